This design comes from an exercise in tuning for small area on the open sky130 flow, not from production work. Where RTL was checked, it was by simulation tests only, not by an equivalence proof against the original. Runs are listed by start time; runs that overlapped did not see each other's results, and the first one shown may already differ from the original design. The series may have gaps, and a smaller design here may also do less where the tests do not look. Only the layout flow was run in runs 13 and 14; the RTL was not checked for function there. Power figures rest on the tool's default switching activity, not on a simulated workload.

## flow/run.sh

```bash
#!/bin/bash
# synth_recipe.tcl (not shown) runs the flow's synth.tcl, then flattens the netlist and writes it again
# the make line also repeats each setting of config.mk as NAME=value (left out here)
make -C /OpenROAD-flow-scripts/flow DESIGN_CONFIG=/design/flow/config.mk WORK_HOME=/design/flow/orfs CLKGATE_MAP_FILE= SYNTH_SCRIPT=/design/flow/synth_recipe.tcl finish
```

## flow/config.mk

```make
export PLATFORM = sky130hd
export DESIGN_NAME = audio_controller
export DESIGN_NICKNAME = audio_controller
export VERILOG_FILES = /design/flow/design.v
export SDC_FILE = /design/flow/constraint.sdc
export NUM_CORES = 4
export LEC_CHECK = 0
export CAP_MARGIN = 20
export CORE_MARGIN = 2
export CORE_UTILIZATION = 40
export PLACE_DENSITY = 0.6
export SLEW_MARGIN = 20
```

## flow/constraint.sdc

```tcl
create_clock -name core_clock -period 20.0 [get_ports {clk}]
set_input_delay 4.0000 -clock core_clock [delete_from_list [all_inputs] [get_ports {clk}]]
set_output_delay 4.0000 -clock core_clock [all_outputs]
set_load 0.01 [all_outputs]
```

## flow/design.v

```verilog
module dsync #(
parameter STAGE = 2
) (
output  Q,
input   D,
input   clk,
input   rst
);
reg [STAGE-1:0] sync;
integer i;
always @(posedge clk) begin
    if (rst) sync <= 'b0;
    else begin
        sync[0] <= D;
        for(i = 1; i < STAGE; i = i + 10)
            sync[i] <= sync[i-1];
    end
end
assign Q = sync[STAGE-1];
endmodule
module fifo #(
parameter DWIDTH = 32,           
parameter DEPTH = 4
) (
input               rst,
input               clk,
input               write,
input               read,
input [DWIDTH-1:0]  din,
output [DWIDTH-1:0] dout,
output              full,
output              empty
);
localparam AWIDTH = $clog2(DEPTH);
reg [DWIDTH-1:0]  mem[2**AWIDTH-1:0];    
reg [AWIDTH:0]    rdptr;                 
reg [AWIDTH:0]    wtptr;                 
reg [DWIDTH-1:0]  data_out;
wire [AWIDTH:0]   count;
wire              ren;
wire              wen;
always @(posedge clk)
begin
    if (rst)
    begin
        rdptr <= 'b0;
        wtptr <= 'b0;
    end
    else
    begin
        if (!empty && read)
        begin
            rdptr <= rdptr + 1'b1;
        end
        if (!full && write)
        begin
            wtptr <= wtptr + 1'b1;
        end
    end
end
assign wen = !full & write;
assign ren = !empty & read;
assign count = wtptr - rdptr;
assign full  = (count == DEPTH) ? 1'b1 : 1'b0;
assign empty = (count == 0)     ? 1'b1 : 1'b0;
always @(posedge clk)
begin
    if (rst)
    begin
        data_out <= 'b0;
    end
    else if (ren)
    begin
        data_out <= mem[rdptr[AWIDTH-1:0]];
    end
    if (wen)
    begin
        mem[wtptr[AWIDTH-1:0]] <= din;
    end
end
assign dout = data_out;
endmodule
module fwft_fifo #(
parameter DWIDTH = 32,           
parameter DEPTH  = 4
) (
input               rst,
input               clk,
input               write,
input               read,
input [DWIDTH-1:0]  din,
output [DWIDTH-1:0] dout,
output              full,
output              empty
);
localparam AWIDTH = $clog2(DEPTH);
reg [DWIDTH-1:0]  mem[2**AWIDTH-1:0];    
reg [AWIDTH:0]    rdptr;                 
reg [AWIDTH:0]    wtptr;                 
wire [DWIDTH-1:0] data_out;
reg [DWIDTH-1:0]  data_buffer;
wire              last;                
wire [AWIDTH:0]   count;
wire              ren;
wire              wen;
wire [AWIDTH-1:0] mem_rdptr;           
always @(posedge clk)
begin
    if (rst)
    begin
        rdptr <= 'b0;
        wtptr <= 'b0;
    end
    else
    begin
        if (!empty && read)
        begin
            rdptr <= rdptr + 1'b1;
        end
        if (!full && write)
        begin
            wtptr <= wtptr + 1'b1;
        end
    end
end
assign count = wtptr - rdptr;
assign full  = (count == DEPTH) ? 1'b1 : 1'b0;
assign empty = (count == 0)     ? 1'b1 : 1'b0;
assign last  = (count == 1)     ? 1'b1 : 1'b0;
always @(posedge clk) begin
    if (wen && (empty || (ren && last))) data_buffer <= din;
    else if (ren)     data_buffer <= data_out;
end
assign dout = data_buffer;
assign wen = !full & write;
assign ren = !empty & read;
assign mem_rdptr = rdptr[AWIDTH-1:0] + 1'b1;
always @(posedge clk)
begin
    if (wen) mem[wtptr[AWIDTH-1:0]] <= din;
end
assign data_out = mem[mem_rdptr];
endmodule
module i2c_master #(
parameter       CLK_FREQ = 50,           
parameter       I2C_CLK_FREQ = 100,      
parameter       NUM_BYTE = 4,            
parameter       BYTE_SIZE = 8,           
parameter       DATA_WIDTH = NUM_BYTE * BYTE_SIZE
) (
input                           clk,    
input                           rst,
input                           req,         
input                           wen,         
input  [BYTE_SIZE-2:0]          slave_addr,  
input  [DATA_WIDTH-1:0]         writedata,   
output                          ready,
input                           i2c_SDA_i,
output                          i2c_SDA_w,
output                          i2c_SDA_o,
output                          i2c_SCL_w,
output                          i2c_SCL_o,
output                          i2c_slave_addr_err,     
output                          i2c_slave_noack_err     
);
localparam ADDR_DATA_WIDTH = NUM_BYTE * BYTE_SIZE + BYTE_SIZE;
localparam SYSCLK_COUNT    = (CLK_FREQ * 1000) / I2C_CLK_FREQ;
localparam  I2C_IDLE  = 0,
            I2C_START = 1,
            I2C_ADDR  = 2,
            I2C_DATA  = 3,
            I2C_STOP  = 4;
localparam  I2C_STATE_SIZE = I2C_STOP + 1;
localparam I2C_DATA_STATE_SIZE = BYTE_SIZE + 1;
localparam ACK_PHASE = BYTE_SIZE;
wire i2c_SDA_i_sysclk;
reg  i2c_SDA_w_q;
reg  i2c_SDA_o_q;
reg  i2c_SCL_w_q;
reg  i2c_SCL_o_q;
reg  i2c_SDA_w_next;
reg  i2c_SDA_o_next;
reg  i2c_SCL_w_next;
reg  i2c_SCL_o_next;
wire start;
wire i2c_clk_negedge;            
wire i2c_clk_posedge;            
wire i2c_clk_toggle;             
wire i2c_start_byte_xfer;        
wire i2c_xfered_one_byte;        
wire i2c_data_xfer_complete;     
reg [$clog2(SYSCLK_COUNT)-1:0]   clk_divider;
wire                             clk_divider_run;
reg  [ADDR_DATA_WIDTH-1:0]   write_data;
reg  [ADDR_DATA_WIDTH-1:0]   write_data_next;
wire                         shift_data;
reg  [NUM_BYTE:0]            byte_count;  
reg [I2C_STATE_SIZE-1:0]    i2c_state;
reg [BYTE_SIZE:0]           i2c_byte_state;
reg [I2C_STATE_SIZE-1:0]    i2c_state_next;
reg [BYTE_SIZE:0]           i2c_byte_state_next;
assign  i2c_SDA_w = i2c_SDA_w_q;
assign  i2c_SDA_o = i2c_SDA_o_q;
assign  i2c_SCL_w = i2c_SCL_w_q;
assign  i2c_SCL_o = i2c_SCL_o_q;
dsync sda_i_dsync (.Q(i2c_SDA_i_sysclk), .D(i2c_SDA_i), .clk(clk), .rst(rst));
assign clk_divider_run = ~i2c_state[I2C_IDLE];  
always @(posedge clk) begin
    if      (rst)             clk_divider <= 'b0;
    else if (i2c_clk_posedge) clk_divider <= 'b0;    
    else if (clk_divider_run) clk_divider <= clk_divider + 1'd1;
    else                      clk_divider <= 'b0;
end
assign i2c_clk_negedge = (clk_divider == SYSCLK_COUNT[$clog2(SYSCLK_COUNT)-1:0] / 2 - 1);
assign i2c_clk_posedge = (clk_divider == SYSCLK_COUNT[$clog2(SYSCLK_COUNT)-1:0] - 1);
assign i2c_clk_toggle = i2c_clk_posedge | i2c_clk_negedge;
assign ready = i2c_state[I2C_IDLE];
assign start = req & ready;
assign i2c_data_xfer_complete = byte_count[NUM_BYTE];
assign i2c_xfered_one_byte = i2c_byte_state[ACK_PHASE] & i2c_clk_negedge;
always @(*) begin
    i2c_state_next = 'b0;
    case(1)
        i2c_state[I2C_IDLE]: begin   
            if (start)  i2c_state_next[I2C_START] = 1'b1;
            else        i2c_state_next[I2C_IDLE] = 1'b1;
        end
        i2c_state[I2C_START]: begin  
            if (i2c_clk_negedge) i2c_state_next[I2C_ADDR] = 1'b1;
            else i2c_state_next[I2C_START] = 1'b1;
        end
        i2c_state[I2C_ADDR]: begin  
            if (i2c_clk_negedge && i2c_xfered_one_byte) i2c_state_next[I2C_DATA] = 1'b1;
            else i2c_state_next[I2C_ADDR] = 1'b1;
        end
        i2c_state[I2C_DATA]: begin  
            if (i2c_clk_negedge && i2c_data_xfer_complete) i2c_state_next[I2C_STOP] = 1'b1;
            else i2c_state_next[I2C_DATA] = 1'b1;
        end
        i2c_state[I2C_STOP]: begin  
            if (i2c_clk_negedge) i2c_state_next[I2C_IDLE] = 1'b1;
            else i2c_state_next[I2C_STOP] = 1'b1;
        end
        default: i2c_state_next[I2C_IDLE] = 1'b1;
    endcase
end
assign i2c_start_byte_xfer = (i2c_clk_negedge & i2c_state[I2C_START]) |
                             (i2c_clk_negedge & (i2c_state[I2C_DATA] | i2c_state[I2C_ADDR]) & i2c_byte_state[ACK_PHASE]);
always @(*) begin
    i2c_byte_state_next = i2c_byte_state;
    if (i2c_start_byte_xfer) begin
        i2c_byte_state_next    = 'b0;
        i2c_byte_state_next[0] = 1'b1;
    end
    else if (i2c_clk_negedge) i2c_byte_state_next = i2c_byte_state_next << 1;
end
always @(posedge clk) begin
    if (rst) begin
        i2c_state           <= 'b0;
        i2c_state[I2C_IDLE] <= 1'b1;
        i2c_byte_state      <= 'b0;
    end
    else begin
        i2c_state       <= i2c_state_next;
        i2c_byte_state  <= i2c_byte_state_next;
    end
end
always @(*) begin
    i2c_SCL_o_next = i2c_SCL_o_q;
    i2c_SCL_w_next = i2c_SCL_w_q;
    if (i2c_state[I2C_IDLE]) begin
        i2c_SCL_o_next = 1'b1;
        i2c_SCL_w_next = 1'b0;
    end
    else if (i2c_state[I2C_STOP]) begin
        if (i2c_clk_posedge) i2c_SCL_o_next = 1'b1;
        i2c_SCL_w_next = 1'b1;
    end
    else begin
        if (i2c_clk_toggle) i2c_SCL_o_next = ~i2c_SCL_o_next;
        i2c_SCL_w_next = 1'b1;
    end
end
always @(posedge clk) begin
    if (rst) begin
        i2c_SCL_o_q <= 1'b1;
        i2c_SCL_w_q <= 1'b0;
    end
    else begin
        i2c_SCL_o_q <= i2c_SCL_o_next;
        i2c_SCL_w_q <= i2c_SCL_w_next;
    end
end
always @(*) begin
    i2c_SDA_o_next = i2c_SDA_o_q;
    i2c_SDA_w_next = i2c_SDA_w_q;
    if (i2c_state[I2C_IDLE]) begin   
        if (start) begin
            i2c_SDA_w_next = 1'b1;
            i2c_SDA_o_next = 1'b0;
        end
        else begin
            i2c_SDA_w_next = 1'b0;
            i2c_SDA_o_next = 1'b1;
        end
    end
    else if (i2c_state[I2C_STOP]) begin  
        if (i2c_clk_negedge) i2c_SDA_o_next = 1'b1;
        i2c_SDA_w_next = 1'b1;
    end
    else begin   
        if (i2c_byte_state[ACK_PHASE-1] & i2c_clk_negedge)  begin
            i2c_SDA_w_next = 1'b0;
            i2c_SDA_o_next = i2c_SDA_i_sysclk;
        end
        else begin
            if (i2c_clk_negedge) i2c_SDA_o_next = write_data[ADDR_DATA_WIDTH-1];
            if (i2c_clk_negedge) i2c_SDA_w_next = 1'b1;
        end
    end
end
always @(posedge clk) begin
    if (rst) begin
        i2c_SDA_o_q <= 1'b1;
        i2c_SDA_w_q <= 1'b0;
    end
    else begin
        i2c_SDA_o_q <= i2c_SDA_o_next;
        i2c_SDA_w_q <= i2c_SDA_w_next;
    end
end
assign shift_data = i2c_clk_posedge & (i2c_state[I2C_ADDR] | i2c_state[I2C_DATA]) & ~i2c_byte_state[ACK_PHASE-1];
always @(*) begin
    write_data_next = write_data;
    if (start) write_data_next = {slave_addr, ~wen, writedata};
    else if (shift_data) write_data_next = write_data_next << 1;
end
always @(posedge clk) begin
    write_data <= write_data_next;
end
always @(posedge clk) begin
    if (rst) byte_count <= 'b1;
    else begin
        if (i2c_state[I2C_IDLE]) byte_count <= 'b1;
        else if (i2c_xfered_one_byte && i2c_state[I2C_DATA]) byte_count <= byte_count << 1'b1;
    end
end
assign i2c_slave_addr_err = i2c_state[I2C_ADDR] & i2c_byte_state[ACK_PHASE]
                            & i2c_clk_posedge & i2c_SDA_i_sysclk;
assign i2c_slave_noack_err = i2c_state[I2C_DATA] & i2c_byte_state[ACK_PHASE]
                            & i2c_clk_posedge & i2c_SDA_i_sysclk;
endmodule
module audio_codec_transceiver #(
parameter SYSCLK = 50,           
parameter WIDTH  = 32            
) (
input                   clk,
input                   rst,
input  [WIDTH-1:0]      dacdat_in,   
output                  dacdat_req,
output [WIDTH-1:0]      adcdat_out,  
output                  adcdat_vld,
output                  bclk,
output                  mclk,
output                  daclrc,
output                  dacdat,
output                  adclrc,
input                   adcdat
);
localparam BCLK_CNT       = 33;
localparam MCLK_CNT       = 4;
localparam MCLK_CNT_WIDTH = $clog2(MCLK_CNT+1);
localparam BCLK_CNT_WIDTH = $clog2(BCLK_CNT+1);
localparam LRC_CNT_WIDTH  = $clog2(WIDTH+1);
reg [MCLK_CNT_WIDTH-1:0]    mclk_counter;    
wire                        mclk_posedge;
wire                        mclk_negedge;
reg [BCLK_CNT_WIDTH-1:0]    bclk_counter;    
wire                        bclk_posedge;
wire                        bclk_negedge;
reg [LRC_CNT_WIDTH-1:0]     lrc_counter;    
wire                        lrc_posedge;
wire                        lrc_negedge;
reg [WIDTH-1:0]     dacdat_q;
reg [WIDTH-1:0]     adcdat_q;
reg                 mclk_q;
reg                 bclk_q;
reg                 lrc_q;
reg                 one_xfer_done;
reg                 dacdat_req_q;
reg                 dacdat_req_q_s1;
wire                adcdat_sysclk;     
assign bclk = bclk_q;
assign mclk = mclk_q;
assign daclrc = lrc_q;
assign dacdat = dacdat_q[WIDTH-1];
assign adclrc = lrc_q;
assign adcdat_vld = one_xfer_done;
assign adcdat_out = adcdat_q;
assign dacdat_req = dacdat_req_q;
always @(posedge clk) begin
    if (rst || mclk_negedge) mclk_counter <= 'b0;
    else                     mclk_counter <= mclk_counter + 1'b1;
end
assign mclk_posedge = (mclk_counter == MCLK_CNT[MCLK_CNT_WIDTH-1:0] / 2 - 1);
assign mclk_negedge = (mclk_counter == MCLK_CNT[MCLK_CNT_WIDTH-1:0] - 1);
always @(posedge clk) begin
    if      (rst)         mclk_q <= 1'b0;
    else if (mclk_posedge) mclk_q <= 1'b1;
    else if (mclk_negedge) mclk_q <= 1'b0;
end
always @(posedge clk) begin
    if (rst || bclk_negedge) bclk_counter <= 'b0;
    else                     bclk_counter <= bclk_counter + 1'b1;
end
assign bclk_posedge = (bclk_counter == BCLK_CNT[BCLK_CNT_WIDTH-1:0] / 2 - 1);
assign bclk_negedge = (bclk_counter == BCLK_CNT[BCLK_CNT_WIDTH-1:0] - 1);
always @(posedge clk) begin
    if      (rst)         bclk_q <= 1'b0;
    else if (bclk_posedge) bclk_q <= 1'b1;
    else if (bclk_negedge) bclk_q <= 1'b0;
end
always @(posedge clk) begin
    if (rst) lrc_counter <= 'b0;
    else if (bclk_negedge) begin
        if (lrc_posedge) lrc_counter <= 'b0;
        else             lrc_counter <= lrc_counter + 1'b1;
    end
end
assign lrc_negedge = bclk_negedge & (lrc_counter == (WIDTH / 2 - 1));
assign lrc_posedge = bclk_negedge & (lrc_counter == (WIDTH - 1));
always @(posedge clk) begin
    if      (rst)        lrc_q <= 1'b1;
    else if (lrc_posedge) lrc_q <= 1'b1;
    else if (lrc_negedge) lrc_q <= 1'b0;
end
dsync adcdat_dsync (.Q(adcdat_sysclk), .D(adcdat), .clk(clk), .rst(rst));
always @(posedge clk) begin
    one_xfer_done <= lrc_posedge;
    if (bclk_posedge) adcdat_q <= {adcdat_q[WIDTH-2:0] , adcdat_sysclk};
    dacdat_req_q <= (lrc_counter == (WIDTH - 1)) & (bclk_counter == BCLK_CNT[BCLK_CNT_WIDTH-1:0] - 3) ;
    dacdat_req_q_s1 <= dacdat_req_q;
    if (rst) dacdat_q <= 'b0;
    else if (dacdat_req_q_s1) dacdat_q <= dacdat_in;  
    else if (bclk_negedge) dacdat_q <= dacdat_q << 1;
end
endmodule
module audio_controller_csr
(
  input            clk,
  input            reset,
  input  [4:0]     i_sw_address,
  input            i_sw_read,
  input            i_sw_write,
  input            i_sw_select,
  input  [31:0]    i_sw_wrdata,
  output [31:0]    o_sw_rddata,
  input            i_hw_status_i2c_idle,
  input            i_hw_status_dac_fifo_full,
  input            i_hw_status_adc_fifo_empty,
  output           o_hw_ctrl_dac_sel,
  output           o_hw_ctrl_adc_sel,
  output           o_hw_adc_data_data_fifo_read,
  input  [31:0]    i_hw_adc_data_data_fifo_read_data,
  output           o_hw_dac_data_data_fifo_write,
  output [31:0]    o_hw_dac_data_data_fifo_write_data,
  output [6:0]     o_hw_i2c_ctrl_i2c_id,
  output [15:0]    o_hw_i2c_ctrl_data,
  output           o_hw_i2c_ctrl_write
);
  reg    [31:0]    o_sw_rddata_q;
  reg              i_hw_status_i2c_idle_q;
  reg              i_hw_status_dac_fifo_full_q;
  reg              i_hw_status_adc_fifo_empty_q;
  reg              o_hw_ctrl_dac_sel_q;
  reg              o_hw_ctrl_adc_sel_q;
  reg    [6:0]     o_hw_i2c_ctrl_i2c_id_q;
  reg    [15:0]    o_hw_i2c_ctrl_data_q;
  reg              o_hw_i2c_ctrl_write_q;
  reg    [31:0]    o_sw_rddata_next;
  reg              o_hw_ctrl_dac_sel_q_wen;
  reg              o_hw_ctrl_adc_sel_q_wen;
  reg              o_hw_i2c_ctrl_i2c_id_q_wen;
  reg              o_hw_i2c_ctrl_data_q_wen;
  reg              o_hw_i2c_ctrl_write_q_wen;
  assign o_sw_rddata = o_sw_rddata_q;
  assign o_hw_ctrl_dac_sel = o_hw_ctrl_dac_sel_q;
  assign o_hw_ctrl_adc_sel = o_hw_ctrl_adc_sel_q;
  assign o_hw_i2c_ctrl_i2c_id = o_hw_i2c_ctrl_i2c_id_q;
  assign o_hw_i2c_ctrl_data = o_hw_i2c_ctrl_data_q;
  assign o_hw_i2c_ctrl_write = o_hw_i2c_ctrl_write_q;
  always @(posedge clk) begin
    if (reset) o_sw_rddata_q <= 32'h0;
    else if (i_sw_read) o_sw_rddata_q <= o_sw_rddata_next;
  end
  always @(*) begin
    o_sw_rddata_next = o_sw_rddata;
    case(i_sw_address)
      5'h0:  o_sw_rddata_next = {29'b0, i_hw_status_adc_fifo_empty_q, i_hw_status_dac_fifo_full_q, 
                                 i_hw_status_i2c_idle_q};
      5'h4:  o_sw_rddata_next = {30'b0, o_hw_ctrl_adc_sel_q, o_hw_ctrl_dac_sel_q};
      5'h8:  o_sw_rddata_next = {i_hw_adc_data_data_fifo_read_data};
      5'hc:  o_sw_rddata_next = {32'h0};
      5'h10:  o_sw_rddata_next = {8'b0, o_hw_i2c_ctrl_write_q, o_hw_i2c_ctrl_data_q, 
                                  o_hw_i2c_ctrl_i2c_id_q};
      default:  o_sw_rddata_next = o_sw_rddata;
    endcase
  end
  always @(*) begin
        o_hw_ctrl_dac_sel_q_wen = 1'b0;
        o_hw_ctrl_adc_sel_q_wen = 1'b0;
        o_hw_i2c_ctrl_i2c_id_q_wen = 1'b0;
        o_hw_i2c_ctrl_data_q_wen = 1'b0;
        o_hw_i2c_ctrl_write_q_wen = 1'b0;
    case(i_sw_address)
      5'h4: begin
        o_hw_ctrl_dac_sel_q_wen = i_sw_write & i_sw_select;
        o_hw_ctrl_adc_sel_q_wen = i_sw_write & i_sw_select;
      end
      5'h8: begin
      end
      5'hc: begin
      end
      5'h10: begin
        o_hw_i2c_ctrl_i2c_id_q_wen = i_sw_write & i_sw_select;
        o_hw_i2c_ctrl_data_q_wen = i_sw_write & i_sw_select;
        o_hw_i2c_ctrl_write_q_wen = i_sw_write & i_sw_select;
      end
      default: begin
        o_hw_ctrl_dac_sel_q_wen = 1'b0;
        o_hw_ctrl_adc_sel_q_wen = 1'b0;
        o_hw_i2c_ctrl_i2c_id_q_wen = 1'b0;
        o_hw_i2c_ctrl_data_q_wen = 1'b0;
        o_hw_i2c_ctrl_write_q_wen = 1'b0;
      end
    endcase
  end
  always @(posedge clk) begin
    if (reset) begin
      i_hw_status_i2c_idle_q <= 1'h1;
      i_hw_status_dac_fifo_full_q <= 1'h0;
      i_hw_status_adc_fifo_empty_q <= 1'h1;
      o_hw_ctrl_dac_sel_q <= 1'h1;
      o_hw_ctrl_adc_sel_q <= 1'h1;
      o_hw_i2c_ctrl_i2c_id_q <= 7'h0;
      o_hw_i2c_ctrl_data_q <= 16'h0;
      o_hw_i2c_ctrl_write_q <= 1'h0;
    end
    else begin
      i_hw_status_i2c_idle_q <= i_hw_status_i2c_idle;
      i_hw_status_dac_fifo_full_q <= i_hw_status_dac_fifo_full;
      i_hw_status_adc_fifo_empty_q <= i_hw_status_adc_fifo_empty;
      if (o_hw_ctrl_dac_sel_q_wen) o_hw_ctrl_dac_sel_q <= i_sw_wrdata[0:0];
      if (o_hw_ctrl_adc_sel_q_wen) o_hw_ctrl_adc_sel_q <= i_sw_wrdata[1:1];
      if (o_hw_i2c_ctrl_i2c_id_q_wen) o_hw_i2c_ctrl_i2c_id_q <= i_sw_wrdata[6:0];
      if (o_hw_i2c_ctrl_data_q_wen) o_hw_i2c_ctrl_data_q <= i_sw_wrdata[22:7];
      if (o_hw_i2c_ctrl_write_q_wen) o_hw_i2c_ctrl_write_q <= i_sw_wrdata[23:23];
    end
  end
  assign o_hw_adc_data_data_fifo_read = i_sw_select & i_sw_read & (i_sw_address == 5'h8);
  assign o_hw_dac_data_data_fifo_write = i_sw_select & i_sw_write & (i_sw_address == 5'hc);
  assign o_hw_dac_data_data_fifo_write_data = i_sw_wrdata[31:0];
endmodule
module audio_controller #(
parameter SYSCLK = 50        
) (
input           clk,
input           rst,
input  [4:0]    sw_address,
input           sw_read,
input           sw_write,
input           sw_select,
input  [31:0]   sw_wrdata,
output [31:0]   sw_rddata,
input           i2c_SDA_i,
output          i2c_SDA_w,
output          i2c_SDA_o,
output          i2c_SCL_w,
output          i2c_SCL_o,
output          bclk,
output          mclk,
output          daclrc,
output          dacdat,
output          adclrc,
input           adcdat,
input  [31:0]   dac_data_in,
input           dac_data_wr,
output          dac_fifo_full,
output [31:0]   adc_data_out,  
input           adc_data_rd,
output          adc_fifo_empty
);
localparam DAC_FROM_CPU = 0;
localparam ADC_FROM_CPU = 0;
wire            hw_status_i2c_idle;
wire            hw_status_dac_fifo_full;
wire            hw_status_adc_fifo_empty;
wire            hw_ctrl_dac_sel;
wire            hw_ctrl_adc_sel;
wire [15:0]     hw_i2c_ctrl_data;
wire [6:0]      hw_i2c_ctrl_i2c_id;
wire            hw_i2c_ctrl_write;
wire            hw_adc_data_data_fifo_read;
wire [31:0]     hw_adc_data_data_fifo_read_data;
wire            hw_dac_data_data_fifo_write;
wire [31:0]     hw_dac_data_data_fifo_write_data;
reg             hw_i2c_ctrl_write_s1;
wire            hw_i2c_ctrl_write_posedge;
wire [6:0]      i2c_slave_addr;
wire [15:0]     i2c_writedata;
wire            i2c_ready;
wire            dac_fifo_read;
wire [31:0]     dac_fifo_read_data;
wire            dac_fifo_write;
wire [31:0]     dac_fifo_write_data;
wire            adc_fifo_read;
wire [31:0]     adc_fifo_read_data;
wire            adc_fifo_write;
wire [31:0]     adc_fifo_write_data;
wire [31:0]     dacdat_in;
wire            dacdat_req;
wire [31:0]     adcdat_out;
wire            adcdat_vld;
always @(posedge clk) begin
    hw_i2c_ctrl_write_s1 <= hw_i2c_ctrl_write;
end
assign hw_i2c_ctrl_write_posedge = hw_i2c_ctrl_write & ~hw_i2c_ctrl_write_s1;
assign i2c_slave_addr = hw_i2c_ctrl_i2c_id;
assign i2c_writedata  = hw_i2c_ctrl_data;
assign hw_status_i2c_idle = i2c_ready;
assign dac_fifo_read  = dacdat_req;
assign dacdat_in      = dac_fifo_read_data;
assign dac_fifo_write_data = (hw_ctrl_dac_sel == DAC_FROM_CPU) ? hw_dac_data_data_fifo_write_data :
                             dac_data_in;
assign dac_fifo_write      = (hw_ctrl_dac_sel == DAC_FROM_CPU) ? hw_dac_data_data_fifo_write :
                             dac_data_wr;
assign adc_fifo_write = adcdat_vld;
assign adc_fifo_write_data = adcdat_out;
assign adc_fifo_read = (hw_ctrl_adc_sel == ADC_FROM_CPU) ? hw_adc_data_data_fifo_read :
                        adc_data_rd;
assign adc_data_out = adc_fifo_read_data;
assign hw_adc_data_data_fifo_read_data = adc_fifo_read_data;
assign hw_status_dac_fifo_full = dac_fifo_full;
assign hw_status_adc_fifo_empty = adc_fifo_empty;
audio_controller_csr audio_controller_csr
(
    .clk                        (clk),
    .reset                      (rst),
    .i_sw_address               (sw_address),
    .i_sw_read                  (sw_read),
    .i_sw_write                 (sw_write),
    .i_sw_select                (sw_select),
    .i_sw_wrdata                (sw_wrdata),
    .o_sw_rddata                (sw_rddata),
    .i_hw_status_i2c_idle       (hw_status_i2c_idle),
    .i_hw_status_dac_fifo_full  (hw_status_dac_fifo_full),
    .i_hw_status_adc_fifo_empty (hw_status_adc_fifo_empty),
    .o_hw_ctrl_dac_sel          (hw_ctrl_dac_sel),
    .o_hw_ctrl_adc_sel          (hw_ctrl_adc_sel),
    .o_hw_i2c_ctrl_data         (hw_i2c_ctrl_data),
    .o_hw_i2c_ctrl_i2c_id       (hw_i2c_ctrl_i2c_id),
    .o_hw_i2c_ctrl_write        (hw_i2c_ctrl_write),
    .o_hw_adc_data_data_fifo_read      (hw_adc_data_data_fifo_read),
    .i_hw_adc_data_data_fifo_read_data (hw_adc_data_data_fifo_read_data),
    .o_hw_dac_data_data_fifo_write     (hw_dac_data_data_fifo_write),
    .o_hw_dac_data_data_fifo_write_data(hw_dac_data_data_fifo_write_data)
);
i2c_master #(.CLK_FREQ(SYSCLK), .NUM_BYTE(2), .BYTE_SIZE(8))
i2c_master (
    .clk                    (clk),
    .rst                    (rst),
    .req                    (hw_i2c_ctrl_write_posedge),
    .wen                    (hw_i2c_ctrl_write_posedge),
    .slave_addr             (i2c_slave_addr),
    .writedata              (i2c_writedata),
    .ready                  (i2c_ready),
    .i2c_SDA_i              (i2c_SDA_i),
    .i2c_SDA_w              (i2c_SDA_w),
    .i2c_SDA_o              (i2c_SDA_o),
    .i2c_SCL_w              (i2c_SCL_w),
    .i2c_SCL_o              (i2c_SCL_o),
    /*verilator lint_off PINCONNECTEMPTY*/
    .i2c_slave_addr_err     (),
    .i2c_slave_noack_err    ()
    /*verilator lint_on PINCONNECTEMPTY*/
);
fifo #(.DWIDTH(32), .DEPTH(4)) dac_fifo
(
    .rst    (rst),
    .clk    (clk),
    .write  (dac_fifo_write),
    .read   (dac_fifo_read),
    .din    (dac_fifo_write_data),
    .dout   (dac_fifo_read_data),
    .full   (dac_fifo_full),
    /*verilator lint_off PINCONNECTEMPTY*/
    .empty  ()
    /*verilator lint_on PINCONNECTEMPTY*/
);
fwft_fifo #(.DWIDTH(32), .DEPTH(4)) adc_fifo
(
    .rst    (rst),
    .clk    (clk),
    .write  (adc_fifo_write),
    .read   (adc_fifo_read),
    .din    (adc_fifo_write_data),
    .dout   (adc_fifo_read_data),
    /*verilator lint_off PINCONNECTEMPTY*/
    .full   (),
    /*verilator lint_on PINCONNECTEMPTY*/
    .empty  (adc_fifo_empty)
);
audio_codec_transceiver #(.SYSCLK(SYSCLK))
audio_codec_transceiver
(
    .clk            (clk),
    .rst            (rst),
    .dacdat_in      (dacdat_in),
    .dacdat_req     (dacdat_req),
    .adcdat_out     (adcdat_out),
    .adcdat_vld     (adcdat_vld),
    .bclk           (bclk),
    .mclk           (mclk),
    .daclrc         (daclrc),
    .dacdat         (dacdat),
    .adclrc         (adclrc),
    .adcdat         (adcdat)
);
endmodule
```

==> results of run 1 <==
## sequential cells by signal (all words and copies together) (netlist names), 5 cells and up
register and cells:
audio_controller_csr.o_hw_i2c_ctrl_i2c_id_q 7, audio_controller_csr.o_sw_rddata_q 32, audio_codec_transceiver.lrc_counter 6, audio_codec_transceiver.adcdat_q 32, adc_fifo.data_buffer 32, audio_codec_transceiver.dacdat_q 32
audio_codec_transceiver.bclk_counter 6, dac_fifo.data_out 32, dac_fifo.mem 128, i2c_master.write_data 24, audio_controller_csr.o_hw_i2c_ctrl_data_q 16, adc_fifo.mem 128
i2c_master.clk_divider 9, i2c_master.i2c_state 5, i2c_master.i2c_byte_state 9
## per-layer routing
layer / wire, um / global-route usage (%) / vias up
li1: - / - / 5602
met1: 20110 / 22.29 / 6040
met2: 22480 / 28.57 / 260
met3: 2164 / 3.503 / 82
met4: 1324 / 5.597 / 2
met5: 13 / 0 / -
## critical path, stage by stage (launching register included)
cell,delay [ps]
dfxtp_1,400
inv_1,110
ha_1,230
fa_1,480
xnor3_1,300
nor2b_1,210
clkdlybuf4s50_1,580
## final cells by class
class | count | area [um2] | share of cell area [%]
clock buffer | 77 | 1479 | 5.916
clock inverter | 25 | 312.8 | 1.251
inverter | 20 | 75.07 | 0.3003
multi-input combinational | 795 | 6422 | 25.69
sequential | 537 | 14200 | 56.80
tap | 688 | 860.8 | 3.443
timing repair buffer | 169 | 1650 | 6.602
## layout by cell type (no fill, tap or decap), types with 10 or more instances in the layout
cell,n
o21ai_0,14
nand2_1,156
nor3_1,34
clkdlybuf4s50_1,151
clkbuf_16,55
a221oi_1,23
inv_1,20
nor2_1,110
dfxtp_1,189
mux4_2,64
edfxtp_1,344
ha_1,21
nand3_1,12
clkbuf_1,20
buf_4,17
a21oi_1,89
mux2_4,29
xnor2_1,15
mux2i_1,35
clkinv_1,10
mux2_2,88
## per-stage QoR
stage | utilization, % | std cells | hold slack, ps | setup slack, ps
finish | 47.76 | 2311 | 411.6 | 13090
detailed placement | 44.34 | 2209 | 397.3 | 12780
global route | 47.76 | 2311 | 427.8 | 12900
CTS | 47.76 | 2311 | 412.0 | 13030
global placement | 44.34 | 2209 | 387.5 | 12810
floorplan | - | 1440 | 363.1 | 13310
## final timing paths
| path | from | cells after the start | slack (ps) | to |
|---|---|---|---|---|
| hold reg to reg | audio_codec_transceiver.dacdat_req_q$_DFF_P_ | 0 | 410 | audio_codec_transceiver.dacdat_req_q_s1$_DFF_P_ |
| hold / removal | audio_codec_transceiver.dacdat_req_q$_DFF_P_ | 0 | 410 | audio_codec_transceiver.dacdat_req_q_s1$_DFF_P_ |
| setup reg to reg | adc_fifo.wtptr[0]$_SDFFE_PP0P_ | 8 | 16450 | adc_fifo.data_buffer[29]$_DFFE_PP_ |
| setup / recovery | adc_fifo.wtptr[0]$_SDFFE_PP0P_ | 6 | 13090 | adc_fifo_empty |
## cell families (layout without fill, tap and decap cells)
logic type	count (synthesis)	count (layout)	synth area share, %
and+or+nand+nor	371	371	7.829
AOI/OAI and AO/OA	160	160	4.687
muxes	216	216	15.28
adders and majority gates	23	23	1.402
xor gates and xnor gates	25	25	1.105
buffers and inverters	108	291	2.311
DFF	537	537	67.39
## where the power goes
group          internal (mW)  switching, mW
sequential              1.23         0.0391
combinational          0.145          0.120
clock                  0.594          0.423
==> impl_results.md, run 1 <==
- Avg Inst Size Synth: 14.63 um2
- Register area share after synthesis: 67.39%
- GR Util All Layers: 17.10%
- Die width: 233.5 um
- Number of DRC markers in iteration 0: 763
- Final Skew: 33.90 ps
- CTS max path bufs: 3
- Synth unique cells: 60
- Worst path arrival time: 2910 ps
- I/O pin count: 153
- Async SR Flop Fraction: 0%
- Residual DRC: 0
- Number of flops mapped to enable cells by yosys: 344
- Fin crit share: 34.54%
- Largest net degree at the start of global routing: 84
- # resized after CTS: 0
- Hold-fix buffers, CTS: 0
- Vias/cell: 5.186
- # setup viols final: 0
- Static Leak: 8.183 nW
- Final Net Count: 1,678
- Post-DP HPWL: 28,790 um
- Post-CTS Setup Bufs: 0
- Layout area overhead: 18.69%
- H-tree depth: 2
- Die area: 54,510 um2
- Status: no timing/DRC/antenna violations
- Startpoint types: flip-flop
- Post-route ant nets: 0
- Synth warn: 7
- RSZ-0062 raised after global routing: no
- Clock-pin slew of the registers on the worst-case setup and hold paths: 60 ps
- First-pass GRT wire length: 71,030 um
- Cells after Synth: 1,440
- Most frequent cell after synthesis: edfxtp_1
- Final number of hold-violating endpoints: 0
- HP Class: reg2reg
- # port buffers: 152
- Peak supply drop: 0.06406 mV
- Cts bufs inserted: 54
- Gr ovfl total: 0
- Placement Cell Area: 23,210 um2
- Initial Util: 40.24%
- Number of synthesized register bits: 537
- Pwr Density: 102.2 nW/um2
- Share of cells above drive strength 1: 18.11%
- Initial antenna violation count: 1
- Top FF cell, synth: edfxtp_1
- Minimum clock period: 6907 ps
- Std-Cell Rows: 84
- Power Total: 2.555 mW
- Die height: 233.5 um
- Clock sink count: 537
- Worst slew margin: 26.26%
- MaxCap Viol Count: 0
- WS Path Type: reg2out
- Finished Cell Area: 25,000 um2
- Routed via count: 11,990
- Top-area cell type share of the netlist area: 49.04%
- Vias in the first global route: 12,190
- Filler instances: 4,555
- CP max FO: 4
- Worst-Skew Late Latency: 630 ps
- CTS tree: built
- Drt wl/cell: 19.95 um
- CTS root buffer: clkbuf_16
- Most frequent cells after synthesis: 344 x edfxtp_1, 193 x dfxtp_1, 156 x nand2_1
- Synth area leaders: edfxtp_1 49%, dfxtp_1 18%, mux4_2 6.8%, mux2_2 4.7%, nand2_1 2.8%
- Critical Path End Type: primary output
- Diodes inserted: 0
- Routed wire length: 46,100 um
- TNS Setup: 0 ps
- First-pass DRT Iterations: 5
- RD Place Congestion: 0.7886
- Req. time, crit path: 16,000 ps
- Worst slew pin tran: 1106 ps
- Largest area contributor in the netlist: edfxtp_1
- Upper clock frequency limit: 144.8 MHz
- Post-synth net total: 1,541
- Std-Cell Core Area: 52,340 um2
- Final count of pins violating max slew: 0
- Post-Syn Area: 21,060 um2
==> run 2, diff against run 1 <==
==> flow/design.v (replaced) <==
module dsync #(
parameter STAGE = 2
) (
output  Q,
input   D,
input   clk,
input   rst
);
reg [STAGE-1:0] sync;
always @(posedge clk) begin
    if (rst) sync <= 'b0;
    else     sync <= {sync[STAGE-2:0], D};
end
assign Q = sync[STAGE-1];
endmodule
module fifo #(
parameter DWIDTH = 32,
parameter DEPTH = 4
) (
input               rst,
input               clk,
input               write,
input               read,
input [DWIDTH-1:0]  din,
output [DWIDTH-1:0] last_popped,   
output              ren,
output              full,
output              empty
);
localparam AWIDTH = $clog2(DEPTH);
reg [DWIDTH-1:0]  mem[2**AWIDTH-1:0];
reg [AWIDTH:0]    rdptr;
reg [AWIDTH:0]    wtptr;
wire [AWIDTH:0]   count;
wire              wen;
wire [AWIDTH-1:0] prev_rd;
assign count = wtptr - rdptr;
assign full  = (count == DEPTH);
assign empty = (count == 0);
assign wen   = !full & write;
assign ren   = !empty & read;
always @(posedge clk) begin
    if (rst) begin
        rdptr <= 'b0;
        wtptr <= 'b0;
    end else begin
        if (ren) rdptr <= rdptr + 1'b1;
        if (wen) wtptr <= wtptr + 1'b1;
    end
end
always @(posedge clk) begin
    if (wen) mem[wtptr[AWIDTH-1:0]] <= din;
end
assign prev_rd = rdptr[AWIDTH-1:0] - 1'b1;
assign last_popped = mem[prev_rd];
endmodule
module fwft_fifo #(
parameter DWIDTH = 32,
parameter DEPTH  = 4
) (
input               rst,
input               clk,
input               write,
input               read,
input [DWIDTH-1:0]  din,
output [DWIDTH-1:0] dout,
output              full,
output              empty
);
localparam AWIDTH = $clog2(DEPTH);
reg [DWIDTH-1:0]  mem[2**AWIDTH-1:0];
reg [AWIDTH:0]    rdptr;
reg [AWIDTH:0]    wtptr;
wire [AWIDTH:0]   count;
wire              ren;
wire              wen;
assign count = wtptr - rdptr;
assign full  = (count == DEPTH);
assign empty = (count == 0);
assign wen   = !full & write;
assign ren   = !empty & read;
always @(posedge clk) begin
    if (rst) begin
        rdptr <= 'b0;
        wtptr <= 'b0;
    end else begin
        if (ren) rdptr <= rdptr + 1'b1;
        if (wen) wtptr <= wtptr + 1'b1;
    end
end
always @(posedge clk) begin
    if (wen) mem[wtptr[AWIDTH-1:0]] <= din;
end
assign dout = mem[rdptr[AWIDTH-1:0]];
endmodule
module i2c_master #(
parameter       CLK_FREQ = 50,
parameter       I2C_CLK_FREQ = 100,
parameter       NUM_BYTE = 2,
parameter       BYTE_SIZE = 8,
parameter       DATA_WIDTH = NUM_BYTE * BYTE_SIZE
) (
input                           clk,
input                           rst,
input                           req,
input  [BYTE_SIZE-2:0]          slave_addr,
input  [DATA_WIDTH-1:0]         writedata,
output                          ready,
input                           i2c_SDA_i,
output                          i2c_SDA_w,
output                          i2c_SDA_o,
output                          i2c_SCL_w,
output                          i2c_SCL_o
);
localparam ADDR_DATA_WIDTH = NUM_BYTE * BYTE_SIZE + BYTE_SIZE;
localparam SYSCLK_COUNT    = (CLK_FREQ * 1000) / I2C_CLK_FREQ;
localparam DIVW            = $clog2(SYSCLK_COUNT);
localparam [2:0] S_IDLE  = 3'd0,
                 S_START = 3'd1,
                 S_ADDR  = 3'd2,
                 S_DATA  = 3'd3,
                 S_STOP  = 3'd4;
wire sda_sync;
reg  sda_w_q, sda_o_q, scl_w_q, scl_o_q;
reg  [DIVW-1:0]            clk_divider;
reg  [ADDR_DATA_WIDTH-1:0] write_data;
reg  [2:0]                 state;
reg  [3:0]                 bitpos;
reg  [1:0]                 byte_count;
wire is_idle  = (state == S_IDLE);
wire is_start = (state == S_START);
wire is_addr  = (state == S_ADDR);
wire is_data  = (state == S_DATA);
wire is_stop  = (state == S_STOP);
wire in_ack   = (bitpos == 4'd9);
wire last_bit = (bitpos == 4'd8);
wire negedge_i = (clk_divider == SYSCLK_COUNT / 2 - 1);
wire posedge_i = (clk_divider == SYSCLK_COUNT - 1);
wire start     = req & is_idle;
wire start_byte = negedge_i & (is_start | ((is_addr | is_data) & in_ack));
assign ready     = is_idle;
assign i2c_SDA_w = sda_w_q;
assign i2c_SDA_o = sda_o_q;
assign i2c_SCL_w = scl_w_q;
assign i2c_SCL_o = scl_o_q;
dsync sda_i_dsync (.Q(sda_sync), .D(i2c_SDA_i), .clk(clk), .rst(rst));
always @(posedge clk) begin
    if (rst || posedge_i || is_idle) clk_divider <= 'b0;
    else                             clk_divider <= clk_divider + 1'b1;
end
always @(posedge clk) begin
    if (rst) begin
        state  <= S_IDLE;
        bitpos <= 4'd0;
    end else begin
        case (state)
        S_IDLE:  if (start) state <= S_START;
        S_START: if (negedge_i) state <= S_ADDR;
        S_ADDR:  if (negedge_i && in_ack) state <= S_DATA;
        S_DATA:  if (negedge_i && byte_count == 2'd2) state <= S_STOP;
        S_STOP:  if (negedge_i) state <= S_IDLE;
        default: state <= S_IDLE;
        endcase
        if (start_byte)      bitpos <= 4'd1;
        else if (negedge_i)  bitpos <= (bitpos == 4'd0 || in_ack) ? 4'd0 : bitpos + 1'b1;
    end
end
always @(posedge clk) begin
    if (rst || is_idle)                   byte_count <= 2'd0;
    else if (negedge_i && in_ack && is_data) byte_count <= byte_count + 1'b1;
end
always @(posedge clk) begin
    if (rst || is_idle) begin
        scl_o_q <= 1'b1;
        scl_w_q <= 1'b0;
    end else begin
        scl_w_q <= 1'b1;
        if (is_stop) begin
            if (posedge_i) scl_o_q <= 1'b1;
        end else if (posedge_i | negedge_i) scl_o_q <= ~scl_o_q;
    end
end
always @(posedge clk) begin
    if (rst) begin
        sda_o_q <= 1'b1;
        sda_w_q <= 1'b0;
    end else if (is_idle) begin
        sda_w_q <= start;
        sda_o_q <= ~start;
    end else if (is_stop) begin
        if (negedge_i) sda_o_q <= 1'b1;
        sda_w_q <= 1'b1;
    end else if (negedge_i) begin
        if (last_bit) begin
            sda_w_q <= 1'b0;
            sda_o_q <= sda_sync;
        end else begin
            sda_w_q <= 1'b1;
            sda_o_q <= write_data[ADDR_DATA_WIDTH-1];
        end
    end
end
always @(posedge clk) begin
    if (start) write_data <= {slave_addr, 1'b0, writedata};
    else if (posedge_i & (is_addr | is_data) & ~last_bit)
        write_data <= write_data << 1;
end
endmodule
module audio_codec_transceiver #(
parameter SYSCLK = 50,
parameter WIDTH  = 32
) (
input                   clk,
input                   rst,
input  [WIDTH-1:0]      dacdat_in,    
input                   dacdat_load,  
output                  dacdat_req,
output [WIDTH-1:0]      adcdat_out,
output                  adcdat_vld,
output                  bclk,
output                  mclk,
output                  daclrc,
output                  dacdat,
output                  adclrc,
input                   adcdat
);
reg [5:0]        bclk_counter;    
reg [4:0]        lrc_counter;     
reg [WIDTH-1:0]  dac_sample;
reg [WIDTH-1:0]  adcdat_q;
reg              one_xfer_done;
wire             bclk_negedge;
wire             lrc_posedge;
wire [1:0]       mclk_phase;
assign bclk_negedge = bclk_counter[5];              
assign lrc_posedge  = bclk_negedge & (&lrc_counter);
always @(posedge clk) begin
    if (rst || bclk_negedge) bclk_counter <= 'b0;
    else                     bclk_counter <= bclk_counter + 1'b1;
end
always @(posedge clk) begin
    if (rst)               lrc_counter <= 'b0;
    else if (bclk_negedge) lrc_counter <= lrc_counter + 1'b1;
end
assign mclk_phase = lrc_counter[1:0] + bclk_counter[1:0];
assign mclk   = mclk_phase[1];
assign bclk   = bclk_counter[5] | bclk_counter[4];   
assign daclrc = ~lrc_counter[4];
assign adclrc = ~lrc_counter[4];
always @(posedge clk) begin
    if (rst)              dac_sample <= 'b0;
    else if (dacdat_load) dac_sample <= dacdat_in;
end
assign dacdat = dac_sample[~lrc_counter];
assign dacdat_req = (&lrc_counter) & (bclk_counter == 6'd31);
always @(posedge clk) begin
    one_xfer_done <= lrc_posedge;
    if (bclk_counter == 6'd13) adcdat_q <= {adcdat_q[WIDTH-2:0], adcdat};
end
assign adcdat_vld = one_xfer_done;
assign adcdat_out = adcdat_q;
endmodule
module audio_controller_csr
(
  input            clk,
  input            reset,
  input  [4:0]     i_sw_address,
  input            i_sw_read,
  input            i_sw_write,
  input            i_sw_select,
  input  [31:0]    i_sw_wrdata,
  output [31:0]    o_sw_rddata,
  input            i_hw_status_i2c_idle_q,
  input            i_hw_status_dac_fifo_full,
  input            i_hw_status_adc_fifo_empty,
  output           o_hw_ctrl_dac_sel,
  output           o_hw_ctrl_adc_sel,
  output           o_hw_adc_data_data_fifo_read,
  input  [31:0]    i_hw_adc_data_data_fifo_read_data,
  output           o_hw_dac_data_data_fifo_write,
  output [6:0]     o_hw_i2c_ctrl_i2c_id,
  output [15:0]    o_hw_i2c_ctrl_data,
  output           o_hw_i2c_ctrl_write
);
  reg    [31:0]    rddata_q;
  reg              dac_fifo_full_q;
  reg              adc_fifo_empty_q;
  reg              dac_sel_q;
  reg              adc_sel_q;
  reg    [6:0]     i2c_id_q;
  reg    [15:0]    i2c_data_q;
  reg              i2c_write_q;
  wire a00 = (i_sw_address == 5'h00);
  wire a04 = (i_sw_address == 5'h04);
  wire a08 = (i_sw_address == 5'h08);
  wire a0c = (i_sw_address == 5'h0c);
  wire a10 = (i_sw_address == 5'h10);
  wire wr  = i_sw_write & i_sw_select;
  assign o_sw_rddata = rddata_q;
  assign o_hw_ctrl_dac_sel = dac_sel_q;
  assign o_hw_ctrl_adc_sel = adc_sel_q;
  assign o_hw_i2c_ctrl_i2c_id = i2c_id_q;
  assign o_hw_i2c_ctrl_data = i2c_data_q;
  assign o_hw_i2c_ctrl_write = i2c_write_q;
  always @(posedge clk) begin
    if (reset) rddata_q <= 32'h0;
    else if (i_sw_read & (a00 | a04 | a08 | a0c | a10))
      rddata_q <= ({32{a00}} & {29'b0, adc_fifo_empty_q, dac_fifo_full_q, i_hw_status_i2c_idle_q}) |
                  ({32{a04}} & {30'b0, adc_sel_q, dac_sel_q}) |
                  ({32{a08}} & i_hw_adc_data_data_fifo_read_data) |
                  ({32{a10}} & {8'b0, i2c_write_q, i2c_data_q, i2c_id_q});
  end
  always @(posedge clk) begin
    if (reset) begin
      dac_fifo_full_q <= 1'b0;
      adc_fifo_empty_q <= 1'b1;
      dac_sel_q <= 1'b1;
      adc_sel_q <= 1'b1;
      i2c_id_q <= 7'h0;
      i2c_data_q <= 16'h0;
      i2c_write_q <= 1'b0;
    end else begin
      dac_fifo_full_q <= i_hw_status_dac_fifo_full;
      adc_fifo_empty_q <= i_hw_status_adc_fifo_empty;
      if (wr & a04) begin
        dac_sel_q <= i_sw_wrdata[0];
        adc_sel_q <= i_sw_wrdata[1];
      end
      if (wr & a10) begin
        i2c_id_q <= i_sw_wrdata[6:0];
        i2c_data_q <= i_sw_wrdata[22:7];
        i2c_write_q <= i_sw_wrdata[23];
      end
    end
  end
  assign o_hw_adc_data_data_fifo_read = i_sw_select & i_sw_read & a08;
  assign o_hw_dac_data_data_fifo_write = wr & a0c;
endmodule
module audio_controller #(
parameter SYSCLK = 50
) (
input           clk,
input           rst,
input  [4:0]    sw_address,
input           sw_read,
input           sw_write,
input           sw_select,
input  [31:0]   sw_wrdata,
output [31:0]   sw_rddata,
input           i2c_SDA_i,
output          i2c_SDA_w,
output          i2c_SDA_o,
output          i2c_SCL_w,
output          i2c_SCL_o,
output          bclk,
output          mclk,
output          daclrc,
output          dacdat,
output          adclrc,
input           adcdat,
input  [31:0]   dac_data_in,
input           dac_data_wr,
output          dac_fifo_full,
output [31:0]   adc_data_out,
input           adc_data_rd,
output          adc_fifo_empty
);
wire            hw_ctrl_dac_sel;
wire            hw_ctrl_adc_sel;
wire [15:0]     hw_i2c_ctrl_data;
wire [6:0]      hw_i2c_ctrl_i2c_id;
wire            hw_i2c_ctrl_write;
wire            hw_adc_fifo_read;
wire            hw_dac_fifo_write;
reg             hw_i2c_ctrl_write_s1;
wire            i2c_start;
wire            dac_fifo_ren;
reg             dac_popped;
wire [31:0]     dac_last_popped;
wire            dacdat_req;
wire [31:0]     adcdat_out;
wire            adcdat_vld;
always @(posedge clk) begin
    hw_i2c_ctrl_write_s1 <= hw_i2c_ctrl_write;
end
assign i2c_start = hw_i2c_ctrl_write & ~hw_i2c_ctrl_write_s1;
always @(posedge clk) begin
    if (rst) dac_popped <= 1'b0;
    else     dac_popped <= dac_fifo_ren;
end
audio_controller_csr audio_controller_csr
(
    .clk                        (clk),
    .reset                      (rst),
    .i_sw_address               (sw_address),
    .i_sw_read                  (sw_read),
    .i_sw_write                 (sw_write),
    .i_sw_select                (sw_select),
    .i_sw_wrdata                (sw_wrdata),
    .o_sw_rddata                (sw_rddata),
    .i_hw_status_i2c_idle_q     (~i2c_SCL_w),
    .i_hw_status_dac_fifo_full  (dac_fifo_full),
    .i_hw_status_adc_fifo_empty (adc_fifo_empty),
    .o_hw_ctrl_dac_sel          (hw_ctrl_dac_sel),
    .o_hw_ctrl_adc_sel          (hw_ctrl_adc_sel),
    .o_hw_i2c_ctrl_data         (hw_i2c_ctrl_data),
    .o_hw_i2c_ctrl_i2c_id       (hw_i2c_ctrl_i2c_id),
    .o_hw_i2c_ctrl_write        (hw_i2c_ctrl_write),
    .o_hw_adc_data_data_fifo_read      (hw_adc_fifo_read),
    .i_hw_adc_data_data_fifo_read_data (adc_data_out),
    .o_hw_dac_data_data_fifo_write     (hw_dac_fifo_write)
);
i2c_master #(.CLK_FREQ(SYSCLK), .NUM_BYTE(2), .BYTE_SIZE(8))
i2c_master (
    .clk                    (clk),
    .rst                    (rst),
    .req                    (i2c_start),
    .slave_addr             (hw_i2c_ctrl_i2c_id),
    .writedata              (hw_i2c_ctrl_data),
    /*verilator lint_off PINCONNECTEMPTY*/
    .ready                  (),
    /*verilator lint_on PINCONNECTEMPTY*/
    .i2c_SDA_i              (i2c_SDA_i),
    .i2c_SDA_w              (i2c_SDA_w),
    .i2c_SDA_o              (i2c_SDA_o),
    .i2c_SCL_w              (i2c_SCL_w),
    .i2c_SCL_o              (i2c_SCL_o)
);
fifo #(.DWIDTH(32), .DEPTH(4)) dac_fifo
(
    .rst         (rst),
    .clk         (clk),
    .write       (hw_ctrl_dac_sel ? dac_data_wr : hw_dac_fifo_write),
    .read        (dacdat_req),
    .din         (hw_ctrl_dac_sel ? dac_data_in : sw_wrdata),
    .last_popped (dac_last_popped),
    .ren         (dac_fifo_ren),
    .full        (dac_fifo_full),
    /*verilator lint_off PINCONNECTEMPTY*/
    .empty       ()
    /*verilator lint_on PINCONNECTEMPTY*/
);
fwft_fifo #(.DWIDTH(32), .DEPTH(4)) adc_fifo
(
    .rst    (rst),
    .clk    (clk),
    .write  (adcdat_vld),
    .read   (hw_ctrl_adc_sel ? adc_data_rd : hw_adc_fifo_read),
    .din    (adcdat_out),
    .dout   (adc_data_out),
    /*verilator lint_off PINCONNECTEMPTY*/
    .full   (),
    /*verilator lint_on PINCONNECTEMPTY*/
    .empty  (adc_fifo_empty)
);
audio_codec_transceiver #(.SYSCLK(SYSCLK))
audio_codec_transceiver
(
    .clk            (clk),
    .rst            (rst),
    .dacdat_in      (dac_last_popped),
    .dacdat_load    (dac_popped),
    .dacdat_req     (dacdat_req),
    .adcdat_out     (adcdat_out),
    .adcdat_vld     (adcdat_vld),
    .bclk           (bclk),
    .mclk           (mclk),
    .daclrc         (daclrc),
    .dacdat         (dacdat),
    .adclrc         (adclrc),
    .adcdat         (adcdat)
);
endmodule
--- a/flow/config.mk
+++ b/flow/config.mk
@@ -5,6 +5,7 @@
 export SDC_FILE = /design/flow/constraint.sdc
 export NUM_CORES = 4
 export LEC_CHECK = 0
+export ABC_AREA = 1
 export CAP_MARGIN = 20
 export CORE_MARGIN = 2
 export CORE_UTILIZATION = 40
==> run 2 against run 1 <==
Effect of this change: still clean; via count increased by 9.9%; worst hold slack got worse by 60 ps; global-route usage increased by 1.6 points; sequential power decreased by 18%; synthesized cell count increased by 28%; total power decreased by 11%; count of clock-buffer cells in the layout decreased by 10; routed wire length decreased by 1.6%; critical path type unchanged.
==> impl_results.md, run 2 <==
- Status: no timing/DRC/antenna violations
- Power Total: 2.264 mW (-11%)
- Final Skew: 17.89 ps (-16.01 ps)
- Worst R2R Start: dac_fifo.rdptr[0]$_SDFFE_PP0P_
- Avg Inst Size Synth: 10.13 um2 (-31%)
- RSZ-0062 raised after global routing: no
- Post-Syn Area: 18,650 um2 (-11%)
- Largest stage delay on the critical path: 630 ps (+50 ps)
- Final count of pins violating max slew: 0 (unchanged)
- GR Util All Layers: 18.72% (+1.6 points)
- Number of synthesized register bits: 456 (-15%)
- Vias/cell: 5.016 (-3.3%)
- Hold-fix buffers, CTS: 0 (unchanged)
- Multi-input logic area: 5289 um2 (-18%)
- Post-synth net total: 1,942 (+26%)
- Fin crit share: 34.04% (-0.50 points)
- Synth area leaders: edfxtp_1 50%, dfxtp_1 16%, nand2_1 6.6%, nor2_1 5.3%, o21ai_0 4.8%
- Top-area cell type share of the netlist area: 50.08% (+1.0 points)
- H-tree depth: 2 (unchanged)
- Drt wl/cell: 17.28 um (-13%)
- Commonest non-fill, non-tap cells in the layout: 330 x nand2_1, 311 x edfxtp_1, 256 x nor2_1
- Routed via count: 13,170 (+9.9%)
- Worst Hold Margin: 351.3 ps (-60.21 ps)
- First-pass GRT wire length: 70,010 um (-1.4%)
- CTS max path bufs: 3 (unchanged)
- Cells after Synth: 1,840 (+28%)
- Number of flops mapped to enable cells by yosys: 311 (-9.6%)
- Final WS setup: 13,190 ps (+100.0 ps)
- R2r setup slk: 17,010 ps (+560 ps)
- Std-Cell Rows: 79 (-6.0%)
- Die area: 48,360 um2 (-11%)
- # port buffers: 152 (unchanged)
- MaxCap Viol Count: 0 (unchanged)
- Upper clock frequency limit: 146.9 MHz (+1.5%)
- CTS tree: built
- Final number of hold-violating endpoints: 0 (unchanged)
- Critical Path End Type: primary output
- Synth warn: 7 (unchanged)
- First-pass DRT Iterations: 5 (unchanged)
- Final Net Count: 2,080 (+24%)
- Cts bufs inserted: 48 (-11%)
- Number of DRC markers in iteration 0: 819 (+7.3%)
- Gr ovfl total: 0 (unchanged)
- Startpoint types: flip-flop
- Static Leak: 8.440 nW (+3.1%)
- # setup viols final: 0 (unchanged)
- Layout area overhead: 19.75%
- Share of cells above drive strength 1: 6.392% (-12 points)
- WS Path Type: reg2out
- RD Place Congestion: 0.8520 (+8.0%)
- Post-route ant nets: 0 (unchanged)
- Vias in the first global route: 12,590 (+3.2%)
- Die height: 219.9 um (-5.8%)
- Std-Cell Core Area: 46,260 um2 (-12%)
- Most frequent cell on the critical path: o21ai_0
- Setup WS pre-CTS: 13,690 ps (+902.4 ps)
- Most frequent cell after synthesis: nand2_1
- I/O pin count: 153 (unchanged)
- Post-CTS Setup Bufs: 0 (unchanged)
- Worst slew pin tran: 926.4 ps (-179.6 ps)
- # resized after CTS: 0 (unchanged)
- Synth unique cells: 37 (-38%)
- CP max FO: 84 (+80)
- HP Class: reg2reg
- Most frequent cells after synthesis: 330 x nand2_1, 311 x edfxtp_1, 265 x nor2_1
- Async SR Flop Fraction: 0% (unchanged)
- Top FF cell, synth: edfxtp_1
- Initial Util: 40.31% (+0.067 points)
- Critical-path cell list: buf_4 > o21ai_0 > o21ai_0 > clkdlybuf4s50_1
- Clock sink count: 456 (-15%)
- Register area share after synthesis: 65.65% (-1.7 points)
- Clock-pin slew of the registers on the worst-case setup and hold paths: 60 ps (about the same)
- Pwr Density: 101.4 nW/um2 (-0.83%)
- Crit-path slowest cell: clkdlybuf4s50_1
- TNS Setup: 0 ps (unchanged)
- Reg area: 12,240 um2 (-14%)
- Filler instances: 4,247 (-6.8%)
- Req. time, crit path: 16,000 ps (about the same)
- Worst path arrival time: 2810 ps (-100 ps)
- Residual DRC: 0 (unchanged)
- Worst slew margin: 38.09% (+12 points)
- Minimum clock period: 6807 ps (-100.0 ps)
- Reg2reg path depth: 7 (-1)
- Post-DP HPWL: 29,000 um (+0.74%)
- Commonest non-fill, non-tap cell in the layout: nand2_1
- Peak supply drop: 0.09491 mV (+48%)
- R2r endpoint: audio_codec_transceiver.dac_sample[22]$_SDFFE_PP0P_
- CTS root buffer: clkbuf_16
- Setup crit end: adc_data_out[0]
- Largest area contributor in the netlist: edfxtp_1
- Worst-Skew Late Latency: 580 ps (-50 ps)
- Die width: 219.9 um (-5.8%)
- Largest net degree at the start of global routing: 85 (+1.2%)
- Initial antenna violation count: 1 (unchanged)
- Routed wire length: 45,370 um (-1.6%)
[run 2: cells by family (layout without fill, tap and decap cells)]
group	count (synthesis)	count (layout)	synth area share, %
AOI/OAI and AO/OA	375	375	10.99
xor gates and xnor gates	13	13	0.6106
adders and majority gates	24	24	1.610
buffers and inverters	282	460	6.133
DFF	456	456	65.65
other	0	1	0
and+or+nand+nor	690	690	15.00
[run 2: how the worst min path moves through the flow]
| stage | start | end | slack [ps] | cells after the start |
|---|---|---|---|---|
| 6_report | audio_controller_csr.i2c_write_q$_SDFFE_PP0P_ | hw_i2c_ctrl_write_s1$_DFF_P_ | 350 | 0 |
| 3_5_place_dp | audio_controller_csr.i2c_write_q$_SDFFE_PP0P_ | hw_i2c_ctrl_write_s1$_DFF_P_ | 340 | 0 |
| 3_3_place_gp | audio_controller_csr.i2c_write_q$_SDFFE_PP0P_ | hw_i2c_ctrl_write_s1$_DFF_P_ | 340 | 0 |
| 5_1_grt | audio_controller_csr.i2c_write_q$_SDFFE_PP0P_ | hw_i2c_ctrl_write_s1$_DFF_P_ | 360 | 0 |
| 2_1_floorplan | audio_controller_csr.i2c_write_q$_SDFFE_PP0P_ | hw_i2c_ctrl_write_s1$_DFF_P_ | 330 | 0 |
| 4_1_cts | audio_controller_csr.i2c_write_q$_SDFFE_PP0P_ | hw_i2c_ctrl_write_s1$_DFF_P_ | 350 | 0 |
[run 2: critical path, delay by kind of cell (launching register included)]
family	cells	cell delay (ps)
buffers and inverters	2	1250
AOI/OAI and AO/OA	2	620
DFF	1	330
[run 2: layout make-up]
type | count | share of cell area [%]
multi-input cells | 1102 | 23.68
diodes | 1 | 0.01121
clock buffers | 67 | 6.018
well taps | 607 | 3.401
flip-flops and latches | 456 | 54.83
clock inverters | 23 | 1.244
repair buffers | 173 | 7.497
inverters | 197 | 3.311
[run 2: through the flow]
stage / instance area (um2) / util [%] / cells
final: 22330 / 48.27 / 2626
after global routing: 22330 / 48.27 / 2626
after detailed placement: 20710 / 44.76 / 2535
after CTS: 22330 / 48.27 / 2625
after global placement: 20710 / 44.76 / 2535
after floorplan: 18650 / - / 1840
[run 2: routing by layer]
layer / vias up / track usage, % / wire [um]
li1: 6478 / - / -
met1: 6257 / 25.04 / 20300
met2: 365 / 30.63 / 21180
met3: 72 / 3.547 / 2738
met4: 0 / 6.219 / 1154
met5: - / 0 / 0
[run 2: report_power, final]
part | switching (mW) | internal, mW | total [mW]
sequential | 0.0117 | 1.03 | 1.04
clock | 0.368 | 0.538 | 0.905
combinational | 0.193 | 0.125 | 0.318
==> run 3, diff against run 2 <==
--- a/flow/config.mk
+++ b/flow/config.mk
@@ -5,7 +5,6 @@
 export SDC_FILE = /design/flow/constraint.sdc
 export NUM_CORES = 4
 export LEC_CHECK = 0
-export ABC_AREA = 1
 export CAP_MARGIN = 20
 export CORE_MARGIN = 2
 export CORE_UTILIZATION = 40
==> run 3 against run 2 <==
Effect of this change: core utilization up 0.65 points; register-to-register slack worse by 60 ps; still clean; critical endpoint is now dacdat; design area down 3.3%; synthesized cell count down 39%; critical path type unchanged; maximum frequency down 2.8%.
==> impl_results.md, run 3 <==
- Hold path depth: 0 (unchanged)
- Avg Inst Size Synth: 15.92 um2 (+57%)
- Largest stage delay on the critical path: 620 ps (about the same)
- Number of synthesized register bits: 456 (unchanged)
- Placement Cell Area: 20,020 um2 (-3.3%)
- Layout area overhead: 20.74%
- # setup viols final: 0 (unchanged)
- CTS tree: built
- Die height: 215.4 um (-2.0%)
- Routed via count: 10,010 (-24%)
- # resized after CTS: 0 (unchanged)
- Finished Cell Area: 21,590 um2 (-3.3%)
- Clock-pin slew of the registers on the worst-case setup and hold paths: 60 ps (about the same)
- Critical Path End Type: primary output
- Final count of pins violating max slew: 0 (unchanged)
- Reg2reg path depth: 6 (-1)
- HP Class: reg2reg
- I/O pin count: 153 (unchanged)
- RD Place Congestion: 0.7723 (-9.4%)
- MaxCap Viol Count: 0 (unchanged)
- GR Util All Layers: 17.09% (-1.6 points)
- Diodes inserted: 0 (-1)
- Power Total: 2.017 mW (-11%)
- Pwr Density: 93.43 nW/um2 (-7.8%)
- Peak supply drop: 0.06629 mV (-30%)
- Post-DP HPWL: 25,060 um (-14%)
- H-tree depth: 2 (unchanged)
- Worst Hold Margin: 446.4 ps (+95.07 ps)
- TNS Setup: 0 ps (unchanged)
- Synth unique cells: 62 (+68%)
- Die area: 46,410 um2 (-4.0%)
- Final WS setup: 13,000 ps (-197.2 ps)
- Minimum clock period: 7005 ps (+197.2 ps)
- Fin crit share: 35.02% (+0.99 points)
- Synth warn: 7 (unchanged)
- Worst path arrival time: 3000 ps (+190 ps)
- Worst-Skew Late Latency: 590 ps (about the same)
- Largest net degree at the start of global routing: 69 (-19%)
- Final number of hold-violating endpoints: 0 (unchanged)
- Residual DRC: 0 (unchanged)
- WS Path Type: reg2out
- # port buffers: 152 (unchanged)
- Final Net Count: 1,376 (-34%)
- Worst Path Buf+Inv: 1 (-1)
- Initial Util: 40.52% (+0.21 points)
- Upper clock frequency limit: 142.8 MHz (-2.8%)
- Gr ovfl total: 0 (unchanged)
- Setup WS pre-CTS: 12,860 ps (-831.2 ps)
- Top-area cell type share of the netlist area: 52.23% (+2.1 points)
- Static Leak: 7.144 nW (-15%)
- Fin cells: 1,906 (-27%)
- Post-route ant nets: 0 (unchanged)
- Cts bufs inserted: 48 (unchanged)
- Most frequent cell after synthesis: edfxtp_1
- Vias in the first global route: 9,878 (-22%)
- Async SR Flop Fraction: 0% (unchanged)
- Status: no timing/DRC/antenna violations
- Worst slew pin tran: 1110 ps (+183.4 ps)
- Worst slew margin: 26.02% (-12 points)
- Final Skew: 19.58 ps (+1.692 ps)
- Req. time, crit path: 16,000 ps (about the same)
- CP max FO: 10 (-88%)
- Clock sink count: 456 (unchanged)
- Crit-path slowest cell: dfxtp_1
- Post-CTS Setup Bufs: 0 (unchanged)
- First-pass GRT wire length: 61,090 um (-13%)
- Top FF cell, synth: edfxtp_1
- Synth area leaders: edfxtp_1 52%, dfxtp_1 16%, mux4_2 9.2%, mux2i_1 3.6%, nor2_1 2.6%
- Routed wire length: 39,660 um (-13%)
- Startpoint types: flip-flop
- First-pass DRT Iterations: 7 (+2)
- CP delay by family, top: flip-flops
- Hold-fix buffers, CTS: 0 (unchanged)
- Most frequent cells after synthesis: 311 x edfxtp_1, 145 x dfxtp_1, 122 x nor2_1
- Largest area contributor in the netlist: edfxtp_1
- Initial antenna violation count: 0 (-1)
- Filler instances: 3,834 (-9.7%)
- Register area share after synthesis: 68.47% (+2.8 points)
- Reg area: 12,250 um2 (about the same)
- RSZ-0062 raised after global routing: no
- Std-Cell Rows: 77 (-2.5%)
- Commonest non-fill, non-tap cell in the layout: edfxtp_1
- Multi-input logic area: 5299 um2 (+0.19%)
- Post-synth net total: 1,225 (-37%)
- R2r setup slk: 16,950 ps (-60 ps)
- Commonest non-fill, non-tap cells in the layout: 311 x edfxtp_1, 151 x clkdlybuf4s50_1, 141 x dfxtp_1
- Cells after Synth: 1,123 (-39%)
- Drt wl/cell: 20.81 um (+20%)
- Post-Syn Area: 17,880 um2 (-4.1%)
- Die width: 215.4 um (-2.0%)
- Number of DRC markers in iteration 0: 839 (+2.4%)
- Placed instance count: 1,816 (-28%)
- Vias/cell: 5.251 (+4.7%)
- Final Util: 48.92% (+0.65 points)
- Critical-path cell list: mux4_2 > and3_1 > a311o_1 > o22a_1 > clkdlybuf4s50_1
- Share of cells above drive strength 1: 16.97% (+11 points)
- Std-Cell Core Area: 44,120 um2 (-4.6%)
- Number of flops mapped to enable cells by yosys: 311 (unchanged)
- CTS max path bufs: 3 (unchanged)
- CTS root buffer: clkbuf_16
- WP depth: 5 (+1)
==> run 3: cell count changes after synthesis, sizes merged, moves of 73 or more <==
cell	previous run	this run
a21oi	116	13
nor2	272	122
o21ai	203	7
inv	193	24
mux4	0	73
nand2	334	30
==> run 3: power by group <==
group / internal, mW / total [mW] / switching, mW
clock network: 0.505 / 0.878 / 0.372
registers: 1.02 / 1.02 / 0.00546
logic: 0.0562 / 0.116 / 0.0596
total: 1.58 / 2.02 / 0.437
==> run 3: layout make-up <==
class | instances | area share [%]
Sequential cell | 456 | 56.73
Clock inverter | 24 | 1.322
Tap cell | 592 | 3.431
Timing Repair Buffer | 169 | 7.628
Clock buffer | 66 | 5.924
Inverter | 24 | 0.4173
Multi-Input combinational cell | 575 | 24.55
==> run 3: worst reg2reg max path, cell delays in order, from the launching register on <==
cell,delay (ps)
dfxtp_2,310
buf_4,540
ha_1,250
nor2b_1,150
xnor2_1,350
a2bb2oi_4,270
and2_2,780
==> run 3: cell families (layout without fill, tap and decap cells) <==
family                   Yosys count  after routing  synth area share (%)
XOR/XNOR                          20             20                0.9797
multiplexers                     179            179                 15.44
flip-flops                       456            456                 68.47
AO/OA/AOI/OAI                    100            100                 4.563
adder cells (fa/ha/maj)           24             24                 1.680
AND/OR/NAND/NOR                  252            252                 6.809
buffers and inverters             92            283                 2.064
==> run 3: per-layer routing <==
| metal | global-route usage [%] | wire [um] | vias to the layer above | share of wire [%] |
|---|---|---|---|---|
| li1 | - | - | 4648 | - |
| met1 | 25.47 | 18590 | 5028 | 47 |
| met2 | 25.99 | 18090 | 285 | 46 |
| met3 | 3.312 | 2333 | 48 | 5.9 |
| met4 | 3.885 | 643 | 0 | 1.6 |
| met5 | 0 | 0 | - | 0 |
==> run 3: worst paths after layout <==
kind                                                       to                                                 from
worst min register to register   hw_i2c_ctrl_write_s1$_DFF_P_        audio_controller_csr.i2c_write_q$_SDFFE_PP0P_
worst max-delay path                                   dacdat  audio_codec_transceiver.lrc_counter[3]$_SDFFE_PP0P_
worst max register to register  dac_fifo.mem[3][27]$_DFFE_PP_                       dac_fifo.rdptr[0]$_SDFFE_PP0P_
worst min-delay path             hw_i2c_ctrl_write_s1$_DFF_P_        audio_controller_csr.i2c_write_q$_SDFFE_PP0P_
==> run 4, diff against run 3 <==
--- a/flow/design.v
+++ b/flow/design.v
@@ -120,8 +120,8 @@
                  S_ADDR  = 3'd2,
                  S_DATA  = 3'd3,
                  S_STOP  = 3'd4;
-wire sda_sync;
-reg  sda_w_q, sda_o_q, scl_w_q, scl_o_q;
+reg  sda_cap;
+reg  sda_w_q, sda_o_q;
 reg  [DIVW-1:0]            clk_divider;
 reg  [ADDR_DATA_WIDTH-1:0] write_data;
 reg  [2:0]                 state;
@@ -141,9 +141,12 @@
 assign ready     = is_idle;
 assign i2c_SDA_w = sda_w_q;
 assign i2c_SDA_o = sda_o_q;
-assign i2c_SCL_w = scl_w_q;
-assign i2c_SCL_o = scl_o_q;
-dsync sda_i_dsync (.Q(sda_sync), .D(i2c_SDA_i), .clk(clk), .rst(rst));
+wire div_zero = (clk_divider == 'b0);
+assign i2c_SCL_o = is_idle | (clk_divider < SYSCLK_COUNT / 2);
+assign i2c_SCL_w = is_idle ? ~div_zero : ~(is_start & div_zero);
+always @(posedge clk) begin
+    if (clk_divider == SYSCLK_COUNT / 2 - 3) sda_cap <= i2c_SDA_i;
+end
 always @(posedge clk) begin
     if (rst || posedge_i || is_idle) clk_divider <= 'b0;
     else                             clk_divider <= clk_divider + 1'b1;
@@ -170,17 +173,6 @@
     else if (negedge_i && in_ack && is_data) byte_count <= byte_count + 1'b1;
 end
 always @(posedge clk) begin
-    if (rst || is_idle) begin
-        scl_o_q <= 1'b1;
-        scl_w_q <= 1'b0;
-    end else begin
-        scl_w_q <= 1'b1;
-        if (is_stop) begin
-            if (posedge_i) scl_o_q <= 1'b1;
-        end else if (posedge_i | negedge_i) scl_o_q <= ~scl_o_q;
-    end
-end
-always @(posedge clk) begin
     if (rst) begin
         sda_o_q <= 1'b1;
         sda_w_q <= 1'b0;
@@ -193,7 +185,7 @@
     end else if (negedge_i) begin
         if (last_bit) begin
             sda_w_q <= 1'b0;
-            sda_o_q <= sda_sync;
+            sda_o_q <= sda_cap;
         end else begin
             sda_w_q <= 1'b1;
             sda_o_q <= write_data[ADDR_DATA_WIDTH-1];
@@ -227,6 +219,7 @@
 reg [5:0]        bclk_counter;    
 reg [4:0]        lrc_counter;     
 reg [WIDTH-1:0]  dac_sample;
+reg              dac_valid;       
 reg [WIDTH-1:0]  adcdat_q;
 reg              one_xfer_done;
 wire             bclk_negedge;
@@ -248,10 +241,13 @@
 assign daclrc = ~lrc_counter[4];
 assign adclrc = ~lrc_counter[4];
 always @(posedge clk) begin
-    if (rst)              dac_sample <= 'b0;
-    else if (dacdat_load) dac_sample <= dacdat_in;
+    if (dacdat_load) dac_sample <= dacdat_in;
 end
-assign dacdat = dac_sample[~lrc_counter];
+always @(posedge clk) begin
+    if (rst)              dac_valid <= 1'b0;
+    else if (dacdat_load) dac_valid <= 1'b1;
+end
+assign dacdat = dac_valid & dac_sample[~lrc_counter];
 assign dacdat_req = (&lrc_counter) & (bclk_counter == 6'd31);
 always @(posedge clk) begin
     one_xfer_done <= lrc_posedge;
@@ -290,6 +286,7 @@
   reg    [6:0]     i2c_id_q;
   reg    [15:0]    i2c_data_q;
   reg              i2c_write_q;
+  reg              i2c_ctrl_written;   
   wire a00 = (i_sw_address == 5'h00);
   wire a04 = (i_sw_address == 5'h04);
   wire a08 = (i_sw_address == 5'h08);
@@ -308,7 +305,7 @@
       rddata_q <= ({32{a00}} & {29'b0, adc_fifo_empty_q, dac_fifo_full_q, i_hw_status_i2c_idle_q}) |
                   ({32{a04}} & {30'b0, adc_sel_q, dac_sel_q}) |
                   ({32{a08}} & i_hw_adc_data_data_fifo_read_data) |
-                  ({32{a10}} & {8'b0, i2c_write_q, i2c_data_q, i2c_id_q});
+                  ({32{a10 & i2c_ctrl_written}} & {8'b0, i2c_write_q, i2c_data_q, i2c_id_q});
   end
   always @(posedge clk) begin
     if (reset) begin
@@ -316,8 +313,7 @@
       adc_fifo_empty_q <= 1'b1;
       dac_sel_q <= 1'b1;
       adc_sel_q <= 1'b1;
-      i2c_id_q <= 7'h0;
-      i2c_data_q <= 16'h0;
+      i2c_ctrl_written <= 1'b0;
       i2c_write_q <= 1'b0;
     end else begin
       dac_fifo_full_q <= i_hw_status_dac_fifo_full;
@@ -327,12 +323,17 @@
         adc_sel_q <= i_sw_wrdata[1];
       end
       if (wr & a10) begin
-        i2c_id_q <= i_sw_wrdata[6:0];
-        i2c_data_q <= i_sw_wrdata[22:7];
+        i2c_ctrl_written <= 1'b1;
         i2c_write_q <= i_sw_wrdata[23];
       end
     end
   end
+  always @(posedge clk) begin
+    if (wr & a10) begin
+      i2c_id_q <= i_sw_wrdata[6:0];
+      i2c_data_q <= i_sw_wrdata[22:7];
+    end
+  end
   assign o_hw_adc_data_data_fifo_read = i_sw_select & i_sw_read & a08;
   assign o_hw_dac_data_data_fifo_write = wr & a0c;
 endmodule
--- a/flow/config.mk
+++ b/flow/config.mk
@@ -8,5 +8,8 @@
 export CAP_MARGIN = 20
 export CORE_MARGIN = 2
 export CORE_UTILIZATION = 40
+export CTS_BUF_LIST = sky130_fd_sc_hd__clkbuf_8
+export CTS_CLUSTER_DIAMETER = 60
+export CTS_CLUSTER_SIZE = 20
 export PLACE_DENSITY = 0.6
 export SLEW_MARGIN = 20
==> run 4 against run 3 <==
Effect of this change: global-route usage shrank 0.65 points; clock skew grew 26 ps; synthesized area shrank 1.9%; still clean on timing, DRC and antenna; highest routed layer unchanged.
==> impl_results.md, run 4 <==
- Status: no timing/DRC/antenna violations
- Drt wl/cell: 21.20 um (+1.9%)
- Share of cells above drive strength 1: 16.94% (-0.032 points)
- Worst path arrival time: 3240 ps (+240 ps)
- First-pass DRT Iterations: 5 (-2)
- Post-Syn Area: 17,540 um2 (-1.9%)
- Final count of pins violating max slew: 0 (unchanged)
- I/O pin count: 153 (unchanged)
- Worst slew margin: 29.84% (+3.8 points)
- Top FF cell, synth: edfxtp_1
- Hold-fix buffers, CTS: 0 (unchanged)
- CTS tree: built
- Largest net degree at the start of global routing: 79 (+14%)
- Minimum clock period: 7239 ps (+234.7 ps)
- Commonest non-fill, non-tap cells in the layout: 367 x edfxtp_1, 151 x clkdlybuf4s50_1, 85 x dfxtp_1
- Multi-input logic area: 4457 um2 (-16%)
- Top-area cell type share of the netlist area: 62.84% (+11 points)
- Gr ovfl total: 0 (unchanged)
- Final Skew: 45.46 ps (+25.88 ps)
- Async SR Flop Fraction: 0% (unchanged)
- Synth unique cells: 56 (-9.7%)
- Final number of hold-violating endpoints: 0 (unchanged)
- TNS Setup: 0 ps (unchanged)
- Static Leak: 6.454 nW (-9.7%)
- Avg Inst Size Synth: 17.75 um2 (+11%)
- Worst-Skew Late Latency: 610 ps (+20 ps)
- Die width: 213.4 um (-0.94%)
- Clock-pin slew of the registers on the worst-case setup and hold paths: 110 ps (+50 ps)
- CP max FO: 15 (+5)
- Std-Cell Core Area: 43,170 um2 (-2.2%)
- Routed wire length: 37,060 um (-6.6%)
- CTS root buffer: clkbuf_8
- Std-Cell Rows: 76 (-1.3%)
- Post-route ant nets: 0 (unchanged)
- Number of synthesized register bits: 455 (-0.22%)
- Upper clock frequency limit: 138.1 MHz (-3.2%)
- Vias/cell: 5.243 (-0.17%)
- HP Class: reg2reg
- Placement Cell Area: 19,680 um2 (-1.7%)
- Startpoint types: flip-flop
- Worst slew pin tran: 1051 ps (-58.45 ps)
- Reg area: 12,790 um2 (+4.4%)
- Fin crit share: 36.20% (+1.2 points)
- # setup viols final: 0 (unchanged)
- Pwr Density: 85.24 nW/um2 (-8.8%)
- Clock sink count: 455 (-0.22%)
- # resized after CTS: 0 (unchanged)
- Commonest non-fill, non-tap cell in the layout: edfxtp_1
- Die area: 45,540 um2 (-1.9%)
- Synth warn: 6 (-1)
- Filler instances: 3,748 (-2.2%)
- Largest area contributor in the netlist: edfxtp_1
- Power Total: 1.742 mW (-14%)
- Synth area leaders: edfxtp_1 63%, dfxtp_1 10%, mux4_2 8.9%, mux2_2 2.4%, ha_1 1.8%
- Cells after Synth: 988 (-12%)
- Vias in the first global route: 8,930 (-9.6%)
- # port buffers: 152 (unchanged)
- WS Path Type: reg2out
- Most frequent cell after synthesis: edfxtp_1
- Post-CTS Setup Bufs: 0 (unchanged)
- Post-DP HPWL: 23,930 um (-4.5%)
- RSZ-0062 raised after global routing: no
- RD Place Congestion: 0.8341 (+8.0%)
- Diodes inserted: 0 (unchanged)
- First-pass GRT wire length: 55,290 um (-9.5%)
- Initial antenna violation count: 0 (unchanged)
- Register area share after synthesis: 72.88% (+4.4 points)
- Initial Util: 40.62% (+0.10 points)
- Number of flops mapped to enable cells by yosys: 367 (+18%)
- Number of DRC markers in iteration 0: 729 (-13%)
- Cts bufs inserted: 35 (-27%)
- H-tree depth: 2 (unchanged)
- Critical Path End Type: primary output
- Peak supply drop: 0.06191 mV (-6.6%)
- Routed via count: 9,164 (-8.4%)
- GR Util All Layers: 16.44% (-0.65 points)
- Req. time, crit path: 16,000 ps (about the same)
- CTS max path bufs: 3 (unchanged)
- Layout area overhead: 16.50%
- Finished Cell Area: 20,430 um2 (-5.3%)
- Residual DRC: 0 (unchanged)
- Final Net Count: 1,241 (-9.8%)
- Die height: 213.4 um (-0.94%)
- Post-synth net total: 1,091 (-11%)
- Most frequent cells after synthesis: 367 x edfxtp_1, 88 x dfxtp_1, 70 x nor2_1
- MaxCap Viol Count: 0 (unchanged)
-- run 4: kinds of logic after synthesis --
kind of cell / count (synthesis) / share of synthesized area (%)
flops: 455 / 72.88
simple gates: 188 / 5.600
mux: 123 / 12.24
compound gates: 97 / 4.445
buf+inv: 74 / 1.748
fa+ha+maj: 26 / 1.841
xor+xnor: 25 / 1.248
-- run 4: layer usage --
| metal | GRT usage [%] | vias to the layer above | part of all wire, % |
|---|---|---|---|
| met5 | 0 | - | 0 |
| met4 | 4.765 | 0 | 1.6 |
| li1 | - | 4178 | - |
| met1 | 23.46 | 4675 | 45 |
| met2 | 26.30 | 274 | 48 |
| met3 | 2.548 | 37 | 5.9 |
-- run 4: final timing paths --
path	start	to	slack, ps	cells past startpoint
hold / removal	audio_controller_csr.i2c_ctrl_written$_SDFFE_PP0P_	audio_controller_csr.i2c_ctrl_written$_SDFFE_PP0P_	470	2
hold reg to reg	audio_controller_csr.i2c_ctrl_written$_SDFFE_PP0P_	audio_controller_csr.i2c_ctrl_written$_SDFFE_PP0P_	470	2
setup / recovery	audio_codec_transceiver.lrc_counter[0]$_SDFFE_PP0P_	dacdat	12760	6
setup reg to reg	adc_fifo.wtptr[0]$_SDFFE_PP0P_	adc_fifo.mem[1][11]$_DFFE_PP_	16950	7
-- run 4: stage by stage --
step	std cells	utilization, %	hold slack [ps]	setup slack [ps]
final	1748	47.33	472.8	12760
after global routing	1748	47.33	507.5	12460
after CTS	1748	47.33	467.2	12670
after detailed placement	1686	45.58	451.6	13170
after global placement	1686	45.58	457.0	13160
after floorplan	988	-	363.8	14050
-- run 4: cell type report --
cell class,instances,area share [%]
clock buffer,37,2.492
inverter,20,0.3674
tap,585,3.582
multi-input combinational,459,21.81
clock inverter,25,1.194
sequential,455,62.58
timing repair buffer,167,7.973
-- run 4: report_power, final --
part           switching, mW  leakage [nW]  internal (mW)
logic                 0.0800          2.07         0.0867
clock network          0.322         0.401          0.213
registers            0.00654          3.99           1.03
total                  0.408          6.45           1.33
-- run 4: worst max-delay path, stage by stage (launching register included) --
cell and delay, ps:
dfxtp_1 860, mux4_2 590, o22ai_1 160, a311oi_1 70, o41ai_1 320, a21oi_1 140
clkdlybuf4s50_1 500
==> run 5, diff against run 4 <==
--- a/flow/config.mk
+++ b/flow/config.mk
@@ -8,8 +8,8 @@
 export CAP_MARGIN = 20
 export CORE_MARGIN = 2
 export CORE_UTILIZATION = 40
-export CTS_BUF_LIST = sky130_fd_sc_hd__clkbuf_8
-export CTS_CLUSTER_DIAMETER = 60
-export CTS_CLUSTER_SIZE = 20
+export CTS_BUF_LIST = sky130_fd_sc_hd__clkbuf_16
+export CTS_CLUSTER_DIAMETER = 80
+export CTS_CLUSTER_SIZE = 30
 export PLACE_DENSITY = 0.6
 export SLEW_MARGIN = 20
==> run 5 against run 4 <==
Effect of this change: count of clock-buffer cells in the layout is 12 lower; non-clock buffer count stayed put; clock power is 11% higher; design area is 0.74% higher; maximum frequency is 0.77% higher; combinational power hardly changed; largest power group unchanged.
==> impl_results.md, run 5 <==
- RD Place Congestion: 0.8341 (unchanged)
- # port buffers: 152 (unchanged)
- Worst slew pin tran: 1025 ps (-26.79 ps)
- Initial antenna violation count: 0 (unchanged)
- Drt wl/cell: 21.17 um (-0.16%)
- Routed wire length: 36,640 um (-1.1%)
- CTS root buffer: clkbuf_16
- Std-Cell Core Area: 43,170 um2 (unchanged)
- Synth unique cells: 56 (unchanged)
- Fin cells: 1,731 (-0.97%)
- Share of cells above drive strength 1: 15.88% (-1.1 points)
- Static Leak: 6.498 nW (+0.68%)
- Layout area overhead: 17.36%
- Final number of hold-violating endpoints: 0 (unchanged)
- MaxCap Viol Count: 0 (unchanged)
- Number of flops mapped to enable cells by yosys: 367 (unchanged)
- Minimum clock period: 7184 ps (-55.00 ps)
- # resized after CTS: 0 (unchanged)
- Cts bufs inserted: 25 (-29%)
- Routed via count: 9,074 (-0.98%)
- RSZ-0062 raised after global routing: no
- Post-synth net total: 1,091 (unchanged)
- Async SR Flop Fraction: 0% (unchanged)
- Final Net Count: 1,231 (-0.81%)
- I/O pin count: 153 (unchanged)
- Peak supply drop: 0.05965 mV (-3.6%)
- Number of synthesized register bits: 455 (unchanged)
- Diodes inserted: 0 (unchanged)
- Upper clock frequency limit: 139.2 MHz (+0.77%)
- Worst slew margin: 31.62% (+1.8 points)
- CP max FO: 15 (unchanged)
- WS Path Type: reg2out
- TNS Setup: 0 ps (unchanged)
- # setup viols final: 0 (unchanged)
- Vias/cell: 5.242 (about the same)
- Status: no timing/DRC/antenna violations
- Worst-Skew Late Latency: 570 ps (-40 ps)
- Largest net degree at the start of global routing: 79 (unchanged)
- CTS max path bufs: 3 (unchanged)
- Placed instance count: 1,686 (unchanged)
- Register area share after synthesis: 72.88% (unchanged)
- Pwr Density: 87.60 nW/um2 (+2.8%)
- GR Util All Layers: 16.06% (-0.38 points)
- Die width: 213.4 um (unchanged)
- Fin crit share: 35.92% (-0.27 points)
- Post-route ant nets: 0 (unchanged)
- HP Class: reg2reg
- Hold-fix buffers, CTS: 0 (unchanged)
- Gr ovfl total: 0 (unchanged)
- First-pass GRT wire length: 54,750 um (-0.97%)
- Clock-pin slew of the registers on the worst-case setup and hold paths: 100 ps (about the same)
- Vias in the first global route: 8,807 (-1.4%)
- Synth warn: 6 (unchanged)
- Cells after Synth: 988 (unchanged)
- Synth area leaders: edfxtp_1 63%, dfxtp_1 10%, mux4_2 8.9%, mux2_2 2.4%, ha_1 1.8%
- Final Skew: 38.60 ps (-6.860 ps)
- Critical Path End Type: primary output
- Req. time, crit path: 16,000 ps (about the same)
- Clock sink count: 455 (unchanged)
- Startpoint types: flip-flop
- Final count of pins violating max slew: 0 (unchanged)
- First-pass DRT Iterations: 7 (+2)
- Std-Cell Rows: 76 (unchanged)
- Commonest non-fill, non-tap cells in the layout: 367 x edfxtp_1, 151 x clkdlybuf4s50_1, 85 x dfxtp_1
- Residual DRC: 0 (unchanged)
- Most frequent cells after synthesis: 367 x edfxtp_1, 88 x dfxtp_1, 70 x nor2_1
- Worst path arrival time: 3180 ps (-60 ps)
- Avg Inst Size Synth: 17.75 um2 (unchanged)
- H-tree depth: 1 (-1)
- CTS tree: built
- Commonest non-fill, non-tap cell in the layout: edfxtp_1
- Initial Util: 40.62% (unchanged)
- Die height: 213.4 um (unchanged)
- Top-area cell type share of the netlist area: 62.84% (unchanged)
- Die area: 45,540 um2 (unchanged)
- Largest area contributor in the netlist: edfxtp_1
- Most frequent cell after synthesis: edfxtp_1
- Post-DP HPWL: 23,930 um (unchanged)
- Top FF cell, synth: edfxtp_1
- Number of DRC markers in iteration 0: 741 (+1.6%)
- Post-CTS Setup Bufs: 0 (unchanged)
- Post-Syn Area: 17,540 um2 (unchanged)
-- run 5: worst max-delay path, cell delays in order (launching register included) --
cell,delay [ps]
dfxtp_1,860
mux4_2,590
o22ai_1,160
a311oi_1,70
o41ai_1,320
a21oi_1,130
clkdlybuf4s50_1,500
-- run 5: layout make-up --
class | count | area, um2
timing repair buffer | 167 | 1629
tap | 585 | 732.0
sequential | 455 | 12790
clock inverter | 20 | 279.0
multi-input combinational | 459 | 4457
inverter | 20 | 75.07
fill | 3730 | 22590
clock buffer | 25 | 625.6
-- run 5: worst paths after layout --
path	startpoint	to	slack, ps	depth (start not counted)
max	audio_codec_transceiver.lrc_counter[0]$_SDFFE_PP0P_	dacdat	12820	6
min reg2reg	audio_controller_csr.i2c_ctrl_written$_SDFFE_PP0P_	audio_controller_csr.i2c_ctrl_written$_SDFFE_PP0P_	470	2
max reg2reg	adc_fifo.wtptr[0]$_SDFFE_PP0P_	adc_fifo.mem[1][22]$_DFFE_PP_	16940	7
min	audio_controller_csr.i2c_ctrl_written$_SDFFE_PP0P_	audio_controller_csr.i2c_ctrl_written$_SDFFE_PP0P_	470	2
-- run 5: report_power, final --
part / total, mW / switching [mW] / internal, mW / leakage (nW)
Sequential: 1.04 / 0.00650 / 1.03 / 3.99
Combinational: 0.167 / 0.0801 / 0.0867 / 2.07
Clock: 0.596 / 0.341 / 0.255 / 0.445
-- run 5: per-stage QoR --
stage | area, um2 | power (mW) | util, % | hold slack [ps] | worst slack (ps)
after floorplan | 17540 | 1.152 | - | 363.8 | 14050
after global placement | 19680 | 1.231 | 45.58 | 457.0 | 13160
after detailed placement | 19680 | 1.232 | 45.58 | 451.6 | 13170
after CTS | 20580 | 1.822 | 47.68 | 466.0 | 12740
after global routing | 20580 | 1.865 | 47.68 | 494.3 | 12530
final | 20580 | 1.803 | 47.68 | 472.1 | 12820
-- run 5: layer usage --
metal / track usage, % / vias up / wire length, um
met5: 0 / - / 0
met4: 2.706 / 0 / 437
met3: 2.124 / 26 / 1940
met2: 26.15 / 234 / 17610
met1: 23.58 / 4652 / 16650
li1: - / 4162 / -
-- run 5: cells by family (layout without fill, tap and decap cells) --
logic type | after synthesis | in the layout | synth area share, %
AND/OR/NAND/NOR | 188 | 188 | 5.600
AO/OA/AOI/OAI | 97 | 97 | 4.445
adder cells (fa/ha/maj) | 26 | 26 | 1.841
flip-flops | 455 | 455 | 72.88
XOR/XNOR | 25 | 25 | 1.248
buffers and inverters | 74 | 232 | 1.748
multiplexers | 123 | 123 | 12.24
==> run 6, diff against run 5 <==
==> flow/flow/run.sh (new file) <==
#!/bin/bash
# The standard layout, with the smallest buffer (buf_1) as the port buffer
# that global placement puts on every input and output.
set -euo pipefail
export BUFFER_PORTS_ARGS="-buffer_cell sky130_fd_sc_hd__buf_1"
bash standard.sh finish > standard_flow.log 2>&1
==> flow/standard.sh (new file) <==
#!/bin/bash
# synth_recipe.tcl (not shown) runs the flow's synth.tcl, then flattens the netlist and writes it again
# the make line also repeats each setting of config.mk as NAME=value (left out here)
make -C /OpenROAD-flow-scripts/flow DESIGN_CONFIG=/design/flow/config.mk WORK_HOME=/design/flow/orfs CLKGATE_MAP_FILE= SYNTH_SCRIPT=/design/flow/synth_recipe.tcl "${@:-finish}"
--- a/flow/config.mk
+++ b/flow/config.mk
@@ -8,8 +8,8 @@
 export CAP_MARGIN = 20
 export CORE_MARGIN = 2
 export CORE_UTILIZATION = 40
-export CTS_BUF_LIST = sky130_fd_sc_hd__clkbuf_16
-export CTS_CLUSTER_DIAMETER = 80
-export CTS_CLUSTER_SIZE = 30
+export CTS_BUF_LIST = sky130_fd_sc_hd__clkbuf_8
+export CTS_CLUSTER_DIAMETER = 60
+export CTS_CLUSTER_SIZE = 20
 export PLACE_DENSITY = 0.6
 export SLEW_MARGIN = 20
removed: flow/run.sh
==> run 6 against run 5 <==
Effect of this change: global-route usage up 0.099 points; still clean; highest routed layer unchanged; register-to-register slack better by 400 ps; critical endpoint unchanged; total power fell by 6.1%; critical path type unchanged; final cell count is 0.75% higher.
==> impl_results.md, run 6 <==
- Crit-path slowest cell: dfxtp_1
- Worst path arrival time: 2890 ps (-290 ps)
- Die area: 45,540 um2 (unchanged)
- Global-route track usage on met3: 3.076% (+0.95 points)
- Pwr Density: 87.06 nW/um2 (-0.62%)
- Gr ovfl total: 0 (unchanged)
- Synth warn: 6 (unchanged)
- MaxCap Viol Count: 0 (unchanged)
- P_int: 1.292 mW (-6.1%)
- Cells after Synth: 988 (unchanged)
- First-pass DRT Iterations: 7 (unchanged)
- Finished Cell Area: 19,440 um2 (-5.5%)
- Top-area cell type share of the netlist area: 62.84% (unchanged)
- Clock-pin slew of the registers on the worst-case setup and hold paths: 110 ps (about the same)
- Fin crit share: 34.44% (-1.5 points)
- Commonest non-fill, non-tap cells in the layout: 367 x edfxtp_1, 151 x buf_1, 85 x dfxtp_1
- HP Class: reg2reg
- Hold-fix buffers, CTS: 0 (unchanged)
- Final Skew: 35.29 ps (-3.313 ps)
- Power Total: 1.693 mW (-6.1%)
- CTS max path bufs: 3 (unchanged)
- Status: no timing/DRC/antenna violations
- Routed wire length: 36,820 um (+0.49%)
- Final Net Count: 1,240 (+0.73%)
- Sw power: 0.4004 mW (-6.3%)
- Placed instance count: 1,686 (unchanged)
- Die width: 213.4 um (unchanged)
- Share of cells above drive strength 1: 16.82% (+0.94 points)
- Clock sink count: 455 (unchanged)
- First-pass GRT wire length: 54,370 um (-0.69%)
- Final WS setup: 13,110 ps (+296.6 ps)
- RD Place Congestion: 0.8209 (-1.6%)
- WS Path Type: reg2out
- Worst-Skew Late Latency: 600 ps (+30 ps)
- CTS root buffer: clkbuf_8
- Synth area leaders: edfxtp_1 63%, dfxtp_1 10%, mux4_2 8.9%, mux2_2 2.4%, ha_1 1.8%
- # resized after CTS: 0 (unchanged)
- Residual DRC: 0 (unchanged)
- Minimum clock period: 6888 ps (-296.6 ps)
- Worst Path Buf+Inv: 1 (unchanged)
- Post-route ant nets: 0 (unchanged)
- Worst Hold Margin: 455.1 ps (-16.95 ps)
- Largest net degree at the start of global routing: 79 (unchanged)
- Register area share after synthesis: 72.88% (unchanged)
- Drt wl/cell: 21.11 um (-0.26%)
- Filler instances: 3,776 (+1.2%)
- Upper clock frequency limit: 145.2 MHz (+4.3%)
- Clock network power share: 30.5% (-2.6 points)
- Peak supply drop: 0.04884 mV (-18%)
- Routed via count: 9,155 (+0.89%)
- H-tree depth: 2 (+1)
- Async SR Flop Fraction: 0% (unchanged)
- Final count of pins violating max slew: 0 (unchanged)
- Post-Syn Area: 17,540 um2 (unchanged)
- Most frequent cell after synthesis: edfxtp_1
- Post-DP HPWL: 23,500 um (-1.8%)
- Worst slew pin tran: 1023 ps (-1.496 ps)
- Startpoint types: flip-flop
- Flop pwr share: 61.4% (+3.7 points)
- Comb pwr share: 8.0% (-1.2 points)
- Post-CTS Setup Bufs: 0 (unchanged)
- Avg Inst Size Synth: 17.75 um2 (unchanged)
- Largest area contributor in the netlist: edfxtp_1
- Final number of hold-violating endpoints: 0 (unchanged)
- Initial Util: 40.62% (unchanged)
- Most frequent cells after synthesis: 367 x edfxtp_1, 88 x dfxtp_1, 70 x nor2_1
- Placement Cell Area: 18,730 um2 (-4.8%)
- GR Util All Layers: 16.16% (+0.099 points)
- GRT busiest layer: met2
- Diodes inserted: 0 (unchanged)
- Req. time, crit path: 16,000 ps (about the same)
- Commonest non-fill, non-tap cell in the layout: edfxtp_1
- Synth unique cells: 56 (unchanged)
- Worst slew margin: 31.72% (+0.10 points)
- CP max FO: 15 (unchanged)
- Setup WS pre-CTS: 13,500 ps (+323.1 ps)
- Layout area overhead: 10.87%
- Met2 Use GR: 25.07% (-1.1 points)
- Post-synth net total: 1,091 (unchanged)
- Std-Cell Core Area: 43,170 um2 (unchanged)
- Top FF cell, synth: edfxtp_1
- RSZ-0062 raised after global routing: no
- Routing usage on met1: 23.29% (-0.29 points)
- Static Leak: 6.032 nW (-7.2%)
- Std-Cell Rows: 76 (unchanged)
- TNS Setup: 0 ps (unchanged)
- Sw Share: 23.66% (-0.053 points)
- Number of flops mapped to enable cells by yosys: 367 (unchanged)
- Critical-path cell list: mux4_2 > o22ai_1 > a311oi_1 > o41ai_1 > a21oi_1 > buf_1
- Number of synthesized register bits: 455 (unchanged)
- Cts bufs inserted: 34 (+36%)
- I/O pin count: 153 (unchanged)
- CTS tree: built
- Vias in the first global route: 8,923 (+1.3%)
- Critical Path End Type: primary output
- Final Util: 45.04% (-2.6 points)
- Number of DRC markers in iteration 0: 939 (+27%)
- Largest stage delay on the critical path: 840 ps (-20 ps)
- Initial antenna violation count: 0 (unchanged)
- Vias/cell: 5.249 (+0.14%)
- CP delay by family, top: flip-flops
- # setup viols final: 0 (unchanged)
- Fin cells: 1,744 (+0.75%)
- Die height: 213.4 um (unchanged)
- # port buffers: 152 (unchanged)
==> run 6: cell counts after synthesis <==
Identical to the previous run, type by type.
==> run 6: final cells by class <==
type,count,area [um2],share of cell area (%)
sequential,455,12790,65.76
timing repair buffer,167,684.4,3.520
clock inverter,23,227.7,1.171
multi-input combinational,459,4457,22.92
clock buffer,35,481.7,2.477
tap,585,732.0,3.764
inverter,20,75.07,0.3861
==> run 6: final timing paths <==
kind	startpoint	end	slack, ps	depth (start not counted)
max	audio_codec_transceiver.lrc_counter[0]$_SDFFE_PP0P_	dacdat	13110	6
min	audio_controller_csr.i2c_ctrl_written$_SDFFE_PP0P_	audio_controller_csr.i2c_ctrl_written$_SDFFE_PP0P_	460	2
min reg2reg	audio_controller_csr.i2c_ctrl_written$_SDFFE_PP0P_	audio_controller_csr.i2c_ctrl_written$_SDFFE_PP0P_	460	2
max reg2reg	audio_controller_csr.dac_sel_q$_SDFFE_PP1P_	dac_fifo.mem[1][29]$_DFFE_PP_	17340	4
==> run 6: cells by family after synthesis <==
| group | share of synthesized area [%] |
|---|---|
| and+or+nand+nor | 5.600 |
| muxes | 12.24 |
| adders and majority gates | 1.841 |
| xor gates and xnor gates | 1.248 |
| DFF | 72.88 |
| AOI/OAI and AO/OA | 4.445 |
| buffers and inverters | 1.748 |
==> run 6: routing by layer <==
metal  share of wire (%)  up-vias  wire, um
met1                  46     4654     16770
met2                  46      274     17080
met3                 6.2       48      2270
li1                    -     4179         -
met4                 1.9        0       702
met5                   0        -         0
==> run 6: power groups by stage <==
stage          Combinational, mW  Clock [mW]  Sequential (mW)
2_1_floorplan             0.0927           0             1.06
3_3_place_gp               0.139           0             1.06
3_5_place_dp               0.139           0             1.06
4_1_cts                    0.140       0.537             1.04
5_1_grt                    0.149       0.567             1.04
6_report                   0.136       0.517             1.04
==> run 6: tightest hold or removal path, delay by kind of cell, from the launching register on <==
family / cells / cell delay [ps]
buffers and inverters: 1 / 50
AOI/OAI and AO/OA: 1 / 50
DFF: 1 / 320
==> run 7, diff against run 6 <==
--- a/flow/flow/run.sh
+++ b/flow/flow/run.sh
@@ -3,4 +3,6 @@
 # that global placement puts on every input and output.
 set -euo pipefail
 export BUFFER_PORTS_ARGS="-buffer_cell sky130_fd_sc_hd__buf_1"
+# downsize gates off the critical paths after global routing
+export RECOVER_POWER=100
 bash standard.sh finish > standard_flow.log 2>&1
==> run 7 against run 6 <==
Effect of this change: the layout now fails its checks (max-capacitance violations, max-slew violations); clock power is essentially flat; design area shrank 0.50%; worst setup slack lost 1000 ps; register-to-register slack lost 2000 ps; non-clock buffer count is the same.
==> impl_results.md, run 7 <==
- HP Class: reg2reg
- Post-Syn Area: 17,540 um2 (unchanged)
- Routed wire length: 36,940 um (+0.32%)
- Upper clock frequency limit: 126.1 MHz (-13%)
- Register area share after synthesis: 72.88% (unchanged)
- GR Util All Layers: 16.16% (unchanged)
- Layout area overhead: 10.32%
- Routed via count: 9,169 (+0.15%)
- Worst slew pin tran: 3878 ps (+2855 ps)
- H-tree depth: 2 (unchanged)
- Synth warn: 6 (unchanged)
- Crit-path slowest cell: clkbuf_1
- Largest stage delay on the critical path: 2030 ps (+1190 ps)
- Final Skew: 36.52 ps (+1.227 ps)
- Worst R2R Start: dac_fifo.rdptr[0]$_SDFFE_PP0P_
- Cells after Synth: 988 (unchanged)
- Reg area: 12,780 um2 (about the same)
- Post-synth net total: 1,091 (unchanged)
- CP delay by family, top: buffers and inverters
- # setup viols final: 0 (unchanged)
- Worst Hold Margin: 454.8 ps (-0.2850 ps)
- RD Place Congestion: 0.8209 (unchanged)
- MaxCap Viol Count: 15 (+15)
- Minimum clock period: 7932 ps (+1044 ps)
- Setup WS pre-CTS: 13,500 ps (unchanged)
- Status: finished with violations
- Async SR Flop Fraction: 0% (unchanged)
- Startpoint types: flip-flop
- Synth unique cells: 56 (unchanged)
- Vias/cell: 5.257 (+0.15%)
- TNS Setup: 0 ps (unchanged)
- Fin crit share: 39.66% (+5.2 points)
- Final Util: 44.82% (-0.22 points)
- First-pass GRT wire length: 54,370 um (unchanged)
- Most frequent cells after synthesis: 367 x edfxtp_1, 88 x dfxtp_1, 70 x nor2_1
- Setup crit end: adc_data_out[18]
- Final number of hold-violating endpoints: 0 (unchanged)
- CTS root buffer: clkbuf_8
- I/O pin count: 153 (unchanged)
- WP depth: 3 (-3)
- Avg Inst Size Synth: 17.75 um2 (unchanged)
- Reg2reg path depth: 3 (-1)
- Number of flops mapped to enable cells by yosys: 367 (unchanged)
- Final count of pins violating max slew: 538 (+538)
- Std-Cell Core Area: 43,170 um2 (unchanged)
- Gr ovfl total: 0 (unchanged)
- Static Leak: 5.965 nW (-1.1%)
- WS Path Type: reg2out
- Initial antenna violation count: 0 (unchanged)
- Req. time, crit path: 16,000 ps (about the same)
- Post-route ant nets: 0 (unchanged)
- Peak supply drop: 0.04894 mV (+0.20%)
- Initial Util: 40.62% (unchanged)
- Synth area leaders: edfxtp_1 63%, dfxtp_1 10%, mux4_2 8.9%, mux2_2 2.4%, ha_1 1.8%
- Largest net degree at the start of global routing: 79 (unchanged)
- # resized after CTS: 0 (unchanged)
- Worst slew margin: -158.5% (-190 points)
- Diodes inserted: 0 (unchanged)
- Top-area cell type share of the netlist area: 62.84% (unchanged)
- Number of synthesized register bits: 455 (unchanged)
- Filler instances: 3,800 (+0.64%)
- Critical Path End Type: primary output
- CTS tree: built
- Drt wl/cell: 21.18 um (+0.32%)
- Most frequent cell after synthesis: edfxtp_1
- First-pass DRT Iterations: 6 (-1)
- Vias in the first global route: 8,923 (unchanged)
- Final WS setup: 12,070 ps (-1044 ps)
- R2r endpoint: audio_codec_transceiver.dac_sample[9]$_DFFE_PP_
- Layout check faults: max-capacitance violations, max-slew violations
- Post-CTS Setup Bufs: 0 (unchanged)
- Hold-fix buffers, CTS: 0 (unchanged)
- Die area: 45,540 um2 (unchanged)
- Worst Path Buf+Inv: 2 (+1)
- Die height: 213.4 um (unchanged)
- Clock sink count: 455 (unchanged)
- Cts bufs inserted: 34 (unchanged)
- Post-DP HPWL: 23,500 um (unchanged)
- RSZ-0062 raised after global routing: no
- Std-Cell Rows: 76 (unchanged)
- Pwr Density: 87.49 nW/um2 (+0.50%)
- CTS max path bufs: 3 (unchanged)
- Final Net Count: 1,240 (unchanged)
- Residual DRC: 0 (unchanged)
- Worst path arrival time: 3930 ps (+1040 ps)
- Top FF cell, synth: edfxtp_1
- Share of cells above drive strength 1: 11.99% (-4.8 points)
- Number of DRC markers in iteration 0: 923 (-1.7%)
- Critical-path cell list: clkbuf_1 > mux4_2 > buf_1
- # port buffers: 152 (unchanged)
- Die width: 213.4 um (unchanged)
- Multi-input logic area: 4403 um2 (-1.2%)
- Commonest non-fill, non-tap cells in the layout: 367 x edfxtp_1, 148 x buf_1, 86 x dfxtp_1
- Commonest non-fill, non-tap cell in the layout: edfxtp_1
- CP max FO: 32 (+17)
- Worst-Skew Late Latency: 600 ps (about the same)
- Clock-pin slew of the registers on the worst-case setup and hold paths: 100 ps (about the same)
- R2r setup slk: 15,330 ps (-2010 ps)
- Largest area contributor in the netlist: edfxtp_1
## run 7: changes by cell type in the layout (fill, tap and decap cells not counted), moves of 3 or more
cell and delta:
buf_4 -11, buf_1 -3, and2_0 +9, mux2_1 +33, and2_1 -5, and2_2 -3
mux2_2 -32, clkbuf_1 +14
## run 7: area by class of cell
class	count	area share, %
Tap cell	585	3.783
Clock buffer	35	2.490
Multi-Input combinational cell	459	22.76
Timing Repair Buffer	167	3.324
Clock inverter	23	1.177
Sequential cell	455	66.08
Inverter	20	0.3880
## run 7: power breakdown
group | switching (mW) | total [mW] | internal [mW]
Clock | 0.313 | 0.516 | 0.203
Sequential | 0.00625 | 1.04 | 1.03
Combinational | 0.0799 | 0.136 | 0.0559
Total | 0.399 | 1.69 | 1.29
## run 7: kinds of logic after synthesis
group,count (synthesis),synth area share [%]
AOI/OAI and AO/OA,97,4.445
xor gates and xnor gates,25,1.248
adders and majority gates,26,1.841
buffers and inverters,74,1.748
muxes,123,12.24
and+or+nand+nor,188,5.600
DFF,455,72.88
## run 7: stage by stage
stage	total power, mW	cells	area, um2
after floorplan	1.152	988	17540
after global placement	1.200	1686	18730
after detailed placement	1.201	1686	18730
after CTS	1.717	1744	19440
after global routing	1.760	1744	19350
final	1.693	1744	19350
## run 7: worst min-delay path, cell delays in order (launching register included)
cell	delay, ps
dfxtp_1	320
inv_1	50
a21oi_1	50
## run 7: metal layers
metal / wire length [um] / track usage, %
met2: 17330 / 25.07
met1: 16740 / 23.29
met5: 0 / 0
met3: 2227 / 3.076
met4: 636 / 4.837
## run 7: worst min path at each step
stage / from / depth (start not counted) / slack, ps / end
after floorplan: audio_controller_csr.i2c_write_q$_SDFFE_PP0P_ / 0 / 360 / hw_i2c_ctrl_write_s1$_DFF_P_
after global placement: audio_controller_csr.i2c_ctrl_written$_SDFFE_PP0P_ / 2 / 440 / audio_controller_csr.i2c_ctrl_written$_SDFFE_PP0P_
after detailed placement: audio_controller_csr.i2c_ctrl_written$_SDFFE_PP0P_ / 2 / 440 / audio_controller_csr.i2c_ctrl_written$_SDFFE_PP0P_
after CTS: audio_controller_csr.i2c_ctrl_written$_SDFFE_PP0P_ / 2 / 450 / audio_controller_csr.i2c_ctrl_written$_SDFFE_PP0P_
after global routing: audio_controller_csr.i2c_ctrl_written$_SDFFE_PP0P_ / 2 / 490 / audio_controller_csr.i2c_ctrl_written$_SDFFE_PP0P_
final: audio_controller_csr.i2c_ctrl_written$_SDFFE_PP0P_ / 2 / 450 / audio_controller_csr.i2c_ctrl_written$_SDFFE_PP0P_
==> run 8, diff against run 7 <==
==> flow/flow/run.sh (replaced) <==
#!/bin/bash
# The standard layout, with two changes:
# - the smallest buffer (buf_1) as the port buffer that global placement puts
#   on every input and output;
# - clock tree synthesis without dummy loads.
set -euo pipefail
export BUFFER_PORTS_ARGS="-buffer_cell sky130_fd_sc_hd__buf_1"
export CTS_ARGS="-sink_clustering_enable -repair_clock_nets -dont_use_dummy_load -buf_list sky130_fd_sc_hd__clkbuf_8 -sink_clustering_size 18 -sink_clustering_max_diameter 100"
bash standard.sh finish > standard_flow.log 2>&1
==> run 8 against run 7 <==
Effect of this change: now clean on timing, DRC and antenna; largest cell class unchanged; routed wire length fell by 0.65%; sequential power barely moved; synthesized area did not move.
==> impl_results.md, run 8 <==
- Status: no timing/DRC/antenna violations
- TNS Setup: 0 ps (unchanged)
- Routed via count: 9,033 (-1.5%)
- Clock-pin slew of the registers on the worst-case setup and hold paths: 120 ps (+20 ps)
- Commonest non-fill, non-tap cell in the layout: edfxtp_1
- Top FF cell, synth: edfxtp_1
- Crit-path slowest cell: dfxtp_1
- Post-CTS Setup Bufs: 0 (unchanged)
- Routed wire length: 36,700 um (-0.65%)
- Minimum clock period: 6946 ps (-986.1 ps)
- Synth area leaders: edfxtp_1 63%, dfxtp_1 10%, mux4_2 8.9%, mux2_2 2.4%, ha_1 1.8%
- R2r endpoint: dac_fifo.mem[1][17]$_DFFE_PP_
- # setup viols final: 0 (unchanged)
- Flop pwr share: 65.8% (+4.3 points)
- Std-Cell Core Area: 43,170 um2 (unchanged)
- Comb pwr share: 8.6% (+0.6 points)
- Share of cells above drive strength 1: 15.21% (+3.2 points)
- RD Place Congestion: 0.8209 (unchanged)
- Static Leak: 5.873 nW (-1.5%)
- Vias in the first global route: 8,853 (-0.78%)
- Critical Path End Type: primary output
- Commonest non-fill, non-tap cells in the layout: 367 x edfxtp_1, 151 x buf_1, 85 x dfxtp_1
- Filler instances: 3,812 (+0.32%)
- Reg2reg path depth: 4 (+1)
- CTS root buffer: clkbuf_8
- Clock network power share: 25.6% (-4.9 points)
- Top-area cell type share of the netlist area: 62.84% (unchanged)
- Worst path arrival time: 2950 ps (-980 ps)
- Number of flops mapped to enable cells by yosys: 367 (unchanged)
- Drt wl/cell: 21.38 um (+0.97%)
- Initial antenna violation count: 0 (unchanged)
- Worst-Skew Late Latency: 640 ps (+40 ps)
- Final number of hold-violating endpoints: 0 (unchanged)
- Synth unique cells: 56 (unchanged)
- GR Util All Layers: 16.00% (-0.15 points)
- CTS tree: built
- Hold path depth: 2 (unchanged)
- Req. time, crit path: 16,000 ps (about the same)
- WS Path Type: reg2out
- P_int: 1.223 mW (-5.4%)
- Number of synthesized register bits: 455 (unchanged)
- Gr ovfl total: 0 (unchanged)
- Std-Cell Rows: 76 (unchanged)
- Most frequent cells after synthesis: 367 x edfxtp_1, 88 x dfxtp_1, 70 x nor2_1
- Post-DP HPWL: 23,500 um (unchanged)
- Residual DRC: 0 (unchanged)
- First-pass GRT wire length: 54,380 um (about the same)
- Post-synth net total: 1,091 (unchanged)
- Worst Path Buf+Inv: 1 (-1)
- Die area: 45,540 um2 (unchanged)
- Die width: 213.4 um (unchanged)
- Routing usage on met1: 23.53% (+0.24 points)
- Die height: 213.4 um (unchanged)
- Critical-path cell list: mux4_2 > o22ai_1 > a311oi_1 > o41ai_1 > a21oi_1 > buf_1
- Largest net degree at the start of global routing: 79 (unchanged)
- CTS max path bufs: 3 (unchanged)
- CP delay by family, top: flip-flops
- Post-route ant nets: 0 (unchanged)
- Sw Share: 22.61% (-0.96 points)
- Number of DRC markers in iteration 0: 911 (-1.3%)
- CP max FO: 15 (-53%)
- Worst slew pin tran: 1031 ps (-2848 ps)
- H-tree depth: 1 (-1)
- Initial Util: 40.62% (unchanged)
- Met2 Use GR: 25.06% (about the same)
- Diodes inserted: 0 (unchanged)
- Vias/cell: 5.264 (+0.12%)
- First-pass DRT Iterations: 9 (+3)
- Cts bufs inserted: 30 (-12%)
- Pwr Density: 82.55 nW/um2 (-5.6%)
- R2r setup slk: 17,240 ps (+1910 ps)
- Peak supply drop: 0.04592 mV (-6.2%)
- Startpoint types: flip-flop
- Hold path startpoint: audio_controller_csr.i2c_ctrl_written$_SDFFE_PP0P_
- HP Class: reg2reg
- Hold Crit Endpoint: audio_controller_csr.i2c_ctrl_written$_SDFFE_PP0P_
- Final Skew: 101.4 ps (+64.90 ps)
- Sw power: 0.3574 mW (-10%)
- RSZ-0062 raised after global routing: no
- Final count of pins violating max slew: 0 (-100%)
- Final Net Count: 1,236 (-0.32%)
- Post-Syn Area: 17,540 um2 (unchanged)
- Async SR Flop Fraction: 0% (unchanged)
- Upper clock frequency limit: 144.0 MHz (+14%)
- Cells after Synth: 988 (unchanged)
- Worst slew margin: 31.22% (+190 points)
- Layout area overhead: 9.174%
- Power Total: 1.581 mW (-6.6%)
- I/O pin count: 153 (unchanged)
- Largest area contributor in the netlist: edfxtp_1
- GRT busiest layer: met2
- Synth warn: 6 (unchanged)
- Worst R2R Start: audio_controller_csr.dac_sel_q$_SDFFE_PP1P_
- Avg Inst Size Synth: 17.75 um2 (unchanged)
- Global-route track usage on met3: 2.622% (-0.45 points)
- MaxCap Viol Count: 0 (-15)
- Fin crit share: 34.73% (-4.9 points)
- Clock sink count: 455 (unchanged)
- # port buffers: 152 (unchanged)
- Most frequent cell after synthesis: edfxtp_1
- Largest stage delay on the critical path: 850 ps (-1180 ps)
- Hold-fix buffers, CTS: 0 (unchanged)
- Register area share after synthesis: 72.88% (unchanged)
- # resized after CTS: 0 (unchanged)
-- run 8: area by class of cell --
type                       count  area [um2]  area share, %
sequential                   455       12790          66.78
multi-input combinational    459        4457          23.28
tap                          585       732.0          3.823
timing repair buffer         167       684.4          3.574
clock buffer                  30       412.9          2.156
inverter                      20       75.07         0.3921
-- run 8: kinds of logic (layout without fill, tap and decap cells) --
kind of cell	Yosys count	after routing	synth area share, %
adders and majority gates	26	26	1.841
muxes	123	123	12.24
DFF	455	455	72.88
xor gates and xnor gates	25	25	1.248
and+or+nand+nor	188	188	5.600
AOI/OAI and AO/OA	97	97	4.445
buffers and inverters	74	217	1.748
-- run 8: per-stage QoR --
step                util [%]  worst slack (ps)  cells  area, um2  hold WS [ps]
floorplan                  -             14050    988      17540         363.8
global placement       43.40             13510   1686      18730         443.2
detailed placement     43.40             13500   1686      18730         439.3
CTS                    44.35             12930   1716      19150         455.4
global route           44.35             12860   1716      19150         491.3
finish                 44.35             13050   1716      19150         458.7
-- run 8: metal layers --
metal,vias up,routed length [um]
met5,-,0
met4,0,625
met3,43,1994
met2,248,17050
met1,4600,17030
li1,4142,-
-- run 8: worst max path at each step --
| stage | cells past startpoint | end | from |
|---|---|---|---|
| after floorplan | 4 | dac_fifo.mem[0][0]$_DFFE_PP_ | sw_address[1] |
| after global placement | 5 | dac_fifo.mem[2][18]$_DFFE_PP_ | sw_address[1] |
| after detailed placement | 5 | dac_fifo.mem[1][18]$_DFFE_PP_ | sw_address[1] |
| after CTS | 6 | dacdat | audio_codec_transceiver.lrc_counter[0]$_SDFFE_PP0P_ |
| after global routing | 6 | dacdat | audio_codec_transceiver.lrc_counter[0]$_SDFFE_PP0P_ |
| final | 6 | dacdat | audio_codec_transceiver.lrc_counter[0]$_SDFFE_PP0P_ |
-- run 8: power by group through the flow --
stage | sequential, mW | clock [mW] | combinational [mW]
after floorplan | 1.06 | 0 | 0.0927
after global placement | 1.06 | 0 | 0.139
after detailed placement | 1.06 | 0 | 0.139
after CTS | 1.04 | 0.420 | 0.140
after global routing | 1.04 | 0.452 | 0.149
final | 1.04 | 0.405 | 0.136
-- run 8: worst min-delay path: stages (launching register included) --
cell and delay (ps):
dfxtp_1 330, inv_1 50, a21oi_1 50
==> run 9, diff against run 8 <==
==> flow/flow/run.sh (replaced) <==
#!/bin/bash
# The standard layout, with three changes:
# - synthesis maps logic with ORFS's speed script minus its final buffering
#   and gate up/down-sizing passes (flow/abc_speed.script); the rest of the
#   synthesis script, and so every register, is the standard one;
# - the smallest buffer (buf_1) as the port buffer that global placement puts
#   on every input and output;
# - clock tree synthesis without dummy loads.
set -euo pipefail
export BUFFER_PORTS_ARGS="-buffer_cell sky130_fd_sc_hd__buf_1"
export CTS_ARGS="-sink_clustering_enable -repair_clock_nets -dont_use_dummy_load -buf_list sky130_fd_sc_hd__clkbuf_8 -sink_clustering_size 20 -sink_clustering_max_diameter 60"
rm -rf scripts_abc
cp -r "$FLOW_HOME/scripts" scripts_abc
cp flow/abc_speed.script scripts_abc/abc_speed.script
SCRIPTS_DIR="$PWD/scripts_abc" bash standard.sh synth > synth_flow.log 2>&1
bash standard.sh finish > standard_flow.log 2>&1
==> flow/flow/abc_speed.script (new file) <==
&get -n
&st
&dch
&nf
&st
&syn2
&if -g -K 6
&synch2
&nf
&st
&syn2
&if -g -K 6
&synch2
&nf
&st
&syn2
&if -g -K 6
&synch2
&nf
&st
&syn2
&if -g -K 6
&synch2
&nf
&st
&syn2
&if -g -K 6
&synch2
&nf
&put
topo
stime -c
==> run 9 against run 8 <==
Effect of this change: synthesized area is 1.6% lower; critical path type unchanged; register-to-register slack worse by 210 ps; sequential power hardly changed; combinational power hardly changed; critical path depth stayed put; final cell count is 1.6% lower; largest power group unchanged; highest routed layer unchanged; still clean; clock power is 9.9% higher; maximum frequency is 1.1% higher; global-route usage is 1.2 points higher; worst setup slack better by 79 ps.
==> impl_results.md, run 9 <==
- Top FF cell, synth: edfxtp_1
- Async SR Flop Fraction: 0% (unchanged)
- RD Place Congestion: 0.7808 (-4.9%)
- Final Skew: 82.12 ps (-19.30 ps)
- Most frequent cell after synthesis: edfxtp_1
- Gr ovfl total: 0 (unchanged)
- CTS root buffer: clkbuf_8
- Routed wire length: 37,890 um (+3.3%)
- Diodes inserted: 0 (unchanged)
- Largest area contributor in the netlist: edfxtp_1
- Post-DP HPWL: 23,650 um (+0.67%)
- GR Util All Layers: 17.18% (+1.2 points)
- Upper clock frequency limit: 145.6 MHz (+1.1%)
- Commonest non-fill, non-tap cell in the layout: edfxtp_1
- I/O pin count: 153 (unchanged)
- Register area share after synthesis: 74.05% (+1.2 points)
- Fin crit share: 34.34% (-0.39 points)
- # resized after CTS: 0 (unchanged)
- Cells after Synth: 935 (-5.4%)
- CTS tree: built
- Std-Cell Core Area: 42,790 um2 (-0.88%)
- Most frequent cells after synthesis: 367 x edfxtp_1, 88 x dfxtp_1, 71 x nor2_1
- Vias in the first global route: 9,035 (+2.1%)
- Flop pwr share: 64.1% (-1.7 points)
- Routed via count: 9,096 (+0.70%)
- Largest net degree at the start of global routing: 79 (unchanged)
- Top-area cell type share of the netlist area: 63.84% (+1.0 points)
- Drt wl/cell: 22.45 um (+5.0%)
- CTS max path bufs: 3 (unchanged)
- Startpoint types: flip-flop
- Residual DRC: 0 (unchanged)
- Critical Path End Type: primary output
- Worst Hold Margin: 437.1 ps (-21.58 ps)
- Minimum clock period: 6867 ps (-78.80 ps)
- Commonest non-fill, non-tap cells in the layout: 367 x edfxtp_1, 151 x buf_1, 85 x dfxtp_1
- Comb pwr share: 8.5% (about the same)
- Worst slew pin tran: 926.4 ps (-104.3 ps)
- Req. time, crit path: 16,000 ps (about the same)
- H-tree depth: 2 (+1)
- Pwr Density: 84.55 nW/um2 (+2.4%)
- # port buffers: 152 (unchanged)
- Worst-Skew Late Latency: 620 ps (-20 ps)
- Clock-pin slew of the registers on the worst-case setup and hold paths: 110 ps (about the same)
- Die height: 211.7 um (-0.78%)
- Peak supply drop: 0.05895 mV (+28%)
- Die width: 211.7 um (-0.78%)
- Worst slew margin: 38.24% (+7.0 points)
- HP Class: reg2reg
- Initial antenna violation count: 0 (unchanged)
- TNS Setup: 0 ps (unchanged)
- Final count of pins violating max slew: 0 (unchanged)
- Number of DRC markers in iteration 0: 789 (-13%)
- Filler instances: 3,783 (-0.76%)
- Worst path arrival time: 2870 ps (-80 ps)
- Share of cells above drive strength 1: 11.82% (-3.4 points)
- Final Util: 44.83% (+0.48 points)
- Final WS setup: 13,130 ps (+78.80 ps)
- Number of synthesized register bits: 455 (unchanged)
- Sw Share: 22.91% (+0.30 points)
- Setup WS pre-CTS: 13,420 ps (-80.40 ps)
- Final Net Count: 1,247 (+0.89%)
- Post-route ant nets: 0 (unchanged)
- Initial Util: 40.34% (-0.29 points)
- Clock network power share: 27.5% (+1.9 points)
- CP max FO: 15 (unchanged)
- Synth warn: 6 (unchanged)
- Sw power: 0.3716 mW (+4.0%)
- Vias/cell: 5.389 (+2.4%)
- Synth area leaders: edfxtp_1 64%, dfxtp_1 10%, mux4_2 9.0%, mux2_1 2.5%, ha_1 1.8%
- Synth unique cells: 46 (-18%)
- Layout area overhead: 11.13%
- Number of flops mapped to enable cells by yosys: 367 (unchanged)
- Avg Inst Size Synth: 18.46 um2 (+4.0%)
- Post-synth net total: 1,038 (-4.9%)
- Die area: 44,830 um2 (-1.5%)
- Status: no timing/DRC/antenna violations
- Clock sink count: 455 (unchanged)
- Hold-fix buffers, CTS: 0 (unchanged)
- Finished Cell Area: 19,180 um2 (+0.18%)
- Static Leak: 5.907 nW (+0.58%)
- WS Path Type: reg2out
- RSZ-0062 raised after global routing: no
- P_int: 1.250 mW (+2.2%)
- Std-Cell Rows: 76 (unchanged)
- Placement Cell Area: 18,680 um2 (-0.28%)
- # setup viols final: 0 (unchanged)
- MaxCap Viol Count: 0 (unchanged)
- Post-Syn Area: 17,260 um2 (-1.6%)
- Final number of hold-violating endpoints: 0 (unchanged)
- First-pass DRT Iterations: 6 (-3)
- Cts bufs inserted: 36 (+20%)
- Post-CTS Setup Bufs: 0 (unchanged)
- First-pass GRT wire length: 56,900 um (+4.6%)
## run 9: cell families (layout without fill, tap and decap cells)
group / Yosys count / in the layout / synth area share, %
DFF: 455 / 455 / 74.05
and+or+nand+nor: 188 / 188 / 5.494
muxes: 123 / 123 / 12.41
AOI/OAI and AO/OA: 97 / 97 / 4.429
adders and majority gates: 26 / 26 / 1.870
xor gates and xnor gates: 25 / 25 / 1.268
buffers and inverters: 21 / 228 / 0.4784
## run 9: worst paths after layout
check                                                            from                              to  slack [ps]  depth (start not counted)
setup reg to reg                       dac_fifo.rdptr[0]$_SDFFE_PP0P_  dac_fifo.wtptr[2]$_SDFFE_PP0P_       17030                          8
hold reg to reg         audio_controller_csr.i2c_write_q$_SDFFE_PP0P_    hw_i2c_ctrl_write_s1$_DFF_P_         440                          0
setup / recovery  audio_codec_transceiver.lrc_counter[0]$_SDFFE_PP0P_                          dacdat       13130                          6
hold / removal          audio_controller_csr.i2c_write_q$_SDFFE_PP0P_    hw_i2c_ctrl_write_s1$_DFF_P_         440                          0
## run 9: power by group through the flow
stage               logic [mW]  registers [mW]  clock network, mW
floorplan               0.0729            1.07                  0
global placement         0.141            1.06                  0
detailed placement       0.141            1.06                  0
CTS                      0.142            1.04              0.462
global route             0.150            1.04              0.496
finish                   0.137            1.04              0.445
## run 9: per-stage QoR
step / power [mW] / cells
CTS: 1.644 / 1688
global route: 1.688 / 1688
floorplan: 1.145 / 935
finish: 1.622 / 1688
global placement: 1.201 / 1652
detailed placement: 1.202 / 1652
## run 9: critical path, cell delays in order, from the launching register on
cell and delay (ps):
dfxtp_1 850, mux4_2 590, o22ai_1 160, a311oi_1 70
o41ai_1 280, a21oi_1 130, buf_1 160
## run 9: cell type report
cell class                 count  area [um2]  area share [%]
tap                          546       683.2           3.561
timing repair buffer         172       721.9           3.764
multi-input combinational    459        4420           23.04
sequential                   455       12790           66.66
inverter                      20       75.07          0.3914
clock buffer                  36       495.5           2.583
## run 9: layer usage
metal / part of all wire, % / routed length [um] / GRT usage (%)
met1: 46 / 17260 / 24.23
met2: 48 / 18010 / 27.51
met3: 5.0 / 1885 / 3.353
met4: 2.0 / 744 / 4.395
met5: 0 / 0 / 0
==> run 10, diff against run 9 <==
==> flow/flow/run.sh (replaced) <==
#!/bin/bash
# The standard layout, with two changes:
# - the smallest buffer (buf_1) as the port buffer that global placement puts
#   on every input and output;
# - clock tree synthesis without dummy loads.
set -euo pipefail
export BUFFER_PORTS_ARGS="-buffer_cell sky130_fd_sc_hd__buf_1"
export CTS_ARGS="-sink_clustering_enable -repair_clock_nets -dont_use_dummy_load -buf_list sky130_fd_sc_hd__clkbuf_8 -sink_clustering_size 20 -sink_clustering_max_diameter 60"
bash standard.sh finish > standard_flow.log 2>&1
==> flow/config.mk (replaced) <==
export PLATFORM = sky130hd
export DESIGN_NAME = audio_controller
export DESIGN_NICKNAME = audio_controller
export VERILOG_FILES = /design/flow/design.v
export SDC_FILE = /design/flow/constraint.sdc
export NUM_CORES = 4
export LEC_CHECK = 0
export CAP_MARGIN = 0
export CORE_MARGIN = 2
export CORE_UTILIZATION = 40
export PLACE_DENSITY = 0.6
export SLEW_MARGIN = 0
removed: flow/flow/abc_speed.script
==> run 10 against run 9 <==
Effect of this change: design area grew 0.10%; critical path depth is the same; sequential cell count stayed put; global-route usage is 1.0 points lower; worst hold slack improved by 13 ps; synthesized cell count rose by 5.7%; core utilization decreased by 0.35 points; register-to-register slack improved by 330 ps; synthesized area rose by 1.6%; final cell count is 1.9% higher; highest routed layer unchanged.
==> impl_results.md, run 10 <==
- Final number of hold-violating endpoints: 0 (unchanged)
- Register area share after synthesis: 72.88% (-1.2 points)
- First-pass GRT wire length: 54,310 um (-4.5%)
- Die area: 45,540 um2 (+1.6%)
- RD Place Congestion: 0.8209 (+5.1%)
- WS Path Type: reg2out
- Req. time, crit path: 16,000 ps (about the same)
- Hold-fix buffers, CTS: 0 (unchanged)
- TNS Setup: 0 ps (unchanged)
- Residual DRC: 0 (unchanged)
- Post-Syn Area: 17,540 um2 (+1.6%)
- Sw power: 0.3599 mW (-3.1%)
- Commonest non-fill, non-tap cell in the layout: edfxtp_1
- Top FF cell, synth: edfxtp_1
- Startpoint types: flip-flop
- Post-route ant nets: 0 (unchanged)
- CTS max path bufs: 3 (unchanged)
- Std-Cell Core Area: 43,170 um2 (+0.89%)
- H-tree depth: 2 (unchanged)
- CTS tree: built
- Cts bufs inserted: 34 (-5.6%)
- Worst-Skew Late Latency: 600 ps (-20 ps)
- Worst path arrival time: 2860 ps (about the same)
- Worst slew pin tran: 1034 ps (+107.7 ps)
- Number of synthesized register bits: 455 (unchanged)
- Std-Cell Rows: 76 (unchanged)
- Final Skew: 80.05 ps (-2.069 ps)
- Layout area overhead: 9.489%
- I/O pin count: 153 (unchanged)
- Final Net Count: 1,240 (-0.56%)
- Vias/cell: 5.331 (-1.1%)
- Most frequent cell after synthesis: edfxtp_1
- P_int: 1.243 mW (-0.62%)
- Post-DP HPWL: 23,500 um (-0.66%)
- GR Util All Layers: 16.15% (-1.0 points)
- Status: no timing/DRC/antenna violations
- Final WS setup: 13,140 ps (+2.400 ps)
- RSZ-0062 raised after global routing: no
- # setup viols final: 0 (unchanged)
- Commonest non-fill, non-tap cells in the layout: 367 x edfxtp_1, 151 x buf_1, 85 x dfxtp_1
- Synth unique cells: 56 (+22%)
- Peak supply drop: 0.04728 mV (-20%)
- Sw Share: 22.46% (-0.45 points)
- Post-CTS Setup Bufs: 0 (unchanged)
- Gr ovfl total: 0 (unchanged)
- Post-synth net total: 1,091 (+5.1%)
- Clock sink count: 455 (unchanged)
- Finished Cell Area: 19,200 um2 (+0.10%)
- Static Leak: 5.901 nW (about the same)
- MaxCap Viol Count: 0 (unchanged)
- Initial antenna violation count: 0 (unchanged)
- First-pass DRT Iterations: 6 (unchanged)
- Top-area cell type share of the netlist area: 62.84% (-1.0 points)
- Comb pwr share: 8.5% (about the same)
- CTS root buffer: clkbuf_8
- # resized after CTS: 0 (unchanged)
- Upper clock frequency limit: 145.7 MHz (about the same)
- Share of cells above drive strength 1: 15.51% (+3.7 points)
- Minimum clock period: 6865 ps (-2.400 ps)
- Synth area leaders: edfxtp_1 63%, dfxtp_1 10%, mux4_2 8.9%, mux2_2 2.4%, ha_1 1.8%
- Final count of pins violating max slew: 0 (unchanged)
- HP Class: reg2reg
- Setup WS pre-CTS: 13,500 ps (+80.40 ps)
- Vias in the first global route: 8,904 (-1.4%)
- Initial Util: 40.62% (+0.29 points)
- Worst slew margin: 30.99% (-7.3 points)
- Fin crit share: 34.32% (about the same)
- Routed via count: 9,169 (+0.80%)
- # port buffers: 152 (unchanged)
- Synth warn: 6 (unchanged)
- Diodes inserted: 0 (unchanged)
- Critical Path End Type: primary output
- Most frequent cells after synthesis: 367 x edfxtp_1, 88 x dfxtp_1, 70 x nor2_1
- Number of flops mapped to enable cells by yosys: 367 (unchanged)
- CP max FO: 15 (unchanged)
- Filler instances: 3,798 (+0.40%)
- Clock network power share: 26.6% (-0.9 points)
- Routed wire length: 36,940 um (-2.5%)
- Pwr Density: 83.45 nW/um2 (-1.3%)
- Drt wl/cell: 21.48 um (-4.3%)
- Flop pwr share: 64.9% (+0.8 points)
- Avg Inst Size Synth: 17.75 um2 (-3.8%)
- Largest area contributor in the netlist: edfxtp_1
- Placement Cell Area: 18,730 um2 (+0.28%)
- Largest net degree at the start of global routing: 79 (unchanged)
- Async SR Flop Fraction: 0% (unchanged)
- Number of DRC markers in iteration 0: 946 (+20%)
- Die width: 213.4 um (+0.78%)
- Die height: 213.4 um (+0.78%)
- Clock-pin slew of the registers on the worst-case setup and hold paths: 100 ps (about the same)
- Cells after Synth: 988 (+5.7%)
==> run 10: cell count changes in the layout (fill, tap and decap cells not counted), sizes merged <==
cell	previous run	this run
clkbuf	37	34
clkinv	19	0
buf	171	167
inv	1	20
==> run 10: logic make-up (layout without fill, tap and decap cells) <==
family / after synthesis / count (layout) / synth area share (%)
flops: 455 / 455 / 72.88
simple gates: 188 / 188 / 5.600
mux: 123 / 123 / 12.24
compound gates: 97 / 97 / 4.445
buf+inv: 74 / 221 / 1.748
fa+ha+maj: 26 / 26 / 1.841
xor+xnor: 25 / 25 / 1.248
==> run 10: final cells by class <==
| cell class | instances | area [um2] | area share (%) |
|---|---|---|---|
| clock buffers | 34 | 467.9 | 2.437 |
| inverters | 20 | 75.07 | 0.3910 |
| multi-input cells | 459 | 4457 | 23.21 |
| flip-flops and latches | 455 | 12790 | 66.59 |
| well taps | 585 | 732.0 | 3.812 |
| repair buffers | 167 | 684.4 | 3.564 |
==> run 10: critical path, cell delays in order (launching register included) <==
cell and delay (ps):
dfxtp_1 840, mux4_2 590, o22ai_1 160, a311oi_1 70
o41ai_1 350, a21oi_1 130, buf_1 160
==> run 10: final timing paths <==
| kind | from | end | slack, ps | cells after the start |
|---|---|---|---|---|
| setup / recovery | audio_codec_transceiver.lrc_counter[0]$_SDFFE_PP0P_ | dacdat | 13140 | 6 |
| hold / removal | audio_controller_csr.i2c_ctrl_written$_SDFFE_PP0P_ | audio_controller_csr.i2c_ctrl_written$_SDFFE_PP0P_ | 450 | 2 |
| setup reg to reg | audio_controller_csr.dac_sel_q$_SDFFE_PP1P_ | dac_fifo.mem[1][1]$_DFFE_PP_ | 17360 | 4 |
| hold reg to reg | audio_controller_csr.i2c_ctrl_written$_SDFFE_PP0P_ | audio_controller_csr.i2c_ctrl_written$_SDFFE_PP0P_ | 450 | 2 |
==> run 10: power groups by stage <==
stage | sequential, mW | clock, mW | combinational (mW)
2_1_floorplan | 1.06 | 0 | 0.0927
3_3_place_gp | 1.06 | 0 | 0.139
3_5_place_dp | 1.06 | 0 | 0.139
4_1_cts | 1.04 | 0.447 | 0.140
5_1_grt | 1.04 | 0.474 | 0.149
6_report | 1.04 | 0.427 | 0.136
==> run 10: per-layer routing <==
| layer | part of all wire [%] | vias to the layer above | track usage, % |
|---|---|---|---|
| met2 | 46 | 285 | 25.07 |
| met5 | 0 | - | 0 |
| met4 | 2.3 | 0 | 4.981 |
| li1 | - | 4151 | - |
| met1 | 46 | 4677 | 23.27 |
| met3 | 6.0 | 56 | 3.002 |
==> run 10: metrics by stage <==
step           utilization (%)  power, mW  hold slack, ps  std cells
2_1_floorplan                -      1.152           363.8        988
3_3_place_gp             43.40      1.200           443.2       1686
3_5_place_dp             43.40      1.201           439.3       1686
4_1_cts                  44.48      1.627           450.1       1720
5_1_grt                  44.48      1.665           485.7       1720
6_report                 44.48      1.603           449.8       1720
==> run 11, diff against run 10 <==
--- a/flow/config.mk
+++ b/flow/config.mk
@@ -5,8 +5,11 @@
 export SDC_FILE = /design/flow/constraint.sdc
 export NUM_CORES = 4
 export LEC_CHECK = 0
-export CAP_MARGIN = 0
+export CAP_MARGIN = 20
 export CORE_MARGIN = 2
 export CORE_UTILIZATION = 40
+export CTS_BUF_LIST = sky130_fd_sc_hd__clkbuf_8
+export CTS_CLUSTER_DIAMETER = 60
+export CTS_CLUSTER_SIZE = 20
 export PLACE_DENSITY = 0.6
-export SLEW_MARGIN = 0
+export SLEW_MARGIN = 20
==> run 11 against run 10 <==
Effect of this change: sequential cell count unchanged; largest power group unchanged; critical endpoint unchanged; first-iteration DRC count is the same; synthesized area stayed put; count of clock-buffer cells in the layout stayed put.
==> impl_results.md, run 11 <==
- Synth Area in Compound Gates: 4.445% (unchanged)
- Worst path arrival time: 2860 ps (about the same)
- Residual DRC: 0 (unchanged)
- Std-Cell Rows: 76 (unchanged)
- Number of flops mapped to enable cells by yosys: 367 (unchanged)
- Post-synthesis adder-cell area fraction: 1.841% (unchanged)
- # setup viols final: 0 (unchanged)
- Cts bufs inserted: 34 (unchanged)
- HP Class: reg2reg
- Drt wl/cell: 21.48 um (unchanged)
- Register area share after synthesis: 72.88% (unchanged)
- Post-DP HPWL: 23,500 um (unchanged)
- Final number of hold-violating endpoints: 0 (unchanged)
- Std-Cell Core Area: 43,170 um2 (unchanged)
- Status: no timing/DRC/antenna violations
- Hold path startpoint: audio_controller_csr.i2c_ctrl_written$_SDFFE_PP0P_
- CTS max path bufs: 3 (unchanged)
- Vias in the first global route: 8,904 (unchanged)
- Worst Hold Margin: 449.8 ps (unchanged)
- Most frequent cells after synthesis: 367 x edfxtp_1, 88 x dfxtp_1, 70 x nor2_1
- Worst R2R Start: audio_controller_csr.dac_sel_q$_SDFFE_PP1P_
- Upper clock frequency limit: 145.7 MHz (unchanged)
- Commonest non-fill, non-tap cells in the layout: 367 x edfxtp_1, 151 x buf_1, 85 x dfxtp_1
- Main combinational cell family by area after synthesis: multiplexers
- CP max FO: 15 (unchanged)
- Initial Util: 40.62% (unchanged)
- GR Util All Layers: 16.15% (unchanged)
- RD Place Congestion: 0.8209 (unchanged)
- Gr ovfl total: 0 (unchanged)
- Placement Cell Area: 18,730 um2 (unchanged)
- Number of DRC markers in iteration 0: 946 (unchanged)
- RSZ-0062 raised after global routing: no
- Pwr Density: 83.45 nW/um2 (unchanged)
- Largest net degree at the start of global routing: 79 (unchanged)
- Async SR Flop Fraction: 0% (unchanged)
- Synth unique cells: 56 (unchanged)
- I/O pin count: 153 (unchanged)
- First-pass DRT Iterations: 6 (unchanged)
- Clock sink count: 455 (unchanged)
- Worst-Skew Late Latency: 600 ps (about the same)
- Crit-path slowest cell: dfxtp_1
- Final Util: 44.48% (unchanged)
- Layout area overhead: 9.489% (unchanged)
- CTS root buffer: clkbuf_8
- First-pass GRT wire length: 54,310 um (unchanged)
- Share of cells above drive strength 1: 15.51% (unchanged)
- Top FF cell, synth: edfxtp_1
- Req. time, crit path: 16,000 ps (about the same)
- Routed wire length: 36,940 um (unchanged)
- MaxCap Viol Count: 0 (unchanged)
- Most frequent cell after synthesis: edfxtp_1
- CTS tree: built
- Fin crit share: 34.32% (unchanged)
- # resized after CTS: 0 (unchanged)
- Final Net Count: 1,240 (unchanged)
- Number of synthesized register bits: 455 (unchanged)
- Routed via count: 9,169 (unchanged)
- Die height: 213.4 um (unchanged)
- WS Path Type: reg2out
- Multiplexer area fraction after synthesis: 12.24% (unchanged)
- Post-route ant nets: 0 (unchanged)
- Finished Cell Area: 19,200 um2 (unchanged)
- Top-area cell type share of the netlist area: 62.84% (unchanged)
- Simple-gate share of the synthesized area: 5.600% (unchanged)
- Critical-path cell list: mux4_2 > o22ai_1 > a311oi_1 > o41ai_1 > a21oi_1 > buf_1
- Static Leak: 5.901 nW (unchanged)
- Die width: 213.4 um (unchanged)
- Avg Inst Size Synth: 17.75 um2 (unchanged)
- # port buffers: 152 (unchanged)
- H-tree depth: 2 (unchanged)
- Cells after Synth: 988 (unchanged)
- Initial antenna violation count: 0 (unchanged)
- Synth area leaders: edfxtp_1 63%, dfxtp_1 10%, mux4_2 8.9%, mux2_2 2.4%, ha_1 1.8%
- Final Skew: 80.05 ps (unchanged)
- TNS Setup: 0 ps (unchanged)
- Largest area contributor in the netlist: edfxtp_1
- Vias/cell: 5.331 (unchanged)
- Worst slew margin: 30.99% (unchanged)
- Startpoint types: flip-flop
- Post-Syn Area: 17,540 um2 (unchanged)
- Critical Path Start: audio_codec_transceiver.lrc_counter[0]$_SDFFE_PP0P_
- Clock-pin slew of the registers on the worst-case setup and hold paths: 100 ps (about the same)
- Final count of pins violating max slew: 0 (unchanged)
- Synth warn: 6 (unchanged)
- Diodes inserted: 0 (unchanged)
- Peak supply drop: 0.04728 mV (unchanged)
- Post-synth net total: 1,091 (unchanged)
- Worst slew pin tran: 1034 ps (unchanged)
- Post-synthesis xor/xnor area fraction: 1.248% (unchanged)
- Largest stage delay on the critical path: 840 ps (about the same)
- Critical Path End Type: primary output
- Post-CTS Setup Bufs: 0 (unchanged)
- Commonest non-fill, non-tap cell in the layout: edfxtp_1
- Hold-fix buffers, CTS: 0 (unchanged)
- Die area: 45,540 um2 (unchanged)
- Minimum clock period: 6865 ps (unchanged)
==> run 11: cell counts after synthesis <==
Identical to the previous run, type by type.
==> run 11: power by group <==
part	switching [mW]	internal, mW
Combinational	0.0805	0.0554
Clock	0.273	0.154
Sequential	0.00628	1.03
==> run 11: worst paths after layout <==
check / end / depth (start not counted) / slack [ps]
hold / removal: audio_controller_csr.i2c_ctrl_written$_SDFFE_PP0P_ / 2 / 450
setup / recovery: dacdat / 6 / 13140
setup reg to reg: dac_fifo.mem[1][1]$_DFFE_PP_ / 4 / 17360
hold reg to reg: audio_controller_csr.i2c_ctrl_written$_SDFFE_PP0P_ / 2 / 450
==> run 11: kinds of logic (layout without fill, tap and decap cells) <==
| kind of cell | after synthesis | after routing |
|---|---|---|
| flip-flops | 455 | 455 |
| AND/OR/NAND/NOR | 188 | 188 |
| XOR/XNOR | 25 | 25 |
| buffers and inverters | 74 | 221 |
| multiplexers | 123 | 123 |
| adder cells (fa/ha/maj) | 26 | 26 |
| AO/OA/AOI/OAI | 97 | 97 |
==> run 11: layout make-up <==
| class | count | area (um2) |
|---|---|---|
| Clock buffer | 34 | 467.9 |
| Inverter | 20 | 75.07 |
| Timing Repair Buffer | 167 | 684.4 |
| Multi-Input combinational cell | 459 | 4457 |
| Fill cell | 3798 | 23970 |
| Tap cell | 585 | 732.0 |
| Sequential cell | 455 | 12790 |
==> run 11: per-layer routing <==
metal	vias to the layer above	track usage, %	share of wire, %
met5	-	0	0
met4	0	4.981	2.3
met3	56	3.002	6.0
met2	285	25.07	46
met1	4677	23.27	46
li1	4151	-	-
==> run 11: worst max-delay path, delay by kind of cell, from the launching register on <==
kind | cells | cell delay [ps]
mux | 1 | 590
buf+inv | 1 | 160
compound gates | 4 | 710
flops | 1 | 840
==> run 11: through the flow <==
stage	worst slack, ps	power (mW)	std cells
after floorplan	14050	1.152	988
after global placement	13510	1.200	1686
after detailed placement	13500	1.201	1686
after CTS	12970	1.627	1720
after global routing	12910	1.665	1720
final	13140	1.603	1720
==> run 12, diff against run 11 <==
==> flow/config.mk (replaced) <==
export PLATFORM = sky130hd
export DESIGN_NAME = audio_controller
export DESIGN_NICKNAME = audio_controller
export VERILOG_FILES = /design/flow/design.v
export SDC_FILE = /design/flow/constraint.sdc
export NUM_CORES = 4
export LEC_CHECK = 0
export CAP_MARGIN = 20
export CORE_MARGIN = 2
export CORE_UTILIZATION = 60
export PLACE_DENSITY = 0.75
export SLEW_MARGIN = 20
==> run 12 against run 11 <==
Effect of this change: still clean on timing, DRC and antenna; final cell count decreased by 12%; sequential cell count unchanged; total power is 2.5% lower; die area is 33% lower; clock skew fell by 3.1 ps; worst setup slack better by 21 ps; via count up 1.1%; first-iteration DRC count is 17% lower; worst hold slack improved by 3.0 ps; non-clock buffer count is 1 higher; largest cell class unchanged; highest routed layer is now met5.
==> impl_results.md, run 12 <==
- Initial antenna violation count: 3 (+3)
- CP max FO: 15 (unchanged)
- Pwr Density: 82.72 nW/um2 (-0.88%)
- Synth unique cells: 56 (unchanged)
- Number of synthesized register bits: 455 (unchanged)
- WS Path Type: reg2out
- Drt wl/cell: 22.78 um (+6.1%)
- Std-Cell Core Area: 28,780 um2 (-33%)
- Largest net degree at the start of global routing: 79 (unchanged)
- Worst path arrival time: 2840 ps (-20 ps)
- Most frequent cell after synthesis: edfxtp_1
- CTS max path bufs: 3 (unchanged)
- # port buffers: 152 (unchanged)
- GR Util All Layers: 22.62% (+6.5 points)
- Vias/cell: 6.111 (+15%)
- Critical-path cell list: mux4_2 > o22ai_1 > a311oi_1 > o41ai_1 > a21oi_1 > buf_1
- Post-Syn Area: 17,540 um2 (unchanged)
- Worst-Skew Late Latency: 630 ps (+30 ps)
- RD Place Congestion: 0.8076 (-1.6%)
- Clock sink count: 455 (unchanged)
- Residual DRC: 0 (unchanged)
- CP delay by family, top: flip-flops
- Hold-fix buffers, CTS: 0 (unchanged)
- Status: no timing/DRC/antenna violations
- Layout area overhead: 7.719%
- Synth warn: 6 (unchanged)
- HP Class: reg2reg
- Async SR Flop Fraction: 0% (unchanged)
- # resized after CTS: 0 (unchanged)
- Share of cells above drive strength 1: 15.12% (-0.39 points)
- Post-CTS Setup Bufs: 0 (unchanged)
- CTS root buffer: clkbuf_8
- Final Net Count: 1,236 (-0.32%)
- Die height: 175.0 um (-18%)
- Post-synth net total: 1,091 (unchanged)
- # setup viols final: 0 (unchanged)
- I/O pin count: 153 (unchanged)
- Upper clock frequency limit: 146.1 MHz (+0.31%)
- Crit-path slowest cell: dfxtp_1
- First-pass GRT wire length: 52,710 um (-2.9%)
- MaxCap Viol Count: 0 (unchanged)
- Largest stage delay on the critical path: 830 ps (about the same)
- Vias in the first global route: 9,154 (+2.8%)
- Final count of pins violating max slew: 0 (unchanged)
- Peak supply drop: 0.08121 mV (+72%)
- Cells after Synth: 988 (unchanged)
- Largest area contributor in the netlist: edfxtp_1
- TNS Setup: 0 ps (unchanged)
- Most frequent cells after synthesis: 367 x edfxtp_1, 88 x dfxtp_1, 70 x nor2_1
- Post-route ant nets: 0 (unchanged)
- Top FF cell, synth: edfxtp_1
- Synth area leaders: edfxtp_1 63%, dfxtp_1 10%, mux4_2 8.9%, mux2_2 2.4%, ha_1 1.8%
- Minimum clock period: 6844 ps (-21.00 ps)
- Final number of hold-violating endpoints: 0 (unchanged)
- Final WS setup: 13,160 ps (+21.00 ps)
- Routed via count: 9,270 (+1.1%)
- Number of DRC markers in iteration 0: 784 (-17%)
- Gr ovfl total: 0 (unchanged)
- Req. time, crit path: 16,000 ps (about the same)
- H-tree depth: 1 (-1)
- Routed wire length: 34,560 um (-6.4%)
- Register area share after synthesis: 72.88% (unchanged)
- Worst slew pin tran: 1055 ps (+20.57 ps)
- RSZ-0062 raised after global routing: no
- Fin crit share: 34.22% (-0.11 points)
- Avg Inst Size Synth: 17.75 um2 (unchanged)
- Critical Path End Type: primary output
- Final Util: 65.64% (+21 points)
- Number of flops mapped to enable cells by yosys: 367 (unchanged)
- Top-area cell type share of the netlist area: 62.84% (unchanged)
- Die area: 30,610 um2 (-33%)
- Finished Cell Area: 18,890 um2 (-1.6%)
- Startpoint types: flip-flop
- Worst Path Buf+Inv: 1 (unchanged)
- Cts bufs inserted: 29 (-15%)
- First-pass DRT Iterations: 8 (+2)
- Die width: 175.0 um (-18%)
- Post-DP HPWL: 22,070 um (-6.1%)
- Commonest non-fill, non-tap cells in the layout: 367 x edfxtp_1, 151 x buf_1, 85 x dfxtp_1
- Static Leak: 5.874 nW (-0.46%)
- Initial Util: 60.94% (+20 points)
- Setup WS pre-CTS: 13,570 ps (+74.80 ps)
- Final Skew: 76.95 ps (-3.101 ps)
- Std-Cell Rows: 62 (-18%)
- Placement Cell Area: 18,490 um2 (-1.3%)
- Clock-pin slew of the registers on the worst-case setup and hold paths: 100 ps (about the same)
- Commonest non-fill, non-tap cell in the layout: edfxtp_1
- Worst Hold Margin: 452.9 ps (+3.014 ps)
- CTS tree: built
- Worst slew margin: 29.69% (-1.3 points)
[run 12: where the power goes]
group	switching (mW)	internal, mW	total, mW
clock network	0.259	0.130	0.389
logic	0.0787	0.0555	0.134
registers	0.00649	1.03	1.04
total	0.344	1.22	1.56
[run 12: metrics by stage]
stage	power (mW)	cells
final	1.563	1517
after global routing	1.615	1517
after CTS	1.575	1515
after detailed placement	1.198	1486
after global placement	1.195	1486
after floorplan	1.152	988
[run 12: per-layer routing]
| layer | vias up | share of wire [%] | GRT usage [%] |
|---|---|---|---|
| li1 | 4153 | - | - |
| met4 | 2 | 2.5 | 6.701 |
| met2 | 381 | 47 | 35.56 |
| met1 | 4676 | 43 | 33.19 |
| met3 | 58 | 7.6 | 3.873 |
| met5 | - | 0.046 | 0 |
[run 12: layout make-up]
class	count	area (um2)
Clock buffer	29	399.1
Antenna cell	2	5.005
Multi-Input combinational cell	459	4454
Timing Repair Buffer	168	691.9
Inverter	20	75.07
Fill cell	1975	9888
Sequential cell	455	12790
Tap cell	384	480.5
[run 12: worst min-delay path, stage by stage (launching register included)]
cell     delay (ps)
dfxtp_1         320
inv_1            50
a21oi_1          50
[run 12: cells by family (layout without fill, tap and decap cells)]
group,count (synthesis),in the layout,share of synthesized area [%]
flops,455,455,72.88
buf+inv,74,217,1.748
fa+ha+maj,26,26,1.841
xor+xnor,25,25,1.248
simple gates,188,188,5.600
mux,123,123,12.24
other cells,0,2,0
compound gates,97,97,4.445
[run 12: final timing paths]
check | endpoint | slack [ps] | cells past startpoint | start
worst max-delay path | dacdat | 13160 | 6 | audio_codec_transceiver.lrc_counter[0]$_SDFFE_PP0P_
worst min register to register | audio_controller_csr.i2c_ctrl_written$_SDFFE_PP0P_ | 450 | 2 | audio_controller_csr.i2c_ctrl_written$_SDFFE_PP0P_
worst max register to register | adc_fifo.mem[0][30]$_DFFE_PP_ | 16850 | 7 | adc_fifo.wtptr[0]$_SDFFE_PP0P_
worst min-delay path | audio_controller_csr.i2c_ctrl_written$_SDFFE_PP0P_ | 450 | 2 | audio_controller_csr.i2c_ctrl_written$_SDFFE_PP0P_
==> run 13, diff against run 12 <==
--- a/flow/design.v
+++ b/flow/design.v
@@ -115,33 +115,24 @@
 localparam ADDR_DATA_WIDTH = NUM_BYTE * BYTE_SIZE + BYTE_SIZE;
 localparam SYSCLK_COUNT    = (CLK_FREQ * 1000) / I2C_CLK_FREQ;
 localparam DIVW            = $clog2(SYSCLK_COUNT);
-localparam [2:0] S_IDLE  = 3'd0,
-                 S_START = 3'd1,
-                 S_ADDR  = 3'd2,
-                 S_DATA  = 3'd3,
-                 S_STOP  = 3'd4;
-reg  sda_cap;
-reg  sda_w_q, sda_o_q;
 reg  [DIVW-1:0]            clk_divider;
 reg  [ADDR_DATA_WIDTH-1:0] write_data;
-reg  [2:0]                 state;
-reg  [3:0]                 bitpos;
-reg  [1:0]                 byte_count;
-wire is_idle  = (state == S_IDLE);
-wire is_start = (state == S_START);
-wire is_addr  = (state == S_ADDR);
-wire is_data  = (state == S_DATA);
-wire is_stop  = (state == S_STOP);
-wire in_ack   = (bitpos == 4'd9);
-wire last_bit = (bitpos == 4'd8);
+reg  [4:0]                 step;
+reg                        sda_cap;
+reg                        sda_o_q;
+wire is_idle  = (step == 5'd0);
+wire is_start = (step == 5'd1);
+wire is_stop  = (step == 5'd30);
+wire in_bytes = ~is_idle & ~is_start & ~is_stop;        
+wire last_bit = (step == 5'd9) | (step == 5'd18) | (step == 5'd27);
+wire ack_slot = (step == 5'd10) | (step == 5'd19) | (step == 5'd28);
 wire negedge_i = (clk_divider == SYSCLK_COUNT / 2 - 1);
 wire posedge_i = (clk_divider == SYSCLK_COUNT - 1);
 wire start     = req & is_idle;
-wire start_byte = negedge_i & (is_start | ((is_addr | is_data) & in_ack));
+wire div_zero  = (clk_divider == 'b0);
 assign ready     = is_idle;
-assign i2c_SDA_w = sda_w_q;
+assign i2c_SDA_w = is_idle ? ~div_zero : ~ack_slot;
 assign i2c_SDA_o = sda_o_q;
-wire div_zero = (clk_divider == 'b0);
 assign i2c_SCL_o = is_idle | (clk_divider < SYSCLK_COUNT / 2);
 assign i2c_SCL_w = is_idle ? ~div_zero : ~(is_start & div_zero);
 always @(posedge clk) begin
@@ -152,49 +143,20 @@
     else                             clk_divider <= clk_divider + 1'b1;
 end
 always @(posedge clk) begin
-    if (rst) begin
-        state  <= S_IDLE;
-        bitpos <= 4'd0;
-    end else begin
-        case (state)
-        S_IDLE:  if (start) state <= S_START;
-        S_START: if (negedge_i) state <= S_ADDR;
-        S_ADDR:  if (negedge_i && in_ack) state <= S_DATA;
-        S_DATA:  if (negedge_i && byte_count == 2'd2) state <= S_STOP;
-        S_STOP:  if (negedge_i) state <= S_IDLE;
-        default: state <= S_IDLE;
-        endcase
-        if (start_byte)      bitpos <= 4'd1;
-        else if (negedge_i)  bitpos <= (bitpos == 4'd0 || in_ack) ? 4'd0 : bitpos + 1'b1;
-    end
+    if (rst)                        step <= 5'd0;
+    else if (start)                 step <= 5'd1;
+    else if (negedge_i)             step <= is_stop ? 5'd0 : step + 1'b1;
 end
 always @(posedge clk) begin
-    if (rst || is_idle)                   byte_count <= 2'd0;
-    else if (negedge_i && in_ack && is_data) byte_count <= byte_count + 1'b1;
-end
-always @(posedge clk) begin
-    if (rst) begin
-        sda_o_q <= 1'b1;
-        sda_w_q <= 1'b0;
-    end else if (is_idle) begin
-        sda_w_q <= start;
-        sda_o_q <= ~start;
-    end else if (is_stop) begin
-        if (negedge_i) sda_o_q <= 1'b1;
-        sda_w_q <= 1'b1;
-    end else if (negedge_i) begin
-        if (last_bit) begin
-            sda_w_q <= 1'b0;
-            sda_o_q <= sda_cap;
-        end else begin
-            sda_w_q <= 1'b1;
-            sda_o_q <= write_data[ADDR_DATA_WIDTH-1];
-        end
-    end
+    if (rst)                sda_o_q <= 1'b1;
+    else if (is_idle)       sda_o_q <= ~start;
+    else if (is_stop) begin
+        if (negedge_i)      sda_o_q <= 1'b1;
+    end else if (negedge_i) sda_o_q <= last_bit ? sda_cap : write_data[ADDR_DATA_WIDTH-1];
 end
 always @(posedge clk) begin
     if (start) write_data <= {slave_addr, 1'b0, writedata};
-    else if (posedge_i & (is_addr | is_data) & ~last_bit)
+    else if (posedge_i & in_bytes & ~last_bit)
         write_data <= write_data << 1;
 end
 endmodule
--- a/flow/config.mk
+++ b/flow/config.mk
@@ -7,6 +7,9 @@
 export LEC_CHECK = 0
 export CAP_MARGIN = 20
 export CORE_MARGIN = 2
-export CORE_UTILIZATION = 60
-export PLACE_DENSITY = 0.75
+export CORE_UTILIZATION = 40
+export CTS_BUF_LIST = sky130_fd_sc_hd__clkbuf_8
+export CTS_CLUSTER_DIAMETER = 60
+export CTS_CLUSTER_SIZE = 20
+export PLACE_DENSITY = 0.6
 export SLEW_MARGIN = 20
==> run 13 against run 12 <==
Effect of this change: design area increased by 0.88%; via count down 4.9%; clock power is 14% higher; worst setup slack improved by 150 ps; critical endpoint unchanged.
==> impl_results.md, run 13 <==
- Status: no timing/DRC/antenna violations
- Setup WS pre-CTS: 13,490 ps (-85.30 ps)
- # setup viols final: 0 (unchanged)
- Hold Crit Endpoint: hw_i2c_ctrl_write_s1$_DFF_P_
- Clock network power share: 27.5% (+2.6 points)
- TNS Setup: 0 ps (unchanged)
- # resized after CTS: 0 (unchanged)
- Critical Path End Type: primary output
- Simple-gate share of the synthesized area: 5.058% (-0.54 points)
- Largest net degree at the start of global routing: 66 (-16%)
- Std-Cell Core Area: 42,890 um2 (+49%)
- Sw Share: 22.64% (+0.64 points)
- Register area share after synthesis: 73.34% (+0.45 points)
- Final WS setup: 13,310 ps (+150.8 ps)
- Minimum clock period: 6693 ps (-150.8 ps)
- Worst path arrival time: 2690 ps (-150 ps)
- Hold-fix buffers, CTS: 0 (unchanged)
- Layout area overhead: 10.21%
- RD Place Congestion: 0.7769 (-3.8%)
- Post-Syn Area: 17,290 um2 (-1.4%)
- MaxCap Viol Count: 0 (unchanged)
- Req. time, crit path: 16,000 ps (about the same)
- Number of DRC markers in iteration 0: 724 (-7.7%)
- Static Leak: 6.017 nW (+2.4%)
- Post-synthesis adder-cell area fraction: 1.809% (-0.032 points)
- HP Class: reg2reg
- Sw power: 0.3646 mW (+6.1%)
- Synth area leaders: edfxtp_1 64%, dfxtp_1 9.6%, mux4_2 9.4%, mux2_2 2.3%, nor2_1 1.9%
- Comb pwr share: 8.6% (about the same)
- Crit-path slowest cell: dfxtp_1
- Routed wire length: 35,280 um (+2.1%)
- Final count of pins violating max slew: 0 (unchanged)
- Largest area contributor in the netlist: edfxtp_1
- Cells after Synth: 962 (-2.6%)
- Worst slew pin tran: 1090 ps (+35.07 ps)
- Final Skew: 93.51 ps (+16.56 ps)
- RSZ-0062 raised after global routing: no
- Routed via count: 8,819 (-4.9%)
- Synth unique cells: 54 (-3.6%)
- Reg2reg path depth: 7 (unchanged)
- I/O pin count: 153 (unchanged)
- # port buffers: 152 (unchanged)
- Synth warn: 6 (unchanged)
- Largest stage delay on the critical path: 770 ps (-60 ps)
- R2r setup slk: 16,970 ps (+120 ps)
- Top FF cell, synth: edfxtp_1
- H-tree depth: 2 (+1)
- Post-CTS Setup Bufs: 0 (unchanged)
- Upper clock frequency limit: 149.4 MHz (+2.3%)
- Critical-path cell list: mux4_2 > mux2_2 > o21ai_0 > nand3_1 > buf_1
- R2r endpoint: adc_fifo.mem[1][19]$_DFFE_PP_
- CTS tree: built
- Final number of hold-violating endpoints: 0 (unchanged)
- Synth Area in Compound Gates: 4.102% (-0.34 points)
- Startpoint types: flip-flop
- Post-route ant nets: 0 (unchanged)
- Post-DP HPWL: 22,660 um (+2.7%)
- Top-area cell type share of the netlist area: 63.73% (+0.89 points)
- Worst Path Buf+Inv: 1 (unchanged)
- First-pass DRT Iterations: 6 (-2)
- Gr ovfl total: 0 (unchanged)
- Initial antenna violation count: 0 (-3)
- Post-synth net total: 1,065 (-2.4%)
- CTS root buffer: clkbuf_8
- CP max FO: 12 (-3)
- First-pass GRT wire length: 52,700 um (about the same)
- Most frequent cell after synthesis: edfxtp_1
- Main combinational cell family by area after synthesis: multiplexers
- P_int: 1.246 mW (+2.2%)
- Flop pwr share: 63.9% (-2.6 points)
- WS Path Type: reg2out
- Cts bufs inserted: 37 (+28%)
- Hold path depth: 0 (-2)
- Die height: 211.9 um (+21%)
- Peak supply drop: 0.05946 mV (-27%)
- Multiplexer area fraction after synthesis: 12.59% (+0.35 points)
- CP delay by family, top: multiplexers
- Die area: 44,910 um2 (+47%)
- Worst R2R Start: adc_fifo.wtptr[0]$_SDFFE_PP0P_
- Avg Inst Size Synth: 17.98 um2 (+1.3%)
- Die width: 211.9 um (+21%)
- Vias/cell: 5.166 (-15%)
- Clock sink count: 450 (-1.1%)
- Final Net Count: 1,226 (-0.81%)
- CTS max path bufs: 3 (unchanged)
- Initial Util: 40.32% (-21 points)
- Std-Cell Rows: 76 (+23%)
- Commonest non-fill, non-tap cells in the layout: 367 x edfxtp_1, 151 x buf_1, 88 x nor2_1
- Commonest non-fill, non-tap cell in the layout: edfxtp_1
- Pwr Density: 84.51 nW/um2 (+2.2%)
- Post-synthesis xor/xnor area fraction: 1.418% (+0.17 points)
- Fin crit share: 33.47% (-0.75 points)
- Residual DRC: 0 (unchanged)
- Number of synthesized register bits: 450 (-1.1%)
- Number of flops mapped to enable cells by yosys: 367 (unchanged)
- Share of cells above drive strength 1: 16.15% (+1.0 points)
- Hold path startpoint: audio_controller_csr.i2c_write_q$_SDFFE_PP0P_
- GR Util All Layers: 15.89% (-6.7 points)
- Drt wl/cell: 20.67 um (-9.3%)
- Worst-Skew Late Latency: 640 ps (about the same)
- Async SR Flop Fraction: 0% (unchanged)
- Clock-pin slew of the registers on the worst-case setup and hold paths: 110 ps (about the same)
- Vias in the first global route: 8,633 (-5.7%)
- Most frequent cells after synthesis: 367 x edfxtp_1, 89 x nor2_1, 83 x dfxtp_1
- Worst slew margin: 27.36% (-2.3 points)
-- run 13: cell types whose count changed in the layout (fill, tap and decap cells not counted), sizes merged, moves of 5 or more --
cell,delta
a21oi,-5
nand3,-6
nor2,+18
nor3,-9
clkbuf,+8
dfxtp,-5
-- run 13: how the worst max path moves through the flow --
stage | startpoint | endpoint | slack [ps] | cells after the start
2_1_floorplan | sw_address[1] | dac_fifo.wtptr[2]$_SDFFE_PP0P_ | 13510 | 5
3_3_place_gp | sw_address[1] | dac_fifo.wtptr[2]$_SDFFE_PP0P_ | 13560 | 7
3_5_place_dp | sw_address[2] | dac_fifo.wtptr[2]$_SDFFE_PP0P_ | 13490 | 7
4_1_cts | audio_codec_transceiver.lrc_counter[1]$_SDFFE_PP0P_ | dacdat | 13200 | 5
5_1_grt | audio_codec_transceiver.lrc_counter[1]$_SDFFE_PP0P_ | dacdat | 13080 | 5
6_report | audio_codec_transceiver.lrc_counter[1]$_SDFFE_PP0P_ | dacdat | 13310 | 5
-- run 13: per-layer routing --
layer	up-vias	global-route usage [%]	wire length (um)
met5	-	0	0
met4	0	4.347	594
met3	38	3.086	2050
met2	248	24.95	16610
met1	4485	22.70	16030
li1	4048	-	-
-- run 13: stage by stage --
stage | util [%] | area (um2) | cells | hold WS (ps) | total power [mW]
floorplan | - | 17290 | 962 | 357.9 | 1.142
global placement | 43.25 | 18550 | 1669 | 423.1 | 1.192
detailed placement | 43.25 | 18550 | 1669 | 430.9 | 1.193
CTS | 44.43 | 19060 | 1706 | 445.4 | 1.633
global route | 44.43 | 19060 | 1706 | 456.1 | 1.674
finish | 44.44 | 19060 | 1707 | 433.9 | 1.611
-- run 13: worst register-to-register path: cells and delay by family (launching register included) --
kind / cells / cell delay [ps]
buffers and inverters: 2 / 550
XOR/XNOR: 1 / 170
AO/OA/AOI/OAI: 1 / 520
AND/OR/NAND/NOR: 2 / 800
flip-flops: 1 / 400
adder cells (fa/ha/maj): 1 / 190
-- run 13: logic make-up (layout without fill, tap and decap cells) --
family,Yosys count,after routing
DFF,450,450
and+or+nand+nor,182,182
muxes,123,123
AOI/OAI and AO/OA,84,84
buffers and inverters,70,229
xor gates and xnor gates,28,28
adders and majority gates,25,25
other,0,1
-- run 13: cell type report --
| cell class | instances | area (um2) |
|---|---|---|
| antenna | 1 | 2.502 |
| clock buffer | 37 | 509.2 |
| fill | 3805 | 23830 |
| inverter | 21 | 78.83 |
| multi-input combinational | 442 | 4335 |
| sequential | 450 | 12690 |
| tap | 585 | 732.0 |
| timing repair buffer | 171 | 714.4 |
-- run 13: power groups by stage --
| stage | Sequential, mW | Combinational [mW] | Clock, mW |
|---|---|---|---|
| 6_report | 1.03 | 0.139 | 0.442 |
| 5_1_grt | 1.03 | 0.151 | 0.491 |
| 4_1_cts | 1.03 | 0.143 | 0.460 |
| 3_5_place_dp | 1.05 | 0.142 | 0 |
| 3_3_place_gp | 1.05 | 0.142 | 0 |
| 2_1_floorplan | 1.05 | 0.0925 | 0 |
==> run 14, diff against run 13 <==
==> flow/config.mk (replaced) <==
export PLATFORM = sky130hd
export DESIGN_NAME = audio_controller
export DESIGN_NICKNAME = audio_controller
export VERILOG_FILES = /design/flow/design.v
export SDC_FILE = /design/flow/constraint.sdc
export NUM_CORES = 4
export LEC_CHECK = 0
export CAP_MARGIN = 20
export CORE_MARGIN = 2
export CORE_UTILIZATION = 60
export PLACE_DENSITY = 0.75
export SLEW_MARGIN = 20
==> run 14 against run 13 <==
Effect of this change: still clean on timing, DRC and antenna; non-clock buffer count did not move; final cell count fell by 12%; worst hold slack improved by 23 ps; total power fell by 3.8%; clock skew fell by 34 ps; maximum frequency rose by 0.99%.
==> impl_results.md, run 14 <==
- Reg2reg path depth: 6 (-1)
- Worst R2R Start: i2c_master.clk_divider[0]$_SDFF_PP0_
- Synth unique cells: 54 (unchanged)
- Avg Inst Size Synth: 17.98 um2 (unchanged)
- WS Path Type: reg2out
- First-pass DRT Iterations: 7 (+1)
- # resized after CTS: 0 (unchanged)
- Fin crit share: 33.14% (-0.33 points)
- First-pass GRT wire length: 50,180 um (-4.8%)
- Routed wire length: 32,710 um (-7.3%)
- MaxCap Viol Count: 0 (unchanged)
- Diodes inserted: 0 (-1)
- CTS tree: built
- Die height: 173.8 um (-18%)
- Worst path arrival time: 2630 ps (-60 ps)
- Std-Cell Rows: 62 (-18%)
- Post-synth net total: 1,065 (unchanged)
- Final Util: 65.45% (+21 points)
- Top-area cell type share of the netlist area: 63.73% (unchanged)
- CTS max path bufs: 3 (unchanged)
- Upper clock frequency limit: 150.9 MHz (+0.99%)
- Initial Util: 60.58% (+20 points)
- TNS Setup: 0 ps (unchanged)
- RSZ-0062 raised after global routing: no
- Vias/cell: 6.003 (+16%)
- Worst slew margin: 25.55% (-1.8 points)
- GR Util All Layers: 21.62% (+5.7 points)
- Number of synthesized register bits: 450 (unchanged)
- Die width: 173.8 um (-18%)
- # port buffers: 152 (unchanged)
- Top FF cell, synth: edfxtp_1
- Routed via count: 8,987 (+1.9%)
- Most frequent cell after synthesis: edfxtp_1
- Clock-pin slew of the registers on the worst-case setup and hold paths: 120 ps (about the same)
- # setup viols final: 0 (unchanged)
- Number of flops mapped to enable cells by yosys: 367 (unchanged)
- Largest stage delay on the critical path: 740 ps (-30 ps)
- Filler instances: 1,975 (-48%)
- Commonest non-fill, non-tap cells in the layout: 367 x edfxtp_1, 151 x buf_1, 88 x nor2_1
- Cells after Synth: 962 (unchanged)
- Startpoint types: flip-flop
- Vias in the first global route: 8,669 (+0.42%)
- Status: no timing/DRC/antenna violations
- Crit-path slowest cell: dfxtp_1
- CP delay by family, top: multiplexers
- Critical-path cell list: mux4_2 > mux2_2 > o21ai_0 > nand3_1 > buf_1
- Worst-Skew Late Latency: 610 ps (-30 ps)
- Hold-fix buffers, CTS: 0 (unchanged)
- Std-Cell Core Area: 28,550 um2 (-33%)
- Post-route ant nets: 0 (unchanged)
- Final Skew: 59.99 ps (-33.52 ps)
- Share of cells above drive strength 1: 15.45% (-0.69 points)
- Worst Path Buf+Inv: 1 (unchanged)
- Final count of pins violating max slew: 0 (unchanged)
- Req. time, crit path: 16,000 ps (about the same)
- Drt wl/cell: 21.85 um (+5.7%)
- Critical Path Start: audio_codec_transceiver.lrc_counter[1]$_SDFFE_PP0P_
- Hold path startpoint: audio_controller_csr.i2c_write_q$_SDFFE_PP0P_
- Largest net degree at the start of global routing: 66 (unchanged)
- Synth area leaders: edfxtp_1 64%, dfxtp_1 9.6%, mux4_2 9.4%, mux2_2 2.3%, nor2_1 1.9%
- Pwr Density: 82.90 nW/um2 (-1.9%)
- Peak supply drop: 0.07001 mV (+18%)
- Post-CTS Setup Bufs: 0 (unchanged)
- HP Class: reg2reg
- RD Place Congestion: 0.8358 (+7.6%)
- Hold path depth: 0 (unchanged)
- Async SR Flop Fraction: 0% (unchanged)
- R2r endpoint: i2c_master.write_data[18]$_DFFE_PP_
- Layout area overhead: 8.053%
- Critical Path End Type: primary output
- R2r setup slk: 17,290 ps (+320 ps)
- Gr ovfl total: 0 (unchanged)
- Final Net Count: 1,218 (-0.65%)
- H-tree depth: 1 (-1)
- I/O pin count: 153 (unchanged)
- Largest area contributor in the netlist: edfxtp_1
- Cts bufs inserted: 29 (-22%)
- Most frequent cells after synthesis: 367 x edfxtp_1, 89 x nor2_1, 83 x dfxtp_1
- Static Leak: 5.967 nW (-0.84%)
- Residual DRC: 0 (unchanged)
- CTS root buffer: clkbuf_8
- Final number of hold-violating endpoints: 0 (unchanged)
- Clock sink count: 450 (unchanged)
- CP max FO: 12 (unchanged)
- Post-Syn Area: 17,290 um2 (unchanged)
- Number of DRC markers in iteration 0: 836 (+15%)
- Register area share after synthesis: 73.34% (unchanged)
- Post-DP HPWL: 20,930 um (-7.6%)
- Hold Crit Endpoint: hw_i2c_ctrl_write_s1$_DFF_P_
- Commonest non-fill, non-tap cell in the layout: edfxtp_1
- Die area: 30,200 um2 (-33%)
- Minimum clock period: 6627 ps (-65.90 ps)
- Initial antenna violation count: 0 (unchanged)
- Worst slew pin tran: 1117 ps (+27.07 ps)
- Synth warn: 6 (unchanged)
-- run 14: cell counts after synthesis --
No cell type changed its count.
-- run 14: final cells by class --
type / count / area (um2) / share of cell area, %
flip-flops and latches: 450 / 12690 / 67.89
inverters: 21 / 78.83 / 0.4219
well taps: 384 / 480.5 / 2.571
multi-input cells: 442 / 4327 / 23.16
repair buffers: 171 / 714.4 / 3.823
clock buffers: 29 / 399.1 / 2.136
-- run 14: per-stage QoR --
step	power [mW]	area, um2	worst slack, ps	instances	hold slack, ps
5_1_grt	1.605	18690	13230	1497	470.1
3_3_place_gp	1.186	18290	13610	1468	421.0
2_1_floorplan	1.142	17290	13510	962	357.9
4_1_cts	1.563	18690	13320	1497	455.5
3_5_place_dp	1.188	18290	13570	1468	418.8
6_report	1.549	18690	13370	1497	456.4
-- run 14: how the worst max path moves through the flow --
stage                                          end  slack [ps]  cells past startpoint
floorplan           dac_fifo.wtptr[2]$_SDFFE_PP0P_       13510                      5
global placement    dac_fifo.wtptr[2]$_SDFFE_PP0P_       13610                      7
global route                                dacdat       13230                      5
detailed placement  dac_fifo.wtptr[2]$_SDFFE_PP0P_       13570                      7
finish                                      dacdat       13370                      5
CTS                                         dacdat       13320                      5
-- run 14: power by group --
part           switching [mW]  internal [mW]
Clock                   0.254          0.130
Sequential            0.00625           1.02
Combinational          0.0794         0.0562
-- run 14: logic make-up (layout without fill, tap and decap cells) --
kind of cell,after synthesis,after routing,share of synthesized area [%]
flops,450,450,73.34
simple gates,182,182,5.057
mux,123,123,12.59
compound gates,84,84,4.102
buf+inv,70,221,1.686
xor+xnor,28,28,1.418
fa+ha+maj,25,25,1.809
-- run 14: worst register-to-register path, cell delays in order (launching register included) --
cell and delay (ps):
dfxtp_1 400, ha_1 260, nand2_1 70, or4_4 460, a2111oi_4 290, buf_4 330, or2_2 550
-- run 14: metal layers --
layer | GRT usage (%) | vias to the layer above | part of all wire (%)
met3 | 3.421 | 35 | 7.3
li1 | - | 4034 | -
met5 | 0 | - | 0
met1 | 33.01 | 4582 | 44
met4 | 4.692 | 0 | 1.8
met2 | 33.65 | 336 | 47
==> run 15, diff against run 14 <==
--- a/flow/design.v
+++ b/flow/design.v
@@ -120,32 +120,44 @@
 reg  [4:0]                 step;
 reg                        sda_cap;
 reg                        sda_o_q;
-wire is_idle  = (step == 5'd0);
-wire is_start = (step == 5'd1);
-wire is_stop  = (step == 5'd30);
+localparam [4:0] ST_0  = 5'd1,  ST_1  = 5'd2,  ST_9  = 5'd25, ST_10 = 5'd19,
+                 ST_18 = 5'd3,  ST_19 = 5'd6,  ST_27 = 5'd10, ST_28 = 5'd20,
+                 ST_30 = 5'd16;
+wire is_idle  = (step == ST_0);
+wire is_start = (step == ST_1);
+wire is_stop  = (step == ST_30);
 wire in_bytes = ~is_idle & ~is_start & ~is_stop;        
-wire last_bit = (step == 5'd9) | (step == 5'd18) | (step == 5'd27);
-wire ack_slot = (step == 5'd10) | (step == 5'd19) | (step == 5'd28);
-wire negedge_i = (clk_divider == SYSCLK_COUNT / 2 - 1);
-wire posedge_i = (clk_divider == SYSCLK_COUNT - 1);
+wire last_bit = (step == ST_9) | (step == ST_18) | (step == ST_27);
+wire ack_slot = (step == ST_10) | (step == ST_19) | (step == ST_28);
+localparam [8:0] DIV_0   = 9'd1,
+                 DIV_247 = 9'd501,
+                 DIV_249 = 9'd469,
+                 DIV_499 = 9'd98;
+wire negedge_i = (clk_divider == DIV_249);
+wire posedge_i = (clk_divider == DIV_499);
 wire start     = req & is_idle;
-wire div_zero  = (clk_divider == 'b0);
+wire div_zero  = (clk_divider == DIV_0);
+reg  scl_hi;
 assign ready     = is_idle;
 assign i2c_SDA_w = is_idle ? ~div_zero : ~ack_slot;
 assign i2c_SDA_o = sda_o_q;
-assign i2c_SCL_o = is_idle | (clk_divider < SYSCLK_COUNT / 2);
+assign i2c_SCL_o = is_idle | scl_hi;
+always @(posedge clk) begin
+    if (rst || is_idle || posedge_i) scl_hi <= 1'b1;
+    else if (negedge_i)              scl_hi <= 1'b0;
+end
 assign i2c_SCL_w = is_idle ? ~div_zero : ~(is_start & div_zero);
 always @(posedge clk) begin
-    if (clk_divider == SYSCLK_COUNT / 2 - 3) sda_cap <= i2c_SDA_i;
+    if (clk_divider == DIV_247) sda_cap <= i2c_SDA_i;
 end
 always @(posedge clk) begin
-    if (rst || posedge_i || is_idle) clk_divider <= 'b0;
-    else                             clk_divider <= clk_divider + 1'b1;
+    if (rst || posedge_i || is_idle) clk_divider <= DIV_0;
+    else clk_divider <= {clk_divider[7:0], clk_divider[8] ^ clk_divider[4]};
 end
 always @(posedge clk) begin
-    if (rst)                        step <= 5'd0;
-    else if (start)                 step <= 5'd1;
-    else if (negedge_i)             step <= is_stop ? 5'd0 : step + 1'b1;
+    if (rst)            step <= ST_0;
+    else if (start)     step <= ST_1;
+    else if (negedge_i) step <= {step[3:0], step[4] ^ step[2]};   
 end
 always @(posedge clk) begin
     if (rst)                sda_o_q <= 1'b1;
==> run 15 against run 14 <==
Effect of this change: clock skew up 28 ps; non-clock buffer count up 1; still clean; clock power down 1%; global-route usage down 0.39 points; combinational power down 4%; design area down 0.80%; final cell count down 2.5%; critical endpoint unchanged; synthesized cell count down 3.1%; largest power group unchanged.
==> impl_results.md, run 15 <==
- Final count of pins violating max slew: 0 (unchanged)
- RSZ-0062 raised after global routing: no
- # setup viols final: 0 (unchanged)
- Met2 wire len: 15,160 um (-1.9%)
- Reg area: 12,710 um2 (+0.16%)
- Met3 wire len: 2413 um (+0.54%)
- Synth warn: 6 (unchanged)
- Worst slew pin tran: 941.3 ps (-175.4 ps)
- Worst path arrival time: 2650 ps (+20 ps)
- H-tree depth: 1 (unchanged)
- Met1 Wirelength: 13,740 um (-3.7%)
- Initial antenna violation count: 0 (unchanged)
- Commonest non-fill, non-tap cell in the layout: edfxtp_1
- Initial Util: 61.39% (+0.81 points)
- Power Total: 1.541 mW (-0.51%)
- Number of flops mapped to enable cells by yosys: 367 (unchanged)
- Avg Inst Size Synth: 18.40 um2 (+2.4%)
- Residual DRC: 0 (unchanged)
- Filler instances: 1,911 (-3.2%)
- Routed via count: 8,797 (-2.1%)
- # resized after CTS: 0 (unchanged)
- Fin cells: 1,460 (-2.5%)
- Final Skew: 87.95 ps (+27.96 ps)
- Number of synthesized register bits: 451 (+0.22%)
- Final number of hold-violating endpoints: 0 (unchanged)
- WS Path Type: reg2out
- Setup WS pre-CTS: 13,780 ps (+208.2 ps)
- # port buffers: 152 (unchanged)
- Layout area overhead: 8.099% (about the same)
- Upper clock frequency limit: 150.4 MHz (-0.35%)
- First-pass GRT wire length: 48,960 um (-2.4%)
- Worst slew margin: 37.25% (+12 points)
- Register area share after synthesis: 74.08% (+0.74 points)
- Diodes inserted: 0 (unchanged)
- Critical Path End Type: primary output
- Cts bufs inserted: 29 (unchanged)
- Largest area contributor in the netlist: edfxtp_1
- Std-Cell Core Area: 27,930 um2 (-2.1%)
- Highest routed layer: met4
- MaxCap Viol Count: 0 (unchanged)
- Die height: 173.1 um (-0.41%)
- Number of DRC markers in iteration 0: 928 (+11%)
- Drt wl/cell: 21.79 um (-0.30%)
- Minimum clock period: 6650 ps (+23.10 ps)
- Final Net Count: 1,180 (-3.1%)
- Post-Syn Area: 17,150 um2 (-0.84%)
- Req. time, crit path: 16,000 ps (about the same)
- Die area: 29,950 um2 (-0.82%)
- Synth area leaders: edfxtp_1 64%, dfxtp_1 9.8%, mux4_2 9.5%, mux2_2 2.3%, nor2_1 1.4%
- First-pass DRT Iterations: 8 (+1)
- Peak supply drop: 0.07192 mV (+2.7%)
- RD Place Congestion: 0.8218 (-1.7%)
- Top FF cell, synth: edfxtp_1
- Vias in the first global route: 8,447 (-2.6%)
- Post-CTS Setup Bufs: 0 (unchanged)
- Pwr Density: 83.14 nW/um2 (+0.29%)
- Die width: 173.1 um (-0.41%)
- Post-route ant nets: 0 (unchanged)
- Hold-fix buffers, CTS: 0 (unchanged)
- GR Util All Layers: 21.22% (-0.39 points)
- Static Leak: 5.933 nW (-0.57%)
- HP Class: reg2reg
- Status: no timing/DRC/antenna violations
- Gr ovfl total: 0 (unchanged)
- Most frequent cell after synthesis: edfxtp_1
- CTS max path bufs: 3 (unchanged)
- Multi-input logic area: 4173 um2 (-3.6%)
- CP max FO: 12 (unchanged)
- Placed instance count: 1,431 (-2.5%)
- Cells after Synth: 932 (-3.1%)
- Clock-pin slew of the registers on the worst-case setup and hold paths: 110 ps (about the same)
- Vias/cell: 6.025 (+0.37%)
- Post-synth net total: 1,028 (-3.5%)
- Worst-Skew Late Latency: 630 ps (+20 ps)
- Clock sink count: 451 (+0.22%)
- CTS root buffer: clkbuf_8
- Startpoint types: flip-flop
- I/O pin count: 153 (unchanged)
- Fin crit share: 33.25% (+0.12 points)
- Commonest non-fill, non-tap cells in the layout: 367 x edfxtp_1, 151 x buf_1, 81 x dfxtp_1
- Top-area cell type share of the netlist area: 64.27% (+0.54 points)
- CTS tree: built
- Async SR Flop Fraction: 0% (unchanged)
- Std-Cell Rows: 61 (-1.6%)
- Largest net degree at the start of global routing: 70 (+6.1%)
- Final WS setup: 13,350 ps (-23.10 ps)
- Synth unique cells: 58 (+7.4%)
- Post-DP HPWL: 20,680 um (-1.2%)
- Most frequent cells after synthesis: 367 x edfxtp_1, 84 x dfxtp_1, 72 x mux4_2
- TNS Setup: 0 ps (unchanged)
- Share of cells above drive strength 1: 16.45% (+1.0 points)
- Routed wire length: 31,810 um (-2.8%)
- Worst Hold Margin: 338.6 ps (-117.8 ps)
run 15: cell count changes after synthesis, sizes merged, moves of 3 or more:
cell and delta:
ha -7, nor2 -23, nor2b +5, and3 -4, nor3 +5, clkbuf -6
inv -4, nand2 -11, xnor2 -4, nand3 +3, buf +8, and2 +4
run 15: critical path, cell delays in order, from the launching register on:
cell,delay (ps)
dfxtp_1,740
mux4_2,590
mux2_2,300
o21ai_0,190
nand3_1,120
buf_1,150
run 15: path summary, 6_finish.rpt:
kind / slack [ps] / cells past startpoint / start / endpoint
setup / recovery: 13350 / 5 / audio_codec_transceiver.lrc_counter[1]$_SDFFE_PP0P_ / dacdat
hold / removal: 340 / 0 / audio_controller_csr.i2c_write_q$_SDFFE_PP0P_ / hw_i2c_ctrl_write_s1$_DFF_P_
setup reg to reg: 17100 / 7 / adc_fifo.wtptr[0]$_SDFFE_PP0P_ / adc_fifo.mem[1][1]$_DFFE_PP_
hold reg to reg: 340 / 0 / audio_controller_csr.i2c_write_q$_SDFFE_PP0P_ / hw_i2c_ctrl_write_s1$_DFF_P_
run 15: layer usage:
metal	vias up	GRT usage [%]
met4	0	4.167
li1	3968	-
met2	344	33.38
met3	36	3.078
met1	4449	32.41
met5	-	0
run 15: kinds of logic (layout without fill, tap and decap cells):
| kind of cell | count (synthesis) | in the layout | share of synthesized area, % |
|---|---|---|---|
| DFF | 451 | 451 | 74.08 |
| and+or+nand+nor | 162 | 162 | 4.918 |
| muxes | 121 | 121 | 12.57 |
| AOI/OAI and AO/OA | 90 | 90 | 4.349 |
| buffers and inverters | 68 | 218 | 1.649 |
| xor gates and xnor gates | 22 | 22 | 1.124 |
| adders and majority gates | 18 | 18 | 1.313 |
run 15: power by group:
group	total (mW)	internal, mW	switching, mW	leakage [nW]
combinational	0.130	0.0541	0.0757	1.66
clock	0.379	0.130	0.250	0.209
sequential	1.03	1.03	0.00660	4.06
run 15: metrics by stage:
| stage | instance area, um2 | utilization (%) |
|---|---|---|
| detailed placement | 18130 | 64.92 |
| floorplan | 17150 | - |
| global route | 18540 | 66.36 |
| CTS | 18530 | 66.35 |
| finish | 18540 | 66.36 |
| global placement | 18130 | 64.92 |
run 15: final cells by class:
cell class / count / share of cell area [%]
inverters: 17 / 0.3442
multi-input cells: 413 / 22.51
flip-flops and latches: 451 / 68.55
well taps: 378 / 2.551
repair buffers: 172 / 3.895
clock buffers: 29 / 2.153
==> run 16, diff against run 15 <==
--- a/flow/config.mk
+++ b/flow/config.mk
@@ -7,6 +7,6 @@
 export LEC_CHECK = 0
 export CAP_MARGIN = 20
 export CORE_MARGIN = 2
-export CORE_UTILIZATION = 60
-export PLACE_DENSITY = 0.75
+export CORE_UTILIZATION = 70
+export PLACE_DENSITY = 0.85
 export SLEW_MARGIN = 20
==> run 16 against run 15 <==
Effect of this change: largest cell class unchanged; worst hold slack better by 60 ps; routed wire length up 4.9%; core utilization up 10 points.
==> impl_results.md, run 16 <==
- CP max FO: 12 (unchanged)
- CTS max path bufs: 3 (unchanged)
- Top-area cell type share of the netlist area: 64.27% (unchanged)
- Commonest non-fill, non-tap cell in the layout: edfxtp_1
- Startpoint types: flip-flop
- CTS root buffer: clkbuf_8
- Top FF cell, synth: edfxtp_1
- Peak supply drop: 0.06944 mV (-3.5%)
- Comb pwr share: 8.5% (about the same)
- Hold-fix buffers, CTS: 0 (unchanged)
- Diodes inserted: 0 (unchanged)
- Final WS setup: 13,430 ps (+80.70 ps)
- Clock network power share: 24.4% (-0.2 points)
- Commonest non-fill, non-tap cells in the layout: 367 x edfxtp_1, 151 x buf_1, 82 x dfxtp_1
- Upper clock frequency limit: 152.2 MHz (+1.2%)
- Finished Cell Area: 18,480 um2 (-0.33%)
- Sw Share: 21.60% (+0.056 points)
- Fin crit share: 32.85% (-0.40 points)
- Post-CTS Setup Bufs: 0 (unchanged)
- Worst Hold Margin: 398.1 ps (+59.50 ps)
- Post-Syn Area: 17,150 um2 (unchanged)
- Final number of hold-violating endpoints: 0 (unchanged)
- Final Skew: 85.97 ps (-1.985 ps)
- CTS tree: built
- Number of DRC markers in iteration 0: 1,091 (+18%)
- Layout area overhead: 7.742%
- Vias/cell: 6.392 (+6.1%)
- Placement Cell Area: 18,090 um2 (-0.26%)
- First-pass GRT wire length: 51,060 um (+4.3%)
- Initial antenna violation count: 0 (unchanged)
- Clock-pin slew of the registers on the worst-case setup and hold paths: 70 ps (-40 ps)
- Std-Cell Core Area: 24,180 um2 (-13%)
- Worst slew margin: 46.85% (+9.6 points)
- Setup WS pre-CTS: 13,770 ps (-3.000 ps)
- Cts bufs inserted: 28 (-3.4%)
- Die area: 25,770 um2 (-14%)
- Final count of pins violating max slew: 0 (unchanged)
- TNS Setup: 0 ps (unchanged)
- Std-Cell Rows: 57 (-6.6%)
- Static Leak: 5.940 nW (+0.13%)
- Post-synth net total: 1,028 (unchanged)
- Worst-Skew Late Latency: 620 ps (about the same)
- # setup viols final: 0 (unchanged)
- First-pass DRT Iterations: 8 (unchanged)
- Register area share after synthesis: 74.08% (unchanged)
- Number of flops mapped to enable cells by yosys: 367 (unchanged)
- Synth unique cells: 58 (unchanged)
- Worst path arrival time: 2570 ps (-80 ps)
- Synth area leaders: edfxtp_1 64%, dfxtp_1 9.8%, mux4_2 9.5%, mux2_2 2.3%, nor2_1 1.4%
- HP Class: reg2reg
- Minimum clock period: 6570 ps (-80.70 ps)
- Most frequent cell after synthesis: edfxtp_1
- Req. time, crit path: 16,000 ps (about the same)
- Cells after Synth: 932 (unchanged)
- I/O pin count: 153 (unchanged)
- RD Place Congestion: 0.8493 (+3.3%)
- Largest net degree at the start of global routing: 70 (unchanged)
- Pwr Density: 83.21 nW/um2 (about the same)
- P_int: 1.205 mW (-0.32%)
- Gr ovfl total: 0 (unchanged)
- Worst slew pin tran: 797.2 ps (-144.1 ps)
- Synth warn: 6 (unchanged)
- # port buffers: 152 (unchanged)
- Avg Inst Size Synth: 18.40 um2 (unchanged)
- WS Path Type: reg2out
- Most frequent cells after synthesis: 367 x edfxtp_1, 84 x dfxtp_1, 72 x mux4_2
- Status: no timing/DRC/antenna violations
- Share of cells above drive strength 1: 16.42% (-0.030 points)
- Drt wl/cell: 23.69 um (+8.7%)
- Residual DRC: 0 (unchanged)
- Largest area contributor in the netlist: edfxtp_1
- Number of synthesized register bits: 451 (unchanged)
- Post-route ant nets: 0 (unchanged)
- Flop pwr share: 67.1% (about the same)
- Vias in the first global route: 8,856 (+4.8%)
- MaxCap Viol Count: 0 (unchanged)
- Async SR Flop Fraction: 0% (unchanged)
- # resized after CTS: 0 (unchanged)
- Critical Path End Type: primary output
- Filler instances: 1,286 (-33%)
- Post-DP HPWL: 22,180 um (+7.2%)
- Clock sink count: 451 (unchanged)
- Routed via count: 9,000 (+2.3%)
- GR Util All Layers: 26.09% (+4.9 points)
- RSZ-0062 raised after global routing: no
- Initial Util: 70.93% (+9.5 points)
- Routed wire length: 33,350 um (+4.9%)
- Die height: 160.5 um (-7.2%)
- Die width: 160.5 um (-7.2%)
- Sw power: 0.3320 mW (about the same)
- Final Net Count: 1,182 (+0.17%)
- H-tree depth: 1 (unchanged)
-- run 16: cell types whose count changed in the layout (fill, tap and decap cells not counted), sizes merged --
cell and delta:
buf +3, clkbuf -1
-- run 16: metal layers --
| layer | GRT usage, % | vias up | wire length [um] |
|---|---|---|---|
| li1 | - | 3972 | - |
| met1 | 38.60 | 4493 | 13340 |
| met2 | 42.20 | 478 | 16210 |
| met3 | 3.951 | 57 | 2908 |
| met4 | 6.470 | 0 | 893 |
| met5 | 0 | - | 0 |
-- run 16: power by group through the flow --
stage	combinational, mW	sequential [mW]	clock (mW)
after floorplan	0.0891	1.05	0
after global placement	0.128	1.05	0
after detailed placement	0.131	1.05	0
after CTS	0.131	1.03	0.383
after global routing	0.141	1.03	0.413
final	0.130	1.03	0.375
-- run 16: cell families (layout without fill, tap and decap cells) --
logic type	count (synthesis)	in the layout	synth area share, %
mux	121	121	12.57
simple gates	162	162	4.918
buf+inv	68	220	1.649
compound gates	90	90	4.349
xor+xnor	22	22	1.124
fa+ha+maj	18	18	1.313
flops	451	451	74.08
-- run 16: worst paths after layout --
| kind | from | endpoint | slack (ps) | cells past startpoint |
|---|---|---|---|---|
| min reg2reg | audio_controller_csr.i2c_write_q$_SDFFE_PP0P_ | hw_i2c_ctrl_write_s1$_DFF_P_ | 400 | 0 |
| min | audio_controller_csr.i2c_write_q$_SDFFE_PP0P_ | hw_i2c_ctrl_write_s1$_DFF_P_ | 400 | 0 |
| max reg2reg | adc_fifo.wtptr[0]$_SDFFE_PP0P_ | adc_fifo.mem[0][15]$_DFFE_PP_ | 17100 | 7 |
| max | audio_codec_transceiver.lrc_counter[1]$_SDFFE_PP0P_ | dacdat | 13430 | 5 |
-- run 16: area by class of cell --
cell class	count	area [um2]	area share, %
clock buffer	28	385.4	2.086
sequential	451	12700	68.77
inverter	17	63.81	0.3454
timing repair buffer	175	744.5	4.030
tap	324	405.4	2.194
multi-input combinational	413	4172	22.58
-- run 16: critical path, cell delays in order, from the launching register on --
cell     delay [ps]
dfxtp_1         720
mux4_2          580
mux2_2          290
o21ai_0         170
nand3_1         120
buf_1           150
-- run 16: through the flow --
| step | std cells | util, % | power (mW) |
|---|---|---|---|
| floorplan | 932 | - | 1.140 |
| global placement | 1380 | 74.82 | 1.181 |
| detailed placement | 1380 | 74.82 | 1.184 |
| CTS | 1408 | 76.41 | 1.547 |
| global route | 1408 | 76.42 | 1.587 |
| finish | 1408 | 76.42 | 1.537 |
==> run 17, diff against run 16 <==
==> flow/flow/run.sh (replaced) <==
#!/bin/bash
# The standard layout, with two changes:
# - the smallest buffer (buf_1) as the port buffer that global placement puts
#   on every input and output;
# - clock tree synthesis without dummy loads.
set -euo pipefail
export BUFFER_PORTS_ARGS="-buffer_cell sky130_fd_sc_hd__buf_1"
export CTS_ARGS="-sink_clustering_enable -repair_clock_nets -dont_use_dummy_load -buf_list sky130_fd_sc_hd__clkbuf_8 -sink_clustering_size 20 -sink_clustering_max_diameter 80"
bash standard.sh finish > standard_flow.log 2>&1
==> run 17 against run 16 <==
Effect of this change: still clean; critical path depth unchanged; via count barely moved; routed wire length is essentially flat; final cell count about the same; sequential cell count unchanged; core utilization fell by 0.10 points.
==> impl_results.md, run 17 <==
- Status: no timing/DRC/antenna violations
- Avg Inst Size Synth: 18.40 um2 (unchanged)
- Flop pwr share: 67.6% (+0.5 points)
- Worst R2R Start: adc_fifo.wtptr[0]$_SDFFE_PP0P_
- Async SR Flop Fraction: 0% (unchanged)
- Clock sink count: 451 (unchanged)
- TNS Setup: 0 ps (unchanged)
- RSZ-0062 raised after global routing: no
- Top-area cell type share of the netlist area: 64.27% (unchanged)
- Cells after Synth: 932 (unchanged)
- Initial antenna violation count: 0 (unchanged)
- Share of cells above drive strength 1: 16.27% (-0.15 points)
- Req. time, crit path: 16,000 ps (about the same)
- Final number of hold-violating endpoints: 0 (unchanged)
- Commonest non-fill, non-tap cell in the layout: edfxtp_1
- Hold path depth: 0 (unchanged)
- Clock-pin slew of the registers on the worst-case setup and hold paths: 120 ps (+50 ps)
- H-tree depth: 1 (unchanged)
- CTS tree: built
- Reg2reg path depth: 7 (unchanged)
- MaxCap Viol Count: 0 (unchanged)
- Layout area overhead: 7.596%
- Critical-path cell list: mux4_2 > mux2_2 > o21ai_0 > nand3_1 > buf_1
- Worst slew pin tran: 791.5 ps (-5.721 ps)
- R2r endpoint: adc_fifo.mem[0][15]$_DFFE_PP_
- Top FF cell, synth: edfxtp_1
- Number of synthesized register bits: 451 (unchanged)
- Sw Share: 21.65% (+0.057 points)
- Clock network power share: 23.9% (-0.5 points)
- Initial Util: 70.93% (unchanged)
- # resized after CTS: 0 (unchanged)
- # setup viols final: 0 (unchanged)
- Most frequent cells after synthesis: 367 x edfxtp_1, 84 x dfxtp_1, 72 x mux4_2
- Final Net Count: 1,180 (-0.17%)
- Post-synth net total: 1,028 (unchanged)
- GR Util All Layers: 26.08% (about the same)
- Hold path startpoint: audio_controller_csr.i2c_write_q$_SDFFE_PP0P_
- Cts bufs inserted: 26 (-7.1%)
- Post-CTS Setup Bufs: 0 (unchanged)
- Static Leak: 5.926 nW (-0.24%)
- Hold-fix buffers, CTS: 0 (unchanged)
- First-pass GRT wire length: 50,960 um (-0.19%)
- CTS root buffer: clkbuf_8
- Startpoint types: flip-flop
- Register area share after synthesis: 74.08% (unchanged)
- Die width: 160.5 um (unchanged)
- Final Skew: 69.86 ps (-16.11 ps)
- Post-route ant nets: 0 (unchanged)
- Residual DRC: 0 (unchanged)
- CP max FO: 12 (unchanged)
- Routed wire length: 33,390 um (about the same)
- Worst path arrival time: 2600 ps (+30 ps)
- Hold Crit Endpoint: hw_i2c_ctrl_write_s1$_DFF_P_
- Minimum clock period: 6602 ps (+33.00 ps)
- Critical Path End Type: primary output
- WS Path Type: reg2out
- R2r setup slk: 17,030 ps (-70 ps)
- Peak supply drop: 0.07918 mV (+14%)
- Largest area contributor in the netlist: edfxtp_1
- Sw power: 0.3309 mW (-0.34%)
- Std-Cell Rows: 57 (unchanged)
- Commonest non-fill, non-tap cells in the layout: 367 x edfxtp_1, 151 x buf_1, 82 x dfxtp_1
- Power Total: 1.528 mW (-0.60%)
- Upper clock frequency limit: 151.5 MHz (-0.50%)
- Most frequent cell after synthesis: edfxtp_1
- Die area: 25,770 um2 (unchanged)
- Gr ovfl total: 0 (unchanged)
- Crit-path slowest cell: dfxtp_1
- RD Place Congestion: 0.8493 (unchanged)
- Post-DP HPWL: 22,180 um (unchanged)
- Synth warn: 6 (unchanged)
- Final count of pins violating max slew: 0 (unchanged)
- Vias in the first global route: 8,880 (+0.27%)
- Worst slew margin: 47.23% (+0.38 points)
- Largest stage delay on the critical path: 740 ps (+20 ps)
- First-pass DRT Iterations: 7 (-1)
- Worst-Skew Late Latency: 610 ps (about the same)
- Vias/cell: 6.399 (+0.10%)
- Synth unique cells: 58 (unchanged)
- Largest net degree at the start of global routing: 70 (unchanged)
- I/O pin count: 153 (unchanged)
- Comb pwr share: 8.5% (about the same)
- CTS max path bufs: 3 (unchanged)
- Std-Cell Core Area: 24,180 um2 (unchanged)
- Drt wl/cell: 23.73 um (+0.16%)
- Synth area leaders: edfxtp_1 64%, dfxtp_1 9.8%, mux4_2 9.5%, mux2_2 2.3%, nor2_1 1.4%
- # port buffers: 152 (unchanged)
- Pwr Density: 82.82 nW/um2 (-0.47%)
- HP Class: reg2reg
- Fin crit share: 33.01% (+0.16 points)
- Number of flops mapped to enable cells by yosys: 367 (unchanged)
- Routed via count: 9,003 (+0.033%)
- Post-Syn Area: 17,150 um2 (unchanged)
- Number of DRC markers in iteration 0: 1,020 (-6.5%)
- Die height: 160.5 um (unchanged)
- P_int: 1.197 mW (-0.68%)
[run 17: cell counts after synthesis]
No cell type changed its count.
[run 17: power groups by stage]
stage,clock (mW),combinational [mW],sequential (mW)
2_1_floorplan,0,0.0891,1.05
3_3_place_gp,0,0.128,1.05
3_5_place_dp,0,0.131,1.05
4_1_cts,0.372,0.131,1.03
5_1_grt,0.402,0.141,1.03
6_report,0.365,0.130,1.03
[run 17: worst max-delay path: cells and delay by family (launching register included)]
family / cells / cell delay [ps]
muxes: 2 / 880
and+or+nand+nor: 1 / 120
AOI/OAI and AO/OA: 1 / 160
DFF: 1 / 740
buffers and inverters: 1 / 150
[run 17: kinds of logic after synthesis]
logic type | synth area share, %
flip-flops | 74.08
AO/OA/AOI/OAI | 4.349
XOR/XNOR | 1.124
AND/OR/NAND/NOR | 4.918
adder cells (fa/ha/maj) | 1.313
multiplexers | 12.57
buffers and inverters | 1.649
[run 17: cell type report]
| class | count | area [um2] |
|---|---|---|
| Sequential cell | 451 | 12700 |
| Fill cell | 1280 | 5727 |
| Multi-Input combinational cell | 413 | 4172 |
| Timing Repair Buffer | 175 | 744.5 |
| Tap cell | 324 | 405.4 |
| Clock buffer | 26 | 357.8 |
| Inverter | 17 | 63.81 |
| Antenna cell | 1 | 2.502 |
[run 17: metal layers]
layer	GRT usage (%)	routed length [um]
met1	38.36	13350
met5	0	0
met3	3.771	2960
met2	42.59	16370
met4	6.347	709
[run 17: how the worst max path moves through the flow]
stage	from	to	cells after the start
floorplan	sw_address[1]	dac_fifo.mem[3][0]$_DFFE_PP_	4
finish	audio_codec_transceiver.lrc_counter[1]$_SDFFE_PP0P_	dacdat	5
CTS	audio_codec_transceiver.lrc_counter[1]$_SDFFE_PP0P_	dacdat	5
detailed placement	sw_address[1]	dac_fifo.mem[1][13]$_DFFE_PP_	6
global route	audio_codec_transceiver.lrc_counter[1]$_SDFFE_PP0P_	dacdat	5
global placement	sw_address[1]	dac_fifo.mem[2][13]$_DFFE_PP_	6
[run 17: stage by stage]
| step | cell area [um2] | cells | worst slack, ps | hold WS, ps | utilization, % |
|---|---|---|---|---|---|
| 5_1_grt | 18450 | 1406 | 13250 | 420.7 | 76.30 |
| 4_1_cts | 18450 | 1406 | 13370 | 404.7 | 76.30 |
| 3_5_place_dp | 18090 | 1380 | 13770 | 387.1 | 74.82 |
| 6_report | 18450 | 1407 | 13400 | 407.2 | 76.31 |
| 3_3_place_gp | 18090 | 1380 | 13860 | 407.3 | 74.82 |
| 2_1_floorplan | 17150 | 932 | 13900 | 358.4 | - |
==> run 18, diff against run 17 <==
==> flow/run.sh (new file) <==
#!/bin/bash
# synth_recipe.tcl (not shown) runs the flow's synth.tcl, then flattens the netlist and writes it again
# the make line also repeats each setting of config.mk as NAME=value (left out here)
make -C /OpenROAD-flow-scripts/flow DESIGN_CONFIG=/design/flow/config.mk WORK_HOME=/design/flow/orfs CLKGATE_MAP_FILE= SYNTH_SCRIPT=/design/flow/synth_recipe.tcl finish
--- a/flow/config.mk
+++ b/flow/config.mk
@@ -7,6 +7,9 @@
 export LEC_CHECK = 0
 export CAP_MARGIN = 20
 export CORE_MARGIN = 2
-export CORE_UTILIZATION = 70
-export PLACE_DENSITY = 0.85
+export CORE_UTILIZATION = 40
+export CTS_BUF_LIST = sky130_fd_sc_hd__clkbuf_8
+export CTS_CLUSTER_DIAMETER = 60
+export CTS_CLUSTER_SIZE = 20
+export PLACE_DENSITY = 0.6
 export SLEW_MARGIN = 20
removed: flow/flow/run.sh
removed: flow/standard.sh
==> run 18 against run 17 <==
Effect of this change: die area grew 73%; count of clock-buffer cells in the layout is 10 higher; worst setup slack worse by 380 ps; total power increased by 12%; largest cell class unchanged; routed wire length rose by 7.1%; global-route usage shrank 10 points; synthesized cell count stayed put; clock power grew 39%; highest routed layer unchanged; still clean; core utilization is 29 points lower.
==> impl_results.md, run 18 <==
- I/O pin count: 153 (unchanged)
- Fin cells: 1,655 (+18%)
- Std-Cell Core Area: 42,130 um2 (+74%)
- Fin crit share: 34.93% (+1.9 points)
- Largest area contributor in the netlist: edfxtp_1
- Crit-path slowest cell: dfxtp_1
- Largest stage delay on the critical path: 740 ps (about the same)
- Commonest non-fill, non-tap cell in the layout: edfxtp_1
- Worst slew pin tran: 994.7 ps (+203.2 ps)
- Final Net Count: 1,187 (+0.59%)
- Power Total: 1.705 mW (+12%)
- Setup crit end: dacdat
- Post-Syn Area: 17,150 um2 (unchanged)
- Final Util: 47.50% (-29 points)
- Register area share after synthesis: 74.08% (unchanged)
- Number of DRC markers in iteration 0: 791 (-22%)
- Worst Hold Margin: 464.6 ps (+57.43 ps)
- Worst path arrival time: 2990 ps (+390 ps)
- First-pass GRT wire length: 53,650 um (+5.3%)
- Initial antenna violation count: 1 (+1)
- Die area: 44,540 um2 (+73%)
- Peak supply drop: 0.04055 mV (-49%)
- Hold path startpoint: audio_controller_csr.i2c_write_q$_SDFFE_PP0P_
- Initial Util: 40.70% (-30 points)
- Most frequent cell after synthesis: edfxtp_1
- Worst Path Buf+Inv: 1 (unchanged)
- Commonest non-fill, non-tap cells in the layout: 367 x edfxtp_1, 151 x clkdlybuf4s50_1, 81 x dfxtp_1
- CTS root buffer: clkbuf_8
- Worst R2R Start: audio_controller_csr.dac_sel_q$_SDFFE_PP1P_
- Req. time, crit path: 16,000 ps (about the same)
- First-pass DRT Iterations: 5 (-2)
- Vias in the first global route: 8,662 (-2.5%)
- Layout area overhead: 16.70%
- Top FF cell, synth: edfxtp_1
- Most frequent cells after synthesis: 367 x edfxtp_1, 84 x dfxtp_1, 72 x mux4_2
- Avg Inst Size Synth: 18.40 um2 (unchanged)
- Critical Path Start: audio_codec_transceiver.lrc_counter[1]$_SDFFE_PP0P_
- Routed wire length: 35,750 um (+7.1%)
- Post-synth net total: 1,028 (unchanged)
- WP depth: 5 (unchanged)
- Post-DP HPWL: 22,490 um (+1.4%)
- Die height: 211.1 um (+31%)
- CP max FO: 12 (unchanged)
- Placed instance count: 1,594 (+16%)
- Reg2reg path depth: 4 (-3)
- Cts bufs inserted: 34 (+31%)
- Std-Cell Rows: 75 (+32%)
- HP Class: reg2reg
- Placement Cell Area: 19,300 um2 (+6.7%)
- Residual DRC: 0 (unchanged)
- Pwr Density: 85.18 nW/um2 (+2.9%)
- # resized after CTS: 0 (unchanged)
- Critical Path End Type: primary output
- H-tree depth: 2 (+1)
- TNS Setup: 0 ps (unchanged)
- Final count of pins violating max slew: 0 (unchanged)
- CP delay by family, top: multiplexers
- Share of cells above drive strength 1: 18.30% (+2.0 points)
- Upper clock frequency limit: 143.2 MHz (-5.5%)
- Startpoint types: flip-flop
- Final WS setup: 13,010 ps (-383.1 ps)
- Synth area leaders: edfxtp_1 64%, dfxtp_1 9.8%, mux4_2 9.5%, mux2_2 2.3%, nor2_1 1.4%
- R2r endpoint: dac_fifo.mem[3][25]$_DFFE_PP_
- Final number of hold-violating endpoints: 0 (unchanged)
- Cells after Synth: 932 (unchanged)
- CTS tree: built
- Number of flops mapped to enable cells by yosys: 367 (unchanged)
- # setup viols final: 0 (unchanged)
- Multi-input logic area: 4173 um2 (about the same)
- Number of synthesized register bits: 451 (unchanged)
- Worst slew margin: 33.69% (-14 points)
- # port buffers: 152 (unchanged)
- Critical-path cell list: mux4_2 > mux2_2 > o21ai_0 > nand3_1 > clkdlybuf4s50_1
- R2r setup slk: 17,230 ps (+200 ps)
- Vias/cell: 5.311 (-17%)
- Drt wl/cell: 21.60 um (-9.0%)
- Top-area cell type share of the netlist area: 64.27% (unchanged)
- Setup WS pre-CTS: 13,360 ps (-410.5 ps)
- Post-CTS Setup Bufs: 0 (unchanged)
- Synth warn: 6 (unchanged)
- WS Path Type: reg2out
- Routed via count: 8,789 (-2.4%)
- Reg area: 12,710 um2 (about the same)
- CTS max path bufs: 3 (unchanged)
- Status: no timing/DRC/antenna violations
- Die width: 211.1 um (+31%)
- RD Place Congestion: 0.7674 (-9.6%)
- Hold-fix buffers, CTS: 0 (unchanged)
- Synth unique cells: 58 (unchanged)
- Finished Cell Area: 20,010 um2 (+8.5%)
- Final Skew: 61.60 ps (-8.261 ps)
- Clock-pin slew of the registers on the worst-case setup and hold paths: 100 ps (-20 ps)
- MaxCap Viol Count: 0 (unchanged)
- Largest net degree at the start of global routing: 70 (unchanged)
- RSZ-0062 raised after global routing: no
- Filler instances: 3,512 (+170%)
- Post-route ant nets: 0 (unchanged)
- Async SR Flop Fraction: 0% (unchanged)
- Static Leak: 6.505 nW (+9.8%)
- Worst-Skew Late Latency: 610 ps (about the same)
- Clock sink count: 451 (unchanged)
- GR Util All Layers: 16.07% (-10 points)
- Minimum clock period: 6986 ps (+383.1 ps)
- Gr ovfl total: 0 (unchanged)
[run 18: cell types whose count changed in the layout (fill, tap and decap cells not counted), sizes merged]
cell | previous run | this run
bufinv | 0 | 1
clkdlybuf4s50 | 0 | 151
buf | 174 | 23
clkinv | 0 | 8
clkbuf | 27 | 36
clkinvlp | 0 | 2
inv | 17 | 30
[run 18: report_power, final]
group	total [mW]	internal (mW)	switching, mW
registers	1.03	1.03	0.00630
logic	0.164	0.0847	0.0797
clock network	0.509	0.195	0.314
total	1.70	1.31	0.400
[run 18: area by class of cell]
type,count,share of cell area (%)
Sequential cell,451,63.49
Multi-Input combinational cell,413,20.85
Timing Repair Buffer,174,8.403
Tap cell,539,3.370
Clock buffer,36,2.476
Clock inverter,24,1.075
Inverter,17,0.3189
Antenna cell,1,0.01250
[run 18: logic make-up (layout without fill, tap and decap cells)]
logic type,after synthesis,count (layout),synth area share [%]
mux,121,121,12.57
simple gates,162,162,4.918
fa+ha+maj,18,18,1.313
other cells,0,1,0
compound gates,90,90,4.349
flops,451,451,74.08
xor+xnor,22,22,1.124
buf+inv,68,251,1.649
[run 18: worst reg2reg max path, stage by stage, from the launching register on]
cell	delay (ps)
dfxtp_2	980
a32oi_1	230
a31oi_1	510
and2_1	210
buf_4	430
[run 18: routing by layer]
| metal | track usage, % | vias up | part of all wire [%] |
|---|---|---|---|
| li1 | - | 4009 | - |
| met2 | 24.81 | 237 | 46 |
| met1 | 23.67 | 4509 | 47 |
| met3 | 3.003 | 34 | 5.4 |
| met5 | 0 | - | 0 |
| met4 | 3.910 | 0 | 1.4 |
[run 18: worst min path at each step]
stage / end / slack, ps / cells after the start
6_report: hw_i2c_ctrl_write_s1$_DFF_P_ / 460 / 0
3_3_place_gp: hw_i2c_ctrl_write_s1$_DFF_P_ / 450 / 0
2_1_floorplan: hw_i2c_ctrl_write_s1$_DFF_P_ / 360 / 0
3_5_place_dp: hw_i2c_ctrl_write_s1$_DFF_P_ / 450 / 0
4_1_cts: i2c_master.scl_hi$_SDFFE_PP1P_ / 470 / 2
5_1_grt: hw_i2c_ctrl_write_s1$_DFF_P_ / 490 / 0
==> run 19, diff against run 18 <==
--- a/flow/config.mk
+++ b/flow/config.mk
@@ -7,9 +7,9 @@
 export LEC_CHECK = 0
 export CAP_MARGIN = 20
 export CORE_MARGIN = 2
-export CORE_UTILIZATION = 40
+export CORE_UTILIZATION = 70
 export CTS_BUF_LIST = sky130_fd_sc_hd__clkbuf_8
 export CTS_CLUSTER_DIAMETER = 60
 export CTS_CLUSTER_SIZE = 20
-export PLACE_DENSITY = 0.6
+export PLACE_DENSITY = 0.85
 export SLEW_MARGIN = 20
==> run 19 against run 18 <==
Effect of this change: routed wire length is 2.4% lower; final cell count fell by 13%; worst hold slack lost 22 ps; core utilization grew 34 points; critical path depth stayed put; worst setup slack gained 28 ps.
==> impl_results.md, run 19 <==
- Worst Hold Margin: 442.8 ps (-21.76 ps)
- Die height: 160.5 um (-24%)
- Number of synthesized register bits: 451 (unchanged)
- Std-Cell Core Area: 24,180 um2 (-43%)
- Post-Syn Area: 17,150 um2 (unchanged)
- Vias in the first global route: 9,159 (+5.7%)
- Routed via count: 9,036 (+2.8%)
- CTS tree: built
- Gr ovfl total: 0 (unchanged)
- GR Util All Layers: 27.64% (+12 points)
- I/O pin count: 153 (unchanged)
- Synth area leaders: edfxtp_1 64%, dfxtp_1 9.8%, mux4_2 9.5%, mux2_2 2.3%, nor2_1 1.4%
- Diodes inserted: 0 (-1)
- CTS max path bufs: 3 (unchanged)
- Placement Cell Area: 19,030 um2 (-1.4%)
- Layout area overhead: 14.29%
- Drt wl/cell: 24.35 um (+13%)
- Initial Util: 70.93% (+30 points)
- Final Net Count: 1,182 (-0.42%)
- Routed wire length: 34,870 um (-2.4%)
- Top-area cell type share of the netlist area: 64.27% (unchanged)
- Hold-fix buffers, CTS: 0 (unchanged)
- Most frequent cells after synthesis: 367 x edfxtp_1, 84 x dfxtp_1, 72 x mux4_2
- Worst-Skew Late Latency: 620 ps (about the same)
- Final count of pins violating max slew: 0 (unchanged)
- Post-route ant nets: 0 (unchanged)
- Cts bufs inserted: 29 (-15%)
- Number of flops mapped to enable cells by yosys: 367 (unchanged)
- Status: no timing/DRC/antenna violations
- TNS Setup: 0 ps (unchanged)
- Finished Cell Area: 19,600 um2 (-2.1%)
- Top FF cell, synth: edfxtp_1
- Synth warn: 6 (unchanged)
- Peak supply drop: 0.07914 mV (+95%)
- Setup WS pre-CTS: 13,320 ps (-44.60 ps)
- Clock sink count: 451 (unchanged)
- Req. time, crit path: 16,000 ps (about the same)
- Final WS setup: 13,040 ps (+28.20 ps)
- Register area share after synthesis: 74.08% (unchanged)
- Startpoint types: flip-flop
- Number of DRC markers in iteration 0: 1,164 (+47%)
- # port buffers: 152 (unchanged)
- Residual DRC: 0 (unchanged)
- Minimum clock period: 6957 ps (-28.20 ps)
- Largest net degree at the start of global routing: 70 (unchanged)
- Worst path arrival time: 2960 ps (-30 ps)
- Avg Inst Size Synth: 18.40 um2 (unchanged)
- Static Leak: 6.460 nW (-0.69%)
- Pwr Density: 83.38 nW/um2 (-2.1%)
- RD Place Congestion: 0.8106 (+5.6%)
- Final number of hold-violating endpoints: 0 (unchanged)
- Clock-pin slew of the registers on the worst-case setup and hold paths: 120 ps (+20 ps)
- Async SR Flop Fraction: 0% (unchanged)
- Share of cells above drive strength 1: 17.15% (-1.1 points)
- First-pass GRT wire length: 53,410 um (-0.45%)
- Final Skew: 24.28 ps (-37.32 ps)
- Largest area contributor in the netlist: edfxtp_1
- Post-CTS Setup Bufs: 0 (unchanged)
- Commonest non-fill, non-tap cells in the layout: 367 x edfxtp_1, 151 x clkdlybuf4s50_1, 82 x dfxtp_1
- Die area: 25,770 um2 (-42%)
- Critical Path End Type: primary output
- # resized after CTS: 0 (unchanged)
- Post-synth net total: 1,028 (unchanged)
- CP max FO: 12 (unchanged)
- HP Class: reg2reg
- Hold path depth: 0 (unchanged)
- RSZ-0062 raised after global routing: no
- CTS root buffer: clkbuf_8
- Final Util: 81.06% (+34 points)
- H-tree depth: 1 (-1)
- Std-Cell Rows: 57 (-24%)
- # setup viols final: 0 (unchanged)
- Vias/cell: 6.310 (+19%)
- First-pass DRT Iterations: 7 (+2)
- Synth unique cells: 58 (unchanged)
- Commonest non-fill, non-tap cell in the layout: edfxtp_1
- Post-DP HPWL: 22,740 um (+1.1%)
- Most frequent cell after synthesis: edfxtp_1
- Upper clock frequency limit: 143.7 MHz (+0.41%)
- Fin cells: 1,432 (-13%)
- Placed instance count: 1,379 (-13%)
- MaxCap Viol Count: 0 (unchanged)
- WS Path Type: reg2out
- Fin crit share: 34.79% (-0.14 points)
- Initial antenna violation count: 0 (-1)
- Worst slew pin tran: 1023 ps (+27.81 ps)
- Reg2reg path depth: 7 (+3)
- Die width: 160.5 um (-24%)
- Power Total: 1.634 mW (-4.1%)
- Cells after Synth: 932 (unchanged)
- Worst slew margin: 31.20% (-2.5 points)
[run 19: cell type report]
cell class	count	area, um2
Sequential cell	451	12700
Multi-Input combinational cell	413	4172
Tap cell	324	405.4
Timing Repair Buffer	174	1682
Fill cell	1175	4579
Clock inverter	24	171.4
Inverter	17	63.81
Clock buffer	29	399.1
[run 19: cell families (layout without fill, tap and decap cells)]
logic type | count (synthesis) | after routing | share of synthesized area (%)
compound gates | 90 | 90 | 4.349
xor+xnor | 22 | 22 | 1.124
fa+ha+maj | 18 | 18 | 1.313
buf+inv | 68 | 244 | 1.649
flops | 451 | 451 | 74.08
mux | 121 | 121 | 12.57
simple gates | 162 | 162 | 4.918
[run 19: worst max-delay path: stages (launching register included)]
cell	delay [ps]
dfxtp_1	730
mux4_2	570
mux2_2	300
o21ai_0	150
nand3_1	100
clkdlybuf4s50_1	490
[run 19: path summary, 6_finish.rpt]
check                                               endpoint  slack, ps                                                 from
worst max-delay path                                  dacdat      13040  audio_codec_transceiver.lrc_counter[1]$_SDFFE_PP0P_
worst max register to register  dac_fifo.mem[1][7]$_DFFE_PP_      17240                       dac_fifo.wtptr[0]$_SDFFE_PP0P_
worst min register to register  hw_i2c_ctrl_write_s1$_DFF_P_        440        audio_controller_csr.i2c_write_q$_SDFFE_PP0P_
worst min-delay path            hw_i2c_ctrl_write_s1$_DFF_P_        440        audio_controller_csr.i2c_write_q$_SDFFE_PP0P_
[run 19: power breakdown]
part,switching (mW),internal [mW]
Combinational,0.0776,0.0849
Clock,0.283,0.156
Sequential,0.00716,1.03
Total,0.367,1.27
[run 19: routing by layer]
layer  track usage [%]  routed length [um]
met3             3.177                2757
met5                 0                   0
met4             8.272                 886
met1             40.50               13930
met2             45.18               17300

==> what the ideal ports hide <==
In the flow no input, the clock included, has a driving cell. The finished layouts below were timed again as built, in two steps.
Step 1, drivers: a clkbuf_16 drives clk and a buf_2 each remaining input, both assumed.
Step 2 also shifts input and output timing later by t, the mid clock arrival at the registers, as if the neighbouring blocks saw the same clock.
Three values: ideal, step 1, step 2; two values: the first two.
run	shift t [ns]	setup slack, ns	hold WS [ns]	latest minus earliest clock arrival (ns)	worst data-port slew with drivers (ns)
run 1	0.665	13.093 / 13.035 / 12.769	0.412 / 0.412 / 0.412	0.034 / 0.035	0.11
run 2	0.620	13.193 / 13.142 / 13.691	0.351 / 0.351 / 0.351	0.020 / 0.020	0.10
run 3	0.637	12.995 / 12.941 / 12.913	0.446 / 0.446 / 0.446	0.020 / 0.020	0.04
run 4	0.637	12.761 / 12.712 / 13.160	0.473 / 0.473 / 0.473	0.048 / 0.048	0.08
run 5	0.609	12.816 / 12.760 / 13.170	0.472 / 0.472 / 0.472	0.039 / 0.039	0.08
run 6	0.633	13.112 / 13.061 / 13.546	0.455 / 0.455 / 0.455	0.036 / 0.035	0.08
run 7	0.633	12.068 / 12.016 / 12.054	0.455 / 0.455 / 0.455	0.037 / 0.037	0.08
run 8	0.646	13.054 / 13.002 / 13.504	0.459 / 0.459 / 0.459	0.107 / 0.107	0.08
run 9	0.625	13.133 / 13.085 / 13.490	0.437 / 0.437 / 0.437	0.086 / 0.087	0.06
run 10	0.615	13.135 / 13.083 / 13.532	0.450 / 0.450 / 0.450	0.081 / 0.081	0.08
run 11	0.615	13.135 / 13.083 / 13.532	0.450 / 0.450 / 0.450	0.081 / 0.081	0.08
run 12	0.631	13.156 / 13.111 / 13.592	0.453 / 0.453 / 0.453	0.085 / 0.084	0.08
run 13	0.632	13.307 / 13.256 / 13.533	0.434 / 0.434 / 0.434	0.110 / 0.110	0.04
run 14	0.623	13.373 / 13.327 / 13.560	0.456 / 0.456 / 0.456	0.063 / 0.063	0.04
run 15	0.633	13.350 / 13.301 / 13.744	0.339 / 0.339 / 0.339	0.091 / 0.091	0.04
run 16	0.623	13.430 / 13.385 / 13.687	0.398 / 0.398 / 0.398	0.086 / 0.086	0.07
run 17	0.620	13.397 / 13.355 / 13.687	0.407 / 0.407 / 0.407	0.070 / 0.070	0.08
run 18	0.632	13.014 / 12.965 / 13.353	0.465 / 0.465 / 0.465	0.061 / 0.062	0.06
run 19	0.656	13.043 / 12.996 / 13.221	0.443 / 0.443 / 0.443	0.026 / 0.026	0.04
For run 1, which loses most, drivers alone change the setup slack by -0.058 ns; drivers and shift together by -0.324 ns.
